Source: an optimization exercise on an open RTL-to-GDS flow (aim: small area, a short achievable clock period and few clock cycles). Production flows keep margins and buffers that such runs may drop. Where RTL was checked, it was by simulation tests only, not by an equivalence proof against the original. Order is by start time. A run may have started before the one above it ended, and the first run may already hold edits. The series may have gaps, and a smaller design here may also do less where the tests do not look. No functional check of the RTL was part of runs 2 and 6. Power figures rest on the tool's default switching activity, not on a simulated workload.

==> flow/design.v <==
module REGISTER(q, d, clk);
   parameter N = 1;
   output reg [N-1:0] q;
   input [N-1:0]      d;
   input 	     clk;
   always @(posedge clk)
    q <= d;
endmodule  
module REGISTER_CE(q, d, ce, clk);
   parameter N = 1;
   output reg [N-1:0] q;
   input [N-1:0]      d;
   input 	      ce, clk;
   always @(posedge clk)
     if (ce) q <= d;
endmodule  
module REGISTER_R(q, d, rst, clk);
   parameter N = 1;
   parameter INIT = {N{1'b0}};
   output reg [N-1:0] q;
   input [N-1:0]      d;
   input 	      rst, clk;
   always @(posedge clk)
     if (rst) q <= INIT;
     else q <= d;
endmodule  
module REGISTER_R_CE(q, d, rst, ce, clk);
   parameter N = 1;
   parameter INIT = {N{1'b0}};
   output reg [N-1:0] q;
   input [N-1:0]      d;
   input 	      rst, ce, clk;
   always @(posedge clk)
     if (rst) q <= INIT;
     else if (ce) q <= d;
endmodule  
module REGFILE_1W2R(d0, addr0, we0, q1, addr1, q2, addr2, clk);
    parameter DWIDTH = 8;                
    parameter AWIDTH = 8;                
    parameter DEPTH = 256;               
    input clk;
    input [DWIDTH-1:0] d0;                
    input [AWIDTH-1:0] addr0;             
    input              we0;               
    input [AWIDTH-1:0] addr1;             
    output [DWIDTH-1:0] q1;
    input [AWIDTH-1:0] addr2;             
    output [DWIDTH-1:0] q2;
    reg [DWIDTH-1:0] mem [DEPTH-1:0];
    always @(posedge clk) begin
        if (we0 == 1 && addr0 != 0)
            mem[addr0] <= d0;
    end
    assign q1 = (addr1 == 0) ? {DWIDTH{1'b0}} : mem[addr1];
    assign q2 = (addr2 == 0) ? {DWIDTH{1'b0}} : mem[addr2];
endmodule  
module uart_transmitter #(
    parameter CLOCK_FREQ = 125_000_000,
    parameter BAUD_RATE = 115_200)
(
    input clk,
    input rst,
    input [7:0] data_in,
    input data_in_valid,
    output data_in_ready,
    output reg serial_out
);
    localparam SYMBOL_EDGE_TIME    = CLOCK_FREQ / BAUD_RATE;
    localparam CLOCK_COUNTER_WIDTH = $clog2(SYMBOL_EDGE_TIME);
    wire [9:0] tx_shift_val;
    reg [9:0] tx_shift_next;
    wire tx_shift_ce;
    REGISTER_CE #(.N(10)) tx_shift (
        .q(tx_shift_val),
        .d(tx_shift_next),
        .ce(tx_shift_ce),
        .clk(clk));
    wire [3:0] bit_counter_val;
    reg [3:0] bit_counter_next;
    wire bit_counter_ce, bit_counter_rst;
    REGISTER_R_CE #(.N(4), .INIT(0)) bit_counter (
        .q(bit_counter_val),
        .d(bit_counter_next),
        .ce(bit_counter_ce),
        .rst(bit_counter_rst),
        .clk(clk)
    );
    wire [CLOCK_COUNTER_WIDTH-1:0] clock_counter_val;
    reg [CLOCK_COUNTER_WIDTH-1:0] clock_counter_next;
    wire clock_counter_ce, clock_counter_rst;
    REGISTER_R_CE #(.N(CLOCK_COUNTER_WIDTH), .INIT(0)) clock_counter (
        .q(clock_counter_val),
        .d(clock_counter_next),
        .ce(clock_counter_ce),
        .rst(clock_counter_rst),
        .clk(clk)
    );
    wire is_symbol_edge = (clock_counter_val == SYMBOL_EDGE_TIME - 1);
    wire data_in_fire = data_in_valid & data_in_ready;
    reg state_next;
    wire state_val;
    assign data_in_ready=~(|bit_counter_val)&&~(|clock_counter_val);
    assign clock_counter_rst=data_in_ready&&~data_in_valid||rst;
    assign tx_shift_ce=1'b1;
    assign bit_counter_ce=1'b1;
    assign clock_counter_ce=1'b1;
    assign bit_counter_rst=rst;
    always @(*) begin
        clock_counter_next=clock_counter_val+1;
        serial_out=tx_shift_val[0];
        if(data_in_ready&&data_in_valid)
            tx_shift_next= {1'b1,data_in,1'b0};
        else begin
            if(is_symbol_edge)
                tx_shift_next={1'b1,tx_shift_val[9:1]};
            else
                tx_shift_next=tx_shift_val;
        end
        if(data_in_ready)
            serial_out=1'b1;
        if(bit_counter_val==9&&is_symbol_edge)
            bit_counter_next=0;
        else begin
            if(is_symbol_edge)
                bit_counter_next=bit_counter_val+1;
            else 
               bit_counter_next=bit_counter_val ;
        end
        if(is_symbol_edge)
            clock_counter_next=0;
    end
endmodule
module uart_receiver #(
    parameter CLOCK_FREQ = 125_000_000,
    parameter BAUD_RATE  = 115_200
) (
    input clk,
    input rst,
    output [7:0] data_out,
    output  data_out_valid,
    input data_out_ready,
    input serial_in
);
    localparam SYMBOL_EDGE_TIME    = CLOCK_FREQ / BAUD_RATE;
    localparam SAMPLE_TIME         = SYMBOL_EDGE_TIME / 2;
    localparam CLOCK_COUNTER_WIDTH = $clog2(SYMBOL_EDGE_TIME);
    wire [9:0] rx_shift_val;
    reg [9:0] rx_shift_next;
    wire rx_shift_ce;
    REGISTER_CE #(.N(10)) rx_shift (
        .q(rx_shift_val),
        .d(rx_shift_next),
        .ce(rx_shift_ce),
        .clk(clk));
    assign data_out=rx_shift_next[8:1];
    wire [3:0] bit_counter_val;
    reg [3:0] bit_counter_next;
    wire bit_counter_ce;
    wire bit_counter_rst;
    REGISTER_R_CE #(.N(4), .INIT(0)) bit_counter (
        .q(bit_counter_val),
        .d(bit_counter_next),
        .ce(bit_counter_ce),
        .rst(bit_counter_rst),
        .clk(clk)
    );
    assign bit_counter_rst=rst;
    wire [CLOCK_COUNTER_WIDTH-1:0] clock_counter_val;
    reg [CLOCK_COUNTER_WIDTH-1:0] clock_counter_next;
    wire clock_counter_ce;
    reg clock_counter_rst;
    REGISTER_R_CE #(.N(CLOCK_COUNTER_WIDTH), .INIT(0)) clock_counter (
        .q(clock_counter_val),
        .d(clock_counter_next),
        .ce(clock_counter_ce),
        .rst(clock_counter_rst),
        .clk(clk)
    );
    wire is_symbol_edge = (clock_counter_val == SYMBOL_EDGE_TIME - 1);
    wire is_sample_time = (clock_counter_val == SAMPLE_TIME - 1);
    wire data_out_fire;
    assign  data_out_fire= data_out_valid & data_out_ready;
    wire state_next;
    wire state_val;
    reg state_rst;
    REGISTER_R_CE #(.N(1),.INIT(0)) negedge_state(.d(state_next),.q(state_val),.rst(state_rst),.clk(clk),.ce(1'b1));
    wire data_out_valid_val;
    reg  data_out_valid_next,data_out_valid_state_ce;
    REGISTER_R_CE #(.N(1),.INIT(0)) data_out_valid_state(.d(data_out_valid_next),.q(data_out_valid_val),.rst(data_out_fire|rst),.ce(data_out_valid_state_ce),.clk(clk));
    reg bit_ce,ser_ce;
    assign data_out_valid=data_out_valid_val;
    assign state_next=bit_ce|~serial_in;
    assign bit_counter_ce=1'b1;  
    assign rx_shift_ce=1'b1;
    assign clock_counter_ce=state_val;
    always @(*) begin
        clock_counter_rst= rst;
        clock_counter_next=clock_counter_val+1;
        bit_counter_next=bit_counter_val;
        rx_shift_next=rx_shift_val;
        data_out_valid_next=1'b0;
        bit_ce=1'b1;
        state_rst=1'b0;
        data_out_valid_state_ce=0;
        if(is_symbol_edge) begin
            clock_counter_next=0;
        end
        if(is_sample_time) begin
            rx_shift_next={serial_in,rx_shift_val[9:1]};
            if(bit_counter_val==4'd9) begin
                data_out_valid_next=1'b1;
                data_out_valid_state_ce=1;
                bit_counter_next=0;
                bit_ce=1'b0;
                state_rst=1'b1;
                clock_counter_rst=1'b1;
                state_rst=1'b1;
            end
            else begin
            bit_counter_next=bit_counter_val+1;
            end
        end
        if(bit_counter_val==4'd0)
            bit_ce=1'b0;
    end
endmodule
module IO_MEM
    #(parameter CPU_CLOCK_FREQ    = 50_000_000,
        parameter BAUD_RATE         = 115200)
    (
    input [31:0] io_addr,
    input [3:0] io_we,
    input clk,
    input rst,
    input inst_valid,
    input [31:0] d,
    input SERIAL_IN,
    input mem_re,
    output reg [31:0] q,
    output SERIAL_OUT
    );
wire  [7:0] io_addr_piped;
wire [31:0] d_piped;
wire  [3:0]io_we_piped;
wire inst_valid_piped;
REGISTER_R #(.N(8))io_addr_reg(.d(io_addr[7:0]),.q(io_addr_piped),.rst(rst),.clk(clk));
REGISTER_R #(.N(32))d_reg(.d(d),.q(d_piped),.rst(rst),.clk(clk));
wire uart_tx_data_in_ready_piped,uart_rx_data_out_valid_piped;
wire [7:0] uart_rx_data_out_piped;
wire io_re_piped;
REGISTER_R #(.N(16))sig_reg(.d({{io_we},{inst_valid},{uart_tx_data_in_ready},{uart_rx_data_out_valid},{uart_rx_data_out},{mem_re&io_addr[31]}}),
                            .q({{io_we_piped},{inst_valid_piped},{uart_tx_data_in_ready_piped},{uart_rx_data_out_valid_piped},{uart_rx_data_out_piped},{io_re_piped}}),
                            .rst(rst),.clk(clk));
wire [7:0] uart_rx_data_out;
wire uart_rx_data_out_valid;
reg uart_rx_data_out_ready;
uart_receiver #(
    .CLOCK_FREQ(CPU_CLOCK_FREQ),
    .BAUD_RATE(BAUD_RATE)) uart_rx (
    .clk(clk),
    .rst(rst),
    .data_out(uart_rx_data_out),              
    .data_out_valid(uart_rx_data_out_valid),  
    .data_out_ready(uart_rx_data_out_ready),  
    .serial_in(SERIAL_IN)                
);
wire [7:0] uart_tx_data_in;
reg uart_tx_data_in_valid;
wire uart_tx_data_in_ready;
uart_transmitter #(
    .CLOCK_FREQ(CPU_CLOCK_FREQ),
    .BAUD_RATE(BAUD_RATE)) uart_tx (
    .clk(clk),
    .rst(rst),
    .data_in(uart_tx_data_in),              
    .data_in_valid(uart_tx_data_in_valid),  
    .data_in_ready(uart_tx_data_in_ready),  
    .serial_out(SERIAL_OUT)             
);
wire [31:0] cycle_conter_next;
wire [31:0] cycle_conter_val;
reg cycle_conter_rst;
REGISTER_R #(.N(32),.INIT(0)) cycle_conter(.clk(clk),.rst(rst|cycle_conter_rst),.d(cycle_conter_next),.q(cycle_conter_val));
assign cycle_conter_next=cycle_conter_val+1;
wire  [31:0] instruct_conter_next;
wire [31:0] instruct_conter_val;
reg instruct_conter_rst;
REGISTER_R #(.N(32),.INIT(0)) instruct_conter(.clk(clk),.rst(rst|instruct_conter_rst),.d(instruct_conter_next),.q(instruct_conter_val));   
wire io_mem_write=io_we_piped[0]|io_we_piped[1]|io_we_piped[2]|io_we_piped[3];
assign instruct_conter_next=instruct_conter_val+inst_valid_piped;
assign uart_tx_data_in=d_piped[7:0];
always @(*)begin
    uart_tx_data_in_valid=0;
    uart_rx_data_out_ready=0;
    cycle_conter_rst=0;
    q=0;
    instruct_conter_rst=0;
    case(io_addr_piped)
        8'h00: q= {30'b0,uart_rx_data_out_valid_piped,uart_tx_data_in_ready_piped};
        8'h04: begin
            q={24'b0,uart_rx_data_out_piped};
            uart_rx_data_out_ready=io_re_piped;
        end 
        8'h08: uart_tx_data_in_valid=io_mem_write;
        8'h10: q=cycle_conter_val;
        8'h14: q=instruct_conter_val;
        8'h18: begin
                cycle_conter_rst=io_mem_write;
                instruct_conter_rst=io_mem_write;
            end
    endcase  
end
endmodule
module alu(dataA,dataB,ALUFunc,resData);
    parameter BIT=32;
    input [BIT-1:0]dataA;
    input [BIT-1:0]dataB;
    input [5-1:0] ALUFunc; 
    output reg[BIT-1:0]resData;
    reg [BIT-1:0]lt_res_sign;
    wire lt_res_unsign,eq_res;
    assign lt_res_unsign=dataA<dataB;
    assign eq_res=dataA==dataB;
    always @(*) begin
        case(ALUFunc)
            5'b0000: resData=dataA+dataB;
            5'b0001: resData=dataA-dataB;
            5'b0010: resData=lt_res_sign;
            5'b0011: resData=lt_res_unsign;
            5'b0100:resData=dataA^dataB;
            5'b0101:resData=dataA|dataB;
            5'b0110:resData=dataA&dataB;
            5'b0111:resData=dataA<<dataB[4:0];
            5'b1000: resData=dataA>>dataB[4:0];
            5'b1001: resData=($signed(dataA))>>>dataB[4:0];
            5'b1010: resData=eq_res;
            5'b11010:resData=~eq_res;
            5'b10010: resData=~lt_res_sign;
            5'b10011:resData=~lt_res_unsign;
            default:
                resData=0;
        endcase
    end
    always@(*)  begin   
            if(!dataA[BIT-1]&&!dataB[BIT-1])begin
                lt_res_sign=dataA<dataB;
            end
            else if (dataA[BIT-1]&&!dataB[BIT-1]) begin
                lt_res_sign=1;
            end
            else if(!dataA[BIT-1]&&dataB[BIT-1])begin
                lt_res_sign=0;
            end
            else begin
                lt_res_sign=dataA[BIT-2:0]<dataB[BIT-2:0];
            end
        end
endmodule
module branch_comp( Br_OP,dataA,dataB,comp_res);
    parameter BIT =32 ;
    input [3-1:0]Br_OP;
    input [BIT-1:0] dataA;
    input [BIT-1:0] dataB;
    output comp_res;
    reg comp_res;
    reg BrLt;
    always @(*) begin
        comp_res=0;
        case (Br_OP)
            3'b001: comp_res=BrLt;
            3'b011:comp_res=dataA<dataB;
            3'b101:comp_res=~BrLt;
            3'b111: comp_res=~(dataA<dataB);
            3'b010: comp_res=dataA==dataB;
            3'b110: comp_res=~(dataA==dataB);
        endcase
    end
    always @(*) begin
        if(!dataA[BIT-1]&&!dataB[BIT-1])begin
            BrLt=dataA<dataB;
        end
        else if (dataA[BIT-1]&&!dataB[BIT-1]) begin
            BrLt=1;
        end
        else if(!dataA[BIT-1]&&dataB[BIT-1])begin
            BrLt=0;
        end
        else begin
            BrLt=dataA[BIT-2:0]<dataB[BIT-2:0];
        end
    end
endmodule
module control(inst,PcJump,Branch,imm,regWE,BSel,ASel,ALUFunc,MemRE,MemWE,WBSel,CSR_EN,load_unsign,bhw,Br_OP);
    input [32-1:0] inst;
    output reg Branch;
    output reg PcJump,BSel,regWE,ASel,load_unsign;
    output reg  MemRE,MemWE;
    output reg [31:0] imm;
    output reg [3:0]bhw;
    output reg [1:0] CSR_EN;
    output reg [3-1:0] Br_OP;
    output reg [1:0]WBSel;
    output reg [5-1:0] ALUFunc;
    wire [6:0] opcode;
    wire [2:0] funct;
    assign opcode=inst[6:0];
    assign funct=inst[14:12];
    always @(*) begin
        Branch=0;
        PcJump=0;
        regWE=0;
        BSel=1;
        ASel=1;
        ALUFunc=5'b0000;
        MemRE=1'b0;
        MemWE=1'b0;
        WBSel=2'b01;
        imm={{20{inst[31]}},inst[31:20]};
        load_unsign=1;
        CSR_EN=0;
        bhw=4'b1111;
        Br_OP=0;
        case(opcode)
            7'b0110111: begin
                regWE=1;
                imm={inst[31:12],12'b0};
                WBSel=2'b11;
            end
            7'b0010111: begin
                regWE=1;
                ASel=0;
                WBSel=2'b01;
                imm={inst[31:12],12'b0};
            end
            7'b1101111: begin
                regWE=1;
                PcJump=1;
                ASel=0;
                WBSel=2'b00;
                imm={{11{inst[31]}},inst[31],inst[19:12],inst[20],inst[30:21],1'b0};
            end
            7'b1100111:begin
                regWE=1;
                PcJump=1;
                WBSel=2'b00;
                imm={{20{inst[31]}},inst[31:20]};
            end
            7'b1100011: begin
                Branch=1;
                WBSel=2'b01;
                ASel=0;
                imm={{19{inst[31]}},inst[31],inst[7],inst[30:25],inst[11:8],1'b0};
                case (funct)
                    3'b000: Br_OP=3'b010;
                    3'b001: Br_OP=3'b110;
                    3'b100: Br_OP=3'b001;
                    3'b101: Br_OP=3'b101;
                    3'b110: Br_OP=3'b011;
                    3'b111: Br_OP=3'b111;
                endcase
            end
            7'b0000011: begin
                regWE=1;
                WBSel=2'b10;
                load_unsign=0;
                MemRE=1;
                case(funct) 
                    3'b000: bhw=4'b001; 
                    3'b001:  bhw=4'b011; 
                    3'b010: bhw=4'b1111; 
                    3'b100:begin
                        load_unsign=1;
                        bhw=4'b001;
                    end
                    3'b101:begin
                        load_unsign=1;
                        bhw=4'b011;
                    end
                endcase
            end
            7'b0100011: begin
                ASel=1;
                 MemWE=1'b1;
                imm={{20{inst[31]}},inst[31:25],inst[11:7]};
                case(funct) 
                    3'b000: bhw=4'b001;
                    3'b001: bhw=4'b011;
                    3'b010: bhw=4'b1111;
                endcase
            end   
        7'b0010011:begin
                regWE=1;
            case(funct)
                3'b000: ALUFunc=5'b0000;
                3'b010:  ALUFunc=5'b0010; 
                3'b011:begin
                    ALUFunc=5'b0011;
                    imm={{20{inst[31]}},inst[31:20]};
                end
                3'b100: ALUFunc=5'b0100;
                3'b110: ALUFunc=5'b0101;
                3'b111: ALUFunc=5'b0110;
                3'b001:begin
                    ALUFunc=5'b0111;
                    imm={{27{inst[31]}},inst[24:20]};
                end
                3'b101:begin
                    if(inst[30])
                        ALUFunc=5'b1001;
                    else 
                        ALUFunc=5'b1000;
                    imm={{27{inst[31]}},inst[24:20]};
                end
         endcase
        end
        7'b0110011:begin
                    imm=32'b0;
                    BSel=0;
                regWE=1;
            case(funct)
                3'b000: begin
                    if(inst[30])
                        ALUFunc=5'b0001;
                    else
                        ALUFunc=5'b0000;
                end 
                3'b010: ALUFunc=5'b0010; 
                3'b011: ALUFunc=5'b0011;
                3'b100: ALUFunc=5'b0100;
                3'b110: ALUFunc=5'b0101;
                3'b111: ALUFunc=5'b0110;
                3'b001:  ALUFunc=5'b0111;
                3'b101:begin
                    if(inst[30])
                        ALUFunc=5'b1001;
                    else
                        ALUFunc=5'b1000;
                end
            endcase
        end
        7'b1110011:begin  
                imm={20'b0,inst[31:20]};
                CSR_EN=2'b0;
                case (funct)
                    3'b001:  CSR_EN=2'b01;
                    3'b101:  CSR_EN=2'b10;
                endcase
            end
    endcase
    end
endmodule
module csr (
    input [31:0] addr,
    input [31:0] data,
    input csr_WE,
    input clk,
    input rst,
    output  reg [31:0] state);
    localparam to_host_addr=31'h51e;
    wire [31:0] to_host_out;
    reg to_host_ce;
    wire [31:0] addr_piped;
    wire [31:0] data_piped;
    wire csr_WE_piped;
    REGISTER_R #(.N(32)) pipe_addr(.d(addr),.q(addr_piped),.clk(clk),.rst(rst));
    REGISTER_R #(.N(32)) pipe_data (.d(data),.q(data_piped),.clk(clk),.rst(rst));
    REGISTER_R #(.N(1)) pipe_con_sig(.d(csr_WE),.q(csr_WE_piped),.rst(rst),.clk(clk)); 
    REGISTER_R_CE #(.N(32),.INIT(0)) to_host(.q(to_host_out),.d(data_piped),.rst(rst),.clk(clk),.ce(to_host_ce));
    always @(*) begin
        to_host_ce=0;
        state=to_host_out;
        if(addr_piped==to_host_addr)begin
            to_host_ce=csr_WE_piped;
        end
    end
endmodule
module mask_bhw(bhw,mask,load_unsign,data_in,data_out);
    input [3:0]bhw;
    input [31:0] data_in;
    input load_unsign;
    output [31:0] data_out;
    input [3:0] mask;
    reg [31:0] data_unsign;
    assign  data_out=data_unsign;
    always @(*) begin
            data_unsign=data_in;
            case (mask)
                4'h1: data_unsign=(load_unsign)? {24'b0,data_in[7:0]}:{{24{data_in[7]}},data_in[7:0]};
                4'h2: data_unsign=(load_unsign)? {24'b0,data_in[15:8]}:{{24{data_in[15]}},data_in[15:8]};
                4'h4: data_unsign=(load_unsign)? {24'b0,data_in[23:16]}:{{24{data_in[23]}},data_in[23:16]};
                4'h8: data_unsign=(load_unsign)? {24'b0,data_in[31:24]}:{{24{data_in[31]}},data_in[31:24]};
                4'h3: data_unsign=(load_unsign)? {16'b0,data_in[15:0]}:{{16{data_in[15]}},data_in[15:0]};
                4'h6: data_unsign=(load_unsign)? {16'b0,data_in[23:8]}:{{16{data_in[23]}},data_in[23:8]};
                4'hc: data_unsign=(load_unsign)? {16'b0,data_in[31:16]}:{{16{data_in[31]}},data_in[31:16]};
            endcase 
        end
endmodule   
module Riscv151 #(
    parameter CPU_CLOCK_FREQ    = 100_000_000,
    parameter RESET_PC          = 32'h4000_0000,
    parameter BAUD_RATE         = 115200
) (
    input  clk,
    input  rst,
    input  FPGA_SERIAL_RX,
    output FPGA_SERIAL_TX,
    output [31:0] csr,
    output [13:0] imem_addra,
    input  [31:0] imem_douta,
    output [13:0] imem_addrb,
    output [31:0] imem_dinb,
    output [3:0]  imem_web,
    output [11:0] bios_addra,
    input  [31:0] bios_douta,
    output [11:0] bios_addrb,
    input  [31:0] bios_doutb,
    output [13:0] dmem_addra,
    output [31:0] dmem_dina,
    output [3:0]  dmem_wea,
    input  [31:0] dmem_douta
);
    wire [31:0] Pc_val;
    wire [31:0] Pc_next;
    wire [31:0] inst_addr_DC, inst_addr_EX,inst_addr_MEM;   
    wire inst_valid,inst_valid_MEM;  
    wire [31:0] Pc_add4=inst_addr+4;
    reg [31:0] inst_addr;
    always @(*) begin
        if(bp_fail)
            if(branch_taken)
                inst_addr=ALU_val;
            else 
                inst_addr=inst_addr_EX+4;
        else if(PcJump_EX)
                inst_addr=ALU_val;
        else if(bp_taken_en)
                inst_addr=branch_addr;
        else
                inst_addr=Pc_val;
    end
    wire PcSel;
    assign Pc_next=Pc_add4;
    REGISTER_R_CE #(.N(32),.INIT(RESET_PC)) pc(.d(Pc_add4),.q(Pc_val),.rst(rst),.clk(clk),.ce(~bubble_from_bypass));
    REGISTER_R_CE #(.N(32),.INIT(0)) PIPE_addr(.d(inst_addr),.q(inst_addr_DC),.rst(rst),.clk(clk),.ce(~bubble_from_bypass));
    localparam IMEM_AWIDTH = 14;
    localparam IMEM_DWIDTH = 32;
    localparam IMEM_DEPTH  = 16384;
    reg [3:0] imem_web_from_cpu;
    assign imem_addra=inst_addr[IMEM_AWIDTH+1:2];
    assign imem_web=imem_web_from_cpu;
    assign imem_dinb=dataB_shift;
    assign imem_addrb=RW_Mem_addr[IMEM_AWIDTH+1:2]; 
    wire regWE,BrUnsig,BSel,ASel,load_unsign,MemWE,MemRE,PcJump,inst_branch;
    wire PcJump_EX,branch_EX,BSel_EX,ASel_EX,loadu_EX,MemWE_EX,MemRE_EX,regWE_EX;
    wire [1:0]CSR_EN,CSR_EN_EX;
    wire [3-1:0] Br_OP,Br_OP_EX;
    wire [5-1:0] ALUFunc,ALUFunc_EX;
    wire [1:0] WBSel,WBSel_EX,WBSel_MEM,WBSel_WB;
    wire [31:0] imm,imm_EX,imm_MEM;
    wire [3:0] bhw,bhw_EX,bhw_MEM;
    assign PcSel=(branch_taken)? 1:PcJump_EX;
    assign inst_valid=~PcSel;
    wire [31:0] inst_back_up;
    wire bubble_from_bypass;
    REGISTER_R #(.N(32)) backup_inst(.d(inst),.q(inst_back_up),.clk(clk),.rst(rst));
    wire [31:0] inst,inst_in_control;
    assign inst= (bubble_inst_from_bypass)? inst_back_up: (inst_addr_DC[30])?  bios_douta:imem_douta;
    assign inst_in_control=(PcJump_EX||bp_fail)? 32'h0:inst;
    control  con(.inst(inst_in_control),.PcJump(PcJump),.Branch(inst_branch),.imm(imm),.regWE(regWE),
                .BSel(BSel),.ASel(ASel),.ALUFunc(ALUFunc),.MemWE(MemWE),.MemRE(MemRE),.WBSel(WBSel),.CSR_EN(CSR_EN),.load_unsign(load_unsign),.bhw(bhw),.Br_OP(Br_OP));
    wire bp_taken_DC,bp_taken_EX;
    REGISTER_R #(.N(1)) backup_bp_taken(.d(bp_taken),.q(bp_taken_DC),.clk(clk),.rst(rst));
    wire bp_taken=1'b0;   
    wire bp_fail=(bp_taken_EX!=branch_taken)&&branch_EX;
    wire [31:0] branch_addr=inst_addr_DC+imm;
    wire bp_taken_en=bp_taken_DC&&inst_branch;
    wire rf_we;
    wire [4:0]  rf_ra1, rf_ra2, rf_wa;
    wire [31:0] rf_wd;
    wire [31:0] rf_rd1, rf_rd2;
    REGFILE_1W2R # (
        .AWIDTH(5),
        .DWIDTH(32),
        .DEPTH(32)
    ) rf (
        .d0(rf_wd),      
        .addr0(rf_wa),   
        .we0(rf_we),     
        .q1(rf_rd1),     
        .addr1(rf_ra1),  
        .q2(rf_rd2),     
        .addr2(rf_ra2),  
        .clk(clk));
    wire [4:0] RS1,RS1_EX,RS2,RS2_EX,RD,RD_MEM,RD_EX;
    assign RD=inst[11:7];
    assign RS1=inst[19:15];
    assign RS2=inst[24:20];
    assign rf_ra1=RS1;
    assign rf_ra2=RS2;
    assign rf_wa=RD_WB;
    assign rf_we=(rf_wa==5'b0)? 0:regWE_WB;
    assign rf_wd=WB_val;
    REGISTER_R #(.N(26),.INIT(0)) PIPE_SIG_EX(
                .d({{PcJump},{inst_branch},{regWE},{BSel},{ASel},{ALUFunc},{MemWE},{MemRE},
                    {WBSel},{CSR_EN},{load_unsign},{bhw},{Br_OP},{inst_valid},{bp_taken_DC}}),
                .q({{PcJump_EX},{branch_EX},{regWE_EX},{BSel_EX},{ASel_EX},{ALUFunc_EX},{MemWE_EX},{MemRE_EX},{WBSel_EX},{CSR_EN_EX},
                    {loadu_EX},{bhw_EX},{Br_OP_EX},{inst_valid_MEM},{bp_taken_EX}}),
                .rst(rst|bubble_from_bypass),.clk(clk));
    REGISTER_R #(.N(32),.INIT(0)) PIPE_IMM_1(.d(imm),.q(imm_EX),.rst(rst),.clk(clk));
    REGISTER_R #(.N(15),.INIT(0)) PIPE_RSRD(.d({{RS1},{RS2},{RD}}),.q({{RS1_EX},{RS2_EX},{RD_EX}}),.rst(rst),.clk(clk));
    wire [31:0] rs1_data,rs1_data_EX,rs2_data,rs2_data_EX;
    REGISTER_R #(.N(32),.INIT(0)) PIPE_rs1_data(.d(rs1_data),.q(rs1_data_EX),.rst(rst),.clk(clk));
    REGISTER_R #(.N(32),.INIT(0)) PIPE_rs2_data(.d(rs2_data),.q(rs2_data_EX),.rst(rst),.clk(clk));
    REGISTER_R_CE #(.N(32),.INIT(0)) PIPE_PC1(.d(inst_addr_DC),.q(inst_addr_EX),.rst(rst),.clk(clk),.ce(1'b1));
    REGISTER_R #(.N(32)) PIPE_PC2(.d(inst_addr_EX),.q(inst_addr_MEM),.rst(rst),.clk(clk));
    wire bypass_EX_EN=(RD_EX!=5'b0)&&regWE_EX&&(~MemRE_EX);
    wire bypass_MEM_EN=(RD_MEM!=5'b0)&&regWE_MEM;
    wire bypass_WB_EN=(RD_WB!=5'b0)&&regWE_WB;
    assign bubble_from_bypass=(RD_EX!=5'b0)&&regWE_EX&&MemRE_EX&&(RS1==RD_EX||RS2==RD_EX);
    reg [31:0] bypass_data_EX,bypass_data_MEM;
    wire [31:0] bypass_data_WB;
    always @(*) begin
        case(WBSel_EX)
            2'b00: bypass_data_EX=inst_addr_DC;
            2'b01: bypass_data_EX=ALU_val; 
            2'b10: bypass_data_EX=0; 
            2'b11: bypass_data_EX=imm_EX; 
        endcase
        case(WBSel_MEM)
            2'b00: bypass_data_MEM=inst_addr_EX;
            2'b01: bypass_data_MEM=ALU_val_MEM; 
            2'b10: bypass_data_MEM=MemSel_out; 
            2'b11: bypass_data_MEM=imm_MEM; 
        endcase
    end
    assign bypass_data_WB=WB_val;
    assign rs1_data=(RS1==RD_EX&&bypass_EX_EN)? bypass_data_EX : (RS1==RD_MEM&&bypass_MEM_EN)? bypass_data_MEM:  (RS1==RD_WB&&bypass_WB_EN)? bypass_data_WB  :rf_rd1 ;
    assign rs2_data=(RS2==RD_EX&&bypass_EX_EN)? bypass_data_EX : (RS2==RD_MEM&&bypass_MEM_EN)? bypass_data_MEM:  (RS2==RD_WB&&bypass_WB_EN)? bypass_data_WB  :rf_rd2 ;
    wire insert_buble_next,bubble_inst_from_bypass;
    REGISTER_R #(.N(1),.INIT(0)) insert_bubble_state(.d({{bubble_from_bypass}}),
            .q({{bubble_inst_from_bypass}}),.rst(rst),.clk(clk));
    wire [31:0] dataA,dataB;
    assign dataA=rs1_data_EX;
    assign dataB=rs2_data_EX;
    wire b_comp_res,branch_taken;
    branch_comp brc(.Br_OP(Br_OP_EX),.dataA(dataA),.dataB(dataB),.comp_res(b_comp_res));
    assign branch_taken=b_comp_res&&branch_EX;
    wire [31:0]csr_next,csr_val;
    wire csr_WE=CSR_EN_EX[0]||CSR_EN_EX[1];
    csr csr_M(.addr(imm_EX),.data(csr_next),.csr_WE(csr_WE),.rst(rst),.clk(clk),.state(csr_val));
    assign csr_next=CSR_EN_EX[0]? dataA:{27'b0,RS1_EX};
    assign csr=csr_val;
    wire [31:0]ALU_in_A;
    wire [31:0]ALU_in_B;
    wire [31:0] ALU_val;
    wire [31:0] ALU_val_MEM;
    assign ALU_in_A=(ASel_EX)? dataA:inst_addr_EX;
    assign ALU_in_B=(BSel_EX)? imm_EX:dataB;
    alu  alu(.dataA(ALU_in_A),.dataB(ALU_in_B),.ALUFunc(ALUFunc_EX),.resData(ALU_val));
    wire regWE_MEM,loadu_MEM;
    reg [3:0]write_mask;
    wire [3:0]write_mask_MEM;
    REGISTER_R #(.N(32),.INIT(32'h0)) PIPE_IMM_2(.d(imm_EX),.q(imm_MEM),.rst(rst),.clk(clk));
    REGISTER_R #(.N(17),.INIT(0)) PIPE_CON_SIG_2(.d({{regWE_EX},{WBSel_EX},{loadu_EX},{bhw_EX},{RD_EX},{write_mask}}),
                .q({{regWE_MEM},{WBSel_MEM},{loadu_MEM},{bhw_MEM},{RD_MEM},{write_mask_MEM}}),
                .rst(rst),.clk(clk));
    REGISTER_R #(.N(32),.INIT(0)) PIPE_ALU_VAL(.d(ALU_val),.q(ALU_val_MEM),.rst(rst),.clk(clk));
    wire [31:0] RW_Mem_addr=ALU_in_A+ALU_in_B;
    localparam BIOS_AWIDTH = 12;
    localparam BIOS_DWIDTH = 32;
    localparam BIOS_DEPTH  = 4096;
    assign bios_addra=inst_addr[BIOS_AWIDTH+1:2];
    assign bios_addrb=RW_Mem_addr[BIOS_AWIDTH+1:2];
    localparam DMEM_AWIDTH = 14;
    localparam DMEM_DWIDTH = 32;
    localparam DMEM_DEPTH  = 16384;
    reg [3:0] dmem_wea_from_cpu;
    assign dmem_addra=RW_Mem_addr[DMEM_AWIDTH+1:2];
    assign dmem_dina=dataB_shift;
    assign dmem_wea=dmem_wea_from_cpu;
    reg [3:0] io_we;
    wire [31:0] IO_out;
    IO_MEM #(.CPU_CLOCK_FREQ(CPU_CLOCK_FREQ),.BAUD_RATE(BAUD_RATE)) io_m(.io_addr(RW_Mem_addr),.io_we(io_we),.clk(clk),.rst(rst),.inst_valid(inst_valid_MEM),.d(dataB),.q(IO_out),
        .SERIAL_IN(FPGA_SERIAL_RX),.SERIAL_OUT(FPGA_SERIAL_TX),.mem_re(MemRE_EX)
    );
    wire [31:0] ALU_val_WB,MemSel_out_MEM,imm_WB;
    wire [4:0] RD_WB;
    wire regWE_WB,MemRE_WB;
    REGISTER_R #(.N(32)) PIPE_ALU_VAL1(.d(ALU_val_MEM),.q(ALU_val_WB),.rst(rst),.clk(clk));
    REGISTER_R #(.N(32)) PIPE_MemSel(.d(MemSel_out),.q(MemSel_out_MEM),.rst(rst),.clk(clk));
    REGISTER_R #(.N(32)) PIPE_IMM2(.d(imm_MEM),.q(imm_WB),.rst(rst),.clk(clk));
    REGISTER_R #(.N(9)) PIPE_RD3(.d({{regWE_MEM},{RD_MEM},{WBSel_MEM},{MemRE_EX}}),
                                    .q({{regWE_WB},{RD_WB},{WBSel_WB},{MemRE_WB}}),.rst(rst),.clk(clk));
    wire [31:0] Mask_out,Mask_in,MemSel_out;
    assign Mask_in=(ALU_val_MEM[30])? bios_doutb:dmem_douta;
    assign MemSel_out=(ALU_val_MEM[31])? IO_out:Mask_out;
    mask_bhw mask(.bhw(bhw_MEM),.mask(write_mask_MEM),.load_unsign(loadu_MEM),.data_in(Mask_in),.data_out(Mask_out));
    reg [31:0] WB_val;
    always @(*) begin
        case (WBSel_WB)
            2'b00: WB_val=inst_addr_MEM;
            2'b01: WB_val=ALU_val_WB;
            2'b10: WB_val=MemSel_out_MEM;
            2'b11: WB_val=imm_WB;
        endcase
    end
    wire bios_M=inst_addr_EX[30];
    reg [31:0]dataB_shift;
    always @(*) begin
        write_mask=bhw_EX<<RW_Mem_addr[1:0];
        dataB_shift=dataB<<{RW_Mem_addr[1:0],3'b0};
        if(RW_Mem_addr[1:0]==2'b11&&bhw_EX==4'b11)begin
                write_mask=4'b1100;
                dataB_shift={dataB[15:0],16'b0};
            end
        io_we=0;
        imem_web_from_cpu=0;
        dmem_wea_from_cpu=0;
        if(MemWE_EX)begin
            io_we=write_mask&{4{RW_Mem_addr[31]}};
            if(RW_Mem_addr[29]&&bios_M)
                imem_web_from_cpu=write_mask;
            else
                dmem_wea_from_cpu=write_mask; 
        end
    end 
endmodule
==> flow/run.sh <==
#!/bin/bash
# synth_recipe.tcl (not shown) runs the flow's synth.tcl, then flattens the netlist and writes it again
# the make line also repeats each setting of config.mk as NAME=value (left out here)
make -C /OpenROAD-flow-scripts/flow DESIGN_CONFIG=/design/flow/config.mk WORK_HOME=/design/flow/orfs CLKGATE_MAP_FILE= SYNTH_SCRIPT=/design/flow/synth_recipe.tcl finish
==> flow/config.mk <==
export PLATFORM = sky130hd
export DESIGN_NAME = Riscv151
export DESIGN_NICKNAME = Riscv151
export VERILOG_FILES = /design/flow/design.v
export SDC_FILE = /design/flow/constraint.sdc
export NUM_CORES = 8
export LEC_CHECK = 0
export CAP_MARGIN = 20
export CORE_MARGIN = 2
export CORE_UTILIZATION = 40
export SLEW_MARGIN = 20
==> flow/constraint.sdc <==
create_clock -name core_clock -period 10.0 [get_ports {clk}]
set_input_delay 2.0000 -clock core_clock [delete_from_list [all_inputs] [get_ports {clk}]]
set_output_delay 2.0000 -clock core_clock [all_outputs]
set_load 0.01 [all_outputs]
==> results.py, run 1 <==
metrics = {
    "yosys": {
        "ys_ff_latch": 1692,
        "synth_cell_types": 107,
        "avgSynthCellArea_um2": 11.9,
        "synth_edf_count": 1033,
        "ys_seq_area_share_pct": 49.7,
        "syn_area_mm2": 0.0889,
        "synth_compound_area_share_pct": 11.4,
        "yosysWarningCount": 27,
        "yosys.area_share.simple_pct": 11.0,
        "ys.flop_type": "edfxtp_1",
        "synth_xor_xnor_area_share_pct": 1.56,
        "synth_cells": 7483,
        "async_flop_share_pct": 0,
        "synth_top_family_by_area": "multiplexers",
        "synth.area.mux_share_pct": 20.1,
        "synthAdderAreaFrac_pct": 2.08,
    },
    "placement": {
        "place_inst": 10334,
        "gp_congestion": 1.10,
        "dp_hpwl_um": 249000,
        "post_dp_cell_area_mm2": 0.0949,
        "portBuffers": 301,
    },
    "job": {
        "maxCapViolCount": 0,
    },
    "clock_network": {
        "cts_sinks": 1692,
        "cts_setup_buffers": 0,
        "cts-hold-fix-buffers": 0,
        "insertion_delay_ns": 0.86,
        "clk_pin_slew_worst_paths_ns": 0.07,
        "cts_made_buffers": 182,
        "ctsHtreeMaxLevel": 4,
        "cts_tree": "yes",
        "clockBufferDepth": 3,
        "cts-root-buf": "clkbuf_16",
        "cts_resized": 0,
    },
    "sta": {
        "period_needed_ns": 8.79,
        "layout_worst_path_cycle_share_pct": 87.9,
        "hold_viol": 0,
        "finalSetupTns_ns": 0,
        "slew_viol_final": 0,
        "tightest_slew_ns": 1.39,
        "slew_headroom_pct": 7.41,
        "setup_violations": 0,
        "rsz0062_at_grt": "no",
        "max_freq_mhz": 114,
        "clock_skew_ns": 0.0594,
    },
    "setup_path": {
        "slowest_delay_ns": 0.78,
        "crit_chain": "buf_4, mux2i_1, ha_1, nor3_1, nand2_1, a2111oi_2, o211ai_1, and3_1, o21a_1, nor3_1, or2_2, mux2_2, clkdlybuf4s50_1",
        "ff2ff_setup_slack_ns": 2.42,
        "slowest_stage": "dfxtp_2",
        "crit_buf_inv": 2,
        "path_max_fanout": 18,
        "crit_family": "simple AND/OR/NAND/NOR gates",
        "r2r-start": "PIPE_SIG_EX.q[21]",
        "cp.depth": 13,
        "crit_path_frequent_cell": "nor3_1",
        "endpoint": "imem_addra[13]",
        "cp-end-kind": "primary output",
        "r2r-end": "PIPE_rs2_data.q[0]",
        "critPathRequiredTime_ns": 8.00,
        "arrival_ns": 6.79,
        "criticalPathCategory": "flop to primary output",
        "crit_path_start_kind": "flop",
        "critPathLaunch": "PIPE_SIG_EX.q[21]",
        "ff2ff_path_depth": 26,
    },
    "routing": {
        "firstDrtPassIters": 6,
        "viasPerCell": 6.34,
        "drc": 0,
        "dr.first_iter.drc_count": 9197,
        "vias": 67734,
        "finalWirelength_um": 356000,
        "ant_nets": 0,
        "wl_per_cell_um": 33.3,
    },
    "floorplanning": {
        "core_mm2": 0.222,
        "die_y_um": 475,
        "die_x_um": 475,
        "initial_utilization_pct": 40.1,
        "rows": 173,
        "ios": 302,
        "dieArea_mm2": 0.226,
    },
    "global_route": {
        "antenna_found_initial": 35,
        "grt_pass1_wl_um": 493000,
        "grt.busiest_layer": "met2",
        "grt_pass1_vias": 64445,
        "met1_usage_pct": 41.2,
        "use_met3_pct": 8.14,
        "grt_start_max_net_pins": 186,
        "track_usage_pct": 30.7,
        "grt_overflow": 0,
        "use_met2_pct": 46.0,
    },
    "power": {
        "ir_drop_uv": 143,
        "p_per_area_mw_per_mm2": 180,
        "p_leak_uw": 0.0349,
    },
    "cells_and_area": {
        "area_delta_synth_final_pct": 13.6,
        "largest_register": "rf.mem",
        "post-route-util_pct": 45.6,
        "layout.nets": 7819,
        "final_area_mm2": 0.101,
        "layout-drive-gt1-share_pct": 15.7,
        "stdcell_count": 10682,
        "largest_reg_flops": 1024,
    },
    "status": {
        "status": "finished clean",
    },
    "worst_hold_path": {
        "hold_path.class": "flop to flop",
    },
}
==> per-stage QoR <==
stage	hold WS [ns]	total power, uW	worst slack, ns
final	0.438	18200	1.21
after global routing	0.456	18700	0.988
after CTS	0.443	18200	1.35
after detailed placement	0.428	11400	2.33
after global placement	0.423	11400	2.28
after floorplan	0.405	9890	3.30
==> worst min path at each step <==
stage | startpoint | end | slack, ns | cells after the start
after floorplan | io_m.uart_rx.rx_shift.q[1] | io_m.uart_rx.rx_shift.q[1] | 0.40 | 2
after global placement | io_m.uart_rx.rx_shift.q[1] | io_m.uart_rx.rx_shift.q[1] | 0.42 | 2
after detailed placement | io_m.uart_rx.rx_shift.q[1] | io_m.uart_rx.rx_shift.q[1] | 0.43 | 2
after CTS | io_m.uart_rx.rx_shift.q[1] | io_m.uart_rx.rx_shift.q[1] | 0.44 | 2
after global routing | PIPE_SIG_EX.q[1] | io_m.sig_reg.q[11] | 0.46 | 1
final | PIPE_SIG_EX.q[1] | io_m.sig_reg.q[11] | 0.44 | 1
==> cell usage after synthesis (33+ instances only) <==
cell type | n | area (um2)
buf_1 | 92 | 345
mux2i_1 | 424 | 4240
a211oi_1 | 313 | 2350
xor2_1 | 74 | 648
dfxtp_1 | 659 | 13200
ha_1 | 142 | 1780
o21a_1 | 61 | 458
nand3_1 | 111 | 556
nor2_1 | 759 | 2850
o21ai_0 | 227 | 1140
o22ai_1 | 76 | 475
o211ai_1 | 46 | 345
buf_4 | 102 | 766
xnor2_1 | 84 | 736
and3_1 | 33 | 206
buf_2 | 54 | 270
mux2_2 | 34 | 383
mux4_2 | 586 | 13200
inv_1 | 198 | 743
and2_1 | 111 | 694
edfxtp_1 | 1033 | 31000
nand4_1 | 47 | 294
clkbuf_1 | 386 | 1450
a21oi_1 | 494 | 2470
nor2b_1 | 316 | 1980
nor3_1 | 99 | 495
nand2_1 | 402 | 1510
==> power by group <==
part | internal [uW] | switching [uW]
logic | 1300 | 2320
clock network | 3940 | 2970
registers | 7490 | 214
==> worst reg2reg max path: stages (launching register included) <==
cell and delay (ns):
dfxtp_2 0.78, buf_4 0.43, mux2i_1 0.55, ha_1 0.45
nor3_1 0.34, nand2_1 0.18, a2111oi_2 0.67, o21ai_1 0.27
a2111oi_1 0.89, o31ai_1 0.23, and2_1 0.22, o21bai_1 0.11
a21oi_1 0.08, nor2_1 0.13, nor2_1 0.09, fa_1 0.44
nor3b_1 0.15, a21oi_1 0.13, nor2_1 0.06, a21oi_1 0.18
nor2_1 0.06, nor3_1 0.19, and3_1 0.29, o21ai_0 0.12
a22o_1 0.24, nand2_1 0.06, a21oi_1 0.07
==> cell families after synthesis <==
family / after synthesis
buffers and inverters: 846
AOI/OAI and AO/OA: 1563
and+or+nand+nor: 2029
adders and majority gates: 146
muxes: 1048
DFF: 1692
xor gates and xnor gates: 158
other: 1
==> layout make-up <==
class	instances	area, um2
clock buffer	237	4960
fill	20091	121000
tap	2975	3720
sequential	1692	44200
inverter	205	776
timing repair buffer	486	4570
multi-input combinational	4976	41700
clock inverter	99	1120
antenna	12	30.0
==> placed cells by master, fill, tap and decap left out, types with 46 or more instances in the layout <==
cell                n
mux4_2            586
nor2_1            725
nand4_1            47
o21a_1             57
nor2b_1           314
clkdlybuf4s50_1   300
a21oi_1           492
nand2_1           402
edfxtp_1         1033
o22ai_1            76
o211ai_1           46
mux2i_1           422
buf_4             172
nand3_1           110
o21ai_0           223
a211oi_1          311
xor2_1             74
ha_1              141
dfxtp_1           649
nor3_1             97
inv_1             196
and2_1            109
xnor2_1            84
clkbuf_16         186
==> layer usage <==
layer | vias to the layer above | wire, um
li1 | 28386 | -
met1 | 34641 | 141000
met2 | 3929 | 156000
met3 | 750 | 38900
met4 | 28 | 19800
met5 | - | 173
Testbench counts, summed over its fixed seeds: cycles 231,151.
==> run 2, diff against run 1 <==
==> flow/design.v (replaced) <==
module uart_transmitter #(
    parameter CLOCK_FREQ = 125_000_000,
    parameter BAUD_RATE = 115_200)
(
    input clk,
    input rst,
    input [7:0] data_in,
    input data_in_valid,
    output data_in_ready,
    output reg serial_out
);
    localparam SYMBOL_EDGE_TIME    = CLOCK_FREQ / BAUD_RATE;
    localparam CLOCK_COUNTER_WIDTH = $clog2(SYMBOL_EDGE_TIME);
    reg [8:0] sh;                  
    reg [3:0] bitc;
    reg [CLOCK_COUNTER_WIDTH-1:0] cc;
    wire edge_ = (cc == SYMBOL_EDGE_TIME - 1);
    assign data_in_ready = (bitc == 4'd0) && (cc == 0);
    always @(posedge clk) begin
        if (data_in_ready && data_in_valid) sh <= {data_in, 1'b0};
        else if (edge_) sh <= {1'b1, sh[8:1]};
        if (rst) bitc <= 4'd0;
        else if (edge_) bitc <= (bitc == 4'd9) ? 4'd0 : bitc + 4'd1;
        if (rst || (data_in_ready && !data_in_valid) || edge_) cc <= 0;
        else cc <= cc + 1'b1;
        if (rst) serial_out <= 1'b1;
        else serial_out <= data_in_ready ? 1'b1 : sh[0];
    end
endmodule
module uart_receiver #(
    parameter CLOCK_FREQ = 125_000_000,
    parameter BAUD_RATE  = 115_200
) (
    input clk,
    input rst,
    output reg [7:0] data_out,
    output reg data_out_valid,
    input data_out_ready,
    input serial_in
);
    localparam SYMBOL_EDGE_TIME    = CLOCK_FREQ / BAUD_RATE;
    localparam SAMPLE_TIME         = SYMBOL_EDGE_TIME / 2;
    localparam CLOCK_COUNTER_WIDTH = $clog2(SYMBOL_EDGE_TIME);
    reg busy;
    reg [3:0] bitc;
    reg [CLOCK_COUNTER_WIDTH-1:0] cc;
    wire edge_ = (cc == SYMBOL_EDGE_TIME - 1);
    wire samp  = (cc == SAMPLE_TIME - 1);
    wire last  = samp && (bitc == 4'd9);
    always @(posedge clk) begin
        if (rst || last) busy <= 1'b0;
        else busy <= ((bitc != 4'd0) || !serial_in);
        if (rst || last) cc <= 0;
        else if (busy) cc <= edge_ ? 0 : cc + 1'b1;
        if (rst) bitc <= 4'd0;
        else if (samp) bitc <= (bitc == 4'd9) ? 4'd0 : bitc + 4'd1;
        if (samp && (bitc != 4'd0) && (bitc != 4'd9)) data_out <= {serial_in, data_out[7:1]};
        if (rst || (data_out_valid && data_out_ready)) data_out_valid <= 1'b0;
        else if (last) data_out_valid <= 1'b1;
    end
endmodule
module Riscv151 #(
    parameter CPU_CLOCK_FREQ    = 100_000_000,
    parameter RESET_PC          = 32'h4000_0000,
    parameter BAUD_RATE         = 115200
) (
    input  clk,
    input  rst,
    input  FPGA_SERIAL_RX,
    output FPGA_SERIAL_TX,
    output [31:0] csr,
    output [13:0] imem_addra,
    input  [31:0] imem_douta,
    output [13:0] imem_addrb,
    output [31:0] imem_dinb,
    output [3:0]  imem_web,
    output [11:0] bios_addra,
    input  [31:0] bios_douta,
    output [11:0] bios_addrb,
    input  [31:0] bios_doutb,
    output [13:0] dmem_addra,
    output [31:0] dmem_dina,
    output [3:0]  dmem_wea,
    input  [31:0] dmem_douta
);
    reg  [31:2] pcF;               
    reg  [31:2] pcD;               
    reg         vD;                
    reg         vX;
    reg  [31:0] opA, opB, aux;     
    reg         fwdA, fwdB, fwdS;  
    reg  [4:0]  rdX;
    reg         wenX, ldX, stX, brX, jalrX, csrX, predX, biosX, subX;
    reg  [2:0]  f3X;
    reg         rAdd, rSll, rSlt, rSltu, rXor, rSr, rOr, rAnd, rAux, sraX;
    reg  [31:0] resM, wdM;
    reg  [3:0]  dweM, iweM;
    reg         stM, ldM, wenM;
    reg  [4:0]  rdM;
    reg  [2:0]  f3M;
    reg  [31:0] resW;
    reg         ldW, wenW;
    reg  [4:0]  rdW;
    reg  [2:0]  f3W;
    reg  [31:0] csr_r;
    reg  [31:0] rf [1:31];
    wire [31:0] wbW;               
    genvar gi;
    generate
        for (gi = 1; gi < 32; gi = gi + 1) begin : g_rf
            always @(posedge clk)
                if (wenW && rdW == gi) rf[gi] <= wbW;
        end
    endgenerate
    assign imem_addra = pcF[15:2];
    assign bios_addra = pcF[13:2];
    wire [31:0] inst = pcD[30] ? bios_douta : imem_douta;
    wire [4:0]  opc  = inst[6:2];
    wire [2:0]  f3   = inst[14:12];
    wire [4:0]  rdD  = inst[11:7];
    wire [4:0]  rs1  = inst[19:15];
    wire [4:0]  rs2  = inst[24:20];
    wire isLUI   = (opc == 5'b01101);
    wire isAUIPC = (opc == 5'b00101);
    wire isJAL   = (opc == 5'b11011);
    wire isJALR  = (opc == 5'b11001);
    wire isBR    = (opc == 5'b11000);
    wire isLD    = (opc == 5'b00000);
    wire isST    = (opc == 5'b01000);
    wire isOPI   = (opc == 5'b00100);
    wire isOP    = (opc == 5'b01100);
    wire isCSR   = (opc == 5'b11100) && (f3[1:0] == 2'b01) && (inst[31:20] == 12'h51e);
    wire wenD  = (isLUI | isAUIPC | isJAL | isJALR | isLD | isOPI | isOP) && (rdD != 5'd0);
    wire use1  = isJALR | isBR | isLD | isST | isOPI | isOP | (isCSR & ~f3[2]);
    wire use2  = isBR | isST | isOP;
    wire [31:0] immI = {{20{inst[31]}}, inst[31:20]};
    wire [31:0] immS = {{20{inst[31]}}, inst[31:25], inst[11:7]};
    wire [31:0] immU = {inst[31:12], 12'b0};
    wire [31:2] immB = {{20{inst[31]}}, inst[7], inst[30:25], inst[11:9]};
    wire [31:2] immJ = {{12{inst[31]}}, inst[19:12], inst[20], inst[30:22]};
    wire ldXw = vX & ldX & wenX;
    wire ldMw = ldM & wenM;
    wire hit1X = (rs1 == rdX), hit2X = (rs2 == rdX);
    wire hit1M = (rs1 == rdM), hit2M = (rs2 == rdM);
    wire replay = vD & ((use1 & ((ldXw & hit1X) | (ldMw & hit1M))) |
                        (use2 & ((ldXw & hit2X) | (ldMw & hit2M))));
    wire [31:1] oh1, oh2;
    generate
        for (gi = 1; gi < 32; gi = gi + 1) begin : g_dec
            assign oh1[gi] = (rs1 == gi);
            assign oh2[gi] = (rs2 == gi);
        end
    endgenerate
    reg [31:0] rf1, rf2;
    integer k;
    always @(*) begin
        rf1 = 32'd0;
        rf2 = 32'd0;
        for (k = 1; k < 32; k = k + 1) begin
            rf1 = rf1 | ({32{oh1[k]}} & rf[k]);
            rf2 = rf2 | ({32{oh2[k]}} & rf[k]);
        end
    end
    wire fM1 = wenM & ~ldM & hit1M, fM2 = wenM & ~ldM & hit2M;
    wire fW1 = wenW & (rs1 == rdW),  fW2 = wenW & (rs2 == rdW);
    wire [31:0] rs1v = fM1 ? resM : fW1 ? wbW : rf1;
    wire [31:0] rs2v = fM2 ? resM : fW2 ? wbW : rf2;
    wire fX1 = vX & wenX & hit1X;
    wire fX2 = vX & wenX & hit2X;
    wire [31:2] tgtD = pcD + (isJAL ? immJ : immB);
    wire predD = isBR & inst[31];
    wire [31:0] A = fwdA ? resM : opA;
    wire [31:0] B = fwdB ? resM : opB;
    wire [31:0] S = fwdS ? resM : aux;
    wire [32:0] sum = {1'b0, A} + {1'b0, B ^ {32{subX}}} + {32'd0, subX};
    wire ltu = ~sum[32];
    wire lt  = (A[31] ^ B[31]) ? A[31] : sum[31];
    wire eq  = (A == B);
    wire [31:0] shl = A << B[4:0];
    wire [31:0] shr = $signed({sraX & A[31], A}) >>> B[4:0];
    wire [31:0] resX = ({32{rAdd}}  & sum[31:0]) |
                       ({32{rSll}}  & shl) |
                       ({32{rSlt}}  & {31'd0, lt}) |
                       ({32{rSltu}} & {31'd0, ltu}) |
                       ({32{rXor}}  & (A ^ B)) |
                       ({32{rSr}}   & shr) |
                       ({32{rOr}}   & (A | B)) |
                       ({32{rAnd}}  & (A & B)) |
                       ({32{rAux}}  & aux);
    wire cond  = (f3X[2] ? (f3X[1] ? ltu : lt) : eq) ^ f3X[0];
    wire misp  = vX & brX & (cond ^ predX);
    wire xjalr = vX & jalrX;
    wire xRedirect = misp | xjalr;
    wire [31:2] xTarget = jalrX ? sum[31:2] : aux[31:2];
    wire [1:0] ao = sum[1:0];
    wire [3:0] smask = (f3X[1:0] == 2'b00) ? (4'b0001 << ao) :
                       (f3X[1:0] == 2'b01) ? (ao[1] ? 4'b1100 : 4'b0011) : 4'b1111;
    wire [31:0] sdata = (f3X[1:0] == 2'b00) ? {4{S[7:0]}} :
                        (f3X[1:0] == 2'b01) ? {2{S[15:0]}} : S;
    wire toImem = sum[29] & biosX;
    wire dRedirect = vD & (isJAL | predD);
    always @(posedge clk) begin
        if (rst) begin
            pcF <= RESET_PC[31:2];
            vD  <= 1'b0;
        end else begin
            if (xRedirect)       pcF <= xTarget;
            else if (replay)     pcF <= pcD;
            else if (dRedirect)  pcF <= tgtD;
            else                 pcF <= pcF + 30'd1;
            vD <= ~(xRedirect | replay | dRedirect);
        end
        pcD <= pcF;
    end
    always @(posedge clk) begin
        if (rst) vX <= 1'b0;
        else     vX <= vD & ~xRedirect & ~replay;
        opA  <= isAUIPC ? {pcD, 2'b00} :
                (isLUI | isCSR & f3[2]) ? {27'd0, rs1 & {5{isCSR}}} : rs1v;
        opB  <= (isOP | isBR) ? rs2v : isST ? immS : (isLUI | isAUIPC) ? immU : immI;
        aux  <= isST ? rs2v : (isBR & ~predD) ? {tgtD, 2'b00} : {pcF, 2'b00};
        fwdA <= fX1 & use1;
        fwdB <= fX2 & (isOP | isBR);
        fwdS <= fX2 & isST;
        rdX  <= rdD;
        wenX <= wenD;
        ldX  <= isLD;
        stX  <= isST;
        brX  <= isBR;
        jalrX <= isJALR;
        csrX <= isCSR;
        predX <= predD;
        biosX <= pcD[30];
        f3X  <= f3;
        subX <= isBR | ((isOP | isOPI) & (f3 == 3'b010 || f3 == 3'b011)) |
                (isOP & f3 == 3'b000 & inst[30]);
        sraX <= inst[30];
        rAdd  <= isLUI | isAUIPC | isLD | isST | ((isOP | isOPI) & f3 == 3'b000);
        rSll  <= (isOP | isOPI) & f3 == 3'b001;
        rSlt  <= (isOP | isOPI) & f3 == 3'b010;
        rSltu <= (isOP | isOPI) & f3 == 3'b011;
        rXor  <= (isOP | isOPI) & f3 == 3'b100;
        rSr   <= (isOP | isOPI) & f3 == 3'b101;
        rOr   <= (isOP | isOPI) & f3 == 3'b110;
        rAnd  <= (isOP | isOPI) & f3 == 3'b111;
        rAux  <= isJAL | isJALR;
    end
    always @(posedge clk) begin
        if (rst) begin
            stM <= 1'b0; ldM <= 1'b0; wenM <= 1'b0;
            dweM <= 4'd0; iweM <= 4'd0;
            csr_r <= 32'd0;
        end else begin
            stM  <= vX & stX;
            ldM  <= vX & ldX;
            wenM <= vX & wenX;
            dweM <= (vX & stX & ~toImem) ? smask : 4'd0;
            iweM <= (vX & stX &  toImem) ? smask : 4'd0;
            if (vX & csrX) csr_r <= A;
        end
        resM <= resX;
        wdM  <= sdata;
        rdM  <= rdX;
        f3M  <= f3X;
    end
    assign dmem_addra = resM[15:2];
    assign imem_addrb = resM[15:2];
    assign bios_addrb = resM[13:2];
    assign dmem_dina  = wdM;
    assign imem_dinb  = wdM;
    assign dmem_wea   = dweM;
    assign imem_web   = iweM;
    assign csr        = csr_r;
    always @(posedge clk) begin
        if (rst) begin
            ldW <= 1'b0; wenW <= 1'b0;
        end else begin
            ldW  <= ldM;
            wenW <= wenM;
        end
        resW <= resM;
        rdW  <= rdM;
        f3W  <= f3M;
    end
    wire ioM = stM & resM[31];
    wire tx_valid = ioM & (resM[7:0] == 8'h08);
    wire cnt_clr  = ioM & (resM[7:0] == 8'h18);
    wire rx_pop   = ldW & resW[31] & (resW[7:0] == 8'h04);
    wire tx_ready, rx_valid;
    wire [7:0] rx_data;
    reg  [31:0] cyc_cnt, ins_cnt;
    always @(posedge clk) begin
        if (rst | cnt_clr) begin
            cyc_cnt <= 32'd0;
            ins_cnt <= 32'd0;
        end else begin
            cyc_cnt <= cyc_cnt + 32'd1;
            ins_cnt <= ins_cnt + {31'd0, vX};
        end
    end
    uart_transmitter #(.CLOCK_FREQ(CPU_CLOCK_FREQ), .BAUD_RATE(BAUD_RATE)) uart_tx (
        .clk(clk), .rst(rst),
        .data_in(wdM[7:0]), .data_in_valid(tx_valid), .data_in_ready(tx_ready),
        .serial_out(FPGA_SERIAL_TX));
    uart_receiver #(.CLOCK_FREQ(CPU_CLOCK_FREQ), .BAUD_RATE(BAUD_RATE)) uart_rx (
        .clk(clk), .rst(rst),
        .data_out(rx_data), .data_out_valid(rx_valid), .data_out_ready(rx_pop),
        .serial_in(FPGA_SERIAL_RX));
    reg [31:0] io_rd;
    always @(*) begin
        case (resW[7:0])
            8'h00:   io_rd = {30'd0, rx_valid, tx_ready};
            8'h04:   io_rd = {24'd0, rx_data};
            8'h10:   io_rd = cyc_cnt;
            8'h14:   io_rd = ins_cnt;
            default: io_rd = 32'd0;
        endcase
    end
    wire [31:0] ldraw = resW[31] ? io_rd : resW[30] ? bios_doutb : dmem_douta;
    wire [31:0] ldsh  = ldraw >> {resW[1:0], 3'b000};
    wire [31:0] ldv   = (f3W[1:0] == 2'b00) ? {{24{~f3W[2] & ldsh[7]}},  ldsh[7:0]} :
                        (f3W[1:0] == 2'b01) ? {{16{~f3W[2] & ldsh[15]}}, ldsh[15:0]} : ldsh;
    assign wbW = ldW ? ldv : resW;
endmodule
==> results.py, run 2 <==
metrics = {
    "sta": {
        "slew_headroom_pct": 6.53,
        "layout_worst_path_cycle_share_pct": 71.6,
        "finalSetupTns_ns": 0,
        "rsz0062_at_grt": "no",
        "setup_violations": 0,
        "period_needed_ns": 7.16,
        "hold_ws_ns": 0.333,
        "fin_ws_ns": 2.84,
        "hold_viol": 0,
        "max_freq_mhz": 140,
        "clock_skew_ns": 0.0529,
        "slew_viol_final": 0,
        "tightest_slew_ns": 1.39,
    },
    "yosys": {
        "synth_edf_count": 1008,
        "avgSynthCellArea_um2": 11.1,
        "yosysWarningCount": 4,
        "synth_top_area_share_pct": 41.1,
        "ys_seq_area_share_pct": 53.1,
        "synth_largest_area_cell": "edfxtp_1",
        "ys.flop_type": "edfxtp_1",
        "synth_cell_types": 101,
        "synthTopCellsByCount": "edfxtp_1, a22oi_1, nor2_1, dfxtp_1, nand2_1",
        "syn_area_mm2": 0.0736,
        "synth_most_common_cell": "edfxtp_1",
        "ys_ff_latch": 1449,
        "synth_area_leaders": "edfxtp_1, dfxtp_1, a22oi_1, mux2i_1, a221oi_1",
        "async_flop_share_pct": 0,
        "synth_cells": 6656,
    },
    "cells_and_area": {
        "mostFrequentLayoutCells": "edfxtp_1, a22oi_1, nor2_1, dfxtp_1, nand2_1",
        "layout_commonest_cell": "edfxtp_1",
        "seq_area_mm2": 0.0391,
        "area_delta_synth_final_pct": 16.9,
        "multi_input_area_mm2": 0.0328,
        "nFillCells": 16736,
        "largest_register": "rf",
        "layout.nets": 7094,
        "largest_reg_flops": 992,
        "layout-drive-gt1-share_pct": 11.8,
    },
    "clock_network": {
        "cts_tree": "yes",
        "cts_made_buffers": 155,
        "cts_resized": 0,
        "insertion_delay_ns": 0.87,
        "cts-root-buf": "clkbuf_16",
        "ctsHtreeMaxLevel": 4,
        "clk_pin_slew_worst_paths_ns": 0.06,
        "cts_sinks": 1449,
        "cts_setup_buffers": 0,
        "cts-hold-fix-buffers": 0,
        "clockBufferDepth": 3,
    },
    "setup_path": {
        "criticalPathCategory": "input pin to flop",
        "ff2ff_setup_slack_ns": 3.32,
        "crit_chain": "clkdlybuf4s50_1, or3b_2, a211oi_1, and2_1, nor2_1, a21oi_1, ha_1, a21oi_1, a2bb2oi_1, a211oi_1, o31ai_1, o21ai_0, o311ai_0, a21boi_1",
        "r2r-start": "fwdA",
        "r2r-end": "pcF[5]",
        "critPathLaunch": "imem_douta[5]",
        "cp-end-kind": "flop",
        "path_max_fanout": 19,
        "ff2ff_path_depth": 13,
        "crit_path_start_kind": "input pin",
        "critPathRequiredTime_ns": 10.77,
        "slowest_delay_ns": 0.96,
        "endpoint": "aux[27]",
        "slowest_stage": "o311ai_0",
        "arrival_ns": 7.93,
    },
    "worst_hold_path": {
        "hold_path.class": "flop to flop",
    },
    "job": {
        "maxCapViolCount": 0,
    },
    "global_route": {
        "grt_pass1_wl_um": 522000,
        "antenna_found_initial": 27,
        "grt_pass1_vias": 64073,
        "track_usage_pct": 40.2,
        "grt_overflow": 0,
        "grt_start_max_net_pins": 65,
    },
    "floorplanning": {
        "ios": 302,
        "initial_utilization_pct": 40.2,
        "rows": 157,
        "die_y_um": 433,
        "die_x_um": 433,
        "dieArea_mm2": 0.187,
        "core_mm2": 0.183,
    },
    "placement": {
        "portBuffers": 297,
        "place_ws_ns": 2.37,
        "dp_hpwl_um": 240000,
        "gp_congestion": 1.05,
    },
    "power": {
        "p_per_area_mw_per_mm2": 194,
        "ir_drop_uv": 128,
        "p_leak_uw": 0.0302,
    },
    "routing": {
        "drc": 0,
        "viasPerCell": 7.33,
        "firstDrtPassIters": 11,
        "vias": 69197,
        "wl_per_cell_um": 41.3,
        "finalWirelength_um": 389000,
        "ant_nets": 0,
        "dr.first_iter.drc_count": 15217,
    },
    "status": {
        "status": "finished clean",
    },
}
-- run 2: changes by cell type after synthesis, sizes merged, moves of 109 or more --
cell    before  now
mux4       586    5
a22oi       32  491
nor2b      317   28
nor2       759  476
a221oi      23  301
dfxtp      659  441
a22o        20  232
a211oi     314  103
a21oi      494  307
mux2i      428  276
nand4       47  164
nand3      111  220
-- run 2: worst max-delay path, delay by kind of cell --
kind,cells,cell delay (ns)
compound gates,9,3.89
fa+ha+maj,1,0.28
buf+inv,1,0.49
simple gates,3,1.25
-- run 2: logic make-up after synthesis --
kind of cell | after synthesis | synth area share, %
xor gates and xnor gates | 210 | 2.50
muxes | 353 | 5.08
and+or+nand+nor | 1645 | 10.8
DFF | 1449 | 53.1
adders and majority gates | 134 | 2.30
AOI/OAI and AO/OA | 2157 | 21.8
buffers and inverters | 708 | 4.40
-- run 2: final cells by class --
cell class / count / share of cell area (%)
Sequential cell: 1449 / 45.5
Clock inverter: 96 / 1.37
Clock buffer: 193 / 4.80
Timing Repair Buffer: 593 / 6.07
Multi-Input combinational cell: 4499 / 38.1
Antenna cell: 12 / 0.0349
Tap cell: 2464 / 3.58
Inverter: 131 / 0.575
-- run 2: power by group --
| part | switching, uW | internal, uW |
|---|---|---|
| clock | 2630 | 3480 |
| combinational | 2530 | 1090 |
| sequential | 237 | 6710 |
| total | 5390 | 11300 |
-- run 2: through the flow --
| stage | std cells | power, uW | util (%) | cell area [um2] |
|---|---|---|---|---|
| 4_1_cts | 9422 | 16400 | 47.0 | 85900 |
| 5_1_grt | 9426 | 17000 | 47.0 | 86000 |
| 2_1_floorplan | 6656 | 8830 | - | 73600 |
| 3_3_place_gp | 9133 | 10400 | 44.1 | 80600 |
| 3_5_place_dp | 9133 | 10400 | 44.1 | 80600 |
| 6_report | 9437 | 16700 | 47.0 | 86000 |
-- run 2: how the worst min path moves through the flow --
stage	start	endpoint	slack, ns	cells after the start
after floorplan	f3M[0]	f3W[0]	0.31	0
after global placement	f3M[2]	f3W[2]	0.32	0
after detailed placement	f3M[2]	f3W[2]	0.31	0
after CTS	f3M[0]	f3W[0]	0.34	0
after global routing	f3M[0]	f3W[0]	0.34	0
final	f3M[0]	f3W[0]	0.33	0
-- run 2: layer usage --
layer,part of all wire [%],vias up,global-route usage (%)
li1,-,26611,-
met1,33,33157,47.0
met2,40,7043,56.3
met3,16,2356,18.3
met4,11,30,32.3
met5,0.13,-,1.35
==> run 3, diff against run 2 <==
--- a/flow/design.v
+++ b/flow/design.v
@@ -86,11 +86,16 @@
     reg  [31:2] pcF;               
     reg  [31:2] pcD;               
     reg         vD;                
+    reg         hitD;              
+    reg  [1:0]  idxD;              
+    reg  [11:0] offD;              
     reg         vX;
     reg  [31:0] opA, opB, aux;     
-    reg         fwdA, fwdB, fwdS;  
     reg  [4:0]  rdX;
-    reg         wenX, ldX, stX, brX, jalrX, csrX, predX, biosX, subX;
+    reg         wenX, ldX, stX, brX, jalrX, csrX, predX, biosX, subX, hitX;
+    reg  [1:0]  idxX;
+    reg  [7:0]  tagX;
+    reg  [11:0] boX;               
     reg  [2:0]  f3X;
     reg         rAdd, rSll, rSlt, rSltu, rXor, rSr, rOr, rAnd, rAux, sraX;
     reg  [31:0] resM, wdM;
@@ -114,6 +119,19 @@
     endgenerate
     assign imem_addra = pcF[15:2];
     assign bios_addra = pcF[13:2];
+    reg         bv [0:3];
+    reg  [7:0]  btag [0:3];
+    reg  [11:0] boff [0:3];
+    reg  [1:0]  bptr;
+    wire [3:0]  bm;
+    generate
+        for (gi = 0; gi < 4; gi = gi + 1) begin : g_bm
+            assign bm[gi] = bv[gi] && (btag[gi] == pcF[9:2]);
+        end
+    endgenerate
+    wire        bhit = |bm;
+    wire [1:0]  bidx = bm[0] ? 2'd0 : bm[1] ? 2'd1 : bm[2] ? 2'd2 : 2'd3;
+    wire [11:0] bo   = bm[0] ? boff[0] : bm[1] ? boff[1] : bm[2] ? boff[2] : boff[3];
     wire [31:0] inst = pcD[30] ? bios_douta : imem_douta;
     wire [4:0]  opc  = inst[6:2];
     wire [2:0]  f3   = inst[14:12];
@@ -136,8 +154,9 @@
     wire [31:0] immI = {{20{inst[31]}}, inst[31:20]};
     wire [31:0] immS = {{20{inst[31]}}, inst[31:25], inst[11:7]};
     wire [31:0] immU = {inst[31:12], 12'b0};
-    wire [31:2] immB = {{20{inst[31]}}, inst[7], inst[30:25], inst[11:9]};
-    wire [31:2] immJ = {{12{inst[31]}}, inst[19:12], inst[20], inst[30:22]};
+    wire [31:2] immBJ = inst[3] ? {{12{inst[31]}}, inst[19:12], inst[20], inst[30:22]}
+                                : {{20{inst[31]}}, inst[7], inst[30:25], inst[11:9]};
+    wire [31:2] tgtD = pcD + immBJ;
     wire ldXw = vX & ldX & wenX;
     wire ldMw = ldM & wenM;
     wire hit1X = (rs1 == rdX), hit2X = (rs2 == rdX);
@@ -161,17 +180,19 @@
             rf2 = rf2 | ({32{oh2[k]}} & rf[k]);
         end
     end
+    wire fX1 = vX & wenX & ~ldX & hit1X;
+    wire fX2 = vX & wenX & ~ldX & hit2X;
     wire fM1 = wenM & ~ldM & hit1M, fM2 = wenM & ~ldM & hit2M;
     wire fW1 = wenW & (rs1 == rdW),  fW2 = wenW & (rs2 == rdW);
-    wire [31:0] rs1v = fM1 ? resM : fW1 ? wbW : rf1;
-    wire [31:0] rs2v = fM2 ? resM : fW2 ? wbW : rf2;
-    wire fX1 = vX & wenX & hit1X;
-    wire fX2 = vX & wenX & hit2X;
-    wire [31:2] tgtD = pcD + (isJAL ? immJ : immB);
-    wire predD = isBR & inst[31];
-    wire [31:0] A = fwdA ? resM : opA;
-    wire [31:0] B = fwdB ? resM : opB;
-    wire [31:0] S = fwdS ? resM : aux;
+    wire [31:0] rs1m = fM1 ? resM : fW1 ? wbW : rf1;
+    wire [31:0] rs2m = fM2 ? resM : fW2 ? wbW : rf2;
+    wire predT  = isJAL | (isBR & (hitD | inst[31]));
+    wire offOk  = (offD == immBJ[13:2]) && (immBJ[31:13] == {19{offD[11]}});
+    wire dWrong = vD & (predT ? ~(hitD & offOk) : hitD);
+    wire [31:2] pcD1 = pcD + 30'd1;
+    wire [31:2] dTarget = predT ? tgtD : pcD1;
+    wire [31:0] A = opA;
+    wire [31:0] B = opB;
     wire [32:0] sum = {1'b0, A} + {1'b0, B ^ {32{subX}}} + {32'd0, subX};
     wire ltu = ~sum[32];
     wire lt  = (A[31] ^ B[31]) ? A[31] : sum[31];
@@ -195,33 +216,62 @@
     wire [1:0] ao = sum[1:0];
     wire [3:0] smask = (f3X[1:0] == 2'b00) ? (4'b0001 << ao) :
                        (f3X[1:0] == 2'b01) ? (ao[1] ? 4'b1100 : 4'b0011) : 4'b1111;
-    wire [31:0] sdata = (f3X[1:0] == 2'b00) ? {4{S[7:0]}} :
-                        (f3X[1:0] == 2'b01) ? {2{S[15:0]}} : S;
+    wire [31:0] sdata = (f3X[1:0] == 2'b00) ? {4{aux[7:0]}} :
+                        (f3X[1:0] == 2'b01) ? {2{aux[15:0]}} : aux;
     wire toImem = sum[29] & biosX;
-    wire dRedirect = vD & (isJAL | predD);
+    wire dRedir = dWrong & ~replay;
     always @(posedge clk) begin
         if (rst) begin
             pcF <= RESET_PC[31:2];
             vD  <= 1'b0;
         end else begin
-            if (xRedirect)       pcF <= xTarget;
-            else if (replay)     pcF <= pcD;
-            else if (dRedirect)  pcF <= tgtD;
-            else                 pcF <= pcF + 30'd1;
-            vD <= ~(xRedirect | replay | dRedirect);
+            if (xRedirect)      pcF <= xTarget;
+            else if (replay)    pcF <= pcD;
+            else if (dRedir)    pcF <= dTarget;
+            else if (bhit)      pcF <= pcF + {{18{bo[11]}}, bo};
+            else                pcF <= pcF + 30'd1;
+            vD <= ~(xRedirect | replay | dRedir);
+        end
+        pcD  <= pcF;
+        hitD <= bhit;
+        idxD <= bidx;
+        offD <= bo;
+    end
+    wire insX  = misp & ~predX;
+    wire dropX = misp & predX & hitX;
+    wire insD  = dRedir & predT;
+    wire dropD = dRedir & ~predT;
+    integer bi;
+    always @(posedge clk) begin
+        if (rst) begin
+            for (bi = 0; bi < 4; bi = bi + 1) bv[bi] <= 1'b0;
+            bptr <= 2'd0;
+        end else if (insX) begin
+            bv[bptr] <= 1'b1;
+            btag[bptr] <= tagX;
+            boff[bptr] <= boX;
+            bptr <= bptr + 2'd1;
+        end else if (dropX) begin
+            bv[idxX] <= 1'b0;
+        end else if (insD) begin
+            bv[hitD ? idxD : bptr] <= 1'b1;
+            btag[hitD ? idxD : bptr] <= pcD[9:2];
+            boff[hitD ? idxD : bptr] <= immBJ[13:2];
+            if (!hitD) bptr <= bptr + 2'd1;
+        end else if (dropD) begin
+            bv[idxD] <= 1'b0;
         end
-        pcD <= pcF;
     end
     always @(posedge clk) begin
         if (rst) vX <= 1'b0;
-        else     vX <= vD & ~xRedirect & ~replay;
-        opA  <= isAUIPC ? {pcD, 2'b00} :
-                (isLUI | isCSR & f3[2]) ? {27'd0, rs1 & {5{isCSR}}} : rs1v;
-        opB  <= (isOP | isBR) ? rs2v : isST ? immS : (isLUI | isAUIPC) ? immU : immI;
-        aux  <= isST ? rs2v : (isBR & ~predD) ? {tgtD, 2'b00} : {pcF, 2'b00};
-        fwdA <= fX1 & use1;
-        fwdB <= fX2 & (isOP | isBR);
-        fwdS <= fX2 & isST;
+        else     vX <= vD & ~replay & ~xRedirect;
+        opA  <= (fX1 & use1) ? resX :
+                isAUIPC ? {pcD, 2'b00} :
+                (isLUI | isCSR & f3[2]) ? {27'd0, rs1 & {5{isCSR}}} : rs1m;
+        opB  <= (fX2 & (isOP | isBR)) ? resX :
+                (isOP | isBR) ? rs2m : isST ? immS : (isLUI | isAUIPC) ? immU : immI;
+        aux  <= (fX2 & isST) ? resX :
+                isST ? rs2m : (isBR & ~predT) ? {tgtD, 2'b00} : {pcD1, 2'b00};
         rdX  <= rdD;
         wenX <= wenD;
         ldX  <= isLD;
@@ -229,7 +279,11 @@
         brX  <= isBR;
         jalrX <= isJALR;
         csrX <= isCSR;
-        predX <= predD;
+        predX <= predT;
+        hitX <= hitD;
+        idxX <= idxD;
+        tagX <= pcD[9:2];
+        boX  <= immBJ[13:2];
         biosX <= pcD[30];
         f3X  <= f3;
         subX <= isBR | ((isOP | isOPI) & (f3 == 3'b010 || f3 == 3'b011)) |
@@ -282,9 +336,9 @@
         rdW  <= rdM;
         f3W  <= f3M;
     end
-    wire ioM = stM & resM[31];
-    wire tx_valid = ioM & (resM[7:0] == 8'h08);
-    wire cnt_clr  = ioM & (resM[7:0] == 8'h18);
+    wire ioS = stM & resM[31];
+    wire tx_valid = ioS & (resM[7:0] == 8'h08);
+    wire cnt_clr  = ioS & (resM[7:0] == 8'h18);
     wire rx_pop   = ldW & resW[31] & (resW[7:0] == 8'h04);
     wire tx_ready, rx_valid;
     wire [7:0] rx_data;
--- a/flow/config.mk
+++ b/flow/config.mk
@@ -8,4 +8,5 @@
 export CAP_MARGIN = 20
 export CORE_MARGIN = 2
 export CORE_UTILIZATION = 40
+export SETUP_SLACK_MARGIN = 5
 export SLEW_MARGIN = 20
==> results.py, run 3 <==
metrics = {
    "setup_path": {
        "criticalPathCategory": "input pin to flop",
        "crit_path_start_kind": "input pin",
        "endpoint": "opA[25]",
        "ff2ff_path_depth": 15,
        "ff2ff_setup_slack_ns": 4.98,
        "cp-end-kind": "flop",
        "critPathLaunch": "imem_douta[18]",
        "path_max_fanout": 19,
        "r2r-end": "pcF[7]",
        "r2r-start": "opB[2]",
        "arrival_ns": 5.89,
        "critPathRequiredTime_ns": 10.74,
    },
    "cells_and_area": {
        "stdcell_count": 10043,
        "reg.largest.list": "rf: 992 flops, boff: 48 flops",
        "nFillCells": 17686,
        "largest_reg_flops": 992,
        "layout.nets": 7544,
        "mostFrequentLayoutCells": "edfxtp_1, dfxtp_1, a22oi_1, nand2_1, nor2_1",
        "largest_register": "rf",
        "area_delta_synth_final_pct": 19.7,
        "layout_commonest_cell": "edfxtp_1",
        "layout-drive-gt1-share_pct": 16.2,
    },
    "routing": {
        "dr.first_iter.drc_count": 13599,
        "finalWirelength_um": 386000,
        "wl_per_cell_um": 38.4,
        "vias": 71134,
        "viasPerCell": 7.08,
        "drc": 0,
        "ant_nets": 0,
        "firstDrtPassIters": 13,
    },
    "global_route": {
        "track_usage_pct": 37.0,
        "grt_pass1_wl_um": 522000,
        "antenna_found_initial": 18,
        "grt_pass1_vias": 66173,
        "grt_start_max_net_pins": 76,
        "grt_overflow": 0,
    },
    "yosys": {
        "synth_most_common_cell": "edfxtp_1",
        "synth_largest_area_cell": "edfxtp_1",
        "synth.area.mux_share_pct": 4.94,
        "async_flop_share_pct": 0,
        "ys.flop_type": "edfxtp_1",
        "synth_compound_area_share_pct": 21.1,
        "synth_top_family_by_area": "compound AO/OA/AOI/OAI gates",
        "synth_edf_count": 1092,
        "synth_xor_xnor_area_share_pct": 3.10,
        "synth_cells": 6944,
        "ys_ff_latch": 1569,
        "ys_seq_area_share_pct": 53.6,
        "synthTopCellsByCount": "edfxtp_1, dfxtp_1, nor2_1, a22oi_1, nand2_1",
        "synth_area_leaders": "edfxtp_1, dfxtp_1, a22oi_1, a221oi_1, a22o_1",
        "synthAdderAreaFrac_pct": 2.64,
        "avgSynthCellArea_um2": 11.4,
        "synth_cell_types": 109,
        "synth_top_area_share_pct": 41.5,
        "yosys.area_share.simple_pct": 10.2,
        "yosysWarningCount": 4,
        "syn_area_mm2": 0.0789,
    },
    "sta": {
        "setup_violations": 0,
        "max_freq_mhz": 194,
        "hold_viol": 0,
        "rsz0062_at_grt": "yes",
        "clock_skew_ns": 0.0563,
        "tightest_slew_ns": 1.30,
        "slew_headroom_pct": 12.9,
        "layout_worst_path_cycle_share_pct": 51.5,
        "slew_viol_final": 0,
        "finalSetupTns_ns": 0,
        "period_needed_ns": 5.15,
    },
    "power": {
        "ir_drop_uv": 184,
        "p_per_area_mw_per_mm2": 182,
        "p_leak_uw": 0.0333,
    },
    "clock_network": {
        "cts_sinks": 1569,
        "cts-hold-fix-buffers": 0,
        "cts-root-buf": "clkbuf_16",
        "insertion_delay_ns": 0.86,
        "cts_tree": "yes",
        "clk_pin_slew_worst_paths_ns": 0.07,
        "ctsHtreeMaxLevel": 4,
        "cts_made_buffers": 168,
        "clockBufferDepth": 3,
    },
    "worst_hold_path": {
        "hold_path.class": "flop to flop",
    },
    "placement": {
        "gp_congestion": 1.06,
        "portBuffers": 297,
        "place_inst": 9564,
        "dp_hpwl_um": 238000,
    },
    "job": {
        "maxCapViolCount": 0,
    },
    "floorplanning": {
        "initial_utilization_pct": 40.1,
        "die_x_um": 448,
        "rows": 163,
        "die_y_um": 448,
        "core_mm2": 0.197,
        "ios": 302,
        "dieArea_mm2": 0.201,
    },
    "status": {
        "status": "finished clean",
    },
}
==> run 3: stage by stage <==
step	cell area, um2	hold slack, ns	total power, uW	util (%)	setup WS (ns)
floorplan	79100	0.310	9180	-	4.82
global placement	85800	0.319	10500	43.6	2.42
detailed placement	85800	0.319	10500	43.6	2.37
CTS	93400	0.320	17000	47.5	4.99
global route	94400	0.313	17600	48.0	4.89
finish	94500	0.320	17200	48.0	4.85
==> run 3: logic make-up after synthesis <==
family | after synthesis
buffers and inverters | 735
xor gates and xnor gates | 279
DFF | 1569
adders and majority gates | 165
and+or+nand+nor | 1670
AOI/OAI and AO/OA | 2243
muxes | 283
==> run 3: routing by layer <==
metal	track usage (%)	vias to the layer above	part of all wire (%)
li1	-	28040	-
met1	43.9	34397	34
met2	54.4	6692	42
met3	14.9	1988	15
met4	26.8	17	9.4
met5	0.289	-	0.069
==> run 3: final cells by class <==
cell class | count | area (um2) | area share [%]
Multi-Input combinational cell | 4648 | 35700 | 37.8
Inverter | 157 | 618 | 0.654
Timing Repair inverter | 1 | 7.51 | 0.00795
Tap cell | 2640 | 3300 | 3.50
Clock inverter | 111 | 1270 | 1.35
Clock buffer | 201 | 4400 | 4.66
Timing Repair Buffer | 703 | 6730 | 7.13
Sequential cell | 1569 | 42400 | 44.9
Antenna cell | 13 | 32.5 | 0.0344
==> run 3: worst min-delay path by stage <==
stage                     startpoint      to  slack, ns  cells past startpoint
final                         f3M[1]  f3W[1]       0.32                      0
after global routing          f3M[1]  f3W[1]       0.31                      0
after CTS                     f3M[1]  f3W[1]       0.32                      0
after detailed placement      f3M[0]  f3W[0]       0.32                      0
after global placement        f3M[0]  f3W[0]       0.32                      0
after floorplan               f3M[0]  f3W[0]       0.31                      0
==> run 3: power breakdown <==
part / total (uW) / switching, uW / internal, uW
clock network: 6490 / 2820 / 3670
logic: 3250 / 2140 / 1110
registers: 7480 / 277 / 7200
==> run 3: what timing repair did <==
action | CTS | global route
resized for setup | 223 | 144
gates cloned | 8 | 1
buffers inserted | 84 | 60
pin swaps | 32 | 46
endpoints found under the setup margin | 297 | 292
==> run 3: critical path, stage by stage <==
cell and delay [ns]:
clkdlybuf4s50_1 0.53, or3_4 0.45, buf_4 0.19, a221oi_4 0.28, buf_4 0.43, buf_4 0.60, a222oi_1 0.18, nand4_1 0.15
nor4_1 0.07, mux2i_2 0.52, a21oi_1 0.19, a211oi_1 0.23
Testbench counts for the RTL of run 3, summed over its fixed seeds: cycles 224,309.
==> run 4, diff against run 3 <==
--- a/flow/design.v
+++ b/flow/design.v
@@ -84,18 +84,19 @@
     input  [31:0] dmem_douta
 );
     reg  [31:2] pcF;               
-    reg  [31:2] pcD;               
-    reg         vD;                
-    reg         hitD;              
-    reg  [1:0]  idxD;              
-    reg  [11:0] offD;              
+    reg  [31:2] pcF2;              
+    reg         vF2;               
+    reg  [31:0] IR;
+    reg  [31:2] pcD;
+    reg         vD;
+    reg  [14:0] offD;              
+    reg         offFitD;           
+    reg         okD;               
     reg         vX;
     reg  [31:0] opA, opB, aux;     
     reg  [4:0]  rdX;
-    reg         wenX, ldX, stX, brX, jalrX, csrX, predX, biosX, subX, hitX;
-    reg  [1:0]  idxX;
+    reg         wenX, ldX, stX, brX, jalrX, csrX, predX, biosX, subX, succX;
     reg  [7:0]  tagX;
-    reg  [11:0] boX;               
     reg  [2:0]  f3X;
     reg         rAdd, rSll, rSlt, rSltu, rXor, rSr, rOr, rAnd, rAux, sraX;
     reg  [31:0] resM, wdM;
@@ -121,7 +122,7 @@
     assign bios_addra = pcF[13:2];
     reg         bv [0:3];
     reg  [7:0]  btag [0:3];
-    reg  [11:0] boff [0:3];
+    reg  [15:2] btgt [0:3];
     reg  [1:0]  bptr;
     wire [3:0]  bm;
     generate
@@ -130,14 +131,15 @@
         end
     endgenerate
     wire        bhit = |bm;
-    wire [1:0]  bidx = bm[0] ? 2'd0 : bm[1] ? 2'd1 : bm[2] ? 2'd2 : 2'd3;
-    wire [11:0] bo   = bm[0] ? boff[0] : bm[1] ? boff[1] : bm[2] ? boff[2] : boff[3];
-    wire [31:0] inst = pcD[30] ? bios_douta : imem_douta;
-    wire [4:0]  opc  = inst[6:2];
-    wire [2:0]  f3   = inst[14:12];
-    wire [4:0]  rdD  = inst[11:7];
-    wire [4:0]  rs1  = inst[19:15];
-    wire [4:0]  rs2  = inst[24:20];
+    wire [15:2] bt   = bm[0] ? btgt[0] : bm[1] ? btgt[1] : bm[2] ? btgt[2] : btgt[3];
+    wire [31:0] inst = pcF2[30] ? bios_douta : imem_douta;
+    wire [31:2] offF2 = pcF - pcF2;           
+    wire        fitF2 = (offF2[31:16] == {16{offF2[16]}});
+    wire [4:0]  opc  = IR[6:2];
+    wire [2:0]  f3   = IR[14:12];
+    wire [4:0]  rdD  = IR[11:7];
+    wire [4:0]  rs1  = IR[19:15];
+    wire [4:0]  rs2  = IR[24:20];
     wire isLUI   = (opc == 5'b01101);
     wire isAUIPC = (opc == 5'b00101);
     wire isJAL   = (opc == 5'b11011);
@@ -147,22 +149,23 @@
     wire isST    = (opc == 5'b01000);
     wire isOPI   = (opc == 5'b00100);
     wire isOP    = (opc == 5'b01100);
-    wire isCSR   = (opc == 5'b11100) && (f3[1:0] == 2'b01) && (inst[31:20] == 12'h51e);
+    wire isCSR   = (opc == 5'b11100) && (f3[1:0] == 2'b01) && (IR[31:20] == 12'h51e);
     wire wenD  = (isLUI | isAUIPC | isJAL | isJALR | isLD | isOPI | isOP) && (rdD != 5'd0);
     wire use1  = isJALR | isBR | isLD | isST | isOPI | isOP | (isCSR & ~f3[2]);
     wire use2  = isBR | isST | isOP;
-    wire [31:0] immI = {{20{inst[31]}}, inst[31:20]};
-    wire [31:0] immS = {{20{inst[31]}}, inst[31:25], inst[11:7]};
-    wire [31:0] immU = {inst[31:12], 12'b0};
-    wire [31:2] immBJ = inst[3] ? {{12{inst[31]}}, inst[19:12], inst[20], inst[30:22]}
-                                : {{20{inst[31]}}, inst[7], inst[30:25], inst[11:9]};
+    wire [31:0] immI = {{20{IR[31]}}, IR[31:20]};
+    wire [31:0] immS = {{20{IR[31]}}, IR[31:25], IR[11:7]};
+    wire [31:0] immU = {IR[31:12], 12'b0};
+    wire [31:2] immBJ = IR[3] ? {{12{IR[31]}}, IR[19:12], IR[20], IR[30:22]}
+                              : {{20{IR[31]}}, IR[7], IR[30:25], IR[11:9]};
     wire [31:2] tgtD = pcD + immBJ;
+    wire [31:2] pcD1 = pcD + 30'd1;
     wire ldXw = vX & ldX & wenX;
     wire ldMw = ldM & wenM;
     wire hit1X = (rs1 == rdX), hit2X = (rs2 == rdX);
     wire hit1M = (rs1 == rdM), hit2M = (rs2 == rdM);
-    wire replay = vD & ((use1 & ((ldXw & hit1X) | (ldMw & hit1M))) |
-                        (use2 & ((ldXw & hit2X) | (ldMw & hit2M))));
+    wire hazard = (use1 & ((ldXw & hit1X) | (ldMw & hit1M))) |
+                  (use2 & ((ldXw & hit2X) | (ldMw & hit2M)));
     wire [31:1] oh1, oh2;
     generate
         for (gi = 1; gi < 32; gi = gi + 1) begin : g_dec
@@ -184,12 +187,12 @@
     wire fX2 = vX & wenX & ~ldX & hit2X;
     wire fM1 = wenM & ~ldM & hit1M, fM2 = wenM & ~ldM & hit2M;
     wire fW1 = wenW & (rs1 == rdW),  fW2 = wenW & (rs2 == rdW);
-    wire [31:0] rs1m = fM1 ? resM : fW1 ? wbW : rf1;
-    wire [31:0] rs2m = fM2 ? resM : fW2 ? wbW : rf2;
-    wire predT  = isJAL | (isBR & (hitD | inst[31]));
-    wire offOk  = (offD == immBJ[13:2]) && (immBJ[31:13] == {19{offD[11]}});
-    wire dWrong = vD & (predT ? ~(hitD & offOk) : hitD);
-    wire [31:2] pcD1 = pcD + 30'd1;
+    wire [31:0] rs1v = fM1 ? resM : fW1 ? wbW : rf1;
+    wire [31:0] rs2v = fM2 ? resM : fW2 ? wbW : rf2;
+    wire offIsT = offFitD && (offD == immBJ[16:2]) && (immBJ[31:17] == {15{offD[14]}});
+    wire offIs1 = offFitD && (offD == 15'd1);
+    wire predT  = isJAL | (isBR & (offIsT | IR[31]));
+    wire dWrong = vD & ~okD & ~isJALR & (predT ? ~offIsT : ~offIs1);
     wire [31:2] dTarget = predT ? tgtD : pcD1;
     wire [31:0] A = opA;
     wire [31:0] B = opB;
@@ -210,68 +213,102 @@
                        ({32{rAux}}  & aux);
     wire cond  = (f3X[2] ? (f3X[1] ? ltu : lt) : eq) ^ f3X[0];
     wire misp  = vX & brX & (cond ^ predX);
-    wire xjalr = vX & jalrX;
-    wire xRedirect = misp | xjalr;
-    wire [31:2] xTarget = jalrX ? sum[31:2] : aux[31:2];
+    wire [31:0] jt = sum[31:0];
+    wire [31:0] jC  = {pcD, A[1:0] + B[1:0]};
+    wire [31:0] jr  = A ^ B ^ jC;
+    wire [31:0] jco = (A & B) | ((A | B) & jr);
+    wire jOk   = succX & vD & (jco[30:0] == jr[31:1]);
+    wire jmisp = vX & jalrX & ~jOk;
+    wire xRedirect = misp | jmisp;
+    wire [31:2] xTarget = jalrX ? jt[31:2] : aux[31:2];
     wire [1:0] ao = sum[1:0];
     wire [3:0] smask = (f3X[1:0] == 2'b00) ? (4'b0001 << ao) :
                        (f3X[1:0] == 2'b01) ? (ao[1] ? 4'b1100 : 4'b0011) : 4'b1111;
     wire [31:0] sdata = (f3X[1:0] == 2'b00) ? {4{aux[7:0]}} :
                         (f3X[1:0] == 2'b01) ? {2{aux[15:0]}} : aux;
     wire toImem = sum[29] & biosX;
-    wire dRedir = dWrong & ~replay;
+    wire stall   = vD & hazard;                 
+    wire dRedir  = dWrong;                      
+    wire refetch = stall & vF2;                 
+    wire advD    = ~stall;                      
     always @(posedge clk) begin
         if (rst) begin
             pcF <= RESET_PC[31:2];
+            vF2 <= 1'b0;
             vD  <= 1'b0;
         end else begin
             if (xRedirect)      pcF <= xTarget;
-            else if (replay)    pcF <= pcD;
             else if (dRedir)    pcF <= dTarget;
-            else if (bhit)      pcF <= pcF + {{18{bo[11]}}, bo};
+            else if (refetch)   pcF <= pcF2;
+            else if (bhit)      pcF <= {pcF[31:16], bt};
             else                pcF <= pcF + 30'd1;
-            vD <= ~(xRedirect | replay | dRedir);
+            vF2 <= ~(xRedirect | dRedir | refetch);
+            if (xRedirect)  vD <= 1'b0;
+            else if (advD)  vD <= vF2 & ~dRedir;
+        end
+        pcF2 <= pcF;
+        if (advD) begin
+            IR      <= inst;
+            pcD     <= pcF2;
+            offD    <= offF2[16:2];
+            offFitD <= fitF2;
+            okD     <= 1'b0;
+        end else if (dRedir) begin
+            okD     <= 1'b1;
         end
-        pcD  <= pcF;
-        hitD <= bhit;
-        idxD <= bidx;
-        offD <= bo;
     end
-    wire insX  = misp & ~predX;
-    wire dropX = misp & predX & hitX;
-    wire insD  = dRedir & predT;
-    wire dropD = dRedir & ~predT;
+    reg         xInsM, xDropM;
+    reg  [7:0]  xTagM;
+    reg  [15:2] xTgtM;
+    always @(posedge clk) begin
+        if (rst) begin
+            xInsM <= 1'b0; xDropM <= 1'b0;
+        end else begin
+            xInsM  <= misp & ~predX | jmisp;
+            xDropM <= misp & predX;
+        end
+        xTagM <= tagX;
+        xTgtM <= jalrX ? jt[15:2] : aux[15:2];
+    end
+    wire        dIns  = dRedir & predT;
+    wire        dDrop = dRedir & ~predT;
+    wire        useX  = xInsM | xDropM;
+    wire [7:0]  uTag  = useX ? xTagM : pcD[9:2];
+    wire [15:2] uTgt  = useX ? xTgtM : tgtD[15:2];
+    wire        uIns  = useX ? xInsM : dIns;
+    wire        uDrop = useX ? xDropM : dDrop;
+    wire [3:0]  um;
+    generate
+        for (gi = 0; gi < 4; gi = gi + 1) begin : g_um
+            assign um[gi] = bv[gi] && (btag[gi] == uTag);
+        end
+    endgenerate
+    wire [1:0]  uSlot = um[0] ? 2'd0 : um[1] ? 2'd1 : um[2] ? 2'd2 : um[3] ? 2'd3 : bptr;
     integer bi;
     always @(posedge clk) begin
         if (rst) begin
             for (bi = 0; bi < 4; bi = bi + 1) bv[bi] <= 1'b0;
             bptr <= 2'd0;
-        end else if (insX) begin
-            bv[bptr] <= 1'b1;
-            btag[bptr] <= tagX;
-            boff[bptr] <= boX;
-            bptr <= bptr + 2'd1;
-        end else if (dropX) begin
-            bv[idxX] <= 1'b0;
-        end else if (insD) begin
-            bv[hitD ? idxD : bptr] <= 1'b1;
-            btag[hitD ? idxD : bptr] <= pcD[9:2];
-            boff[hitD ? idxD : bptr] <= immBJ[13:2];
-            if (!hitD) bptr <= bptr + 2'd1;
-        end else if (dropD) begin
-            bv[idxD] <= 1'b0;
+        end else if (uIns) begin
+            bv[uSlot]   <= 1'b1;
+            btag[uSlot] <= uTag;
+            btgt[uSlot] <= uTgt;
+            if (um == 4'd0) bptr <= bptr + 2'd1;
+        end else if (uDrop) begin
+            for (bi = 0; bi < 4; bi = bi + 1)
+                if (um[bi]) bv[bi] <= 1'b0;
         end
     end
     always @(posedge clk) begin
         if (rst) vX <= 1'b0;
-        else     vX <= vD & ~replay & ~xRedirect;
+        else     vX <= vD & ~stall & ~xRedirect;
         opA  <= (fX1 & use1) ? resX :
                 isAUIPC ? {pcD, 2'b00} :
-                (isLUI | isCSR & f3[2]) ? {27'd0, rs1 & {5{isCSR}}} : rs1m;
+                (isLUI | isCSR & f3[2]) ? {27'd0, rs1 & {5{isCSR}}} : rs1v;
         opB  <= (fX2 & (isOP | isBR)) ? resX :
-                (isOP | isBR) ? rs2m : isST ? immS : (isLUI | isAUIPC) ? immU : immI;
+                (isOP | isBR) ? rs2v : isST ? immS : (isLUI | isAUIPC) ? immU : immI;
         aux  <= (fX2 & isST) ? resX :
-                isST ? rs2m : (isBR & ~predT) ? {tgtD, 2'b00} : {pcD1, 2'b00};
+                isST ? rs2v : (isBR & ~predT) ? {tgtD, 2'b00} : {pcD1, 2'b00};
         rdX  <= rdD;
         wenX <= wenD;
         ldX  <= isLD;
@@ -280,15 +317,13 @@
         jalrX <= isJALR;
         csrX <= isCSR;
         predX <= predT;
-        hitX <= hitD;
-        idxX <= idxD;
+        succX <= vF2;              
         tagX <= pcD[9:2];
-        boX  <= immBJ[13:2];
         biosX <= pcD[30];
         f3X  <= f3;
         subX <= isBR | ((isOP | isOPI) & (f3 == 3'b010 || f3 == 3'b011)) |
-                (isOP & f3 == 3'b000 & inst[30]);
-        sraX <= inst[30];
+                (isOP & f3 == 3'b000 & IR[30]);
+        sraX <= IR[30];
         rAdd  <= isLUI | isAUIPC | isLD | isST | ((isOP | isOPI) & f3 == 3'b000);
         rSll  <= (isOP | isOPI) & f3 == 3'b001;
         rSlt  <= (isOP | isOPI) & f3 == 3'b010;
@@ -336,9 +371,9 @@
         rdW  <= rdM;
         f3W  <= f3M;
     end
-    wire ioS = stM & resM[31];
-    wire tx_valid = ioS & (resM[7:0] == 8'h08);
-    wire cnt_clr  = ioS & (resM[7:0] == 8'h18);
+    wire ioM = stM & resM[31];
+    wire tx_valid = ioM & (resM[7:0] == 8'h08);
+    wire cnt_clr  = ioM & (resM[7:0] == 8'h18);
     wire rx_pop   = ldW & resW[31] & (resW[7:0] == 8'h04);
     wire tx_ready, rx_valid;
     wire [7:0] rx_data;
==> flow/flow/run.sh (new file) <==
#!/bin/bash
set -euo pipefail
cd "$(dirname "$0")/.."
bash standard.sh SETUP_SLACK_MARGIN=6.5 finish > flow_make.log 2>&1
==> flow/standard.sh (new file) <==
#!/bin/bash
# synth_recipe.tcl (not shown) runs the flow's synth.tcl, then flattens the netlist and writes it again
# the make line also repeats each setting of config.mk as NAME=value (left out here)
make -C /OpenROAD-flow-scripts/flow DESIGN_CONFIG=/design/flow/config.mk WORK_HOME=/design/flow/orfs CLKGATE_MAP_FILE= SYNTH_SCRIPT=/design/flow/synth_recipe.tcl "${@:-finish}"
--- a/flow/config.mk
+++ b/flow/config.mk
@@ -7,6 +7,7 @@
 export LEC_CHECK = 0
 export CAP_MARGIN = 20
 export CORE_MARGIN = 2
-export CORE_UTILIZATION = 40
-export SETUP_SLACK_MARGIN = 5
+export CORE_UTILIZATION = 55
+export CTS_CLUSTER_DIAMETER = 80
+export CTS_CLUSTER_SIZE = 24
 export SLEW_MARGIN = 20
removed: flow/run.sh
==> results.py, run 4 <==
metrics = {
    "routing": {
        "ant_nets": 0,
        "dr.first_iter.drc_count": 17554,
        "wl_per_cell_um": 41.3,
        "drc": 0,
        "finalWirelength_um": 423000,
        "vias": 79206,
        "firstDrtPassIters": 22,
        "viasPerCell": 7.72,
    },
    "setup_path": {
        "arrival_ns": 4.60,
        "path_max_fanout": 6,
        "crit_chain": "clkinvlp_4, fa_1, xnor2_1, nor4_1, nand4_1, o311a_1, or3_4, nor2_4, buf_12, buf_12, buf_16, buf_12, o221a_4, nor3_2",
        "critPathLaunch": "pcD[3]",
        "slowest_delay_ns": 0.55,
        "crit_path_start_kind": "flop",
        "r2r-start": "pcD[3]",
        "cp-end-kind": "flop",
        "slowest_stage": "edfxtp_1",
        "criticalPathCategory": "flop to flop",
        "critPathRequiredTime_ns": 10.62,
        "crit_path_frequent_cell": "buf_12",
    },
    "clock_network": {
        "ctsHtreeMaxLevel": 3,
        "cts_sinks": 1651,
        "cts_tree": "yes",
        "clk_pin_slew_worst_paths_ns": 0.10,
        "cts-root-buf": "clkbuf_16",
        "cts_made_buffers": 92,
        "cts-hold-fix-buffers": 0,
        "clockBufferDepth": 3,
        "insertion_delay_ns": 0.79,
    },
    "power": {
        "p_leak_uw": 0.0374,
        "p_total_uw": 16800,
        "p_per_area_mw_per_mm2": 165,
        "ir_drop_uv": 206,
    },
    "sta": {
        "period_needed_ns": 3.99,
        "tightest_slew_ns": 1.37,
        "slew_headroom_pct": 8.22,
        "setup_violations": 0,
        "max_freq_mhz": 251,
        "hold_ws_ns": 0.333,
        "hold_viol": 0,
        "finalSetupTns_ns": 0,
        "rsz0062_at_grt": "yes",
        "layout_worst_path_cycle_share_pct": 39.9,
        "slew_viol_final": 0,
        "clock_skew_ns": 0.0531,
    },
    "yosys": {
        "ys_ff_latch": 1651,
        "syn_area_mm2": 0.0835,
        "async_flop_share_pct": 0,
        "synth_most_common_cell": "edfxtp_1",
        "synth_cells": 7614,
        "ys.flop_type": "edfxtp_1",
        "synth_largest_area_cell": "edfxtp_1",
        "synth_area_leaders": "edfxtp_1, dfxtp_1, a22oi_1, nand2_1, xnor2_1",
        "synth_edf_count": 1172,
        "synthTopCellsByCount": "edfxtp_1, a22oi_1, nand2_1, nor2_1, dfxtp_1",
        "yosysWarningCount": 4,
        "synth_top_area_share_pct": 42.1,
        "avgSynthCellArea_um2": 11.0,
        "synth_cell_types": 87,
        "ys_seq_area_share_pct": 53.6,
    },
    "cells_and_area": {
        "largest_register": "rf",
        "reg.largest.list": "rf: 992 flops, btgt: 56 flops",
        "mostFrequentLayoutCells": "edfxtp_1, a22oi_1, nand2_1, dfxtp_1, nor2_1",
        "layout.nets": 8462,
        "layout_commonest_cell": "edfxtp_1",
        "area_delta_synth_final_pct": 22.4,
        "layout-drive-gt1-share_pct": 21.2,
        "largest_reg_flops": 992,
    },
    "global_route": {
        "grt_overflow": 0,
        "track_usage_pct": 52.0,
        "grt_pass1_wl_um": 566000,
        "grt_pass1_vias": 71563,
        "grt_start_max_net_pins": 78,
        "antenna_found_initial": 27,
    },
    "floorplanning": {
        "die_x_um": 394,
        "dieArea_mm2": 0.155,
        "initial_utilization_pct": 55.2,
        "rows": 143,
        "die_y_um": 394,
        "ios": 302,
        "core_mm2": 0.151,
    },
    "worst_hold_path": {
        "hold_start": "tagX[4]",
        "hold_path.class": "flop to flop",
    },
    "placement": {
        "portBuffers": 297,
        "dp_hpwl_um": 239000,
        "gp_congestion": 1.07,
    },
    "job": {
        "maxCapViolCount": 0,
    },
    "status": {
        "status": "finished clean",
    },
}
run 4: worst paths after layout:
check	slack (ns)	cells after the start	end
worst min-delay path	0.33	0	xTagM[4]
worst max register to register	6.01	14	pcF[26]
worst min register to register	0.33	0	xTagM[4]
worst max-delay path	6.01	14	pcF[26]
run 4: final cells by class:
| cell class | instances | area [um2] |
|---|---|---|
| fill | 11507 | 49200 |
| sequential | 1651 | 44900 |
| multi-input combinational | 5174 | 40200 |
| timing repair buffer | 985 | 10400 |
| tap | 2030 | 2540 |
| clock buffer | 121 | 2450 |
| inverter | 219 | 920 |
| clock inverter | 44 | 542 |
| timing repair inverter | 13 | 166 |
| antenna | 21 | 52.6 |
run 4: cells by family after synthesis:
kind of cell / share of synthesized area (%)
compound gates: 18.5
buf+inv: 4.22
mux: 4.62
simple gates: 11.8
flops: 53.6
fa+ha+maj: 3.21
xor+xnor: 4.03
run 4: timing repair:
action / 4_1_cts / 5_1_grt
buffers inserted: 286 / 146
pin swaps: 185 / 211
gates resized for setup: 880 / 463
endpoints found under the setup margin: 1418 / 1053
cloned: 53 / 20
run 4: routing by layer:
| metal | part of all wire, % | vias to the layer above | track usage, % | wire length [um] |
|---|---|---|---|---|
| met5 | 0.38 | - | 5.05 | 1630 |
| met4 | 11 | 61 | 42.2 | 47200 |
| met3 | 18 | 2816 | 26.1 | 74300 |
| met2 | 39 | 8638 | 71.5 | 166000 |
| met1 | 32 | 37470 | 60.5 | 135000 |
| li1 | - | 30221 | - | - |
run 4: critical path: cells and delay by family, from the launching register on:
kind	cells	cell delay, ns
simple gates	5	1.08
compound gates	2	0.66
buf+inv	5	0.84
fa+ha+maj	1	0.53
flops	1	0.55
xor+xnor	1	0.18
run 4: metrics by stage:
step | std cells | util [%] | setup slack, ns | cell area [um2]
final | 10258 | 67.5 | 6.01 | 102000
after global routing | 10242 | 67.5 | 5.97 | 102000
after global placement | 9564 | 59.1 | 4.36 | 89400
after CTS | 10068 | 65.1 | 6.03 | 98500
after floorplan | 7614 | - | 5.84 | 84400
after detailed placement | 9564 | 59.1 | 4.33 | 89400
run 4: power breakdown:
group	internal (uW)	total (uW)	switching, uW	leakage [uW]
logic	1710	4460	2750	0.0211
clock network	1900	4420	2520	0.00146
registers	7630	7940	312	0.0149
Testbench counts for the RTL of run 4, summed over its fixed seeds: cycles 224,474.
==> run 5, diff against run 4 <==
--- a/flow/config.mk
+++ b/flow/config.mk
@@ -7,7 +7,7 @@
 export LEC_CHECK = 0
 export CAP_MARGIN = 20
 export CORE_MARGIN = 2
-export CORE_UTILIZATION = 55
+export CORE_UTILIZATION = 40
 export CTS_CLUSTER_DIAMETER = 80
 export CTS_CLUSTER_SIZE = 24
 export SLEW_MARGIN = 20
==> results.py, run 5 <==
metrics = {
    "routing": {
        "drc": 0,
        "ant_nets": 0,
        "dr.first_iter.drc_count": 16517,
        "wl_per_cell_um": 39.9,
        "firstDrtPassIters": 11,
        "viasPerCell": 7.13,
        "finalWirelength_um": 441000,
        "vias": 78783,
    },
    "sta": {
        "hold_ws_ns": 0.296,
        "slew_viol_final": 0,
        "clock_skew_ns": 0.0832,
        "rsz0062_at_grt": "yes",
        "setup_violations": 0,
        "max_freq_mhz": 254,
        "slew_headroom_pct": 13.1,
        "finalSetupTns_ns": 0,
        "tightest_slew_ns": 1.30,
        "layout_worst_path_cycle_share_pct": 39.4,
        "hold_viol": 0,
        "period_needed_ns": 3.94,
    },
    "global_route": {
        "track_usage_pct": 39.7,
        "grt_start_max_net_pins": 65,
        "grt_pass1_vias": 72031,
        "antenna_found_initial": 22,
        "grt_overflow": 0,
        "grt_pass1_wl_um": 586000,
    },
    "setup_path": {
        "crit_chain": "buf_12, xor2_4, ha_4, a21oi_4, o21ai_1, a221o_1, a22o_4, o21a_1, mux2_4, or3_4, nor2_4, buf_6, buf_12, buf_16, nor2_4, a211oi_2",
        "crit_path_start_kind": "flop",
        "cp-end-kind": "flop",
        "path_max_fanout": 8,
        "criticalPathCategory": "flop to flop",
        "slowest_delay_ns": 0.46,
        "arrival_ns": 4.67,
        "crit_buf_inv": 4,
        "slowest_stage": "dfxtp_4",
        "crit_family": "compound AO/OA/AOI/OAI gates",
        "critPathRequiredTime_ns": 10.73,
    },
    "yosys": {
        "ys.flop_type": "edfxtp_1",
        "yosysWarningCount": 4,
        "synth_top_area_share_pct": 42.1,
        "syn_area_mm2": 0.0835,
        "synth_cell_types": 87,
        "synth_cells": 7614,
        "synth_edf_count": 1172,
        "avgSynthCellArea_um2": 11.0,
        "synth_area_leaders": "edfxtp_1, dfxtp_1, a22oi_1, nand2_1, xnor2_1",
        "async_flop_share_pct": 0,
        "synth_largest_area_cell": "edfxtp_1",
        "ys_ff_latch": 1651,
        "synth_most_common_cell": "edfxtp_1",
        "ys_seq_area_share_pct": 53.6,
        "synthTopCellsByCount": "edfxtp_1, a22oi_1, nand2_1, nor2_1, dfxtp_1",
    },
    "cells_and_area": {
        "layout-drive-gt1-share_pct": 22.8,
        "reg.largest.list": "rf: 992 flops, btgt: 56 flops",
        "layout.nets": 8489,
        "largest_register": "rf",
        "stdcell_count": 11053,
        "area_delta_synth_final_pct": 24.4,
        "final_area_mm2": 0.104,
        "largest_reg_flops": 992,
        "layout_commonest_cell": "edfxtp_1",
        "mostFrequentLayoutCells": "edfxtp_1, a22oi_1, nand2_1, buf_4, dfxtp_1",
    },
    "clock_network": {
        "cts-root-buf": "clkbuf_16",
        "clockBufferDepth": 3,
        "cts_sinks": 1651,
        "cts_made_buffers": 97,
        "insertion_delay_ns": 0.86,
        "ctsHtreeMaxLevel": 3,
        "cts_tree": "yes",
        "cts-hold-fix-buffers": 0,
        "clk_pin_slew_worst_paths_ns": 0.10,
    },
    "placement": {
        "dp_hpwl_um": 250000,
        "portBuffers": 297,
        "gp_congestion": 1.01,
        "post_dp_cell_area_mm2": 0.0905,
        "place_inst": 10340,
    },
    "status": {
        "status": "finished clean",
    },
    "power": {
        "p_sw_share_pct": 33.7,
        "pwr-share-seq_pct": 46.1,
        "p_int_uw": 11400,
        "p_leak_uw": 0.0375,
        "p_per_area_mw_per_mm2": 165,
        "power.net_switching_uw": 5780,
        "clock_power_share_pct": 27.0,
        "p_comb_share_pct": 26.9,
        "ir_drop_uv": 152,
    },
    "floorplanning": {
        "die_y_um": 461,
        "initial_utilization_pct": 40.3,
        "dieArea_mm2": 0.212,
        "core_mm2": 0.207,
        "die_x_um": 461,
        "rows": 167,
        "ios": 302,
    },
    "job": {
        "maxCapViolCount": 0,
    },
    "worst_hold_path": {
        "hold_path.class": "flop to flop",
    },
}
-- run 5: cell counts after synthesis --
No cell type changed its count.
-- run 5: per-layer routing --
metal  track usage [%]  up-vias  wire, um
met4              30.9       38     46200
met5              2.94        -      1440
li1                  -    30276         -
met1              46.7    37828    145000
met2              55.0     8043    174000
met3              19.1     2598     74500
-- run 5: stage by stage --
stage / power, uW / util, % / setup slack [ns]
finish: 17100 / 50.1 / 6.06
global route: 17400 / 50.1 / 6.01
CTS: 16400 / 48.5 / 6.13
detailed placement: 11200 / 43.7 / 4.39
global placement: 11200 / 43.7 / 4.45
floorplan: 9840 / - / 5.84
-- run 5: kinds of logic after synthesis --
kind of cell    count (synthesis)  share of synthesized area, %
compound gates               2161                          18.5
simple gates                 2112                          11.8
flops                        1651                          53.6
buf+inv                       821                          4.22
xor+xnor                      384                          4.03
mux                           290                          4.62
fa+ha+maj                     195                          3.21
-- run 5: repair_timing --
action                                  4_1_cts  5_1_grt
endpoints found under the setup margin     1500     1015
resized for setup                          1017      476
setup buffers                               303      147
gates cloned                                 48       13
pin swaps                                   220      200
-- run 5: area by class of cell --
class / count / area, um2
Tap cell: 2788 / 3490
Multi-Input combinational cell: 5172 / 40600
Timing Repair Buffer: 1015 / 10500
Antenna cell: 32 / 80.1
Timing Repair inverter: 7 / 66.3
Sequential cell: 1651 / 44900
Inverter: 219 / 907
Clock inverter: 61 / 746
Clock buffer: 108 / 2540
Fill cell: 18199 / 103000
-- run 5: final timing paths --
check | endpoint | slack [ns] | from | cells past startpoint
worst max-delay path | pcF[5] | 6.06 | subX | 16
worst min-delay path | f3W[0] | 0.30 | f3M[0] | 0
worst max register to register | pcF[5] | 6.06 | subX | 16
worst min register to register | f3W[0] | 0.30 | f3M[0] | 0
-- run 5: power groups by stage --
stage	logic (uW)	registers, uW	clock network (uW)
6_report	4620	7900	4630
5_1_grt	4680	7900	4830
4_1_cts	3920	7880	4610
3_5_place_dp	3180	8070	0
3_3_place_gp	3150	8060	0
2_1_floorplan	1910	7940	0
-- run 5: worst reg2reg max path, cell delays in order, from the launching register on --
cell      delay (ns)
dfxtp_4         0.46
buf_12          0.20
xor2_4          0.19
ha_4            0.24
a21oi_4         0.19
o21ai_1         0.10
a221o_1         0.39
a22o_4          0.30
o21a_1          0.22
mux2_4          0.32
or3_4           0.37
nor2_4          0.27
buf_6           0.17
buf_12          0.10
buf_16          0.12
nor2_4          0.04
a211oi_2        0.18
==> run 6, diff against run 5 <==
--- a/flow/design.v
+++ b/flow/design.v
@@ -84,14 +84,17 @@
     input  [31:0] dmem_douta
 );
     reg  [31:2] pcF;               
+    reg  [3:0]  iweM;              
     reg  [31:2] pcF2;              
     reg         vF2;               
     reg  [31:0] IR;
     reg  [31:2] pcD;
     reg         vD;
-    reg  [14:0] offD;              
-    reg         offFitD;           
+    reg         offTD;             
+    reg         off1D;             
     reg         okD;               
+    reg         h1X, h1M, h1W;     
+    reg         h2X, h2M, h2W;     
     reg         vX;
     reg  [31:0] opA, opB, aux;     
     reg  [4:0]  rdX;
@@ -100,7 +103,7 @@
     reg  [2:0]  f3X;
     reg         rAdd, rSll, rSlt, rSltu, rXor, rSr, rOr, rAnd, rAux, sraX;
     reg  [31:0] resM, wdM;
-    reg  [3:0]  dweM, iweM;
+    reg  [3:0]  dweM;
     reg         stM, ldM, wenM;
     reg  [4:0]  rdM;
     reg  [2:0]  f3M;
@@ -130,11 +133,13 @@
             assign bm[gi] = bv[gi] && (btag[gi] == pcF[9:2]);
         end
     endgenerate
-    wire        bhit = |bm;
+    wire        bhit = |bm & ~(~pcF[30] & |iweM);
     wire [15:2] bt   = bm[0] ? btgt[0] : bm[1] ? btgt[1] : bm[2] ? btgt[2] : btgt[3];
     wire [31:0] inst = pcF2[30] ? bios_douta : imem_douta;
     wire [31:2] offF2 = pcF - pcF2;           
-    wire        fitF2 = (offF2[31:16] == {16{offF2[16]}});
+    wire [31:2] immF2 = inst[3] ? {{12{inst[31]}}, inst[19:12], inst[20], inst[30:22]}    
+                                : {{20{inst[31]}}, inst[7], inst[30:25], inst[11:9]};      
+    wire [4:0]  r1F2 = inst[19:15], r2F2 = inst[24:20];
     wire [4:0]  opc  = IR[6:2];
     wire [2:0]  f3   = IR[14:12];
     wire [4:0]  rdD  = IR[11:7];
@@ -160,12 +165,8 @@
                               : {{20{IR[31]}}, IR[7], IR[30:25], IR[11:9]};
     wire [31:2] tgtD = pcD + immBJ;
     wire [31:2] pcD1 = pcD + 30'd1;
-    wire ldXw = vX & ldX & wenX;
-    wire ldMw = ldM & wenM;
-    wire hit1X = (rs1 == rdX), hit2X = (rs2 == rdX);
-    wire hit1M = (rs1 == rdM), hit2M = (rs2 == rdM);
-    wire hazard = (use1 & ((ldXw & hit1X) | (ldMw & hit1M))) |
-                  (use2 & ((ldXw & hit2X) | (ldMw & hit2M)));
+    wire hazard = (use1 & ((ldX & h1X) | (ldM & h1M))) |
+                  (use2 & ((ldX & h2X) | (ldM & h2M)));
     wire [31:1] oh1, oh2;
     generate
         for (gi = 1; gi < 32; gi = gi + 1) begin : g_dec
@@ -183,16 +184,13 @@
             rf2 = rf2 | ({32{oh2[k]}} & rf[k]);
         end
     end
-    wire fX1 = vX & wenX & ~ldX & hit1X;
-    wire fX2 = vX & wenX & ~ldX & hit2X;
-    wire fM1 = wenM & ~ldM & hit1M, fM2 = wenM & ~ldM & hit2M;
-    wire fW1 = wenW & (rs1 == rdW),  fW2 = wenW & (rs2 == rdW);
+    wire fX1 = h1X & ~ldX, fX2 = h2X & ~ldX;
+    wire fM1 = h1M & ~ldM, fM2 = h2M & ~ldM;
+    wire fW1 = h1W,        fW2 = h2W;
     wire [31:0] rs1v = fM1 ? resM : fW1 ? wbW : rf1;
     wire [31:0] rs2v = fM2 ? resM : fW2 ? wbW : rf2;
-    wire offIsT = offFitD && (offD == immBJ[16:2]) && (immBJ[31:17] == {15{offD[14]}});
-    wire offIs1 = offFitD && (offD == 15'd1);
-    wire predT  = isJAL | (isBR & (offIsT | IR[31]));
-    wire dWrong = vD & ~okD & ~isJALR & (predT ? ~offIsT : ~offIs1);
+    wire predT  = isJAL | (isBR & (offTD | IR[31]));
+    wire dWrong = vD & ~okD & ~isJALR & (predT ? ~offTD : ~off1D);
     wire [31:2] dTarget = predT ? tgtD : pcD1;
     wire [31:0] A = opA;
     wire [31:0] B = opB;
@@ -200,8 +198,16 @@
     wire ltu = ~sum[32];
     wire lt  = (A[31] ^ B[31]) ? A[31] : sum[31];
     wire eq  = (A == B);
-    wire [31:0] shl = A << B[4:0];
-    wire [31:0] shr = $signed({sraX & A[31], A}) >>> B[4:0];
+    wire [31:0] Arev, shOut, shl;
+    generate
+        for (gi = 0; gi < 32; gi = gi + 1) begin : g_rev
+            assign Arev[gi] = A[31 - gi];
+            assign shl[gi]  = shOut[31 - gi];
+        end
+    endgenerate
+    wire [31:0] shIn  = rSll ? Arev : A;
+    assign shOut = $signed({sraX & ~rSll & A[31], shIn}) >>> B[4:0];
+    wire [31:0] shr   = shOut;
     wire [31:0] resX = ({32{rAdd}}  & sum[31:0]) |
                        ({32{rSll}}  & shl) |
                        ({32{rSlt}}  & {31'd0, lt}) |
@@ -248,10 +254,21 @@
         end
         pcF2 <= pcF;
         if (advD) begin
+            h1X <= vD & wenD & (r1F2 == rdD);
+            h1M <= vX & wenX & (r1F2 == rdX);
+            h1W <= wenM & (r1F2 == rdM);
+            h2X <= vD & wenD & (r2F2 == rdD);
+            h2M <= vX & wenX & (r2F2 == rdX);
+            h2W <= wenM & (r2F2 == rdM);
+        end else begin
+            h1X <= 1'b0; h1M <= h1X; h1W <= h1M;
+            h2X <= 1'b0; h2M <= h2X; h2W <= h2M;
+        end
+        if (advD) begin
             IR      <= inst;
             pcD     <= pcF2;
-            offD    <= offF2[16:2];
-            offFitD <= fitF2;
+            offTD   <= (offF2 == immF2);
+            off1D   <= (offF2 == 30'd1);
             okD     <= 1'b0;
         end else if (dRedir) begin
             okD     <= 1'b1;
==> flow/flow/run.sh (replaced) <==
#!/bin/bash
set -euo pipefail
cd "$(dirname "$0")/.."
bash standard.sh SETUP_SLACK_MARGIN=6.5 "BUFFER_PORTS_ARGS=-buffer_cell sky130_fd_sc_hd__buf_2" finish > flow_make.log 2>&1
==> results.py, run 6 <==
metrics = {
    "yosys": {
        "synth.area.mux_share_pct": 3.75,
        "synth_top_family_by_area": "compound AO/OA/AOI/OAI gates",
        "avgSynthCellArea_um2": 11.2,
        "synth_cells": 7297,
        "synth_edf_count": 1158,
        "synth_xor_xnor_area_share_pct": 4.08,
        "async_flop_share_pct": 0,
        "ys_ff_latch": 1643,
        "synth_top_area_share_pct": 42.6,
        "synth_largest_area_cell": "edfxtp_1",
        "syn_area_mm2": 0.0817,
        "synth_cell_types": 91,
        "yosys.area_share.simple_pct": 10.7,
        "synth_area_leaders": "edfxtp_1, dfxtp_1, a22oi_1, a22o_1, nand2_1",
        "synth_most_common_cell": "edfxtp_1",
        "synth_compound_area_share_pct": 19.6,
        "synthTopCellsByCount": "edfxtp_1, nand2_1, nor2_1, a22oi_1, dfxtp_1",
        "yosysWarningCount": 4,
        "ys_seq_area_share_pct": 54.5,
        "ys.flop_type": "edfxtp_1",
        "synthAdderAreaFrac_pct": 3.27,
    },
    "sta": {
        "tightest_slew_ns": 1.65,
        "slew_headroom_pct": -10.9,
        "hold_ws_ns": 0.333,
        "layout_worst_path_cycle_share_pct": 42.3,
        "clock_skew_ns": 0.0699,
        "setup_violations": 0,
        "period_needed_ns": 4.23,
        "max_freq_mhz": 236,
        "rsz0062_at_grt": "yes",
        "hold_viol": 0,
        "slew_viol_final": 10,
        "finalSetupTns_ns": 0,
    },
    "clock_network": {
        "clockBufferDepth": 3,
        "cts-root-buf": "clkbuf_16",
        "insertion_delay_ns": 0.85,
        "ctsHtreeMaxLevel": 3,
        "clk_pin_slew_worst_paths_ns": 0.09,
        "cts_tree": "yes",
        "cts-hold-fix-buffers": 0,
        "cts_sinks": 1643,
        "cts_made_buffers": 96,
    },
    "routing": {
        "dr.first_iter.drc_count": 15783,
        "ant_nets": 0,
        "finalWirelength_um": 415000,
        "viasPerCell": 7.14,
        "wl_per_cell_um": 39.3,
        "drc": 0,
        "firstDrtPassIters": 12,
        "vias": 75333,
    },
    "floorplanning": {
        "rows": 165,
        "dieArea_mm2": 0.208,
        "core_mm2": 0.203,
        "die_x_um": 456,
        "die_y_um": 456,
        "initial_utilization_pct": 40.3,
        "ios": 302,
    },
    "cells_and_area": {
        "stdcell_count": 10548,
        "layout-drive-gt1-share_pct": 24.7,
        "post-route-util_pct": 48.9,
        "mostFrequentLayoutCells": "edfxtp_1, nand2_1, a22oi_1, dfxtp_1, buf_4",
        "largest_register": "rf",
        "layout_commonest_cell": "edfxtp_1",
        "seq_area_mm2": 0.0446,
        "largest_reg_flops": 992,
        "layout.nets": 8130,
        "reg.largest.list": "rf: 992 flops, btgt: 56 flops",
        "area_delta_synth_final_pct": 21.3,
        "nFillCells": 17659,
        "multi_input_area_mm2": 0.0387,
    },
    "setup_path": {
        "path_max_fanout": 5,
        "arrival_ns": 4.98,
        "crit_path_frequent_cell": "buf_6",
        "cp-end-kind": "flop",
        "ff2ff_path_depth": 14,
        "crit_path_start_kind": "input pin",
        "crit_chain": "buf_6, mux2i_4, nor2_4, a31oi_4, mux4_2, a311oi_4, buf_6, buf_12, o22ai_4, buf_6, a221oi_4, a21o_1, nand3_1, o21ai_1, a31o_2",
        "critPathRequiredTime_ns": 10.75,
        "crit_family": "compound AO/OA/AOI/OAI gates",
        "endpoint": "aux[27]",
        "crit_buf_inv": 4,
        "slowest_delay_ns": 0.56,
        "ff2ff_setup_slack_ns": 5.88,
        "critPathLaunch": "bios_doutb[31]",
        "slowest_stage": "mux4_2",
        "cp.depth": 15,
        "r2r-start": "resW[7]",
        "r2r-end": "aux[27]",
        "criticalPathCategory": "input pin to flop",
    },
    "power": {
        "ir_drop_uv": 199,
        "p_leak_uw": 0.0355,
        "p_per_area_mw_per_mm2": 187,
    },
    "placement": {
        "place_inst": 9940,
        "gp_congestion": 1.04,
        "dp_hpwl_um": 242000,
        "portBuffers": 297,
    },
    "status": {
        "status": "complete, but fails checks",
        "failed_checks": "max-capacitance violations, max-slew violations",
    },
    "global_route": {
        "grt_start_max_net_pins": 65,
        "grt_pass1_wl_um": 553000,
        "antenna_found_initial": 11,
        "track_usage_pct": 37.7,
        "grt_overflow": 0,
        "grt_pass1_vias": 69083,
    },
    "worst_hold_path": {
        "hold_path.class": "flop to flop",
        "hold_depth": 0,
    },
    "job": {
        "maxCapViolCount": 3,
    },
}
## run 6: cell types whose count changed after synthesis, moves of 41 or more
cell	previous run	this run
nand2_1	710	601
a221oi_1	93	239
a222oi_1	60	2
o21ai_0	292	236
nand3_1	246	166
nand4_1	106	147
a22o_1	54	275
a22oi_1	869	506
a221o_1	25	92
a21oi_1	260	336
## run 6: how the worst min path moves through the flow
stage | start | endpoint
floorplan | f3M[0] | f3W[0]
global placement | tagX[0] | xTagM[0]
detailed placement | tagX[3] | xTagM[3]
CTS | tagX[3] | xTagM[3]
global route | tagX[3] | xTagM[3]
finish | tagX[3] | xTagM[3]
## run 6: repair_timing
item | CTS | global route
setup buffers | 252 | 119
gates resized for setup | 696 | 349
cloned | 47 | 20
setup endpoints to repair | 1371 | 1087
pin swaps | 185 | 166
## run 6: kinds of logic after synthesis
group | Yosys count
buffers and inverters | 786
adders and majority gates | 194
muxes | 247
DFF | 1643
AOI/OAI and AO/OA | 2174
xor gates and xnor gates | 380
and+or+nand+nor | 1873
## run 6: layout make-up
class                      count  share of cell area, %
sequential                  1643                   45.0
multi-input combinational   4903                   39.1
timing repair buffer         922                   8.20
tap                         2672                   3.38
clock buffer                 107                   2.53
inverter                     231                   1.01
clock inverter                52                  0.685
timing repair inverter         8                 0.0821
antenna                       10                 0.0253
## run 6: per-layer routing
layer | track usage (%) | vias up | wire [um]
met3 | 18.1 | 2351 | 70800
met4 | 27.3 | 20 | 41300
met1 | 45.0 | 36198 | 139000
li1 | - | 29124 | -
met2 | 52.6 | 7640 | 163000
met5 | 0.161 | - | 496
## run 6: worst register-to-register path: cells and delay by family, from the launching register on
family / cells / cell delay, ns
DFF: 1 / 0.38
AOI/OAI and AO/OA: 7 / 1.66
buffers and inverters: 3 / 0.56
and+or+nand+nor: 3 / 0.92
muxes: 1 / 0.54
## run 6: through the flow
| stage | total power [uW] | worst slack, ns | area (um2) |
|---|---|---|---|
| 2_1_floorplan | 10600 | 5.76 | 82200 |
| 3_3_place_gp | 12400 | 4.29 | 86900 |
| 3_5_place_dp | 12400 | 4.30 | 87000 |
| 4_1_cts | 17700 | 5.93 | 96100 |
| 5_1_grt | 18800 | 5.78 | 99000 |
| 6_report | 18500 | 5.77 | 99000 |
## run 6: where the power goes
group	leakage, uW	switching, uW	internal (uW)
logic	0.0192	3660	2150
clock network	0.00152	2570	1960
registers	0.0148	496	7710
total	0.0355	6730	11800
==> run 7, diff against run 6 <==
--- a/flow/design.v
+++ b/flow/design.v
@@ -90,11 +90,9 @@
     reg  [31:0] IR;
     reg  [31:2] pcD;
     reg         vD;
-    reg         offTD;             
-    reg         off1D;             
+    reg  [14:0] offD;              
+    reg         offFitD;           
     reg         okD;               
-    reg         h1X, h1M, h1W;     
-    reg         h2X, h2M, h2W;     
     reg         vX;
     reg  [31:0] opA, opB, aux;     
     reg  [4:0]  rdX;
@@ -137,9 +135,7 @@
     wire [15:2] bt   = bm[0] ? btgt[0] : bm[1] ? btgt[1] : bm[2] ? btgt[2] : btgt[3];
     wire [31:0] inst = pcF2[30] ? bios_douta : imem_douta;
     wire [31:2] offF2 = pcF - pcF2;           
-    wire [31:2] immF2 = inst[3] ? {{12{inst[31]}}, inst[19:12], inst[20], inst[30:22]}    
-                                : {{20{inst[31]}}, inst[7], inst[30:25], inst[11:9]};      
-    wire [4:0]  r1F2 = inst[19:15], r2F2 = inst[24:20];
+    wire        fitF2 = (offF2[31:16] == {16{offF2[16]}});
     wire [4:0]  opc  = IR[6:2];
     wire [2:0]  f3   = IR[14:12];
     wire [4:0]  rdD  = IR[11:7];
@@ -165,8 +161,12 @@
                               : {{20{IR[31]}}, IR[7], IR[30:25], IR[11:9]};
     wire [31:2] tgtD = pcD + immBJ;
     wire [31:2] pcD1 = pcD + 30'd1;
-    wire hazard = (use1 & ((ldX & h1X) | (ldM & h1M))) |
-                  (use2 & ((ldX & h2X) | (ldM & h2M)));
+    wire ldXw = vX & ldX & wenX;
+    wire ldMw = ldM & wenM;
+    wire hit1X = (rs1 == rdX), hit2X = (rs2 == rdX);
+    wire hit1M = (rs1 == rdM), hit2M = (rs2 == rdM);
+    wire hazard = (use1 & ((ldXw & hit1X) | (ldMw & hit1M))) |
+                  (use2 & ((ldXw & hit2X) | (ldMw & hit2M)));
     wire [31:1] oh1, oh2;
     generate
         for (gi = 1; gi < 32; gi = gi + 1) begin : g_dec
@@ -184,13 +184,16 @@
             rf2 = rf2 | ({32{oh2[k]}} & rf[k]);
         end
     end
-    wire fX1 = h1X & ~ldX, fX2 = h2X & ~ldX;
-    wire fM1 = h1M & ~ldM, fM2 = h2M & ~ldM;
-    wire fW1 = h1W,        fW2 = h2W;
+    wire fX1 = vX & wenX & ~ldX & hit1X;
+    wire fX2 = vX & wenX & ~ldX & hit2X;
+    wire fM1 = wenM & ~ldM & hit1M, fM2 = wenM & ~ldM & hit2M;
+    wire fW1 = wenW & (rs1 == rdW),  fW2 = wenW & (rs2 == rdW);
     wire [31:0] rs1v = fM1 ? resM : fW1 ? wbW : rf1;
     wire [31:0] rs2v = fM2 ? resM : fW2 ? wbW : rf2;
-    wire predT  = isJAL | (isBR & (offTD | IR[31]));
-    wire dWrong = vD & ~okD & ~isJALR & (predT ? ~offTD : ~off1D);
+    wire offIsT = offFitD && (offD == immBJ[16:2]) && (immBJ[31:17] == {15{offD[14]}});
+    wire offIs1 = offFitD && (offD == 15'd1);
+    wire predT  = isJAL | (isBR & (offIsT | IR[31]));
+    wire dWrong = vD & ~okD & ~isJALR & (predT ? ~offIsT : ~offIs1);
     wire [31:2] dTarget = predT ? tgtD : pcD1;
     wire [31:0] A = opA;
     wire [31:0] B = opB;
@@ -254,21 +257,10 @@
         end
         pcF2 <= pcF;
         if (advD) begin
-            h1X <= vD & wenD & (r1F2 == rdD);
-            h1M <= vX & wenX & (r1F2 == rdX);
-            h1W <= wenM & (r1F2 == rdM);
-            h2X <= vD & wenD & (r2F2 == rdD);
-            h2M <= vX & wenX & (r2F2 == rdX);
-            h2W <= wenM & (r2F2 == rdM);
-        end else begin
-            h1X <= 1'b0; h1M <= h1X; h1W <= h1M;
-            h2X <= 1'b0; h2M <= h2X; h2W <= h2M;
-        end
-        if (advD) begin
             IR      <= inst;
             pcD     <= pcF2;
-            offTD   <= (offF2 == immF2);
-            off1D   <= (offF2 == 30'd1);
+            offD    <= offF2[16:2];
+            offFitD <= fitF2;
             okD     <= 1'b0;
         end else if (dRedir) begin
             okD     <= 1'b1;
==> results.py, run 7 <==
metrics = {
    "yosys": {
        "syn_area_mm2": 0.0823,
        "ys_ff_latch": 1651,
        "synthTopCellsByCount": "edfxtp_1, a22oi_1, nand2_1, dfxtp_1, nor2_1",
        "yosysWarningCount": 4,
        "async_flop_share_pct": 0,
        "synth_top_area_share_pct": 42.7,
        "ys.flop_type": "edfxtp_1",
        "synth_cells": 7473,
        "avgSynthCellArea_um2": 11.0,
        "synth_edf_count": 1172,
        "synth_area_leaders": "edfxtp_1, dfxtp_1, a22oi_1, nand2_1, ha_1",
        "synth_largest_area_cell": "edfxtp_1",
        "ys_seq_area_share_pct": 54.4,
        "synth_most_common_cell": "edfxtp_1",
        "synth_cell_types": 92,
    },
    "clock_network": {
        "insertion_delay_ns": 0.90,
        "ctsHtreeMaxLevel": 3,
        "cts_sinks": 1651,
        "cts_made_buffers": 104,
        "cts-root-buf": "clkbuf_16",
        "cts_tree": "yes",
        "clk_pin_slew_worst_paths_ns": 0.09,
        "clockBufferDepth": 3,
    },
    "sta": {
        "layout_worst_path_cycle_share_pct": 39.5,
        "setup_violations": 0,
        "max_freq_mhz": 253,
        "rsz0062_at_grt": "yes",
        "period_needed_ns": 3.95,
        "slew_viol_final": 0,
        "clock_skew_ns": 0.115,
        "finalSetupTns_ns": 0,
        "hold_viol": 0,
        "tightest_slew_ns": 1.21,
        "slew_headroom_pct": 19.2,
    },
    "worst_hold_path": {
        "hold_path.class": "flop to flop",
    },
    "setup_path": {
        "slowest_delay_ns": 0.61,
        "cp-end-kind": "flop",
        "crit_path_frequent_cell": "o211ai_1",
        "crit_chain": "buf_6, mux2i_4, nor2_2, a311oi_2, o32a_1, o32a_4, o211ai_1, o21ai_4, buf_12, inv_6, o211ai_1, a22oi_1",
        "crit_family": "compound AO/OA/AOI/OAI gates",
        "critPathRequiredTime_ns": 10.64,
        "slowest_stage": "o211ai_1",
        "criticalPathCategory": "input pin to flop",
        "crit_buf_inv": 3,
        "path_max_fanout": 3,
        "arrival_ns": 4.59,
        "crit_path_start_kind": "input pin",
    },
    "job": {
        "maxCapViolCount": 0,
    },
    "global_route": {
        "grt_pass1_wl_um": 576000,
        "grt_overflow": 0,
        "grt_start_max_net_pins": 73,
        "track_usage_pct": 39.5,
        "antenna_found_initial": 26,
        "grt_pass1_vias": 69979,
    },
    "routing": {
        "vias": 77018,
        "finalWirelength_um": 437000,
        "firstDrtPassIters": 14,
        "dr.first_iter.drc_count": 16701,
        "ant_nets": 0,
        "wl_per_cell_um": 40.5,
        "drc": 0,
        "viasPerCell": 7.13,
    },
    "cells_and_area": {
        "layout_commonest_cell": "edfxtp_1",
        "reg.largest.list": "rf: 992 flops, btgt: 56 flops",
        "post-route-util_pct": 49.1,
        "nFillCells": 18152,
        "layout-drive-gt1-share_pct": 25.0,
        "layout.nets": 8327,
        "largest_reg_flops": 992,
        "mostFrequentLayoutCells": "edfxtp_1, a22oi_1, nand2_1, buf_4, dfxtp_1",
        "largest_register": "rf",
        "area_delta_synth_final_pct": 22.0,
    },
    "placement": {
        "portBuffers": 297,
        "dp_hpwl_um": 262000,
        "gp_congestion": 1.02,
    },
    "status": {
        "status": "finished clean",
    },
    "floorplanning": {
        "rows": 166,
        "ios": 302,
        "die_y_um": 458,
        "core_mm2": 0.205,
        "die_x_um": 458,
        "initial_utilization_pct": 40.2,
        "dieArea_mm2": 0.209,
    },
    "power": {
        "p_per_area_mw_per_mm2": 167,
        "ir_drop_uv": 159,
        "p_leak_uw": 0.0367,
    },
}
-- run 7: area by class of cell --
cell class | instances | area (um2) | area share, %
clock buffers | 121 | 2770 | 2.76
repair buffers | 940 | 8170 | 8.13
well taps | 2688 | 3360 | 3.35
repair inverters | 2 | 15.0 | 0.0149
inverters | 225 | 873 | 0.869
multi-input cells | 5078 | 39400 | 39.2
clock inverters | 65 | 901 | 0.897
diodes | 28 | 70.1 | 0.0697
flip-flops and latches | 1651 | 44900 | 44.7
-- run 7: kinds of logic after synthesis --
kind of cell | Yosys count | share of synthesized area [%]
AOI/OAI and AO/OA | 2129 | 18.5
xor gates and xnor gates | 381 | 4.05
adders and majority gates | 194 | 3.24
DFF | 1651 | 54.4
and+or+nand+nor | 2066 | 11.7
buffers and inverters | 787 | 4.13
muxes | 265 | 4.02
-- run 7: power by group --
part | internal (uW) | switching, uW | total, uW
logic | 1400 | 2530 | 3930
registers | 7610 | 295 | 7900
clock network | 2210 | 2780 | 4990
-- run 7: per-stage QoR --
step           cell area, um2  power (uW)  hold WS [ns]  instances  setup slack, ns
3_5_place_dp            87500       10900         0.313      10134             3.86
2_1_floorplan           82800        9600         0.310       7473             5.74
3_3_place_gp            87500       10900         0.310      10133             3.98
6_report               100000       16800         0.309      10798             6.05
4_1_cts                 97100       16200         0.330      10622             6.22
5_1_grt                100000       17100         0.334      10773             6.05
-- run 7: worst paths after layout --
kind / to / cells after the start / slack, ns / startpoint
hold / removal: rdW[0] / 0 / 0.31 / rdM[0]
setup / recovery: opA[23] / 12 / 6.05 / dmem_douta[15]
setup reg to reg: aux[20] / 16 / 6.12 / IR[3]
hold reg to reg: rdW[0] / 0 / 0.31 / rdM[0]
-- run 7: routing by layer --
layer / up-vias / wire length, um / global-route usage [%]
met3: 2375 / 72300 / 18.3
met1: 37196 / 148000 / 47.2
li1: 29659 / - / -
met2: 7770 / 175000 / 55.6
met4: 18 / 42100 / 28.9
met5: - / 190 / 0.0459
-- run 7: timing repair --
action / CTS / global route
setup endpoints to repair: 1297 / 637
setup buffers: 258 / 125
pin swaps: 178 / 154
gates cloned: 44 / 23
resized for setup: 731 / 398
hold buffers: 0 / 0
Testbench counts for the RTL of run 7, summed over its fixed seeds: cycles 224,474.
==> run 8, diff against run 7 <==
--- a/flow/config.mk
+++ b/flow/config.mk
@@ -5,9 +5,10 @@
 export SDC_FILE = /design/flow/constraint.sdc
 export NUM_CORES = 8
 export LEC_CHECK = 0
-export CAP_MARGIN = 20
+export CAP_MARGIN = 30
 export CORE_MARGIN = 2
 export CORE_UTILIZATION = 40
 export CTS_CLUSTER_DIAMETER = 80
 export CTS_CLUSTER_SIZE = 24
-export SLEW_MARGIN = 20
+export PLACE_DENSITY = 0.9
+export SLEW_MARGIN = 30
==> results.py, run 8 <==
metrics = {
    "floorplanning": {
        "dieArea_mm2": 0.209,
        "die_x_um": 458,
        "rows": 166,
        "die_y_um": 458,
        "ios": 302,
        "core_mm2": 0.205,
        "initial_utilization_pct": 40.2,
    },
    "sta": {
        "hold_viol": 0,
        "tightest_slew_ns": 1.14,
        "rsz0062_at_grt": "yes",
        "clock_skew_ns": 0.151,
        "period_needed_ns": 3.91,
        "max_freq_mhz": 256,
        "slew_viol_final": 0,
        "layout_worst_path_cycle_share_pct": 39.1,
        "slew_headroom_pct": 23.8,
        "hold_ws_ns": 0.321,
        "setup_violations": 0,
        "finalSetupTns_ns": 0,
    },
    "yosys": {
        "synth_cell_types": 92,
        "synth_area_leaders": "edfxtp_1, dfxtp_1, a22oi_1, nand2_1, ha_1",
        "synthTopCellsByCount": "edfxtp_1, a22oi_1, nand2_1, dfxtp_1, nor2_1",
        "synth_top_area_share_pct": 42.7,
        "synth_edf_count": 1172,
        "ys_seq_area_share_pct": 54.4,
        "synth_most_common_cell": "edfxtp_1",
        "yosysWarningCount": 4,
        "avgSynthCellArea_um2": 11.0,
        "synth_cells": 7473,
        "async_flop_share_pct": 0,
        "ys.flop_type": "edfxtp_1",
        "syn_area_mm2": 0.0823,
        "synth_largest_area_cell": "edfxtp_1",
        "ys_ff_latch": 1651,
    },
    "setup_path": {
        "path_max_fanout": 7,
        "cp-end-kind": "flop",
        "criticalPathCategory": "flop to flop",
        "slowest_delay_ns": 0.47,
        "slowest_stage": "dfxtp_4",
        "arrival_ns": 4.61,
        "ff2ff_setup_slack_ns": 6.09,
        "crit_path_start_kind": "flop",
        "r2r-end": "aux[30]",
        "crit_chain": "buf_16, xor2_2, ha_1, a211oi_2, o21bai_2, a2111oi_4, a21oi_4, buf_4, buf_12, o41ai_4, o22ai_2, mux2i_2, o21a_2, inv_2, mux2i_1, o21bai_1",
        "critPathRequiredTime_ns": 10.69,
        "r2r-start": "subX",
        "ff2ff_path_depth": 16,
    },
    "cells_and_area": {
        "area_delta_synth_final_pct": 18.8,
        "layout.nets": 8218,
        "layout-drive-gt1-share_pct": 22.9,
        "stdcell_count": 10671,
        "largest_reg_flops": 992,
        "layout_commonest_cell": "edfxtp_1",
        "multi_input_area_mm2": 0.0383,
        "seq_area_mm2": 0.0449,
        "mostFrequentLayoutCells": "edfxtp_1, a22oi_1, nand2_1, buf_4, dfxtp_1",
        "final_area_mm2": 0.0978,
        "nFillCells": 17773,
        "reg.largest.list": "rf: 992 flops, btgt: 56 flops",
        "largest_register": "rf",
    },
    "placement": {
        "dp_hpwl_um": 252000,
        "post_dp_cell_area_mm2": 0.0874,
        "portBuffers": 297,
        "place_inst": 10124,
        "gp_congestion": 1.05,
    },
    "routing": {
        "firstDrtPassIters": 13,
        "drc": 0,
        "finalWirelength_um": 419000,
        "wl_per_cell_um": 39.2,
        "viasPerCell": 7.22,
        "dr.first_iter.drc_count": 18098,
        "vias": 77013,
        "ant_nets": 0,
    },
    "clock_network": {
        "cts-hold-fix-buffers": 0,
        "cts-root-buf": "clkbuf_16",
        "insertion_delay_ns": 0.87,
        "cts_sinks": 1651,
        "clockBufferDepth": 3,
        "ctsHtreeMaxLevel": 3,
        "clk_pin_slew_worst_paths_ns": 0.10,
        "cts_tree": "yes",
        "cts_made_buffers": 100,
    },
    "status": {
        "status": "finished clean",
    },
    "global_route": {
        "antenna_found_initial": 26,
        "grt_start_max_net_pins": 81,
        "track_usage_pct": 37.7,
        "grt_pass1_wl_um": 556000,
        "grt_overflow": 0,
        "grt_pass1_vias": 70682,
    },
    "worst_hold_path": {
        "holdPathEnd": "f3W[0]",
        "hold_path.class": "flop to flop",
        "hold_start": "f3M[0]",
        "hold_depth": 0,
    },
    "power": {
        "clock_power_share_pct": 28.8,
        "p_sw_share_pct": 33.4,
        "p_int_uw": 10900,
        "p_leak_uw": 0.0357,
        "p_per_area_mw_per_mm2": 167,
        "ir_drop_uv": 167,
        "power.net_switching_uw": 5460,
        "pwr-share-seq_pct": 48.3,
        "p_comb_share_pct": 23.0,
    },
    "job": {
        "maxCapViolCount": 0,
    },
}
run 8: changes by cell type in the layout (fill, tap and decap cells not counted), moves of 11 or more:
| cell | previous run | this run |
|---|---|---|
| o21ai_4 | 30 | 19 |
| a21oi_1 | 216 | 227 |
| nand2b_4 | 21 | 8 |
| clkbuf_16 | 117 | 105 |
| ha_4 | 18 | 7 |
| buf_12 | 58 | 35 |
| buf_4 | 438 | 424 |
| buf_6 | 108 | 65 |
run 8: kinds of logic (layout without fill, tap and decap cells):
logic type	after synthesis	after routing	share of synthesized area [%]
compound gates	2129	2142	18.5
flops	1651	1651	54.4
mux	265	265	4.02
xor+xnor	381	381	4.05
simple gates	2066	2077	11.7
buf+inv	787	1248	4.13
fa+ha+maj	194	194	3.24
other cells	0	25	0
run 8: worst max-delay path by stage:
stage / from / endpoint / depth (start not counted)
5_1_grt: subX / aux[30] / 16
3_5_place_dp: bios_doutb[31] / opA[19] / 10
2_1_floorplan: bios_doutb[15] / aux[8] / 10
4_1_cts: IR[3] / aux[24] / 15
6_report: subX / aux[30] / 16
3_3_place_gp: bios_doutb[31] / opA[17] / 10
run 8: repair_timing:
action | in CTS | in global routing
pin swaps | 128 | 132
buffers inserted | 194 | 121
cloned | 21 | 15
endpoints found under the setup margin | 1306 | 483
resized for setup | 564 | 309
run 8: critical path: cells and delay by family (launching register included):
| family | cells | cell delay (ns) |
|---|---|---|
| flip-flops | 1 | 0.47 |
| XOR/XNOR | 1 | 0.16 |
| adder cells (fa/ha/maj) | 1 | 0.28 |
| AO/OA/AOI/OAI | 8 | 1.87 |
| multiplexers | 2 | 0.46 |
| buffers and inverters | 4 | 0.50 |
run 8: metrics by stage:
stage | util (%) | setup slack (ns) | power [uW]
2_1_floorplan | - | 5.74 | 9600
3_3_place_gp | 42.7 | 4.16 | 10800
3_5_place_dp | 42.7 | 4.04 | 10900
4_1_cts | 46.4 | 6.22 | 15800
5_1_grt | 47.8 | 6.02 | 16600
6_report | 47.8 | 6.09 | 16400
run 8: layout make-up:
cell class	count	area share, %
clock inverter	50	0.811
inverter	225	0.903
timing repair buffer	854	6.99
timing repair inverter	2	0.0128
multi-input combinational	5059	39.2
antenna	25	0.0640
sequential	1651	46.0
clock buffer	117	2.65
tap	2688	3.44
run 8: power groups by stage:
stage | logic (uW) | registers (uW) | clock network, uW
detailed placement | 2810 | 8060 | 0
floorplan | 1700 | 7900 | 0
finish | 3760 | 7900 | 4710
global placement | 2780 | 8050 | 0
global route | 3810 | 7900 | 4900
CTS | 3250 | 7880 | 4660
run 8: layer usage:
metal  vias up  global-route usage, %  share of wire [%]
li1      29391                      -                  -
met1     36263                   43.2                 32
met2      8459                   53.3                 40
met3      2848                   18.0                 17
met4        52                   29.6                 11
met5         -                   5.53               0.44
==> run 9, diff against run 8 <==
--- a/flow/config.mk
+++ b/flow/config.mk
@@ -10,5 +10,5 @@
 export CORE_UTILIZATION = 40
 export CTS_CLUSTER_DIAMETER = 80
 export CTS_CLUSTER_SIZE = 24
-export PLACE_DENSITY = 0.9
+export PLACE_DENSITY = 0.8
 export SLEW_MARGIN = 30
==> results.py, run 9 <==
metrics = {
    "cells_and_area": {
        "post-route-util_pct": 48.4,
        "reg.largest.list": "rf: 992 flops, btgt: 56 flops",
        "layout_commonest_cell": "edfxtp_1",
        "largest_reg_flops": 992,
        "area_delta_synth_final_pct": 20.3,
        "layout.nets": 8270,
        "final_area_mm2": 0.0990,
        "stdcell_count": 10718,
        "largest_register": "rf",
        "mostFrequentLayoutCells": "edfxtp_1, a22oi_1, nand2_1, buf_4, dfxtp_1",
        "layout-drive-gt1-share_pct": 24.1,
    },
    "placement": {
        "post_dp_cell_area_mm2": 0.0874,
        "dp_hpwl_um": 241000,
        "gp_congestion": 1.05,
        "place_inst": 10125,
        "portBuffers": 297,
        "place_ws_ns": 3.92,
    },
    "sta": {
        "slew_headroom_pct": 19.0,
        "clock_skew_ns": 0.112,
        "period_needed_ns": 4.01,
        "rsz0062_at_grt": "yes",
        "hold_viol": 0,
        "setup_violations": 0,
        "fin_ws_ns": 5.99,
        "max_freq_mhz": 249,
        "finalSetupTns_ns": 0,
        "slew_viol_final": 0,
        "tightest_slew_ns": 1.22,
        "layout_worst_path_cycle_share_pct": 40.1,
    },
    "routing": {
        "firstDrtPassIters": 17,
        "vias": 78603,
        "wl_per_cell_um": 38.7,
        "viasPerCell": 7.33,
        "ant_nets": 0,
        "dr.first_iter.drc_count": 19520,
        "finalWirelength_um": 415000,
        "drc": 0,
    },
    "yosys": {
        "syn_area_mm2": 0.0823,
        "yosys.area_share.simple_pct": 11.7,
        "async_flop_share_pct": 0,
        "yosysWarningCount": 4,
        "synth_cells": 7473,
        "synth_xor_xnor_area_share_pct": 4.05,
        "ys_seq_area_share_pct": 54.4,
        "synth_edf_count": 1172,
        "synth.area.mux_share_pct": 4.02,
        "ys.flop_type": "edfxtp_1",
        "synth_most_common_cell": "edfxtp_1",
        "synthTopCellsByCount": "edfxtp_1, a22oi_1, nand2_1, dfxtp_1, nor2_1",
        "synth_largest_area_cell": "edfxtp_1",
        "synth_top_family_by_area": "compound AO/OA/AOI/OAI gates",
        "avgSynthCellArea_um2": 11.0,
        "ys_ff_latch": 1651,
        "synthAdderAreaFrac_pct": 3.24,
        "synth_top_area_share_pct": 42.7,
        "synth_cell_types": 92,
        "synth_compound_area_share_pct": 18.5,
        "synth_area_leaders": "edfxtp_1, dfxtp_1, a22oi_1, nand2_1, ha_1",
    },
    "floorplanning": {
        "initial_utilization_pct": 40.2,
        "die_x_um": 458,
        "core_mm2": 0.205,
        "dieArea_mm2": 0.209,
        "rows": 166,
        "ios": 302,
        "die_y_um": 458,
    },
    "setup_path": {
        "slowest_stage": "o211ai_1",
        "crit_path_frequent_cell": "buf_6",
        "path_max_fanout": 5,
        "r2r-end": "aux[26]",
        "slowest_delay_ns": 0.69,
        "critPathRequiredTime_ns": 10.69,
        "r2r-start": "IR[20]",
        "crit_path_start_kind": "input pin",
        "ff2ff_path_depth": 13,
        "crit_chain": "buf_6, mux2i_4, nor2_2, a311oi_1, o32a_1, o32a_4, buf_12, nand2b_4, buf_6, nand2_4, o211ai_1, a22oi_1",
        "arrival_ns": 4.70,
        "ff2ff_setup_slack_ns": 6.00,
        "criticalPathCategory": "input pin to flop",
        "cp-end-kind": "flop",
    },
    "power": {
        "pwr-share-seq_pct": 48.4,
        "ir_drop_uv": 168,
        "p_comb_share_pct": 24.2,
        "p_int_uw": 10900,
        "p_per_area_mw_per_mm2": 165,
        "clock_power_share_pct": 27.4,
        "p_sw_share_pct": 33.1,
        "power.net_switching_uw": 5410,
        "p_leak_uw": 0.0361,
    },
    "status": {
        "status": "finished clean",
    },
    "clock_network": {
        "clk_pin_slew_worst_paths_ns": 0.11,
        "insertion_delay_ns": 0.84,
        "cts_made_buffers": 93,
        "clockBufferDepth": 3,
        "cts-root-buf": "clkbuf_16",
        "cts_tree": "yes",
        "ctsHtreeMaxLevel": 3,
        "cts_sinks": 1651,
    },
    "global_route": {
        "grt_start_max_net_pins": 65,
        "track_usage_pct": 37.4,
        "grt_overflow": 0,
        "grt_pass1_vias": 71404,
        "antenna_found_initial": 31,
        "grt_pass1_wl_um": 553000,
    },
    "worst_hold_path": {
        "holdPathEnd": "f3W[0]",
        "hold_start": "f3M[0]",
        "hold_path.class": "flop to flop",
        "hold_depth": 0,
    },
    "job": {
        "maxCapViolCount": 0,
    },
}
==> run 9: cell counts after synthesis <==
No cell type changed its count.
==> run 9: worst max-delay path: cells and delay by family <==
| family | cells | cell delay [ns] |
|---|---|---|
| AO/OA/AOI/OAI | 5 | 1.75 |
| multiplexers | 1 | 0.18 |
| buffers and inverters | 3 | 0.39 |
| AND/OR/NAND/NOR | 3 | 0.35 |
==> run 9: per-stage QoR <==
step           hold WS [ns]  total power (uW)
3_3_place_gp          0.310             10800
5_1_grt               0.316             16500
3_5_place_dp          0.312             10800
2_1_floorplan         0.310              9600
4_1_cts               0.318             15600
6_report              0.315             16300
==> run 9: cell type report <==
cell class                 count  area [um2]
antenna                       27        67.6
clock buffer                 116        2480
clock inverter                37         579
fill                       17298      106000
inverter                     225         888
multi-input combinational   5060       38900
sequential                  1651       44900
tap                         2688        3360
timing repair buffer         910        7790
timing repair inverter         4        25.0
==> run 9: logic make-up (layout without fill, tap and decap cells) <==
family / count (synthesis) / count (layout)
compound gates: 2129 / 2144
xor+xnor: 381 / 381
fa+ha+maj: 194 / 194
buf+inv: 787 / 1292
flops: 1651 / 1651
mux: 265 / 265
other cells: 0 / 27
simple gates: 2066 / 2076
==> run 9: worst max path at each step <==
stage / from / end / cells past startpoint / slack (ns)
final: dmem_douta[15] / opA[30] / 12 / 5.99
after global routing: IR[3] / pcF[2] / 11 / 5.97
after CTS: IR[3] / pcF[20] / 15 / 6.19
after detailed placement: bios_doutb[31] / opA[19] / 10 / 3.92
after global placement: bios_doutb[31] / opA[19] / 10 / 4.06
after floorplan: bios_doutb[15] / aux[8] / 10 / 5.74
==> run 9: timing repair <==
action                                  4_1_cts  5_1_grt
gates cloned                                 35        8
hold buffers                                  0        0
endpoints found under the setup margin     1195      684
hold endpoints to repair                      0        0
resized for setup                           670      387
setup buffers                               252      117
pin swaps                                   170      151
==> run 9: layer usage <==
metal | track usage [%] | wire, um | vias to the layer above
li1 | - | - | 29482
met1 | 41.4 | 128000 | 36884
met2 | 50.5 | 158000 | 8862
met3 | 21.4 | 74800 | 3305
met4 | 32.4 | 51200 | 70
met5 | 5.69 | 2730 | -
==> run 9: power groups by stage <==
stage          Sequential [uW]  Combinational [uW]  Clock (uW)
2_1_floorplan             7900                1700           0
3_3_place_gp              8060                2720           0
3_5_place_dp              8060                2760           0
4_1_cts                   7880                3330        4400
5_1_grt                   7910                3970        4660
6_report                  7910                3950        4480

-- port drivers added, routing unchanged --
No port has a modelled driver above. Below, the same layouts with a new extraction and two added sets of constraints. Step 1 (the two cells are an assumption about what drives the block):
set clk [get_ports {clk}]
set_driving_cell -lib_cell sky130_fd_sc_hd__clkbuf_16 $clk
set_driving_cell -lib_cell sky130_fd_sc_hd__buf_2 [delete_from_list [all_inputs] $clk]
Step 2 adds t to the input delays and takes it off the output delays; t is the mean of the earliest and latest rising clock arrival at the registers after step 1. Input paths then give back, and output paths get back, about the clock's delay inside the block. Slacks: ideal ports / drivers / drivers and shift; pairs: ideal ports / drivers.
run | shift t [ns] | slack for setup (ns) | worst data-port slew with drivers (ns)
run 1 | 0.922 | 1.210 / 1.120 / 2.042 | 0.14
run 2 | 0.927 | 2.842 / 2.886 / 1.958 | 0.05
run 3 | 0.921 | 4.848 / 4.882 / 3.961 | 0.10
run 4 | 0.852 | 6.014 / 6.014 / 5.239 | 0.05
run 5 | 0.902 | 6.061 / 6.061 / 5.448 | 0.05
run 6 | 0.910 | 5.766 / 5.815 / 4.905 | 0.05
run 7 | 0.931 | 6.052 / 6.093 / 5.162 | 0.07
run 8 | 0.894 | 6.086 / 6.086 / 5.234 | 0.05
run 9 | 0.889 | 5.988 / 6.002 / 5.151 | 0.12
For run 7, which loses most, drivers alone change the setup slack by +0.041 ns; drivers and shift together by -0.890 ns.
